This design comes from an exercise in tuning for small area on the open sky130 flow, not from production work.
In this exercise RTL edits were held to simulation tests only and were not proved equivalent to the original.
Order is by start time. A run may have started before the one above it ended, and the first run may already hold edits.
The series may have gaps, and a smaller design here may also do less where the tests do not look.

### design/flow/run.sh
#!/bin/bash
# synth_recipe.tcl (not shown) runs the flow's synth.tcl, then flattens the netlist and writes it again
# the make line also repeats each setting of config.mk as NAME=value (left out here)
make -C /OpenROAD-flow-scripts/flow DESIGN_CONFIG=/design/flow/config.mk WORK_HOME=/design/flow/orfs CLKGATE_MAP_FILE= SYNTH_SCRIPT=/design/flow/synth_recipe.tcl finish
### design/flow/config.mk
export PLATFORM = sky130hd
export DESIGN_NAME = SA
export DESIGN_NICKNAME = SA
export VERILOG_FILES = /design/flow/design.v
export SDC_FILE = /design/flow/constraint.sdc
export NUM_CORES = 4
export LEC_CHECK = 0
export CAP_MARGIN = 20
export CORE_MARGIN = 2
export CORE_UTILIZATION = 35
export PLACE_DENSITY = 0.55
export SLEW_MARGIN = 20
### design/flow/constraint.sdc
create_clock -name core_clock -period 10.0 [get_ports {clk}]
set_input_delay 2.0000 -clock core_clock [delete_from_list [all_inputs] [get_ports {clk}]]
set_output_delay 2.0000 -clock core_clock [all_outputs]
set_load 0.01 [all_outputs]
### design/flow/design.v
module Counter #(
    parameter COUNT_NUM = 4
    )
    (
    input   clk,
    input   rst_n,
    input   start_i,
    output  done_o
    );
    localparam COUNT_LG2 = $clog2(COUNT_NUM);
    localparam IDLE = 2'b00;
    localparam RUN  = 2'b01;
    localparam DONE = 2'b10;
    reg [1:0] c_state, n_state;
    reg [COUNT_LG2-1:0] cnt_num;
    always @(posedge clk, negedge rst_n) begin
        if (!rst_n) begin
            c_state <= IDLE;
        end else begin
            c_state <= n_state;
        end
    end
    always @(*) begin 
        n_state = c_state;   
        case (c_state)
            IDLE    : begin
                if (start_i) begin
                    n_state = RUN;
                end
            end
            RUN     : begin
                if (cnt_num==COUNT_NUM-1) begin
                    n_state = DONE;
                end
            end
            DONE    : begin
                n_state = IDLE;
            end
            default : begin
                n_state = IDLE;
            end
        endcase
    end
    always @(posedge clk, negedge rst_n) begin
        if (!rst_n) begin
            cnt_num <= {(COUNT_LG2){1'b0}};
        end else begin
            case (c_state)
                IDLE    : cnt_num <= {(COUNT_LG2){1'b0}};
                RUN     : cnt_num <= cnt_num + 'd1;
                DONE    : cnt_num <= {(COUNT_LG2){1'b0}};
                default : cnt_num <= {(COUNT_LG2){1'b0}};
            endcase
        end
    end
    assign done_o = (c_state==DONE);
endmodule
module PE #(
    parameter DATA_WIDTH = 8,
    parameter PSUM_WIDTH = 32
    )
    (
    input   clk,
    input   rst_n,
    input   [DATA_WIDTH-1:0]        ifmap_i,
    input   [DATA_WIDTH-1:0]        weight_i,
    input   [PSUM_WIDTH-1:0]        psum_i,
    input                           ifmap_en_i,
    input                           weight_en_i,
    input                           psum_en_i,
    output  [DATA_WIDTH-1:0]        ifmap_o,
    output  [DATA_WIDTH-1:0]        weight_o,
    output  [PSUM_WIDTH-1:0]        psum_o,
    output                          weight_en_o,
    output                          psum_en_o
    );
    reg     [DATA_WIDTH-1:0]        ifmap_r;
    reg     [DATA_WIDTH-1:0]        weight_r;
    reg     [PSUM_WIDTH-1:0]        psum_r;
    reg     [(DATA_WIDTH*2)-1:0]    product_r;       
    reg                             weight_en_r;
    reg                             psum_en_r;
    always @(posedge clk, negedge rst_n) begin
        if (!rst_n) begin
            weight_en_r <= 1'b0;
            psum_en_r   <= 1'b0;
        end else begin
            weight_en_r <= weight_en_i;
            psum_en_r   <= psum_en_i;
        end
    end
    always @(posedge clk, negedge rst_n) begin
        if (!rst_n) begin
            ifmap_r <= {(DATA_WIDTH){1'b0}};
        end
        else if (ifmap_en_i) begin
            ifmap_r <= ifmap_i;
        end
    end
    always @(posedge clk, negedge rst_n) begin
        if (!rst_n) begin
            weight_r <= {(DATA_WIDTH){1'b0}};
        end 
        else if (weight_en_i) begin
            weight_r <= weight_i;
        end
    end
    always @(posedge clk, negedge rst_n) begin
        if (!rst_n) begin
            psum_r <= {(PSUM_WIDTH){1'b0}};
        end
        else if (psum_en_i) begin
            psum_r <= psum_i;        
        end
    end
    always @(posedge clk, negedge rst_n) begin
        if (!rst_n) begin
            product_r <= {(DATA_WIDTH*2){1'b0}};
        end else if (weight_en_i) begin
            product_r <= ifmap_r * weight_i;
        end
    end
    assign psum_o = product_r + psum_r;
    assign ifmap_o  = ifmap_r;
    assign weight_o = weight_r;
    assign weight_en_o  = weight_en_r;
    assign psum_en_o    = psum_en_r;
endmodule
module SA #(
    parameter PE_SIZE       = 8,
    parameter DATA_WIDTH    = 8,
    parameter PSUM_WIDTH    = 32
    )
    (
    input clk,
    input rst_n,
    input   [DATA_WIDTH*PE_SIZE-1:0]    ifmap_row_i,
    input   [DATA_WIDTH*PE_SIZE-1:0]    weight_col_i,
    input   [PSUM_WIDTH*PE_SIZE-1:0]    psum_row_i,
    input                               ifmap_preload_i,
    input   [PE_SIZE-1:0]               weight_en_col_i,
    input   [PE_SIZE-1:0]               psum_en_row_i,
    output  [DATA_WIDTH*PE_SIZE-1:0]    ifmap_row_o,
    output  [DATA_WIDTH*PE_SIZE-1:0]    weight_col_o,
    output  [PSUM_WIDTH*PE_SIZE-1:0]    psum_row_o,
    output  [PE_SIZE-1:0]               weight_en_col_o,      
    output  [PE_SIZE-1:0]               psum_en_row_o       
    );
    wire    [DATA_WIDTH*PE_SIZE-1:0]    ifmap_row_w         [0:PE_SIZE];
    wire    [DATA_WIDTH*PE_SIZE-1:0]    weight_col_w        [0:PE_SIZE];
    wire    [PSUM_WIDTH*PE_SIZE-1:0]    psum_row_w          [0:PE_SIZE];
    wire                                ifmap_en_w;
    wire    [PE_SIZE-1:0]               weight_en_col_w     [0:PE_SIZE];
    wire    [PE_SIZE-1:0]               psum_en_row_w       [0:PE_SIZE];
    assign ifmap_row_w[0]       = ifmap_row_i;
    assign weight_col_w[0]      = weight_col_i;
    assign psum_row_w[0]        = psum_row_i;
    assign weight_en_col_w[0]   = weight_en_col_i;
    assign psum_en_row_w[0]     = psum_en_row_i;
    wire preload_done_w;
    Counter #(
        .COUNT_NUM ( PE_SIZE-1 )
    )u_Counter(
        .clk     ( clk              ),
        .rst_n   ( rst_n            ),
        .start_i ( ifmap_preload_i  ),
        .done_o  ( preload_done_w   )
    );
    reg preload_r;
    always @(posedge clk, negedge rst_n) begin
        if (!rst_n) begin
            preload_r <= 1'b0;
        end else if (ifmap_preload_i) begin
            preload_r <= 1'b1;
        end else if (preload_done_w) begin
            preload_r <= 1'b0;
        end
    end 
    assign ifmap_en_w = (!preload_done_w) & (ifmap_preload_i | preload_r);
    genvar j, k;
    generate
        for (j=0; j < PE_SIZE; j=j+1) begin : GEN_COL_PE
            for (k=0; k < PE_SIZE; k=k+1) begin : GEN_ROW_PE
                PE #(
                    .DATA_WIDTH(DATA_WIDTH),
                    .PSUM_WIDTH(PSUM_WIDTH)
                ) PE_INST (   
                    .clk            ( clk   ), 
                    .rst_n          ( rst_n ), 
                    .ifmap_i        ( ifmap_row_w    [k][DATA_WIDTH*(PE_SIZE-j)-1 -: DATA_WIDTH] ), 
                    .weight_i       ( weight_col_w   [j][DATA_WIDTH*(PE_SIZE-k)-1 -: DATA_WIDTH] ), 
                    .psum_i         ( psum_row_w     [k][PSUM_WIDTH*(PE_SIZE-j)-1 -: PSUM_WIDTH] ), 
                    .ifmap_en_i     ( ifmap_en_w ), 
                    .weight_en_i    ( weight_en_col_w[j][(PE_SIZE-k)-1] ), 
                    .psum_en_i      ( psum_en_row_w  [k][(PE_SIZE-j)-1] ), 
                    .ifmap_o        ( ifmap_row_w    [k+1][DATA_WIDTH*(PE_SIZE-j)-1 -: DATA_WIDTH] ), 
                    .weight_o       ( weight_col_w   [j+1][DATA_WIDTH*(PE_SIZE-k)-1 -: DATA_WIDTH] ), 
                    .psum_o         ( psum_row_w     [k+1][PSUM_WIDTH*(PE_SIZE-j)-1 -: PSUM_WIDTH] ), 
                    .weight_en_o    ( weight_en_col_w[j+1][(PE_SIZE-k)-1] ), 
                    .psum_en_o      ( psum_en_row_w  [k+1][(PE_SIZE-j)-1] )
                );
            end
        end
    endgenerate
    assign ifmap_row_o  = ifmap_row_w   [PE_SIZE];
    assign weight_col_o = weight_col_w  [PE_SIZE];
    assign psum_row_o   = psum_row_w    [PE_SIZE];
    assign weight_en_col_o  = weight_en_col_w   [PE_SIZE];
    assign psum_en_row_o    = psum_en_row_w     [PE_SIZE];
endmodule
==> results of run 1 <==
[routing by layer]
| layer | part of all wire [%] | up-vias |
|---|---|---|
| met5 | 0.020 | - |
| met4 | 2.7 | 28 |
| met3 | 4.0 | 1015 |
| met2 | 43 | 4098 |
| met1 | 51 | 122500 |
| li1 | - | 115800 |
[cell families (layout without fill, tap and decap cells)]
kind of cell / after synthesis / count (layout) / synth area share [%]
xor gates and xnor gates: 2518 / 2518 / 6.375
AOI/OAI and AO/OA: 4865 / 4865 / 8.860
DFF: 4230 / 4230 / 30.60
adders and majority gates: 5698 / 5698 / 25.75
other: 0 / 31 / 0
and+or+nand+nor: 9266 / 9266 / 13.86
muxes: 2878 / 2878 / 9.328
buffers and inverters: 4799 / 5872 / 5.232
[cells in the final DEF (no fill, tap or decap), types with 112 or more instances in the layout]
cell type,Yosys,layout
a211oi_1,116,116
a21o_1,667,667
a21oi_1,2060,2060
a31oi_1,126,126
and2_1,3327,3327
and3_1,330,330
buf_4,17,143
clkbuf_16,0,565
clkdlybuf4s50_1,0,797
dfrtp_1,4230,4194
fa_1,2368,2368
ha_1,3330,3330
inv_1,3913,3913
mux2_2,2765,2765
mux2i_1,112,112
nand2_1,1864,1864
nand2b_1,138,138
nand3_1,610,610
nand4_1,170,170
nor2_1,1803,1803
nor2b_1,249,249
nor3_1,380,380
o21a_1,162,162
o21ai_0,660,660
o21bai_1,271,271
xnor2_1,1735,1735
xor2_1,783,783
[cell type report]
type                            count  share of cell area (%)
Antenna cell                       31                 0.02003
Clock inverter                    225                  0.7426
Sequential cell                  4230                   27.34
Clock buffer                      756                   4.091
Inverter                         3920                   3.799
Tap cell                        13030                   4.208
Multi-Input combinational cell  25230                   57.32
Timing Repair Buffer              971                   2.485
[flip-flops by register name, indices dropped and copies added (netlist names)]
register                                   flops
u_Counter.c_state                              2
u_Counter.cnt_num                              3
GEN_COL_PE.GEN_ROW_PE.PE_INST.psum_en_r       64
GEN_COL_PE.GEN_ROW_PE.PE_INST.product_r     1024
GEN_COL_PE.GEN_ROW_PE.PE_INST.ifmap_r        512
GEN_COL_PE.GEN_ROW_PE.PE_INST.weight_r       512
preload_r                                      1
GEN_COL_PE.GEN_ROW_PE.PE_INST.psum_r        2048
GEN_COL_PE.GEN_ROW_PE.PE_INST.weight_en_r     64
[stage by stage]
step	setup WS (ns)	utilization, %	cells	cell area [µm²]	hold slack (ns)
final	2.700	39.27	48390	387400	0.4348
after global routing	2.313	39.26	48360	387300	0.4405
after CTS	2.610	39.26	48350	387200	0.4353
after detailed placement	3.060	37.36	47370	368500	0.4238
after global placement	3.082	37.36	47370	368500	0.4148
after floorplan	4.123	-	34250	346000	0.3519
[worst max-delay path, stage by stage (launching register included)]
cell and delay, ns:
dfrtp_1 0.38, ha_1 0.29, a21o_1 0.11, a21oi_1 0.08, o21ai_0 0.18, a21oi_1 0.15, a2111oi_0 0.61, o21ai_0 0.24
a21oi_1 0.53, nand2_1 0.14, xnor2_1 0.66, clkdlybuf4s50_1 0.91
[worst min path at each step]
stage / slack, ns / cells past startpoint / endpoint / startpoint
floorplan: 0.35 / 0 / GEN_COL_PE[0].GEN_ROW_PE[2].PE_INST.psum_en_r / GEN_COL_PE[0].GEN_ROW_PE[1].PE_INST.psum_en_r
global placement: 0.41 / 1 / u_Counter.c_state[0] / u_Counter.c_state[1]
detailed placement: 0.42 / 1 / u_Counter.c_state[0] / u_Counter.c_state[1]
CTS: 0.44 / 1 / u_Counter.c_state[0] / u_Counter.c_state[1]
global route: 0.44 / 1 / u_Counter.c_state[0] / u_Counter.c_state[1]
finish: 0.43 / 1 / u_Counter.c_state[0] / u_Counter.c_state[1]
==> impl_metrics.ini, run 1 <==
[floorplanning]
fp.dieH_um = 998.2
fp.dieArea_um2 = 996400
fp.coreArea_um2 = 986400
pin_count = 803
die_x_um = 998.2
rows = 365
start_util_pct = 35.07

[finish]
synthToLayoutAreaGrowth_pct = 11.97
seqCellArea_um2 = 105900
n_fill_cell = 96920
multi_input_area_um2 = 222000
fin_nets = 41000
final_layout_size_suffix_gt1_share_pct = 11.49

[logic_synthesis]
ys_async_sr_fraction_pct = 100.0
yosysWarningCount = 3
synth.distinct_cells = 116
yosysTopAreaCell = dfrtp_1
synth_edf_count = 0
yosysMostFrequentCell = dfrtp_1
synthFlopType = dfrtp_1
synthTopCellsByArea = dfrtp_1 (31%), fa_1 (14%), ha_1 (12%), mux2_2 (9.0%), and2_1 (6.0%)
syn_area_um2 = 346000
synth_area_per_cell_um2 = 10.10
ys_seq_area_share_pct = 30.60
synth_top_area_share_pct = 30.60
synth_cells = 34250
yosys_register_bits = 4230
synth_commonest_cells = dfrtp_1 (4230), inv_1 (3913), ha_1 (3330)
syn_nets = 40360

[sta]
fin_crit_sh_pct = 73.00
rsz0062_at_grt = false
setup_violations = 0
period_minus_slack_ns = 7.300
tns_ns = 0
final_max_slew_viol_count = 0
final_hold_viol_count = 0
fmax_ghz = 0.1370
slew_headroom_pct = 18.35
fin_skew_ns = 0.1570
tightest_slew_ns = 1.219

[cts]
holdBufCountCts = 0
cts_root_buf = clkbuf_16
cts_sinks = 4230
clkSlewWorstSetupHoldPaths_ns = 0.06
cts_setup_buffers = 0
ctsHtreeMaxLevel = 6
cts_tree = built
post_cts_resized = 0
cts_buffers = 555
cts.path.max_buffers = 5
insertion_delay_ns = 1.08

[global_routing]
first_global_vias = 247600
grt_util_met3_pct = 2.142
busiest_layer = met1
grt.met2_usage_pct = 27.59
grt_pass1_wl_mm = 1462
grt-ovfl-total = 0
use_met1_pct = 28.01
gr-usage-all-layers_pct = 18.38
antenna_found_initial = 44
grt_max_degree = 174

[flow_run]
max_cap_violations = 0

[critical_path]
worstRegToRegCells = 16
start_kind = flip-flop
startpoint = GEN_COL_PE[5].GEN_ROW_PE[7].PE_INST.product_r[1]
cp-endpoint = psum_row_o[91]
critical_path_class = flip-flop to output pin
arrival_ns = 5.30
r2r_start = GEN_COL_PE[0].GEN_ROW_PE[3].PE_INST.weight_r[3]
end_kind = output pin
crit_required_ns = 8.00
ff2ff_setup_slack_ns = 5.01
cp_max_fo = 6

[placement]
gp_congestion = 0.8694
place_hpwl_mm = 724.6
io_buffers = 802

[detailed_routing]
drtIter0Drc = 14740
via_count = 243500
dr.pass1.iters = 7
routed_wl_mm = 922.0
ant_nets = 0
routed_via_density = 5.032
drc_errors = 0
wl_per_cell_um = 19.06

[min_path]
hold_path_class = flip-flop to flip-flop

[run_status]
run_status = finished clean
Power of run 1 is not shown: the default activity estimate is doubtful for this run.
==> inputs of run 2 (changes only) <==
==> design/flow/design.v (replaced) <==
module Counter #(
    parameter COUNT_NUM = 4
    )
    (
    input   clk,
    input   rst_n,
    input   start_i,
    output  done_o
    );
    localparam COUNT_LG2 = $clog2(COUNT_NUM);
    localparam IDLE = 2'b00;
    localparam RUN  = 2'b01;
    localparam DONE = 2'b10;
    reg [1:0] c_state, n_state;
    reg [COUNT_LG2-1:0] cnt_num;
    always @(posedge clk, negedge rst_n) begin
        if (!rst_n) begin
            c_state <= IDLE;
        end else begin
            c_state <= n_state;
        end
    end
    always @(*) begin 
        n_state = c_state;   
        case (c_state)
            IDLE    : begin
                if (start_i) begin
                    n_state = RUN;
                end
            end
            RUN     : begin
                if (cnt_num==COUNT_NUM-1) begin
                    n_state = DONE;
                end
            end
            DONE    : begin
                n_state = IDLE;
            end
            default : begin
                n_state = IDLE;
            end
        endcase
    end
    always @(posedge clk, negedge rst_n) begin
        if (!rst_n) begin
            cnt_num <= {(COUNT_LG2){1'b0}};
        end else begin
            case (c_state)
                IDLE    : cnt_num <= {(COUNT_LG2){1'b0}};
                RUN     : cnt_num <= cnt_num + 'd1;
                DONE    : cnt_num <= {(COUNT_LG2){1'b0}};
                default : cnt_num <= {(COUNT_LG2){1'b0}};
            endcase
        end
    end
    assign done_o = (c_state==DONE);
endmodule
module PE #(
    parameter DATA_WIDTH = 8,
    parameter WEIGHT_RST = 0
    )
    (
    input                           clk,
    input                           rst_n,
    input   [DATA_WIDTH-1:0]        ifmap_i,     
    input   [DATA_WIDTH-1:0]        weight_i,
    input                           weight_en_i,
    input   [15:0]                  lo_i,        
    output  [DATA_WIDTH-1:0]        weight_o,
    output  [16:0]                  sum_o        
    );
    reg     [DATA_WIDTH-1:0]        weight_r;
    reg     [DATA_WIDTH-1:0]        icopy_r;
    generate
        if (WEIGHT_RST) begin : G_WRST
            always @(posedge clk, negedge rst_n) begin
                if (!rst_n)
                    weight_r <= {(DATA_WIDTH){1'b0}};
                else if (weight_en_i)
                    weight_r <= weight_i;
            end
        end else begin : G_WNORST
            always @(posedge clk) begin
                if (weight_en_i)
                    weight_r <= weight_i;
            end
        end
    endgenerate
    always @(posedge clk, negedge rst_n) begin
        if (!rst_n)
            icopy_r <= {(DATA_WIDTH){1'b0}};
        else if (weight_en_i)
            icopy_r <= ifmap_i;
    end
    wire [7:0] pp [0:7];
    genvar g;
    generate
        for (g = 0; g < 8; g = g + 1) begin : G_PP
            assign pp[g] = icopy_r & {8{weight_r[g]}};
        end
    endgenerate
    wire s1, c2;
    assign s1 = pp[0][5] ^ pp[1][4];
    assign c2 = pp[0][5] & pp[1][4];
    wire s3, c4;
    assign s3 = pp[0][6] ^ pp[1][5] ^ pp[2][4];
    assign c4 = (pp[0][6] & pp[1][5]) | (pp[0][6] & pp[2][4]) | (pp[1][5] & pp[2][4]);
    wire s5, c6;
    assign s5 = pp[3][3] ^ pp[4][2];
    assign c6 = pp[3][3] & pp[4][2];
    wire s7, c8;
    assign s7 = pp[0][7] ^ pp[1][6] ^ pp[2][5];
    assign c8 = (pp[0][7] & pp[1][6]) | (pp[0][7] & pp[2][5]) | (pp[1][6] & pp[2][5]);
    wire s9, c10;
    assign s9 = pp[3][4] ^ pp[4][3] ^ pp[5][2];
    assign c10 = (pp[3][4] & pp[4][3]) | (pp[3][4] & pp[5][2]) | (pp[4][3] & pp[5][2]);
    wire s11, c12;
    assign s11 = pp[6][1] ^ pp[7][0];
    assign c12 = pp[6][1] & pp[7][0];
    wire s13, c14;
    assign s13 = pp[1][7] ^ pp[2][6] ^ pp[3][5];
    assign c14 = (pp[1][7] & pp[2][6]) | (pp[1][7] & pp[3][5]) | (pp[2][6] & pp[3][5]);
    wire s15, c16;
    assign s15 = pp[4][4] ^ pp[5][3] ^ pp[6][2];
    assign c16 = (pp[4][4] & pp[5][3]) | (pp[4][4] & pp[6][2]) | (pp[5][3] & pp[6][2]);
    wire s17, c18;
    assign s17 = pp[7][1] ^ lo_i[8];
    assign c18 = pp[7][1] & lo_i[8];
    wire s19, c20;
    assign s19 = pp[2][7] ^ pp[3][6] ^ pp[4][5];
    assign c20 = (pp[2][7] & pp[3][6]) | (pp[2][7] & pp[4][5]) | (pp[3][6] & pp[4][5]);
    wire s21, c22;
    assign s21 = pp[5][4] ^ pp[6][3] ^ pp[7][2];
    assign c22 = (pp[5][4] & pp[6][3]) | (pp[5][4] & pp[7][2]) | (pp[6][3] & pp[7][2]);
    wire s23, c24;
    assign s23 = pp[3][7] ^ pp[4][6] ^ pp[5][5];
    assign c24 = (pp[3][7] & pp[4][6]) | (pp[3][7] & pp[5][5]) | (pp[4][6] & pp[5][5]);
    wire s25, c26;
    assign s25 = pp[0][3] ^ pp[1][2];
    assign c26 = pp[0][3] & pp[1][2];
    wire s27, c28;
    assign s27 = pp[0][4] ^ pp[1][3] ^ pp[2][2];
    assign c28 = (pp[0][4] & pp[1][3]) | (pp[0][4] & pp[2][2]) | (pp[1][3] & pp[2][2]);
    wire s29, c30;
    assign s29 = pp[3][1] ^ pp[4][0];
    assign c30 = pp[3][1] & pp[4][0];
    wire s31, c32;
    assign s31 = s1 ^ pp[2][3] ^ pp[3][2];
    assign c32 = (s1 & pp[2][3]) | (s1 & pp[3][2]) | (pp[2][3] & pp[3][2]);
    wire s33, c34;
    assign s33 = pp[4][1] ^ pp[5][0] ^ lo_i[5];
    assign c34 = (pp[4][1] & pp[5][0]) | (pp[4][1] & lo_i[5]) | (pp[5][0] & lo_i[5]);
    wire s35, c36;
    assign s35 = s3 ^ s5 ^ pp[5][1];
    assign c36 = (s3 & s5) | (s3 & pp[5][1]) | (s5 & pp[5][1]);
    wire s37, c38;
    assign s37 = pp[6][0] ^ lo_i[6] ^ c2;
    assign c38 = (pp[6][0] & lo_i[6]) | (pp[6][0] & c2) | (lo_i[6] & c2);
    wire s39, c40;
    assign s39 = s7 ^ s9 ^ s11;
    assign c40 = (s7 & s9) | (s7 & s11) | (s9 & s11);
    wire s41, c42;
    assign s41 = lo_i[7] ^ c4 ^ c6;
    assign c42 = (lo_i[7] & c4) | (lo_i[7] & c6) | (c4 & c6);
    wire s43, c44;
    assign s43 = s13 ^ s15 ^ s17;
    assign c44 = (s13 & s15) | (s13 & s17) | (s15 & s17);
    wire s45, c46;
    assign s45 = c8 ^ c10 ^ c12;
    assign c46 = (c8 & c10) | (c8 & c12) | (c10 & c12);
    wire s47, c48;
    assign s47 = s19 ^ s21 ^ lo_i[9];
    assign c48 = (s19 & s21) | (s19 & lo_i[9]) | (s21 & lo_i[9]);
    wire s49, c50;
    assign s49 = c14 ^ c16 ^ c18;
    assign c50 = (c14 & c16) | (c14 & c18) | (c16 & c18);
    wire s51, c52;
    assign s51 = s23 ^ pp[6][4] ^ pp[7][3];
    assign c52 = (s23 & pp[6][4]) | (s23 & pp[7][3]) | (pp[6][4] & pp[7][3]);
    wire s53, c54;
    assign s53 = lo_i[10] ^ c20 ^ c22;
    assign c54 = (lo_i[10] & c20) | (lo_i[10] & c22) | (c20 & c22);
    wire s55, c56;
    assign s55 = pp[4][7] ^ pp[5][6] ^ pp[6][5];
    assign c56 = (pp[4][7] & pp[5][6]) | (pp[4][7] & pp[6][5]) | (pp[5][6] & pp[6][5]);
    wire s57, c58;
    assign s57 = pp[7][4] ^ lo_i[11] ^ c24;
    assign c58 = (pp[7][4] & lo_i[11]) | (pp[7][4] & c24) | (lo_i[11] & c24);
    wire s59, c60;
    assign s59 = pp[5][7] ^ pp[6][6] ^ pp[7][5];
    assign c60 = (pp[5][7] & pp[6][6]) | (pp[5][7] & pp[7][5]) | (pp[6][6] & pp[7][5]);
    wire s61, c62;
    assign s61 = pp[0][2] ^ pp[1][1];
    assign c62 = pp[0][2] & pp[1][1];
    wire s63, c64;
    assign s63 = s25 ^ pp[2][1] ^ pp[3][0];
    assign c64 = (s25 & pp[2][1]) | (s25 & pp[3][0]) | (pp[2][1] & pp[3][0]);
    wire s65, c66;
    assign s65 = s27 ^ s29 ^ lo_i[4];
    assign c66 = (s27 & s29) | (s27 & lo_i[4]) | (s29 & lo_i[4]);
    wire s67, c68;
    assign s67 = s31 ^ s33 ^ c28;
    assign c68 = (s31 & s33) | (s31 & c28) | (s33 & c28);
    wire s69, c70;
    assign s69 = s35 ^ s37 ^ c32;
    assign c70 = (s35 & s37) | (s35 & c32) | (s37 & c32);
    wire s71, c72;
    assign s71 = s39 ^ s41 ^ c36;
    assign c72 = (s39 & s41) | (s39 & c36) | (s41 & c36);
    wire s73, c74;
    assign s73 = s43 ^ s45 ^ c40;
    assign c74 = (s43 & s45) | (s43 & c40) | (s45 & c40);
    wire s75, c76;
    assign s75 = s47 ^ s49 ^ c44;
    assign c76 = (s47 & s49) | (s47 & c44) | (s49 & c44);
    wire s77, c78;
    assign s77 = s51 ^ s53 ^ c48;
    assign c78 = (s51 & s53) | (s51 & c48) | (s53 & c48);
    wire s79, c80;
    assign s79 = s55 ^ s57 ^ c52;
    assign c80 = (s55 & s57) | (s55 & c52) | (s57 & c52);
    wire s81, c82;
    assign s81 = s59 ^ lo_i[12] ^ c56;
    assign c82 = (s59 & lo_i[12]) | (s59 & c56) | (lo_i[12] & c56);
    wire s83, c84;
    assign s83 = pp[6][7] ^ pp[7][6] ^ lo_i[13];
    assign c84 = (pp[6][7] & pp[7][6]) | (pp[6][7] & lo_i[13]) | (pp[7][6] & lo_i[13]);
    wire s85, c86;
    assign s85 = pp[0][1] ^ pp[1][0];
    assign c86 = pp[0][1] & pp[1][0];
    wire s87, c88;
    assign s87 = s61 ^ pp[2][0] ^ lo_i[2];
    assign c88 = (s61 & pp[2][0]) | (s61 & lo_i[2]) | (pp[2][0] & lo_i[2]);
    wire s89, c90;
    assign s89 = s63 ^ lo_i[3] ^ c62;
    assign c90 = (s63 & lo_i[3]) | (s63 & c62) | (lo_i[3] & c62);
    wire s91, c92;
    assign s91 = s65 ^ c26 ^ c64;
    assign c92 = (s65 & c26) | (s65 & c64) | (c26 & c64);
    wire s93, c94;
    assign s93 = s67 ^ c30 ^ c66;
    assign c94 = (s67 & c30) | (s67 & c66) | (c30 & c66);
    wire s95, c96;
    assign s95 = s69 ^ c34 ^ c68;
    assign c96 = (s69 & c34) | (s69 & c68) | (c34 & c68);
    wire s97, c98;
    assign s97 = s71 ^ c38 ^ c70;
    assign c98 = (s71 & c38) | (s71 & c70) | (c38 & c70);
    wire s99, c100;
    assign s99 = s73 ^ c42 ^ c72;
    assign c100 = (s73 & c42) | (s73 & c72) | (c42 & c72);
    wire s101, c102;
    assign s101 = s75 ^ c46 ^ c74;
    assign c102 = (s75 & c46) | (s75 & c74) | (c46 & c74);
    wire s103, c104;
    assign s103 = s77 ^ c50 ^ c76;
    assign c104 = (s77 & c50) | (s77 & c76) | (c50 & c76);
    wire s105, c106;
    assign s105 = s79 ^ c54 ^ c78;
    assign c106 = (s79 & c54) | (s79 & c78) | (c54 & c78);
    wire s107, c108;
    assign s107 = s81 ^ c58 ^ c80;
    assign c108 = (s81 & c58) | (s81 & c80) | (c58 & c80);
    wire s109, c110;
    assign s109 = s83 ^ c60 ^ c82;
    assign c110 = (s83 & c60) | (s83 & c82) | (c60 & c82);
    wire s111, c112;
    assign s111 = pp[7][7] ^ lo_i[14] ^ c84;
    assign c112 = (pp[7][7] & lo_i[14]) | (pp[7][7] & c84) | (lo_i[14] & c84);
    wire s113, c114;
    assign s113 = pp[0][0] ^ lo_i[0];
    assign c114 = pp[0][0] & lo_i[0];
    wire s115, c116;
    assign s115 = s85 ^ lo_i[1] ^ c114;
    assign c116 = (s85 & lo_i[1]) | (s85 & c114) | (lo_i[1] & c114);
    wire s117, c118;
    assign s117 = s87 ^ c86 ^ c116;
    assign c118 = (s87 & c86) | (s87 & c116) | (c86 & c116);
    wire s119, c120;
    assign s119 = s89 ^ c88 ^ c118;
    assign c120 = (s89 & c88) | (s89 & c118) | (c88 & c118);
    wire s121, c122;
    assign s121 = s91 ^ c90 ^ c120;
    assign c122 = (s91 & c90) | (s91 & c120) | (c90 & c120);
    wire s123, c124;
    assign s123 = s93 ^ c92 ^ c122;
    assign c124 = (s93 & c92) | (s93 & c122) | (c92 & c122);
    wire s125, c126;
    assign s125 = s95 ^ c94 ^ c124;
    assign c126 = (s95 & c94) | (s95 & c124) | (c94 & c124);
    wire s127, c128;
    assign s127 = s97 ^ c96 ^ c126;
    assign c128 = (s97 & c96) | (s97 & c126) | (c96 & c126);
    wire s129, c130;
    assign s129 = s99 ^ c98 ^ c128;
    assign c130 = (s99 & c98) | (s99 & c128) | (c98 & c128);
    wire s131, c132;
    assign s131 = s101 ^ c100 ^ c130;
    assign c132 = (s101 & c100) | (s101 & c130) | (c100 & c130);
    wire s133, c134;
    assign s133 = s103 ^ c102 ^ c132;
    assign c134 = (s103 & c102) | (s103 & c132) | (c102 & c132);
    wire s135, c136;
    assign s135 = s105 ^ c104 ^ c134;
    assign c136 = (s105 & c104) | (s105 & c134) | (c104 & c134);
    wire s137, c138;
    assign s137 = s107 ^ c106 ^ c136;
    assign c138 = (s107 & c106) | (s107 & c136) | (c106 & c136);
    wire s139, c140;
    assign s139 = s109 ^ c108 ^ c138;
    assign c140 = (s109 & c108) | (s109 & c138) | (c108 & c138);
    wire s141, c142;
    assign s141 = s111 ^ c110 ^ c140;
    assign c142 = (s111 & c110) | (s111 & c140) | (c110 & c140);
    wire s143, c144;
    assign s143 = lo_i[15] ^ c112 ^ c142;
    assign c144 = (lo_i[15] & c112) | (lo_i[15] & c142) | (c112 & c142);
    assign sum_o = {c144, s143, s141, s139, s137, s135, s133, s131, s129, s127, s125, s123, s121, s119, s117, s115, s113};
    assign weight_o = weight_r;
endmodule
module SA #(
    parameter PE_SIZE       = 8,
    parameter DATA_WIDTH    = 8,
    parameter PSUM_WIDTH    = 32
    )
    (
    input clk,
    input rst_n,
    input   [DATA_WIDTH*PE_SIZE-1:0]    ifmap_row_i,
    input   [DATA_WIDTH*PE_SIZE-1:0]    weight_col_i,
    input   [PSUM_WIDTH*PE_SIZE-1:0]    psum_row_i,
    input                               ifmap_preload_i,
    input   [PE_SIZE-1:0]               weight_en_col_i,
    input   [PE_SIZE-1:0]               psum_en_row_i,
    output  [DATA_WIDTH*PE_SIZE-1:0]    ifmap_row_o,
    output  [DATA_WIDTH*PE_SIZE-1:0]    weight_col_o,
    output  [PSUM_WIDTH*PE_SIZE-1:0]    psum_row_o,
    output  [PE_SIZE-1:0]               weight_en_col_o,
    output  [PE_SIZE-1:0]               psum_en_row_o
    );
    localparam N  = PE_SIZE;
    localparam DW = DATA_WIDTH;
    localparam HW = PSUM_WIDTH - 16;      
    localparam CW = $clog2(N);            
    wire preload_done_w;
    Counter #(
        .COUNT_NUM ( PE_SIZE-1 )
    ) u_Counter (
        .clk     ( clk              ),
        .rst_n   ( rst_n            ),
        .start_i ( ifmap_preload_i  ),
        .done_o  ( preload_done_w   )
    );
    reg preload_r;
    always @(posedge clk, negedge rst_n) begin
        if (!rst_n)
            preload_r <= 1'b0;
        else if (ifmap_preload_i)
            preload_r <= 1'b1;
        else if (preload_done_w)
            preload_r <= 1'b0;
    end
    wire ifmap_en_w = (!preload_done_w) & (ifmap_preload_i | preload_r);
    genvar j, k;
    generate
        for (j = 0; j < N; j = j + 1) begin : G_LANE
            reg  [DW-1:0] ifmap_r [0:N-1];
            reg  [N-1:0]  pen_r;
            wire [15:0]   lo_q  [0:N-1];
            wire [HW-1:0] hi_q  [0:N-1];
            wire [CW-1:0] cnt_q [0:N-1];
            wire [16:0]   sum_w [0:N-1];
            always @(posedge clk, negedge rst_n) begin
                if (!rst_n)
                    pen_r <= {N{1'b0}};
                else
                    pen_r <= {pen_r[N-2:0], psum_en_row_i[N-1-j]};
            end
            for (k = 0; k < N; k = k + 1) begin : G_STAGE
                always @(posedge clk, negedge rst_n) begin
                    if (!rst_n)
                        ifmap_r[k] <= {DW{1'b0}};
                    else if (ifmap_en_w)
                        ifmap_r[k] <= (k == 0) ? ifmap_row_i[DW*(N-j)-1 -: DW] : ifmap_r[k-1 < 0 ? 0 : k-1];
                end
                if (k < N-1) begin : G_MID
                    localparam KW = (k == 0) ? 1 : $clog2(k+1);
                    reg [15:0]   lo_r;
                    reg [HW-1:0] hi_r;
                    reg [KW-1:0] c_r;
                    always @(posedge clk) begin
                        if (k == 0) begin
                            lo_r <= psum_row_i[PSUM_WIDTH*(N-j)-1-HW -: 16];
                            hi_r <= psum_row_i[PSUM_WIDTH*(N-j)-1 -: HW];
                            c_r  <= {KW{1'b0}};
                        end else begin
                            lo_r <= G_STAGE[k-1 < 0 ? 0 : k-1].G_MID.lo_n;
                            hi_r <= hi_q[k-1 < 0 ? 0 : k-1];
                            c_r  <= G_STAGE[k-1 < 0 ? 0 : k-1].G_MID.c_n[KW-1:0];
                        end
                    end
                    wire [15:0]  lo_n = sum_w[k][15:0];
                    wire [KW:0]  c_n  = c_r + sum_w[k][16];
                    assign lo_q[k]  = lo_r;
                    assign hi_q[k]  = hi_r;
                    assign cnt_q[k] = c_r;
                end else begin : G_LAST
                    reg [15:0]   lo_r;
                    reg [HW-1:0] hi_r;
                    reg [CW-1:0] c_r;
                    always @(posedge clk, negedge rst_n) begin
                        if (!rst_n) begin
                            lo_r <= 16'd0;
                            hi_r <= {HW{1'b0}};
                            c_r  <= {CW{1'b0}};
                        end else if (pen_r[N-2]) begin
                            lo_r <= G_STAGE[N-2].G_MID.lo_n;
                            hi_r <= hi_q[N-2];
                            c_r  <= G_STAGE[N-2].G_MID.c_n;
                        end
                    end
                    assign lo_q[k]  = lo_r;
                    assign hi_q[k]  = hi_r;
                    assign cnt_q[k] = c_r;
                    assign psum_row_o[PSUM_WIDTH*(N-j)-1 -: PSUM_WIDTH] =
                        {hi_r + c_r + sum_w[k][16], sum_w[k][15:0]};
                end
            end
            assign ifmap_row_o[DW*(N-j)-1 -: DW] = ifmap_r[N-1];
            assign psum_en_row_o[N-1-j] = pen_r[N-1];
        end
        for (k = 0; k < N; k = k + 1) begin : G_COL
            reg  [N-1:0]  wen_r;
            wire [DW-1:0] w_q [0:N-1];
            always @(posedge clk, negedge rst_n) begin
                if (!rst_n)
                    wen_r <= {N{1'b0}};
                else
                    wen_r <= {wen_r[N-2:0], weight_en_col_i[N-1-k]};
            end
            for (j = 0; j < N; j = j + 1) begin : G_PE
                PE #(
                    .DATA_WIDTH ( DW ),
                    .WEIGHT_RST ( j == N-1 )
                ) PE_INST (
                    .clk         ( clk ),
                    .rst_n       ( rst_n ),
                    .ifmap_i     ( G_LANE[j].ifmap_r[k] ),
                    .weight_i    ( (j == 0) ? weight_col_i[DW*(N-k)-1 -: DW] : w_q[j == 0 ? 0 : j-1] ),
                    .weight_en_i ( (j == 0) ? weight_en_col_i[N-1-k] : wen_r[j == 0 ? 0 : j-1] ),
                    .lo_i        ( G_LANE[j].lo_q[k] ),
                    .weight_o    ( w_q[j] ),
                    .sum_o       ( G_LANE[j].sum_w[k] )
                );
            end
            assign weight_col_o[DW*(N-k)-1 -: DW] = w_q[N-1];
            assign weight_en_col_o[N-1-k] = wen_r[N-1];
        end
    endgenerate
endmodule
==> run 2 against run 1 <==
Against the previous run:
- now fails the layout checks on setup timing
- first-iteration DRC count decreased by 63%
- sequential share of layout area grew 5.2 points
- core utilization increased by 1.2 points
- global-route usage decreased by 0.83 points
- wire length shrank 35%
- critical path type unchanged
==> impl_metrics.ini, run 2 <==
[run_status]
run_status = finished with violations
so.violations = setup timing

[sta]
fin_skew_ns = 0.1074
tightest_slew_ns = 1.109
final_max_slew_viol_count = 0
rsz0062_at_grt = true
fmax_ghz = 0.09201
final_hold_viol_count = 0
setup_violations = 120
fin_crit_sh_pct = 108.7
slew_headroom_pct = 26.05
period_minus_slack_ns = 10.87
setup_ws_ns = -0.8690

[placement]
gp_congestion = 0.8624
io_buffers = 802
post-place-ws_ns = -1.218
place_hpwl_mm = 472.9

[global_routing]
busiest_layer = met2
grt.met2_usage_pct = 29.94
first_global_vias = 145400
antenna_found_initial = 78
grt_pass1_wl_mm = 914.0
gr-usage-all-layers_pct = 17.55
grt-ovfl-total = 0
use_met1_pct = 23.10
grt_max_degree = 125
grt_util_met3_pct = 2.711

[critical_path]
cpMaxStageDelayCell = fa_1
cp_common_cell = fa_2
critical_path_class = flip-flop to output pin
start_kind = flip-flop
cp_max_fo = 4
arrival_ns = 8.87
worstRegToRegCells = 27
cpPeakStageDelay_ns = 0.51
end_kind = output pin
crit_required_ns = 8.00

[finish]
most-common-layout-cells = inv_1 (4184), fa_1 (3924), and2_1 (2983), dfxtp_1 (1904), dfrtp_1 (1491)
final_layout_size_suffix_gt1_share_pct = 13.81
layout_commonest_cell = inv_1
synthToLayoutAreaGrowth_pct = 15.47
multi_input_area_um2 = 131300
fin_nets = 25380
seqCellArea_um2 = 89170
n_fill_cell = 64280
reg_top3 = G_LANE.G_STAGE.G_MID.hi_r x896, G_LANE.G_STAGE.G_MID.lo_r x896

[logic_synthesis]
yosysTopAreaCell = fa_1
yosysWarningCount = 20
synth_commonest_cells = inv_1 (4256), fa_1 (4048), and2_1 (3026)
synthTopCellsByArea = fa_1 (34%), dfxtp_1 (16%), dfrtp_1 (16%), and2_1 (8.0%), inv_1 (6.7%)
synth.distinct_cells = 42
syn_area_um2 = 237000
yosys_register_bits = 3854
synth_top_area_share_pct = 34.19
ys_seq_area_share_pct = 37.62
yosysMostFrequentCell = inv_1
syn_nets = 24160
synthFlopType = dfxtp_1
synth_cells = 19030
synth_edf_count = 448
ys_async_sr_fraction_pct = 38.97
synth_area_per_cell_um2 = 12.45

[detailed_routing]
routed_via_density = 4.398
drc_errors = 0
ant_nets = 0
wl_per_cell_um = 20.08
routed_wl_mm = 595.4
dr.pass1.iters = 8
drtIter0Drc = 5420
via_count = 130400

[cts]
cts.path.max_buffers = 4
cts_buffers = 440
cts_root_buf = clkbuf_16
insertion_delay_ns = 1.07
clkSlewWorstSetupHoldPaths_ns = 0.06
ctsHtreeMaxLevel = 5
cts_tree = built
cts_sinks = 3854

[floorplanning]
pin_count = 803
start_util_pct = 35.08
fp.dieH_um = 826.9
die_x_um = 826.9
fp.dieArea_um2 = 683700
rows = 302
fp.coreArea_um2 = 675600

[min_path]
hold_path_class = flip-flop to flip-flop
holdPathStages = 0

[flow_run]
max_cap_violations = 0
[run 2: cell count changes after synthesis, sizes merged, moves of 1502 or more]
cell,previous run,this run
fa,2368,4048
dfrtp,4230,1502
ha,3330,674
mux2,2766,1264
nor2,1803,41
dfxtp,0,1904
xnor2,1735,89
a21oi,2066,32
[run 2: worst max-delay path, delay by kind of cell, from the launching register on]
kind | cells | cell delay, ns
fa+ha+maj | 18 | 6.03
buf+inv | 9 | 0.56
simple gates | 3 | 0.49
flops | 1 | 0.40
compound gates | 1 | 0.19
xor+xnor | 1 | 0.12
[run 2: routing by layer]
metal,up-vias,wire length [µm]
li1,58610,-
met1,68660,255600
met2,2277,292000
met3,817,26820
met4,38,20740
met5,-,231
[run 2: logic make-up after synthesis]
group,after synthesis,synth area share [%]
buf+inv,4575,7.554
flops,3854,37.62
compound gates,107,0.2450
simple gates,4335,10.16
xor+xnor,145,0.5359
fa+ha+maj,4722,37.75
mux,1294,6.133
[run 2: final cells by class]
class / count / share of cell area, %
well taps: 8968 / 4.100
diodes: 27 / 0.02469
inverters: 4256 / 5.839
repair buffers: 1104 / 3.722
flip-flops and latches: 3854 / 32.58
multi-input cells: 10600 / 47.99
clock buffers: 586 / 4.632
clock inverters: 251 / 1.107
[run 2: what timing repair did]
action	CTS	global route
buffers inserted	39	35
hold buffers	0	0
endpoints found under the setup margin	157	138
pin swaps	197	81
resized for setup	795	186
[run 2: metrics by stage]
| stage | util, % | instance area [µm²] | std cells | hold WS [ns] | setup TNS (ns) |
|---|---|---|---|---|---|
| floorplan | - | 237100 | 19030 | 0.3096 | 0 |
| global placement | 37.96 | 256500 | 28720 | 0.3096 | -81.07 |
| detailed placement | 37.96 | 256500 | 28720 | 0.3121 | -85.05 |
| CTS | 40.37 | 272700 | 29590 | 0.2678 | -84.46 |
| global route | 40.50 | 273600 | 29630 | 0.2808 | -93.66 |
| finish | 40.50 | 273700 | 29650 | 0.2700 | -58.06 |
[run 2: final timing paths]
kind                                                              to  slack, ns                                  from
worst max-delay path                                 psum_row_o[250]      -0.87  G_COL[7].G_PE[0].PE_INST.weight_r[0]
worst min-delay path              G_LANE[7].G_STAGE[5].G_MID.hi_r[4]       0.27    G_LANE[7].G_STAGE[4].G_MID.hi_r[4]
min in group asynchronous       G_LANE[4].G_STAGE[7].G_LAST.hi_r[12]       0.89                                 rst_n
max in group asynchronous                    G_LANE[7].ifmap_r[3][0]       7.05                                 rst_n
worst max register to register    G_LANE[0].G_STAGE[7].G_LAST.c_r[2]       1.14  G_COL[6].G_PE[0].PE_INST.weight_r[1]
worst min register to register    G_LANE[7].G_STAGE[5].G_MID.hi_r[4]       0.27    G_LANE[7].G_STAGE[4].G_MID.hi_r[4]
Power of run 2 is not shown: the default activity estimate is doubtful for this run.
==> inputs of run 3 (changes only) <==
==> design/flow/design.v (replaced) <==
module Counter #(
    parameter COUNT_NUM = 4
    )
    (
    input   clk,
    input   rst_n,
    input   start_i,
    output  done_o
    );
    localparam COUNT_LG2 = $clog2(COUNT_NUM);
    localparam IDLE = 2'b00;
    localparam RUN  = 2'b01;
    localparam DONE = 2'b10;
    reg [1:0] c_state, n_state;
    reg [COUNT_LG2-1:0] cnt_num;
    always @(posedge clk, negedge rst_n) begin
        if (!rst_n) begin
            c_state <= IDLE;
        end else begin
            c_state <= n_state;
        end
    end
    always @(*) begin 
        n_state = c_state;   
        case (c_state)
            IDLE    : begin
                if (start_i) begin
                    n_state = RUN;
                end
            end
            RUN     : begin
                if (cnt_num==COUNT_NUM-1) begin
                    n_state = DONE;
                end
            end
            DONE    : begin
                n_state = IDLE;
            end
            default : begin
                n_state = IDLE;
            end
        endcase
    end
    always @(posedge clk, negedge rst_n) begin
        if (!rst_n) begin
            cnt_num <= {(COUNT_LG2){1'b0}};
        end else begin
            case (c_state)
                IDLE    : cnt_num <= {(COUNT_LG2){1'b0}};
                RUN     : cnt_num <= cnt_num + 'd1;
                DONE    : cnt_num <= {(COUNT_LG2){1'b0}};
                default : cnt_num <= {(COUNT_LG2){1'b0}};
            endcase
        end
    end
    assign done_o = (c_state==DONE);
endmodule
module PE #(
    parameter DATA_WIDTH = 8,
    parameter WEIGHT_RST = 0
    )
    (
    input                           clk,
    input                           rst_n,
    input   [DATA_WIDTH-1:0]        ifmap_i,     
    input   [DATA_WIDTH-1:0]        weight_i,
    input                           weight_en_i,
    input   [15:0]                  lo_n_i,      
    output  [DATA_WIDTH-1:0]        weight_o,
    output  [16:0]                  sum_n_o      
    );
    reg     [DATA_WIDTH-1:0]        weight_r;
    reg     [DATA_WIDTH-1:0]        icopy_r;
    generate
        if (WEIGHT_RST) begin : G_WRST
            always @(posedge clk, negedge rst_n) begin
                if (!rst_n)
                    weight_r <= {(DATA_WIDTH){1'b0}};
                else if (weight_en_i)
                    weight_r <= weight_i;
            end
        end else begin : G_WNORST
            always @(posedge clk) begin
                if (weight_en_i)
                    weight_r <= weight_i;
            end
        end
    endgenerate
    always @(posedge clk, negedge rst_n) begin
        if (!rst_n)
            icopy_r <= {(DATA_WIDTH){1'b0}};
        else if (weight_en_i)
            icopy_r <= ifmap_i;
    end
    wire [7:0] ppn [0:7];
    genvar g;
    generate
        for (g = 0; g < 8; g = g + 1) begin : G_PP
            assign ppn[g] = ~(icopy_r & {8{weight_r[g]}});
        end
    endgenerate
    wire s1, c2;
    XNOR2 u_s1 (.a(ppn[0][5]), .b(ppn[1][4]), .y(s1));
    assign c2 = ppn[0][5] | ppn[1][4];
    wire s3, c4;
    FA u_s3 (.a(ppn[0][6]), .b(ppn[1][5]), .c(ppn[2][4]), .s(s3), .co(c4));
    wire s5, c6;
    XNOR2 u_s5 (.a(ppn[3][3]), .b(ppn[4][2]), .y(s5));
    assign c6 = ppn[3][3] | ppn[4][2];
    wire s7, c8;
    FA u_s7 (.a(ppn[0][7]), .b(ppn[1][6]), .c(ppn[2][5]), .s(s7), .co(c8));
    wire s9, c10;
    FA u_s9 (.a(ppn[3][4]), .b(ppn[4][3]), .c(ppn[5][2]), .s(s9), .co(c10));
    wire s11, c12;
    XNOR2 u_s11 (.a(ppn[6][1]), .b(ppn[7][0]), .y(s11));
    assign c12 = ppn[6][1] | ppn[7][0];
    wire s13, c14;
    FA u_s13 (.a(ppn[1][7]), .b(ppn[2][6]), .c(ppn[3][5]), .s(s13), .co(c14));
    wire s15, c16;
    FA u_s15 (.a(ppn[4][4]), .b(ppn[5][3]), .c(ppn[6][2]), .s(s15), .co(c16));
    wire s17, c18;
    XNOR2 u_s17 (.a(ppn[7][1]), .b(lo_n_i[8]), .y(s17));
    assign c18 = ppn[7][1] | lo_n_i[8];
    wire s19, c20;
    FA u_s19 (.a(ppn[2][7]), .b(ppn[3][6]), .c(ppn[4][5]), .s(s19), .co(c20));
    wire s21, c22;
    FA u_s21 (.a(ppn[5][4]), .b(ppn[6][3]), .c(ppn[7][2]), .s(s21), .co(c22));
    wire s23, c24;
    FA u_s23 (.a(ppn[3][7]), .b(ppn[4][6]), .c(ppn[5][5]), .s(s23), .co(c24));
    wire s25, c26;
    XNOR2 u_s25 (.a(ppn[0][3]), .b(ppn[1][2]), .y(s25));
    assign c26 = ppn[0][3] | ppn[1][2];
    wire s27, c28;
    FA u_s27 (.a(ppn[0][4]), .b(ppn[1][3]), .c(ppn[2][2]), .s(s27), .co(c28));
    wire s29, c30;
    XNOR2 u_s29 (.a(ppn[3][1]), .b(ppn[4][0]), .y(s29));
    assign c30 = ppn[3][1] | ppn[4][0];
    wire s31, c32;
    FA u_s31 (.a(s1), .b(ppn[2][3]), .c(ppn[3][2]), .s(s31), .co(c32));
    wire s33, c34;
    FA u_s33 (.a(ppn[4][1]), .b(ppn[5][0]), .c(lo_n_i[5]), .s(s33), .co(c34));
    wire s35, c36;
    FA u_s35 (.a(s3), .b(s5), .c(ppn[5][1]), .s(s35), .co(c36));
    wire s37, c38;
    FA u_s37 (.a(ppn[6][0]), .b(lo_n_i[6]), .c(c2), .s(s37), .co(c38));
    wire s39, c40;
    FA u_s39 (.a(s7), .b(s9), .c(s11), .s(s39), .co(c40));
    wire s41, c42;
    FA u_s41 (.a(lo_n_i[7]), .b(c4), .c(c6), .s(s41), .co(c42));
    wire s43, c44;
    FA u_s43 (.a(s13), .b(s15), .c(s17), .s(s43), .co(c44));
    wire s45, c46;
    FA u_s45 (.a(c8), .b(c10), .c(c12), .s(s45), .co(c46));
    wire s47, c48;
    FA u_s47 (.a(s19), .b(s21), .c(lo_n_i[9]), .s(s47), .co(c48));
    wire s49, c50;
    FA u_s49 (.a(c14), .b(c16), .c(c18), .s(s49), .co(c50));
    wire s51, c52;
    FA u_s51 (.a(s23), .b(ppn[6][4]), .c(ppn[7][3]), .s(s51), .co(c52));
    wire s53, c54;
    FA u_s53 (.a(lo_n_i[10]), .b(c20), .c(c22), .s(s53), .co(c54));
    wire s55, c56;
    FA u_s55 (.a(ppn[4][7]), .b(ppn[5][6]), .c(ppn[6][5]), .s(s55), .co(c56));
    wire s57, c58;
    FA u_s57 (.a(ppn[7][4]), .b(lo_n_i[11]), .c(c24), .s(s57), .co(c58));
    wire s59, c60;
    FA u_s59 (.a(ppn[5][7]), .b(ppn[6][6]), .c(ppn[7][5]), .s(s59), .co(c60));
    wire s61, c62;
    XNOR2 u_s61 (.a(ppn[0][2]), .b(ppn[1][1]), .y(s61));
    assign c62 = ppn[0][2] | ppn[1][1];
    wire s63, c64;
    FA u_s63 (.a(s25), .b(ppn[2][1]), .c(ppn[3][0]), .s(s63), .co(c64));
    wire s65, c66;
    FA u_s65 (.a(s27), .b(s29), .c(lo_n_i[4]), .s(s65), .co(c66));
    wire s67, c68;
    FA u_s67 (.a(s31), .b(s33), .c(c28), .s(s67), .co(c68));
    wire s69, c70;
    FA u_s69 (.a(s35), .b(s37), .c(c32), .s(s69), .co(c70));
    wire s71, c72;
    FA u_s71 (.a(s39), .b(s41), .c(c36), .s(s71), .co(c72));
    wire s73, c74;
    FA u_s73 (.a(s43), .b(s45), .c(c40), .s(s73), .co(c74));
    wire s75, c76;
    FA u_s75 (.a(s47), .b(s49), .c(c44), .s(s75), .co(c76));
    wire s77, c78;
    FA u_s77 (.a(s51), .b(s53), .c(c48), .s(s77), .co(c78));
    wire s79, c80;
    FA u_s79 (.a(s55), .b(s57), .c(c52), .s(s79), .co(c80));
    wire s81, c82;
    FA u_s81 (.a(s59), .b(lo_n_i[12]), .c(c56), .s(s81), .co(c82));
    wire s83, c84;
    FA u_s83 (.a(ppn[6][7]), .b(ppn[7][6]), .c(lo_n_i[13]), .s(s83), .co(c84));
    wire s85, c86;
    XNOR2 u_s85 (.a(ppn[0][1]), .b(ppn[1][0]), .y(s85));
    assign c86 = ppn[0][1] | ppn[1][0];
    wire s87, c88;
    FA u_s87 (.a(s61), .b(ppn[2][0]), .c(lo_n_i[2]), .s(s87), .co(c88));
    wire s89, c90;
    FA u_s89 (.a(s63), .b(lo_n_i[3]), .c(c62), .s(s89), .co(c90));
    wire s91, c92;
    FA u_s91 (.a(s65), .b(c26), .c(c64), .s(s91), .co(c92));
    wire s93, c94;
    FA u_s93 (.a(s67), .b(c30), .c(c66), .s(s93), .co(c94));
    wire s95, c96;
    FA u_s95 (.a(s69), .b(c34), .c(c68), .s(s95), .co(c96));
    wire s97, c98;
    FA u_s97 (.a(s71), .b(c38), .c(c70), .s(s97), .co(c98));
    wire s99, c100;
    FA u_s99 (.a(s73), .b(c42), .c(c72), .s(s99), .co(c100));
    wire s101, c102;
    FA u_s101 (.a(s75), .b(c46), .c(c74), .s(s101), .co(c102));
    wire s103, c104;
    FA u_s103 (.a(s77), .b(c50), .c(c76), .s(s103), .co(c104));
    wire s105, c106;
    FA u_s105 (.a(s79), .b(c54), .c(c78), .s(s105), .co(c106));
    wire s107, c108;
    FA u_s107 (.a(s81), .b(c58), .c(c80), .s(s107), .co(c108));
    wire s109, c110;
    FA u_s109 (.a(s83), .b(c60), .c(c82), .s(s109), .co(c110));
    wire s111, c112;
    FA u_s111 (.a(ppn[7][7]), .b(lo_n_i[14]), .c(c84), .s(s111), .co(c112));
    XNOR2 u_s113 (.a(ppn[0][0]), .b(lo_n_i[0]), .y(sum_n_o[0]));
    assign c114 = ppn[0][0] | lo_n_i[0];
    FA u_s115 (.a(s85), .b(lo_n_i[1]), .c(c114), .s(sum_n_o[1]), .co(c116));
    FA u_s117 (.a(s87), .b(c86), .c(c116), .s(sum_n_o[2]), .co(c118));
    FA u_s119 (.a(s89), .b(c88), .c(c118), .s(sum_n_o[3]), .co(c120));
    FA u_s121 (.a(s91), .b(c90), .c(c120), .s(sum_n_o[4]), .co(c122));
    FA u_s123 (.a(s93), .b(c92), .c(c122), .s(sum_n_o[5]), .co(c124));
    FA u_s125 (.a(s95), .b(c94), .c(c124), .s(sum_n_o[6]), .co(c126));
    FA u_s127 (.a(s97), .b(c96), .c(c126), .s(sum_n_o[7]), .co(c128));
    FA u_s129 (.a(s99), .b(c98), .c(c128), .s(sum_n_o[8]), .co(c130));
    FA u_s131 (.a(s101), .b(c100), .c(c130), .s(sum_n_o[9]), .co(c132));
    FA u_s133 (.a(s103), .b(c102), .c(c132), .s(sum_n_o[10]), .co(c134));
    FA u_s135 (.a(s105), .b(c104), .c(c134), .s(sum_n_o[11]), .co(c136));
    FA u_s137 (.a(s107), .b(c106), .c(c136), .s(sum_n_o[12]), .co(c138));
    FA u_s139 (.a(s109), .b(c108), .c(c138), .s(sum_n_o[13]), .co(c140));
    FA u_s141 (.a(s111), .b(c110), .c(c140), .s(sum_n_o[14]), .co(c142));
    FA u_s143 (.a(lo_n_i[15]), .b(c112), .c(c142), .s(sum_n_o[15]), .co(sum_n_o[16]));
    assign weight_o = weight_r;
endmodule
module FA (input a, input b, input c, output s, output co);
    assign s  = a ^ b ^ c;
    assign co = (a & b) | (a & c) | (b & c);
endmodule
module XNOR2 (input a, input b, output y);
    assign y = ~(a ^ b);
endmodule
module SA #(
    parameter PE_SIZE       = 8,
    parameter DATA_WIDTH    = 8,
    parameter PSUM_WIDTH    = 32
    )
    (
    input clk,
    input rst_n,
    input   [DATA_WIDTH*PE_SIZE-1:0]    ifmap_row_i,
    input   [DATA_WIDTH*PE_SIZE-1:0]    weight_col_i,
    input   [PSUM_WIDTH*PE_SIZE-1:0]    psum_row_i,
    input                               ifmap_preload_i,
    input   [PE_SIZE-1:0]               weight_en_col_i,
    input   [PE_SIZE-1:0]               psum_en_row_i,
    output  [DATA_WIDTH*PE_SIZE-1:0]    ifmap_row_o,
    output  [DATA_WIDTH*PE_SIZE-1:0]    weight_col_o,
    output  [PSUM_WIDTH*PE_SIZE-1:0]    psum_row_o,
    output  [PE_SIZE-1:0]               weight_en_col_o,
    output  [PE_SIZE-1:0]               psum_en_row_o
    );
    localparam N  = PE_SIZE;
    localparam DW = DATA_WIDTH;
    localparam HW = PSUM_WIDTH - 16;      
    localparam CW = $clog2(N);            
    wire preload_done_w;
    Counter #(
        .COUNT_NUM ( PE_SIZE-1 )
    ) u_Counter (
        .clk     ( clk              ),
        .rst_n   ( rst_n            ),
        .start_i ( ifmap_preload_i  ),
        .done_o  ( preload_done_w   )
    );
    reg preload_r;
    always @(posedge clk, negedge rst_n) begin
        if (!rst_n)
            preload_r <= 1'b0;
        else if (ifmap_preload_i)
            preload_r <= 1'b1;
        else if (preload_done_w)
            preload_r <= 1'b0;
    end
    wire ifmap_en_w = (!preload_done_w) & (ifmap_preload_i | preload_r);
    genvar j, k;
    generate
        for (j = 0; j < N; j = j + 1) begin : G_LANE
            reg  [DW-1:0] ifmap_r [0:N-1];
            reg  [N-1:0]  pen_r;
            wire [15:0]   lo_q  [0:N-1];
            wire [HW-1:0] hi_q  [0:N-1];
            wire [CW-1:0] cnt_q [0:N-1];
            wire [16:0]   sum_w [0:N-1];
            always @(posedge clk, negedge rst_n) begin
                if (!rst_n)
                    pen_r <= {N{1'b0}};
                else
                    pen_r <= {pen_r[N-2:0], psum_en_row_i[N-1-j]};
            end
            for (k = 0; k < N; k = k + 1) begin : G_STAGE
                always @(posedge clk, negedge rst_n) begin
                    if (!rst_n)
                        ifmap_r[k] <= {DW{1'b0}};
                    else if (ifmap_en_w)
                        ifmap_r[k] <= (k == 0) ? ifmap_row_i[DW*(N-j)-1 -: DW] : ifmap_r[k-1 < 0 ? 0 : k-1];
                end
                if (k < N-1) begin : G_MID
                    localparam KW = (k == 0) ? 1 : $clog2(k+1);
                    reg [15:0]   lo_r;
                    reg [HW-1:0] hi_r;
                    reg [KW-1:0] c_r;
                    always @(posedge clk) begin
                        if (k == 0) begin
                            lo_r <= ~psum_row_i[PSUM_WIDTH*(N-j)-1-HW -: 16];
                            hi_r <= psum_row_i[PSUM_WIDTH*(N-j)-1 -: HW];
                            c_r  <= {KW{1'b0}};
                        end else begin
                            lo_r <= G_STAGE[k-1 < 0 ? 0 : k-1].G_MID.lo_n;
                            hi_r <= hi_q[k-1 < 0 ? 0 : k-1];
                            c_r  <= G_STAGE[k-1 < 0 ? 0 : k-1].G_MID.c_n[KW-1:0];
                        end
                    end
                    wire [15:0]  lo_n = sum_w[k][15:0];
                    wire [KW:0]  c_n  = c_r + !sum_w[k][16];
                    assign lo_q[k]  = lo_r;
                    assign hi_q[k]  = hi_r;
                    assign cnt_q[k] = c_r;
                end else begin : G_LAST
                    reg [15:0]   lo_r;
                    reg [HW-1:0] hi_r;
                    reg [CW-1:0] c_r;
                    always @(posedge clk, negedge rst_n) begin
                        if (!rst_n) begin
                            lo_r <= 16'hffff;
                            hi_r <= {HW{1'b0}};
                            c_r  <= {CW{1'b0}};
                        end else if (pen_r[N-2]) begin
                            lo_r <= G_STAGE[N-2].G_MID.lo_n;
                            hi_r <= hi_q[N-2];
                            c_r  <= G_STAGE[N-2].G_MID.c_n;
                        end
                    end
                    assign lo_q[k]  = lo_r;
                    assign hi_q[k]  = hi_r;
                    assign cnt_q[k] = c_r;
                    assign psum_row_o[PSUM_WIDTH*(N-j)-1 -: PSUM_WIDTH] =
                        {hi_r + c_r + !sum_w[k][16], ~sum_w[k][15:0]};
                end
            end
            assign ifmap_row_o[DW*(N-j)-1 -: DW] = ifmap_r[N-1];
            assign psum_en_row_o[N-1-j] = pen_r[N-1];
        end
        for (k = 0; k < N; k = k + 1) begin : G_COL
            reg  [N-1:0]  wen_r;
            wire [DW-1:0] w_q [0:N-1];
            always @(posedge clk, negedge rst_n) begin
                if (!rst_n)
                    wen_r <= {N{1'b0}};
                else
                    wen_r <= {wen_r[N-2:0], weight_en_col_i[N-1-k]};
            end
            for (j = 0; j < N; j = j + 1) begin : G_PE
                PE #(
                    .DATA_WIDTH ( DW ),
                    .WEIGHT_RST ( j == N-1 )
                ) PE_INST (
                    .clk         ( clk ),
                    .rst_n       ( rst_n ),
                    .ifmap_i     ( G_LANE[j].ifmap_r[k] ),
                    .weight_i    ( (j == 0) ? weight_col_i[DW*(N-k)-1 -: DW] : w_q[j == 0 ? 0 : j-1] ),
                    .weight_en_i ( (j == 0) ? weight_en_col_i[N-1-k] : wen_r[j == 0 ? 0 : j-1] ),
                    .lo_n_i      ( G_LANE[j].lo_q[k] ),
                    .weight_o    ( w_q[j] ),
                    .sum_n_o     ( G_LANE[j].sum_w[k] )
                );
            end
            assign weight_col_o[DW*(N-k)-1 -: DW] = w_q[N-1];
            assign weight_en_col_o[N-1-k] = wen_r[N-1];
        end
    endgenerate
endmodule
--- a/design/flow/config.mk
+++ b/design/flow/config.mk
@@ -11,2 +11,3 @@
 export PLACE_DENSITY = 0.55
 export SLEW_MARGIN = 20
+export SYNTH_HIERARCHICAL = 1
==> run 3 against run 2 <==
Against the previous run:
- critical path type unchanged
- flip-flop and latch count unchanged
- core utilization is 0.48 points lower
- via count is 6.4% lower
- non-clock buffer count up 82
- synthesized cell count down 13%
- area after synthesis is 5.7% lower
- global-route usage fell by 0.75 points
- final cell count fell by 13%
- sequential share of layout area up 2.5 points
- clock-buffer cell count stayed put
- the layout still fails its checks (setup timing)
- die area is 5.7% lower
- largest cell class unchanged
==> impl_metrics.ini, run 3 <==
[critical_path]
worstRegToRegCells = 22
ff2ff_setup_slack_ns = 1.81
arrival_ns = 9.08
crit_required_ns = 8.00
start_kind = flip-flop
startpoint = G_COL[7].G_PE[7].PE_INST.icopy_r[2]
cp_max_fo = 4
cp-endpoint = psum_row_o[24]
end_kind = output pin
r2r_start = G_COL[6].G_PE[6].PE_INST.weight_r[1]
critical_path_class = flip-flop to output pin
r2r-end = G_LANE[6].G_STAGE[7].G_LAST.c_r[1]

[floorplanning]
pin_count = 803
die_x_um = 802.9
start_util_pct = 35.10
fp.dieH_um = 802.9
rows = 293
fp.coreArea_um2 = 636400
fp.dieArea_um2 = 644700

[placement]
gp_congestion = 0.8290
dpl.cell_count = 24860
place_hpwl_mm = 410.9
io_buffers = 802

[logic_synthesis]
ys_async_sr_fraction_pct = 38.97
yosysWarningCount = 86
synth_cells = 16540
syn_area_um2 = 223400
yosysTopAreaCell = fa_1
yosys_register_bits = 3854
ys_seq_area_share_pct = 39.98
synth_commonest_cells = nand2_1 (4153), fa_1 (4048), dfxtp_1 (1904)
synth_area_per_cell_um2 = 13.50
syn_nets = 21090
synth.distinct_cells = 41
synth_edf_count = 448
synthTopCellsByArea = fa_1 (36%), dfxtp_1 (17%), dfrtp_1 (15%), nand2_1 (7.0%), edfxtp_1 (6.0%)
synth_top_area_share_pct = 36.27
synthFlopType = dfxtp_1
yosysMostFrequentCell = nand2_1

[min_path]
hp-start = G_LANE[7].G_STAGE[2].G_MID.hi_r[1]
hold_path_class = flip-flop to flip-flop

[global_routing]
grt_pass1_wl_mm = 839.1
first_global_vias = 136700
grt_max_degree = 145
gr-usage-all-layers_pct = 16.80
grt-ovfl-total = 0
antenna_found_initial = 19

[sta]
setup_ws_ns = -1.082
fin_crit_sh_pct = 110.8
final_hold_viol_count = 0
final_max_slew_viol_count = 0
fin_skew_ns = 0.09132
slew_headroom_pct = 28.07
period_minus_slack_ns = 11.08
tightest_slew_ns = 1.079
rsz0062_at_grt = true
setup_violations = 127
fmax_ghz = 0.09024

[detailed_routing]
routed_wl_mm = 537.9
ant_nets = 0
routed_via_density = 4.737
drc_errors = 0
wl_per_cell_um = 20.87
via_count = 122100
dr.pass1.iters = 6
drtIter0Drc = 6801

[cts]
ctsHtreeMaxLevel = 5
cts.path.max_buffers = 4
insertion_delay_ns = 1.05
clkSlewWorstSetupHoldPaths_ns = 0.06
cts_root_buf = clkbuf_16
cts_tree = built
cts_sinks = 3854
cts_buffers = 434
holdBufCountCts = 0

[finish]
n_fill_cell = 59670
fin_util_pct = 40.02
most-common-layout-cells = nand2_1 (4107), fa_1 (3913), dfxtp_1 (1904), dfrtp_1 (1362), mux2_2 (807)
layout_commonest_cell = nand2_1
final_layout_size_suffix_gt1_share_pct = 17.62
fin_nets = 21510
instances_no_fill = 25770
synthToLayoutAreaGrowth_pct = 14.02
reg_top3 = G_LANE.G_STAGE.G_MID.hi_r x896, G_LANE.G_STAGE.G_MID.lo_r x896

[flow_run]
max_cap_violations = 0

[run_status]
run_status = finished with violations
so.violations = setup timing
==> run 3: cells by family (layout without fill, tap and decap cells) <==
family	count (synthesis)	in the layout	share of synthesized area, %
simple gates	4859	4859	9.002
fa+ha+maj	4146	4146	36.82
mux	1335	1335	7.616
flops	3854	3854	39.98
buf+inv	1558	2369	3.573
xor+xnor	721	721	2.827
compound gates	70	70	0.1831
other cells	0	7	0
==> run 3: metrics by stage <==
stage / setup WS (ns) / TNS, ns / hold slack [ns] / area (µm²)
after detailed placement: -0.9540 / -75.04 / 0.3121 / 238000
after CTS: -1.325 / -108.30 / 0.2779 / 253800
after global routing: -1.373 / -122.54 / 0.2909 / 254700
after floorplan: -0.01746 / -0.01746 / 0.3096 / 223700
after global placement: -0.8477 / -63.54 / 0.3095 / 238000
final: -1.082 / -84.60 / 0.2879 / 254700
==> run 3: cell type report <==
type / count / area [µm²] / share of cell area (%)
Inverter: 357 / 1344 / 0.5275
Tap cell: 8407 / 10520 / 4.129
Timing Repair Buffer: 1186 / 10840 / 4.255
Multi-Input combinational cell: 11130 / 127500 / 50.07
Sequential cell: 3854 / 89330 / 35.07
Antenna cell: 7 / 17.52 / 0.006877
Clock buffer: 586 / 12370 / 4.858
Clock inverter: 240 / 2761 / 1.084
==> run 3: worst max-delay path, stage by stage (launching register included) <==
cell and delay [ns]:
dfrtp_1 0.42, nand2_2 0.08, xnor2_2 0.14, fa_1 0.55, fa_1 0.46, fa_2 0.37, fa_2 0.40, fa_2 0.35
fa_2 0.35, fa_2 0.35, fa_2 0.36, fa_2 0.37, fa_2 0.36, fa_2 0.37, fa_2 0.36, fa_2 0.38
fa_2 0.38, fa_2 0.37, fa_2 0.37, fa_2 0.39, nor2b_4 0.14, o211a_1 0.20, buf_6 0.14, nand4_1 0.13
xnor2_2 0.17, buf_2 0.14
==> run 3: metal layers <==
metal | global-route usage (%) | routed length [µm] | up-vias
li1 | - | - | 52830
met1 | 20.81 | 207200 | 65680
met2 | 31.09 | 293900 | 2773
met3 | 2.093 | 22370 | 757
met4 | 3.977 | 14360 | 12
met5 | 0 | 76 | -
==> run 3: Yosys stat by module (local to each module, per instance), excerpt <==
module / flops+latches / area [µm²] / times used
FA: 0 / 20.02 / 4032
SA: 2825 / 76190 / 1
XNOR2: 0 / 8.758 / 576
==> run 3: timing repair <==
action | in CTS | in global routing
resized for setup | 831 | 132
setup endpoints to repair | 150 | 140
setup buffers | 45 | 35
pin swaps | 130 | 106
==> run 3: how the worst min path moves through the flow <==
stage | to | slack (ns) | cells after the start
2_1_floorplan | G_LANE[0].G_STAGE[1].G_MID.hi_r[0] | 0.31 | 0
3_3_place_gp | G_LANE[7].G_STAGE[4].G_MID.hi_r[0] | 0.31 | 0
3_5_place_dp | G_LANE[5].G_STAGE[2].G_MID.hi_r[13] | 0.31 | 0
4_1_cts | G_LANE[2].G_STAGE[6].G_MID.hi_r[10] | 0.28 | 0
5_1_grt | G_LANE[2].G_STAGE[6].G_MID.hi_r[10] | 0.29 | 0
6_report | G_LANE[7].G_STAGE[3].G_MID.hi_r[1] | 0.29 | 0
Power of run 3 is not shown: default switching activity piles up to over one toggle a cycle in this logic, so the estimate is an artifact.
==> inputs of run 4 (changes only) <==
--- a/design/flow/design.v
+++ b/design/flow/design.v
@@ -6,5 +6,6 @@
     input   rst_n,
     input   start_i,
-    output  done_o
+    output  done_o,
+    output  done_n_o         
     );
     localparam COUNT_LG2 = $clog2(COUNT_NUM);
@@ -54,5 +55,14 @@
         end
     end
+    reg done_nr;
+    always @(posedge clk, negedge rst_n) begin
+        if (!rst_n) begin
+            done_nr <= 1'b1;
+        end else begin
+            done_nr <= (n_state!=DONE);
+        end
+    end
     assign done_o = (c_state==DONE);
+    assign done_n_o = done_nr;
 endmodule
 module PE #(
@@ -66,4 +76,5 @@
     input   [DATA_WIDTH-1:0]        weight_i,
     input                           weight_en_i,
+    input                           weight_hold_i,   
     input   [15:0]                  lo_n_i,      
     output  [DATA_WIDTH-1:0]        weight_o,
@@ -72,4 +83,6 @@
     reg     [DATA_WIDTH-1:0]        weight_r;
     reg     [DATA_WIDTH-1:0]        icopy_r;
+    wire    [DATA_WIDTH-1:0]        en_m   = {(DATA_WIDTH){weight_en_i}};
+    wire    [DATA_WIDTH-1:0]        hold_m = {(DATA_WIDTH){weight_hold_i}};
     generate
         if (WEIGHT_RST) begin : G_WRST
@@ -77,11 +90,10 @@
                 if (!rst_n)
                     weight_r <= {(DATA_WIDTH){1'b0}};
-                else if (weight_en_i)
-                    weight_r <= weight_i;
+                else
+                    weight_r <= (weight_i & en_m) | (weight_r & hold_m);
             end
         end else begin : G_WNORST
             always @(posedge clk) begin
-                if (weight_en_i)
-                    weight_r <= weight_i;
+                weight_r <= (weight_i & en_m) | (weight_r & hold_m);
             end
         end
@@ -90,6 +102,6 @@
         if (!rst_n)
             icopy_r <= {(DATA_WIDTH){1'b0}};
-        else if (weight_en_i)
-            icopy_r <= ifmap_i;
+        else
+            icopy_r <= (ifmap_i & en_m) | (icopy_r & hold_m);
     end
     wire [7:0] ppn [0:7];
@@ -239,4 +251,240 @@
     assign weight_o = weight_r;
 endmodule
+module PE_LAST #(
+    parameter DATA_WIDTH = 8,
+    parameter WEIGHT_RST = 0
+    )
+    (
+    input                           clk,
+    input                           rst_n,
+    input   [DATA_WIDTH-1:0]        ifmap_i,     
+    input   [DATA_WIDTH-1:0]        weight_i,
+    input                           weight_en_i,
+    input                           weight_hold_i,   
+    input   [15:0]                  lo_n_i,      
+    output  [DATA_WIDTH-1:0]        weight_o,
+    output  [16:0]                  sum_n_o      
+    );
+    reg     [DATA_WIDTH-1:0]        weight_r;
+    reg     [DATA_WIDTH-1:0]        icopy_r;
+    wire    [DATA_WIDTH-1:0]        en_m   = {(DATA_WIDTH){weight_en_i}};
+    wire    [DATA_WIDTH-1:0]        hold_m = {(DATA_WIDTH){weight_hold_i}};
+    generate
+        if (WEIGHT_RST) begin : G_WRST
+            always @(posedge clk, negedge rst_n) begin
+                if (!rst_n)
+                    weight_r <= {(DATA_WIDTH){1'b0}};
+                else
+                    weight_r <= (weight_i & en_m) | (weight_r & hold_m);
+            end
+        end else begin : G_WNORST
+            always @(posedge clk) begin
+                weight_r <= (weight_i & en_m) | (weight_r & hold_m);
+            end
+        end
+    endgenerate
+    always @(posedge clk, negedge rst_n) begin
+        if (!rst_n)
+            icopy_r <= {(DATA_WIDTH){1'b0}};
+        else
+            icopy_r <= (ifmap_i & en_m) | (icopy_r & hold_m);
+    end
+    wire [7:0] ppn [0:7];
+    genvar g;
+    generate
+        for (g = 0; g < 8; g = g + 1) begin : G_PP
+            assign ppn[g] = ~(icopy_r & {8{weight_r[g]}});
+        end
+    endgenerate
+    wire s145, c146;
+    XNOR2 u_s145 (.a(ppn[0][5]), .b(ppn[1][4]), .y(s145));
+    assign c146 = ppn[0][5] | ppn[1][4];
+    wire s147, c148;
+    FA u_s147 (.a(ppn[0][6]), .b(ppn[1][5]), .c(ppn[2][4]), .s(s147), .co(c148));
+    wire s149, c150;
+    XNOR2 u_s149 (.a(ppn[3][3]), .b(ppn[4][2]), .y(s149));
+    assign c150 = ppn[3][3] | ppn[4][2];
+    wire s151, c152;
+    FA u_s151 (.a(ppn[0][7]), .b(ppn[1][6]), .c(ppn[2][5]), .s(s151), .co(c152));
+    wire s153, c154;
+    FA u_s153 (.a(ppn[3][4]), .b(ppn[4][3]), .c(ppn[5][2]), .s(s153), .co(c154));
+    wire s155, c156;
+    XNOR2 u_s155 (.a(ppn[6][1]), .b(ppn[7][0]), .y(s155));
+    assign c156 = ppn[6][1] | ppn[7][0];
+    wire s157, c158;
+    FA u_s157 (.a(ppn[1][7]), .b(ppn[2][6]), .c(ppn[3][5]), .s(s157), .co(c158));
+    wire s159, c160;
+    FA u_s159 (.a(ppn[4][4]), .b(ppn[5][3]), .c(ppn[6][2]), .s(s159), .co(c160));
+    wire s161, c162;
+    XNOR2 u_s161 (.a(ppn[7][1]), .b(lo_n_i[8]), .y(s161));
+    assign c162 = ppn[7][1] | lo_n_i[8];
+    wire s163, c164;
+    FA u_s163 (.a(ppn[2][7]), .b(ppn[3][6]), .c(ppn[4][5]), .s(s163), .co(c164));
+    wire s165, c166;
+    FA u_s165 (.a(ppn[5][4]), .b(ppn[6][3]), .c(ppn[7][2]), .s(s165), .co(c166));
+    wire s167, c168;
+    FA u_s167 (.a(ppn[3][7]), .b(ppn[4][6]), .c(ppn[5][5]), .s(s167), .co(c168));
+    wire s169, c170;
+    XNOR2 u_s169 (.a(ppn[0][3]), .b(ppn[1][2]), .y(s169));
+    assign c170 = ppn[0][3] | ppn[1][2];
+    wire s171, c172;
+    FA u_s171 (.a(ppn[0][4]), .b(ppn[1][3]), .c(ppn[2][2]), .s(s171), .co(c172));
+    wire s173, c174;
+    XNOR2 u_s173 (.a(ppn[3][1]), .b(ppn[4][0]), .y(s173));
+    assign c174 = ppn[3][1] | ppn[4][0];
+    wire s175, c176;
+    FA u_s175 (.a(s145), .b(ppn[2][3]), .c(ppn[3][2]), .s(s175), .co(c176));
+    wire s177, c178;
+    FA u_s177 (.a(ppn[4][1]), .b(ppn[5][0]), .c(lo_n_i[5]), .s(s177), .co(c178));
+    wire s179, c180;
+    FA u_s179 (.a(s147), .b(s149), .c(ppn[5][1]), .s(s179), .co(c180));
+    wire s181, c182;
+    FA u_s181 (.a(ppn[6][0]), .b(lo_n_i[6]), .c(c146), .s(s181), .co(c182));
+    wire s183, c184;
+    FA u_s183 (.a(s151), .b(s153), .c(s155), .s(s183), .co(c184));
+    wire s185, c186;
+    FA u_s185 (.a(lo_n_i[7]), .b(c148), .c(c150), .s(s185), .co(c186));
+    wire s187, c188;
+    FA u_s187 (.a(s157), .b(s159), .c(s161), .s(s187), .co(c188));
+    wire s189, c190;
+    FA u_s189 (.a(c152), .b(c154), .c(c156), .s(s189), .co(c190));
+    wire s191, c192;
+    FA u_s191 (.a(s163), .b(s165), .c(lo_n_i[9]), .s(s191), .co(c192));
+    wire s193, c194;
+    FA u_s193 (.a(c158), .b(c160), .c(c162), .s(s193), .co(c194));
+    wire s195, c196;
+    FA u_s195 (.a(s167), .b(ppn[6][4]), .c(ppn[7][3]), .s(s195), .co(c196));
+    wire s197, c198;
+    FA u_s197 (.a(lo_n_i[10]), .b(c164), .c(c166), .s(s197), .co(c198));
+    wire s199, c200;
+    FA u_s199 (.a(ppn[4][7]), .b(ppn[5][6]), .c(ppn[6][5]), .s(s199), .co(c200));
+    wire s201, c202;
+    FA u_s201 (.a(ppn[7][4]), .b(lo_n_i[11]), .c(c168), .s(s201), .co(c202));
+    wire s203, c204;
+    FA u_s203 (.a(ppn[5][7]), .b(ppn[6][6]), .c(ppn[7][5]), .s(s203), .co(c204));
+    wire s205, c206;
+    XNOR2 u_s205 (.a(ppn[0][2]), .b(ppn[1][1]), .y(s205));
+    assign c206 = ppn[0][2] | ppn[1][1];
+    wire s207, c208;
+    FA u_s207 (.a(s169), .b(ppn[2][1]), .c(ppn[3][0]), .s(s207), .co(c208));
+    wire s209, c210;
+    FA u_s209 (.a(s171), .b(s173), .c(lo_n_i[4]), .s(s209), .co(c210));
+    wire s211, c212;
+    FA u_s211 (.a(s175), .b(s177), .c(c172), .s(s211), .co(c212));
+    wire s213, c214;
+    FA u_s213 (.a(s179), .b(s181), .c(c176), .s(s213), .co(c214));
+    wire s215, c216;
+    FA u_s215 (.a(s183), .b(s185), .c(c180), .s(s215), .co(c216));
+    wire s217, c218;
+    FA u_s217 (.a(s187), .b(s189), .c(c184), .s(s217), .co(c218));
+    wire s219, c220;
+    FA u_s219 (.a(s191), .b(s193), .c(c188), .s(s219), .co(c220));
+    wire s221, c222;
+    FA u_s221 (.a(s195), .b(s197), .c(c192), .s(s221), .co(c222));
+    wire s223, c224;
+    FA u_s223 (.a(s199), .b(s201), .c(c196), .s(s223), .co(c224));
+    wire s225, c226;
+    FA u_s225 (.a(s203), .b(lo_n_i[12]), .c(c200), .s(s225), .co(c226));
+    wire s227, c228;
+    FA u_s227 (.a(ppn[6][7]), .b(ppn[7][6]), .c(lo_n_i[13]), .s(s227), .co(c228));
+    wire s229, c230;
+    XNOR2 u_s229 (.a(ppn[0][1]), .b(ppn[1][0]), .y(s229));
+    assign c230 = ppn[0][1] | ppn[1][0];
+    wire s231, c232;
+    FA u_s231 (.a(s205), .b(ppn[2][0]), .c(lo_n_i[2]), .s(s231), .co(c232));
+    wire s233, c234;
+    FA u_s233 (.a(s207), .b(lo_n_i[3]), .c(c206), .s(s233), .co(c234));
+    wire s235, c236;
+    FA u_s235 (.a(s209), .b(c170), .c(c208), .s(s235), .co(c236));
+    wire s237, c238;
+    FA u_s237 (.a(s211), .b(c174), .c(c210), .s(s237), .co(c238));
+    wire s239, c240;
+    FA u_s239 (.a(s213), .b(c178), .c(c212), .s(s239), .co(c240));
+    wire s241, c242;
+    FA u_s241 (.a(s215), .b(c182), .c(c214), .s(s241), .co(c242));
+    wire s243, c244;
+    FA u_s243 (.a(s217), .b(c186), .c(c216), .s(s243), .co(c244));
+    wire s245, c246;
+    FA u_s245 (.a(s219), .b(c190), .c(c218), .s(s245), .co(c246));
+    wire s247, c248;
+    FA u_s247 (.a(s221), .b(c194), .c(c220), .s(s247), .co(c248));
+    wire s249, c250;
+    FA u_s249 (.a(s223), .b(c198), .c(c222), .s(s249), .co(c250));
+    wire s251, c252;
+    FA u_s251 (.a(s225), .b(c202), .c(c224), .s(s251), .co(c252));
+    wire s253, c254;
+    FA u_s253 (.a(s227), .b(c204), .c(c226), .s(s253), .co(c254));
+    wire s255, c256;
+    FA u_s255 (.a(ppn[7][7]), .b(lo_n_i[14]), .c(c228), .s(s255), .co(c256));
+    wire s257, c258;
+    XNOR2 u_s257 (.a(ppn[0][0]), .b(lo_n_i[0]), .y(s257));
+    assign c258 = ppn[0][0] | lo_n_i[0];
+    wire s259, c260;
+    FA u_s259 (.a(s229), .b(lo_n_i[1]), .c(c258), .s(s259), .co(c260));
+    wire s261, c262;
+    FA u_s261 (.a(s231), .b(c230), .c(c260), .s(s261), .co(c262));
+    wire s263, c264;
+    FA u_s263 (.a(s233), .b(c232), .c(c262), .s(s263), .co(c264));
+    wire s265, c266;
+    FA u_s265 (.a(s235), .b(c234), .c(c264), .s(s265), .co(c266));
+    wire s267, c268;
+    FA u_s267 (.a(s237), .b(c236), .c(c266), .s(s267), .co(c268));
+    wire s269, c270;
+    FA u_s269 (.a(s239), .b(c238), .c(c268), .s(s269), .co(c270));
+    wire s271, c272;
+    FA u_s271 (.a(s241), .b(c240), .c(c270), .s(s271), .co(c272));
+    wire s273, c274;
+    XNOR2 u_s273 (.a(s243), .b(c242), .y(s273));
+    assign c274 = s243 | c242;
+    wire s275, c276;
+    FA u_s275 (.a(s245), .b(c244), .c(c274), .s(s275), .co(c276));
+    wire s277, c278;
+    FA u_s277 (.a(s247), .b(c246), .c(c276), .s(s277), .co(c278));
+    wire s279, c280;
+    FA u_s279 (.a(s249), .b(c248), .c(c278), .s(s279), .co(c280));
+    wire s281, c282;
+    FA u_s281 (.a(s251), .b(c250), .c(c280), .s(s281), .co(c282));
+    wire s283, c284;
+    FA u_s283 (.a(s253), .b(c252), .c(c282), .s(s283), .co(c284));
+    wire s285, c286;
+    FA u_s285 (.a(s255), .b(c254), .c(c284), .s(s285), .co(c286));
+    wire s287, c288;
+    FA u_s287 (.a(lo_n_i[15]), .b(c256), .c(c286), .s(s287), .co(c288));
+    wire s289, c290;
+    assign s289 = s243 ^ c242;
+    assign c290 = s243 & c242;
+    wire s291, c292;
+    FA u_s291 (.a(s245), .b(c244), .c(c290), .s(s291), .co(c292));
+    wire s293, c294;
+    FA u_s293 (.a(s247), .b(c246), .c(c292), .s(s293), .co(c294));
+    wire s295, c296;
+    FA u_s295 (.a(s249), .b(c248), .c(c294), .s(s295), .co(c296));
+    wire s297, c298;
+    FA u_s297 (.a(s251), .b(c250), .c(c296), .s(s297), .co(c298));
+    wire s299, c300;
+    FA u_s299 (.a(s253), .b(c252), .c(c298), .s(s299), .co(c300));
+    wire s301, c302;
+    FA u_s301 (.a(s255), .b(c254), .c(c300), .s(s301), .co(c302));
+    wire s303, c304;
+    FA u_s303 (.a(lo_n_i[15]), .b(c256), .c(c302), .s(s303), .co(c304));
+    assign sum_n_o[0] = s257;
+    assign sum_n_o[1] = s259;
+    assign sum_n_o[2] = s261;
+    assign sum_n_o[3] = s263;
+    assign sum_n_o[4] = s265;
+    assign sum_n_o[5] = s267;
+    assign sum_n_o[6] = s269;
+    assign sum_n_o[7] = s271;
+    assign sum_n_o[8] = c272 ? s273 : s289;
+    assign sum_n_o[9] = c272 ? s275 : s291;
+    assign sum_n_o[10] = c272 ? s277 : s293;
+    assign sum_n_o[11] = c272 ? s279 : s295;
+    assign sum_n_o[12] = c272 ? s281 : s297;
+    assign sum_n_o[13] = c272 ? s283 : s299;
+    assign sum_n_o[14] = c272 ? s285 : s301;
+    assign sum_n_o[15] = c272 ? s287 : s303;
+    assign sum_n_o[16] = c272 ? c288 : c304;
+    assign weight_o = weight_r;
+endmodule
 module FA (input a, input b, input c, output s, output co);
     assign s  = a ^ b ^ c;
@@ -271,4 +519,5 @@
     localparam CW = $clog2(N);            
     wire preload_done_w;
+    wire preload_ndone_w;     
     Counter #(
         .COUNT_NUM ( PE_SIZE-1 )
@@ -277,5 +526,6 @@
         .rst_n   ( rst_n            ),
         .start_i ( ifmap_preload_i  ),
-        .done_o  ( preload_done_w   )
+        .done_o  ( preload_done_w   ),
+        .done_n_o( preload_ndone_w  )
     );
     reg preload_r;
@@ -288,5 +538,15 @@
             preload_r <= 1'b0;
     end
-    wire ifmap_en_w = (!preload_done_w) & (ifmap_preload_i | preload_r);
+    reg preload_rb;
+    always @(posedge clk, negedge rst_n) begin
+        if (!rst_n)
+            preload_rb <= 1'b1;
+        else if (ifmap_preload_i)
+            preload_rb <= 1'b0;
+        else if (!preload_ndone_w)
+            preload_rb <= 1'b1;
+    end
+    wire ifmap_en_w   = (!preload_done_w) & (ifmap_preload_i | preload_r);
+    wire ifmap_hold_w = (!preload_ndone_w) | (!ifmap_preload_i & preload_rb);
     genvar j, k;
     generate
@@ -294,4 +554,5 @@
             reg  [DW-1:0] ifmap_r [0:N-1];
             reg  [N-1:0]  pen_r;
+            reg           pen_hold_r;
             wire [15:0]   lo_q  [0:N-1];
             wire [HW-1:0] hi_q  [0:N-1];
@@ -304,10 +565,17 @@
                     pen_r <= {pen_r[N-2:0], psum_en_row_i[N-1-j]};
             end
+            always @(posedge clk, negedge rst_n) begin
+                if (!rst_n)
+                    pen_hold_r <= 1'b1;
+                else
+                    pen_hold_r <= !pen_r[N-3];
+            end
             for (k = 0; k < N; k = k + 1) begin : G_STAGE
                 always @(posedge clk, negedge rst_n) begin
                     if (!rst_n)
                         ifmap_r[k] <= {DW{1'b0}};
-                    else if (ifmap_en_w)
-                        ifmap_r[k] <= (k == 0) ? ifmap_row_i[DW*(N-j)-1 -: DW] : ifmap_r[k-1 < 0 ? 0 : k-1];
+                    else
+                        ifmap_r[k] <= (((k == 0) ? ifmap_row_i[DW*(N-j)-1 -: DW] : ifmap_r[k-1 < 0 ? 0 : k-1]) & {DW{ifmap_en_w}})
+                                    | (ifmap_r[k] & {DW{ifmap_hold_w}});
                 end
                 if (k < N-1) begin : G_MID
@@ -341,8 +609,8 @@
                             hi_r <= {HW{1'b0}};
                             c_r  <= {CW{1'b0}};
-                        end else if (pen_r[N-2]) begin
-                            lo_r <= G_STAGE[N-2].G_MID.lo_n;
-                            hi_r <= hi_q[N-2];
-                            c_r  <= G_STAGE[N-2].G_MID.c_n;
+                        end else begin
+                            lo_r <= (G_STAGE[N-2].G_MID.lo_n & {16{pen_r[N-2]}}) | (lo_r & {16{pen_hold_r}});
+                            hi_r <= (hi_q[N-2] & {HW{pen_r[N-2]}}) | (hi_r & {HW{pen_hold_r}});
+                            c_r  <= (G_STAGE[N-2].G_MID.c_n[CW-1:0] & {CW{pen_r[N-2]}}) | (c_r & {CW{pen_hold_r}});
                         end
                     end
@@ -350,6 +618,7 @@
                     assign hi_q[k]  = hi_r;
                     assign cnt_q[k] = c_r;
+                    wire [HW-1:0] hi_c = hi_r + c_r;
                     assign psum_row_o[PSUM_WIDTH*(N-j)-1 -: PSUM_WIDTH] =
-                        {hi_r + c_r + !sum_w[k][16], ~sum_w[k][15:0]};
+                        {hi_c + !sum_w[k][16], ~sum_w[k][15:0]};
                 end
             end
@@ -359,4 +628,5 @@
         for (k = 0; k < N; k = k + 1) begin : G_COL
             reg  [N-1:0]  wen_r;
+            reg  [N-1:0]  wen_hold_r;    
             wire [DW-1:0] w_q [0:N-1];
             always @(posedge clk, negedge rst_n) begin
@@ -366,18 +636,42 @@
                     wen_r <= {wen_r[N-2:0], weight_en_col_i[N-1-k]};
             end
+            always @(posedge clk, negedge rst_n) begin
+                if (!rst_n)
+                    wen_hold_r <= {N{1'b1}};
+                else
+                    wen_hold_r <= ~{wen_r[N-2:0], weight_en_col_i[N-1-k]};
+            end
             for (j = 0; j < N; j = j + 1) begin : G_PE
-                PE #(
-                    .DATA_WIDTH ( DW ),
-                    .WEIGHT_RST ( j == N-1 )
-                ) PE_INST (
-                    .clk         ( clk ),
-                    .rst_n       ( rst_n ),
-                    .ifmap_i     ( G_LANE[j].ifmap_r[k] ),
-                    .weight_i    ( (j == 0) ? weight_col_i[DW*(N-k)-1 -: DW] : w_q[j == 0 ? 0 : j-1] ),
-                    .weight_en_i ( (j == 0) ? weight_en_col_i[N-1-k] : wen_r[j == 0 ? 0 : j-1] ),
-                    .lo_n_i      ( G_LANE[j].lo_q[k] ),
-                    .weight_o    ( w_q[j] ),
-                    .sum_n_o     ( G_LANE[j].sum_w[k] )
-                );
+                if (k < N-1) begin : G_MIDPE
+                    PE #(
+                        .DATA_WIDTH ( DW ),
+                        .WEIGHT_RST ( j == N-1 )
+                    ) PE_INST (
+                        .clk         ( clk ),
+                        .rst_n       ( rst_n ),
+                        .ifmap_i     ( G_LANE[j].ifmap_r[k] ),
+                        .weight_i    ( (j == 0) ? weight_col_i[DW*(N-k)-1 -: DW] : w_q[j == 0 ? 0 : j-1] ),
+                        .weight_en_i ( (j == 0) ? weight_en_col_i[N-1-k] : wen_r[j == 0 ? 0 : j-1] ),
+                        .weight_hold_i ( (j == 0) ? !weight_en_col_i[N-1-k] : wen_hold_r[j == 0 ? 0 : j-1] ),
+                        .lo_n_i      ( G_LANE[j].lo_q[k] ),
+                        .weight_o    ( w_q[j] ),
+                        .sum_n_o     ( G_LANE[j].sum_w[k] )
+                    );
+                end else begin : G_LASTPE
+                    PE_LAST #(
+                        .DATA_WIDTH ( DW ),
+                        .WEIGHT_RST ( j == N-1 )
+                    ) PE_INST (
+                        .clk         ( clk ),
+                        .rst_n       ( rst_n ),
+                        .ifmap_i     ( G_LANE[j].ifmap_r[k] ),
+                        .weight_i    ( (j == 0) ? weight_col_i[DW*(N-k)-1 -: DW] : w_q[j == 0 ? 0 : j-1] ),
+                        .weight_en_i ( (j == 0) ? weight_en_col_i[N-1-k] : wen_r[j == 0 ? 0 : j-1] ),
+                        .weight_hold_i ( (j == 0) ? !weight_en_col_i[N-1-k] : wen_hold_r[j == 0 ? 0 : j-1] ),
+                        .lo_n_i      ( G_LANE[j].lo_q[k] ),
+                        .weight_o    ( w_q[j] ),
+                        .sum_n_o     ( G_LANE[j].sum_w[k] )
+                    );
+                end
             end
             assign weight_col_o[DW*(N-k)-1 -: DW] = w_q[N-1];
--- a/design/flow/config.mk
+++ b/design/flow/config.mk
@@ -9,4 +9,5 @@
 export CORE_MARGIN = 2
 export CORE_UTILIZATION = 35
+export CTS_BUF_LIST = sky130_fd_sc_hd__clkbuf_8
 export PLACE_DENSITY = 0.55
 export SLEW_MARGIN = 20
==> run 4 against run 3 <==
Against the previous run:
- the layout still fails its checks (setup timing)
- setup slack improved by 0.63 ns
- fmax rose by 6.0%
- via count rose by 8.8%
- worst hold slack improved by 0.013 ns
- final cell count rose by 4.7%
- global-route usage rose by 0.80 points
- synthesized cell count rose by 6.5%
- die area rose by 0.36%
- clock-buffer cell count rose by 279
- non-clock buffer count fell by 9
- register-to-register slack got worse by 0.13 ns
- flip-flop and latch count rose by 66
- critical path type unchanged
- largest cell class unchanged
==> impl_metrics.ini, run 4 <==
[logic_synthesis]
synth.distinct_cells = 52
ys_seq_area_share_pct = 38.61
syn_area_um2 = 224200
yosys_register_bits = 3920
synth_cells = 17610
yosysMostFrequentCell = nand2_1
synth_top_area_share_pct = 36.57
ys_async_sr_fraction_pct = 40.00
synth_commonest_cells = nand2_1 (4133), fa_1 (4096), dfxtp_1 (2352)
synthFlopType = dfxtp_1
yosysTopAreaCell = fa_1
syn_nets = 22230
synthTopCellsByArea = fa_1 (37%), dfxtp_1 (21%), dfrtp_1 (15%), a22o_1 (7.1%), nand2_1 (6.9%)
yosysWarningCount = 88
synth_area_per_cell_um2 = 12.73
synth_edf_count = 0

[finish]
most-common-layout-cells = nand2_1 (4091), fa_1 (3924), dfxtp_1 (2315), a22o_1 (1815), dfrtp_1 (1351)
fin_nets = 22570
stdcell_area_um2 = 253300
layout_commonest_cell = nand2_1
final_layout_size_suffix_gt1_share_pct = 12.10
reg_top3 = G_LANE.G_STAGE.G_MID.hi_r x896, G_LANE.G_STAGE.G_MID.lo_r x896, G_LANE.ifmap_r x512
instances_no_fill = 26990
synthToLayoutAreaGrowth_pct = 12.96

[detailed_routing]
routed_wl_mm = 569.4
drtIter0Drc = 7859
drc_errors = 0
via_count = 132800
dr.pass1.iters = 6
ant_nets = 0
wl_per_cell_um = 21.10
routed_via_density = 4.921

[global_routing]
antenna_found_initial = 43
first_global_vias = 145800
grt_max_degree = 141
grt_pass1_wl_mm = 888.6
gr-usage-all-layers_pct = 17.61
grt-ovfl-total = 0

[floorplanning]
pin_count = 803
fp.coreArea_um2 = 637500
rows = 293
die_x_um = 804.4
start_util_pct = 35.17
fp.dieH_um = 804.4
fp.dieArea_um2 = 647000

[cts]
cts_buffers = 706
insertion_delay_ns = 1.29
cts_sinks = 3920
cts_tree = built
holdBufCountCts = 0
ctsHtreeMaxLevel = 6
cts_root_buf = clkbuf_8
clkSlewWorstSetupHoldPaths_ns = 0.06
cts.path.max_buffers = 4

[critical_path]
end_kind = output pin
startpoint = G_COL[7].G_PE[7].G_LASTPE.PE_INST.weight_r[1]
cp_max_fo = 4
start_kind = flip-flop
crit_required_ns = 8.00
critical-path-top-delay-family = adder cells
cp_common_cell = fa_2
r2r_start = G_COL[6].G_PE[4].G_MIDPE.PE_INST.weight_r[1]
arrival_ns = 8.46
worstRegToRegCells = 22
critical_path_class = flip-flop to output pin
critical_path_buf_inv_count = 6
cpPeakStageDelay_ns = 0.56
critical_path_depth = 26
cpMaxStageDelayCell = fa_1

[sta]
fmax_ghz = 0.09564
final_max_slew_viol_count = 0
fin_skew_ns = 0.06686
fin_crit_sh_pct = 104.6
rsz0062_at_grt = true
period_minus_slack_ns = 10.46
setup_violations = 79
final_hold_viol_count = 0
tightest_slew_ns = 1.028
setup_ws_ns = -0.4555
slew_headroom_pct = 31.45

[min_path]
hp-start = G_LANE[1].G_STAGE[3].G_MID.hi_r[12]
hold_path_class = flip-flop to flip-flop
holdPathStages = 0

[flow_run]
max_cap_violations = 0

[run_status]
run_status = finished with violations
so.violations = setup timing

[placement]
dpl.cell_count = 25520
dpl-instance-area_um2 = 235700
gp_congestion = 0.8297
place_hpwl_mm = 422.6
io_buffers = 802
-- run 4: kinds of logic after synthesis --
| family | after synthesis | synth area share (%) |
|---|---|---|
| simple gates | 4839 | 8.948 |
| fa+ha+maj | 4210 | 37.21 |
| flops | 3920 | 38.61 |
| buf+inv | 1990 | 4.800 |
| compound gates | 1855 | 7.229 |
| xor+xnor | 728 | 2.844 |
| mux | 72 | 0.3616 |
-- run 4: worst register-to-register path, cell delays in order (launching register included) --
cell and delay [ns]:
dfxtp_1 0.80, nand2_1 0.16, xnor2_1 0.27, fa_1 0.46, fa_1 0.52, fa_1 0.44
fa_1 0.38, fa_1 0.39, fa_1 0.38, fa_1 0.38, fa_1 0.40, fa_1 0.40
fa_1 0.40, fa_1 0.39, fa_1 0.39, fa_1 0.39, fa_1 0.38, fa_1 0.36
inv_1 0.06, ha_1 0.14, ha_1 0.15, xor2_1 0.42, a22o_1 0.20
-- run 4: what timing repair did --
| item | CTS | global route |
|---|---|---|
| hold endpoints to repair | 0 | 0 |
| gates cloned | 0 | 0 |
| pin swaps | 182 | 117 |
| setup endpoints to repair | 136 | 123 |
| gates resized for setup | 837 | 183 |
| buffers inserted | 96 | 42 |
-- run 4: worst paths after layout --
path	endpoint	slack [ns]
worst max-delay path	psum_row_o[26]	-0.46
worst min-delay path	G_LANE[1].G_STAGE[4].G_MID.hi_r[12]	0.30
worst max register to register	G_LANE[4].G_STAGE[7].G_LAST.c_r[2]	1.68
worst min register to register	G_LANE[1].G_STAGE[4].G_MID.hi_r[12]	0.30
max in group asynchronous	G_COL[0].G_PE[7].G_MIDPE.PE_INST.weight_r[2]	7.32
min in group asynchronous	G_LANE[5].G_STAGE[7].G_LAST.hi_r[13]	0.61
-- run 4: through the flow --
stage | hold WS (ns) | TNS, ns | util (%) | setup WS [ns]
after floorplan | 0.3096 | 0 | - | 0.5565
after global placement | 0.3096 | -0.1078 | 36.98 | -0.08759
after detailed placement | 0.3121 | -1.063 | 36.98 | -0.2229
after CTS | 0.2956 | -32.68 | 39.57 | -0.7156
after global routing | 0.2850 | -46.62 | 39.72 | -0.7798
final | 0.3014 | -13.22 | 39.73 | -0.4555
-- run 4: layer usage --
metal | wire length [µm] | GRT usage, %
met1 | 220600 | 22.01
met2 | 306000 | 31.86
met3 | 26590 | 2.468
met4 | 16110 | 4.696
met5 | 113 | 0
-- run 4: cell type report --
class	instances	area, µm²
sequential	3920	86660
multi-input combinational	11700	128200
clock inverter	459	3440
inverter	445	1673
tap	8407	10520
antenna	11	27.53
timing repair buffer	1177	10830
fill	60220	384200
clock buffer	865	11910
-- run 4: modules after synthesis (local to each module, per instance), excerpt --
| module | cells inside | cell area (µm²) |
|---|---|---|
| XNOR2 | 1 | 8.758 |
| SA | 4746 | 76410 |
| FA | 1 | 20.02 |
Power of run 4 is not shown: the default activity estimate is doubtful for this run.
==> inputs of run 5 (changes only) <==
--- a/design/flow/design.v
+++ b/design/flow/design.v
@@ -73,11 +73,12 @@
     input                           clk,
     input                           rst_n,
-    input   [DATA_WIDTH-1:0]        ifmap_i,     
+    input   [DATA_WIDTH-1:0]        ifmap_i,         
+    input                           ifmap_valid_i,   
     input   [DATA_WIDTH-1:0]        weight_i,
     input                           weight_en_i,
     input                           weight_hold_i,   
-    input   [15:0]                  lo_n_i,      
+    input   [15:0]                  lo_n_i,          
     output  [DATA_WIDTH-1:0]        weight_o,
-    output  [16:0]                  sum_n_o      
+    output  [16:0]                  sum_n_o          
     );
     reg     [DATA_WIDTH-1:0]        weight_r;
@@ -99,9 +100,10 @@
         end
     endgenerate
+    wire                            ld_v   = weight_en_i & ifmap_valid_i;
     always @(posedge clk, negedge rst_n) begin
         if (!rst_n)
             icopy_r <= {(DATA_WIDTH){1'b0}};
         else
-            icopy_r <= (ifmap_i & en_m) | (icopy_r & hold_m);
+            icopy_r <= (ifmap_i & {(DATA_WIDTH){ld_v}}) | (icopy_r & hold_m);
     end
     wire [7:0] ppn [0:7];
@@ -258,14 +260,15 @@
     input                           clk,
     input                           rst_n,
-    input   [DATA_WIDTH-1:0]        ifmap_i,     
+    input   [DATA_WIDTH-1:0]        ifmap_i,         
+    input                           ifmap_valid_i,   
     input   [DATA_WIDTH-1:0]        weight_i,
     input                           weight_en_i,
     input                           weight_hold_i,   
-    input   [15:0]                  lo_n_i,      
+    input   [15:0]                  lo_n_i,          
     output  [DATA_WIDTH-1:0]        weight_o,
-    output  [16:0]                  sum_n_o      
+    output  [16:0]                  sum_o            
     );
     reg     [DATA_WIDTH-1:0]        weight_r;
-    reg     [DATA_WIDTH-1:0]        icopy_r;
+    reg     [15:0]                  prod_n_r;        
     wire    [DATA_WIDTH-1:0]        en_m   = {(DATA_WIDTH){weight_en_i}};
     wire    [DATA_WIDTH-1:0]        hold_m = {(DATA_WIDTH){weight_hold_i}};
@@ -280,209 +283,227 @@
         end else begin : G_WNORST
             always @(posedge clk) begin
-                weight_r <= (weight_i & en_m) | (weight_r & hold_m);
+                weight_r <= weight_i;
             end
         end
     endgenerate
-    always @(posedge clk, negedge rst_n) begin
-        if (!rst_n)
-            icopy_r <= {(DATA_WIDTH){1'b0}};
-        else
-            icopy_r <= (ifmap_i & en_m) | (icopy_r & hold_m);
-    end
+    wire    [DATA_WIDTH-1:0]        ifm = ifmap_i & {(DATA_WIDTH){ifmap_valid_i}};
     wire [7:0] ppn [0:7];
     genvar g;
     generate
         for (g = 0; g < 8; g = g + 1) begin : G_PP
-            assign ppn[g] = ~(icopy_r & {8{weight_r[g]}});
+            assign ppn[g] = ~(ifm & {8{weight_i[g]}});
         end
     endgenerate
+    wire [15:0] prod_n;
+    wire s1, c2;
+    XNOR2 u_s1 (.a(ppn[0][6]), .b(ppn[1][5]), .y(s1));
+    assign c2 = ppn[0][6] | ppn[1][5];
+    wire s3, c4;
+    FA u_s3 (.a(ppn[0][7]), .b(ppn[1][6]), .c(ppn[2][5]), .s(s3), .co(c4));
+    wire s5, c6;
+    XNOR2 u_s5 (.a(ppn[3][4]), .b(ppn[4][3]), .y(s5));
+    assign c6 = ppn[3][4] | ppn[4][3];
+    wire s7, c8;
+    FA u_s7 (.a(ppn[1][7]), .b(ppn[2][6]), .c(ppn[3][5]), .s(s7), .co(c8));
+    wire s9, c10;
+    XNOR2 u_s9 (.a(ppn[4][4]), .b(ppn[5][3]), .y(s9));
+    assign c10 = ppn[4][4] | ppn[5][3];
+    wire s11, c12;
+    FA u_s11 (.a(ppn[2][7]), .b(ppn[3][6]), .c(ppn[4][5]), .s(s11), .co(c12));
+    wire s13, c14;
+    XNOR2 u_s13 (.a(ppn[0][4]), .b(ppn[1][3]), .y(s13));
+    assign c14 = ppn[0][4] | ppn[1][3];
+    wire s15, c16;
+    FA u_s15 (.a(ppn[0][5]), .b(ppn[1][4]), .c(ppn[2][3]), .s(s15), .co(c16));
+    wire s17, c18;
+    XNOR2 u_s17 (.a(ppn[3][2]), .b(ppn[4][1]), .y(s17));
+    assign c18 = ppn[3][2] | ppn[4][1];
+    wire s19, c20;
+    FA u_s19 (.a(s1), .b(ppn[2][4]), .c(ppn[3][3]), .s(s19), .co(c20));
+    wire s21, c22;
+    FA u_s21 (.a(ppn[4][2]), .b(ppn[5][1]), .c(ppn[6][0]), .s(s21), .co(c22));
+    wire s23, c24;
+    FA u_s23 (.a(s3), .b(s5), .c(ppn[5][2]), .s(s23), .co(c24));
+    wire s25, c26;
+    FA u_s25 (.a(ppn[6][1]), .b(ppn[7][0]), .c(c2), .s(s25), .co(c26));
+    wire s27, c28;
+    FA u_s27 (.a(s7), .b(s9), .c(ppn[6][2]), .s(s27), .co(c28));
+    wire s29, c30;
+    FA u_s29 (.a(ppn[7][1]), .b(c4), .c(c6), .s(s29), .co(c30));
+    wire s31, c32;
+    FA u_s31 (.a(s11), .b(ppn[5][4]), .c(ppn[6][3]), .s(s31), .co(c32));
+    wire s33, c34;
+    FA u_s33 (.a(ppn[7][2]), .b(c8), .c(c10), .s(s33), .co(c34));
+    wire s35, c36;
+    FA u_s35 (.a(ppn[3][7]), .b(ppn[4][6]), .c(ppn[5][5]), .s(s35), .co(c36));
+    wire s37, c38;
+    FA u_s37 (.a(ppn[6][4]), .b(ppn[7][3]), .c(c12), .s(s37), .co(c38));
+    wire s39, c40;
+    FA u_s39 (.a(ppn[4][7]), .b(ppn[5][6]), .c(ppn[6][5]), .s(s39), .co(c40));
+    wire s41, c42;
+    XNOR2 u_s41 (.a(ppn[0][3]), .b(ppn[1][2]), .y(s41));
+    assign c42 = ppn[0][3] | ppn[1][2];
+    wire s43, c44;
+    FA u_s43 (.a(s13), .b(ppn[2][2]), .c(ppn[3][1]), .s(s43), .co(c44));
+    wire s45, c46;
+    FA u_s45 (.a(s15), .b(s17), .c(ppn[5][0]), .s(s45), .co(c46));
+    wire s47, c48;
+    FA u_s47 (.a(s19), .b(s21), .c(c16), .s(s47), .co(c48));
+    wire s49, c50;
+    FA u_s49 (.a(s23), .b(s25), .c(c20), .s(s49), .co(c50));
+    wire s51, c52;
+    FA u_s51 (.a(s27), .b(s29), .c(c24), .s(s51), .co(c52));
+    wire s53, c54;
+    FA u_s53 (.a(s31), .b(s33), .c(c28), .s(s53), .co(c54));
+    wire s55, c56;
+    FA u_s55 (.a(s35), .b(s37), .c(c32), .s(s55), .co(c56));
+    wire s57, c58;
+    FA u_s57 (.a(s39), .b(ppn[7][4]), .c(c36), .s(s57), .co(c58));
+    wire s59, c60;
+    FA u_s59 (.a(ppn[5][7]), .b(ppn[6][6]), .c(ppn[7][5]), .s(s59), .co(c60));
+    wire s61, c62;
+    XNOR2 u_s61 (.a(ppn[0][2]), .b(ppn[1][1]), .y(s61));
+    assign c62 = ppn[0][2] | ppn[1][1];
+    wire s63, c64;
+    FA u_s63 (.a(s41), .b(ppn[2][1]), .c(ppn[3][0]), .s(s63), .co(c64));
+    wire s65, c66;
+    FA u_s65 (.a(s43), .b(ppn[4][0]), .c(c42), .s(s65), .co(c66));
+    wire s67, c68;
+    FA u_s67 (.a(s45), .b(c14), .c(c44), .s(s67), .co(c68));
+    wire s69, c70;
+    FA u_s69 (.a(s47), .b(c18), .c(c46), .s(s69), .co(c70));
+    wire s71, c72;
+    FA u_s71 (.a(s49), .b(c22), .c(c48), .s(s71), .co(c72));
+    wire s73, c74;
+    FA u_s73 (.a(s51), .b(c26), .c(c50), .s(s73), .co(c74));
+    wire s75, c76;
+    FA u_s75 (.a(s53), .b(c30), .c(c52), .s(s75), .co(c76));
+    wire s77, c78;
+    FA u_s77 (.a(s55), .b(c34), .c(c54), .s(s77), .co(c78));
+    wire s79, c80;
+    FA u_s79 (.a(s57), .b(c38), .c(c56), .s(s79), .co(c80));
+    wire s81, c82;
+    FA u_s81 (.a(s59), .b(c40), .c(c58), .s(s81), .co(c82));
+    wire s83, c84;
+    FA u_s83 (.a(ppn[6][7]), .b(ppn[7][6]), .c(c60), .s(s83), .co(c84));
+    wire s85, c86;
+    XNOR2 u_s85 (.a(ppn[0][1]), .b(ppn[1][0]), .y(s85));
+    assign c86 = ppn[0][1] | ppn[1][0];
+    wire s87, c88;
+    FA u_s87 (.a(s61), .b(ppn[2][0]), .c(c86), .s(s87), .co(c88));
+    wire s89, c90;
+    FA u_s89 (.a(s63), .b(c62), .c(c88), .s(s89), .co(c90));
+    wire s91, c92;
+    FA u_s91 (.a(s65), .b(c64), .c(c90), .s(s91), .co(c92));
+    wire s93, c94;
+    FA u_s93 (.a(s67), .b(c66), .c(c92), .s(s93), .co(c94));
+    wire s95, c96;
+    FA u_s95 (.a(s69), .b(c68), .c(c94), .s(s95), .co(c96));
+    wire s97, c98;
+    FA u_s97 (.a(s71), .b(c70), .c(c96), .s(s97), .co(c98));
+    wire s99, c100;
+    FA u_s99 (.a(s73), .b(c72), .c(c98), .s(s99), .co(c100));
+    wire s101, c102;
+    FA u_s101 (.a(s75), .b(c74), .c(c100), .s(s101), .co(c102));
+    wire s103, c104;
+    FA u_s103 (.a(s77), .b(c76), .c(c102), .s(s103), .co(c104));
+    wire s105, c106;
+    FA u_s105 (.a(s79), .b(c78), .c(c104), .s(s105), .co(c106));
+    wire s107, c108;
+    FA u_s107 (.a(s81), .b(c80), .c(c106), .s(s107), .co(c108));
+    wire s109, c110;
+    FA u_s109 (.a(s83), .b(c82), .c(c108), .s(s109), .co(c110));
+    wire s111, c112;
+    FA u_s111 (.a(ppn[7][7]), .b(c84), .c(c110), .s(s111), .co(c112));
+    assign prod_n[0] = ppn[0][0];
+    assign prod_n[1] = s85;
+    assign prod_n[2] = s87;
+    assign prod_n[3] = s89;
+    assign prod_n[4] = s91;
+    assign prod_n[5] = s93;
+    assign prod_n[6] = s95;
+    assign prod_n[7] = s97;
+    assign prod_n[8] = s99;
+    assign prod_n[9] = s101;
+    assign prod_n[10] = s103;
+    assign prod_n[11] = s105;
+    assign prod_n[12] = s107;
+    assign prod_n[13] = s109;
+    assign prod_n[14] = s111;
+    assign prod_n[15] = c112;
+    always @(posedge clk, negedge rst_n) begin
+        if (!rst_n)
+            prod_n_r <= 16'hffff;
+        else
+            prod_n_r <= (prod_n & {16{weight_en_i}}) | (prod_n_r & {16{weight_hold_i}});
+    end
+    wire s113, c114;
+    XNOR2 u_s113 (.a(lo_n_i[0]), .b(prod_n_r[0]), .y(s113));
+    assign c114 = lo_n_i[0] | prod_n_r[0];
+    wire s115, c116;
+    FA u_s115 (.a(lo_n_i[1]), .b(prod_n_r[1]), .c(c114), .s(s115), .co(c116));
+    wire s117, c118;
+    FA u_s117 (.a(lo_n_i[2]), .b(prod_n_r[2]), .c(c116), .s(s117), .co(c118));
+    wire s119, c120;
+    FA u_s119 (.a(lo_n_i[3]), .b(prod_n_r[3]), .c(c118), .s(s119), .co(c120));
+    wire s121, c122;
+    FA u_s121 (.a(lo_n_i[4]), .b(prod_n_r[4]), .c(c120), .s(s121), .co(c122));
+    wire s123, c124;
+    FA u_s123 (.a(lo_n_i[5]), .b(prod_n_r[5]), .c(c122), .s(s123), .co(c124));
+    wire s125, c126;
+    FA u_s125 (.a(lo_n_i[6]), .b(prod_n_r[6]), .c(c124), .s(s125), .co(c126));
+    wire s127, c128;
+    FA u_s127 (.a(lo_n_i[7]), .b(prod_n_r[7]), .c(c126), .s(s127), .co(c128));
+    wire s129, c130;
+    XNOR2 u_s129 (.a(lo_n_i[8]), .b(prod_n_r[8]), .y(s129));
+    assign c130 = lo_n_i[8] | prod_n_r[8];
+    wire s131, c132;
+    FA u_s131 (.a(lo_n_i[9]), .b(prod_n_r[9]), .c(c130), .s(s131), .co(c132));
+    wire s133, c134;
+    FA u_s133 (.a(lo_n_i[10]), .b(prod_n_r[10]), .c(c132), .s(s133), .co(c134));
+    wire s135, c136;
+    FA u_s135 (.a(lo_n_i[11]), .b(prod_n_r[11]), .c(c134), .s(s135), .co(c136));
+    wire s137, c138;
+    FA u_s137 (.a(lo_n_i[12]), .b(prod_n_r[12]), .c(c136), .s(s137), .co(c138));
+    wire s139, c140;
+    FA u_s139 (.a(lo_n_i[13]), .b(prod_n_r[13]), .c(c138), .s(s139), .co(c140));
+    wire s141, c142;
+    FA u_s141 (.a(lo_n_i[14]), .b(prod_n_r[14]), .c(c140), .s(s141), .co(c142));
+    wire s143, c144;
+    FA u_s143 (.a(lo_n_i[15]), .b(prod_n_r[15]), .c(c142), .s(s143), .co(c144));
     wire s145, c146;
-    XNOR2 u_s145 (.a(ppn[0][5]), .b(ppn[1][4]), .y(s145));
-    assign c146 = ppn[0][5] | ppn[1][4];
+    assign s145 = lo_n_i[8] ^ prod_n_r[8];
+    assign c146 = lo_n_i[8] & prod_n_r[8];
     wire s147, c148;
-    FA u_s147 (.a(ppn[0][6]), .b(ppn[1][5]), .c(ppn[2][4]), .s(s147), .co(c148));
+    FA u_s147 (.a(lo_n_i[9]), .b(prod_n_r[9]), .c(c146), .s(s147), .co(c148));
     wire s149, c150;
-    XNOR2 u_s149 (.a(ppn[3][3]), .b(ppn[4][2]), .y(s149));
-    assign c150 = ppn[3][3] | ppn[4][2];
+    FA u_s149 (.a(lo_n_i[10]), .b(prod_n_r[10]), .c(c148), .s(s149), .co(c150));
     wire s151, c152;
-    FA u_s151 (.a(ppn[0][7]), .b(ppn[1][6]), .c(ppn[2][5]), .s(s151), .co(c152));
+    FA u_s151 (.a(lo_n_i[11]), .b(prod_n_r[11]), .c(c150), .s(s151), .co(c152));
     wire s153, c154;
-    FA u_s153 (.a(ppn[3][4]), .b(ppn[4][3]), .c(ppn[5][2]), .s(s153), .co(c154));
+    FA u_s153 (.a(lo_n_i[12]), .b(prod_n_r[12]), .c(c152), .s(s153), .co(c154));
     wire s155, c156;
-    XNOR2 u_s155 (.a(ppn[6][1]), .b(ppn[7][0]), .y(s155));
-    assign c156 = ppn[6][1] | ppn[7][0];
+    FA u_s155 (.a(lo_n_i[13]), .b(prod_n_r[13]), .c(c154), .s(s155), .co(c156));
     wire s157, c158;
-    FA u_s157 (.a(ppn[1][7]), .b(ppn[2][6]), .c(ppn[3][5]), .s(s157), .co(c158));
+    FA u_s157 (.a(lo_n_i[14]), .b(prod_n_r[14]), .c(c156), .s(s157), .co(c158));
     wire s159, c160;
-    FA u_s159 (.a(ppn[4][4]), .b(ppn[5][3]), .c(ppn[6][2]), .s(s159), .co(c160));
-    wire s161, c162;
-    XNOR2 u_s161 (.a(ppn[7][1]), .b(lo_n_i[8]), .y(s161));
-    assign c162 = ppn[7][1] | lo_n_i[8];
-    wire s163, c164;
-    FA u_s163 (.a(ppn[2][7]), .b(ppn[3][6]), .c(ppn[4][5]), .s(s163), .co(c164));
-    wire s165, c166;
-    FA u_s165 (.a(ppn[5][4]), .b(ppn[6][3]), .c(ppn[7][2]), .s(s165), .co(c166));
-    wire s167, c168;
-    FA u_s167 (.a(ppn[3][7]), .b(ppn[4][6]), .c(ppn[5][5]), .s(s167), .co(c168));
-    wire s169, c170;
-    XNOR2 u_s169 (.a(ppn[0][3]), .b(ppn[1][2]), .y(s169));
-    assign c170 = ppn[0][3] | ppn[1][2];
-    wire s171, c172;
-    FA u_s171 (.a(ppn[0][4]), .b(ppn[1][3]), .c(ppn[2][2]), .s(s171), .co(c172));
-    wire s173, c174;
-    XNOR2 u_s173 (.a(ppn[3][1]), .b(ppn[4][0]), .y(s173));
-    assign c174 = ppn[3][1] | ppn[4][0];
-    wire s175, c176;
-    FA u_s175 (.a(s145), .b(ppn[2][3]), .c(ppn[3][2]), .s(s175), .co(c176));
-    wire s177, c178;
-    FA u_s177 (.a(ppn[4][1]), .b(ppn[5][0]), .c(lo_n_i[5]), .s(s177), .co(c178));
-    wire s179, c180;
-    FA u_s179 (.a(s147), .b(s149), .c(ppn[5][1]), .s(s179), .co(c180));
-    wire s181, c182;
-    FA u_s181 (.a(ppn[6][0]), .b(lo_n_i[6]), .c(c146), .s(s181), .co(c182));
-    wire s183, c184;
-    FA u_s183 (.a(s151), .b(s153), .c(s155), .s(s183), .co(c184));
-    wire s185, c186;
-    FA u_s185 (.a(lo_n_i[7]), .b(c148), .c(c150), .s(s185), .co(c186));
-    wire s187, c188;
-    FA u_s187 (.a(s157), .b(s159), .c(s161), .s(s187), .co(c188));
-    wire s189, c190;
-    FA u_s189 (.a(c152), .b(c154), .c(c156), .s(s189), .co(c190));
-    wire s191, c192;
-    FA u_s191 (.a(s163), .b(s165), .c(lo_n_i[9]), .s(s191), .co(c192));
-    wire s193, c194;
-    FA u_s193 (.a(c158), .b(c160), .c(c162), .s(s193), .co(c194));
-    wire s195, c196;
-    FA u_s195 (.a(s167), .b(ppn[6][4]), .c(ppn[7][3]), .s(s195), .co(c196));
-    wire s197, c198;
-    FA u_s197 (.a(lo_n_i[10]), .b(c164), .c(c166), .s(s197), .co(c198));
-    wire s199, c200;
-    FA u_s199 (.a(ppn[4][7]), .b(ppn[5][6]), .c(ppn[6][5]), .s(s199), .co(c200));
-    wire s201, c202;
-    FA u_s201 (.a(ppn[7][4]), .b(lo_n_i[11]), .c(c168), .s(s201), .co(c202));
-    wire s203, c204;
-    FA u_s203 (.a(ppn[5][7]), .b(ppn[6][6]), .c(ppn[7][5]), .s(s203), .co(c204));
-    wire s205, c206;
-    XNOR2 u_s205 (.a(ppn[0][2]), .b(ppn[1][1]), .y(s205));
-    assign c206 = ppn[0][2] | ppn[1][1];
-    wire s207, c208;
-    FA u_s207 (.a(s169), .b(ppn[2][1]), .c(ppn[3][0]), .s(s207), .co(c208));
-    wire s209, c210;
-    FA u_s209 (.a(s171), .b(s173), .c(lo_n_i[4]), .s(s209), .co(c210));
-    wire s211, c212;
-    FA u_s211 (.a(s175), .b(s177), .c(c172), .s(s211), .co(c212));
-    wire s213, c214;
-    FA u_s213 (.a(s179), .b(s181), .c(c176), .s(s213), .co(c214));
-    wire s215, c216;
-    FA u_s215 (.a(s183), .b(s185), .c(c180), .s(s215), .co(c216));
-    wire s217, c218;
-    FA u_s217 (.a(s187), .b(s189), .c(c184), .s(s217), .co(c218));
-    wire s219, c220;
-    FA u_s219 (.a(s191), .b(s193), .c(c188), .s(s219), .co(c220));
-    wire s221, c222;
-    FA u_s221 (.a(s195), .b(s197), .c(c192), .s(s221), .co(c222));
-    wire s223, c224;
-    FA u_s223 (.a(s199), .b(s201), .c(c196), .s(s223), .co(c224));
-    wire s225, c226;
-    FA u_s225 (.a(s203), .b(lo_n_i[12]), .c(c200), .s(s225), .co(c226));
-    wire s227, c228;
-    FA u_s227 (.a(ppn[6][7]), .b(ppn[7][6]), .c(lo_n_i[13]), .s(s227), .co(c228));
-    wire s229, c230;
-    XNOR2 u_s229 (.a(ppn[0][1]), .b(ppn[1][0]), .y(s229));
-    assign c230 = ppn[0][1] | ppn[1][0];
-    wire s231, c232;
-    FA u_s231 (.a(s205), .b(ppn[2][0]), .c(lo_n_i[2]), .s(s231), .co(c232));
-    wire s233, c234;
-    FA u_s233 (.a(s207), .b(lo_n_i[3]), .c(c206), .s(s233), .co(c234));
-    wire s235, c236;
-    FA u_s235 (.a(s209), .b(c170), .c(c208), .s(s235), .co(c236));
-    wire s237, c238;
-    FA u_s237 (.a(s211), .b(c174), .c(c210), .s(s237), .co(c238));
-    wire s239, c240;
-    FA u_s239 (.a(s213), .b(c178), .c(c212), .s(s239), .co(c240));
-    wire s241, c242;
-    FA u_s241 (.a(s215), .b(c182), .c(c214), .s(s241), .co(c242));
-    wire s243, c244;
-    FA u_s243 (.a(s217), .b(c186), .c(c216), .s(s243), .co(c244));
-    wire s245, c246;
-    FA u_s245 (.a(s219), .b(c190), .c(c218), .s(s245), .co(c246));
-    wire s247, c248;
-    FA u_s247 (.a(s221), .b(c194), .c(c220), .s(s247), .co(c248));
-    wire s249, c250;
-    FA u_s249 (.a(s223), .b(c198), .c(c222), .s(s249), .co(c250));
-    wire s251, c252;
-    FA u_s251 (.a(s225), .b(c202), .c(c224), .s(s251), .co(c252));
-    wire s253, c254;
-    FA u_s253 (.a(s227), .b(c204), .c(c226), .s(s253), .co(c254));
-    wire s255, c256;
-    FA u_s255 (.a(ppn[7][7]), .b(lo_n_i[14]), .c(c228), .s(s255), .co(c256));
-    wire s257, c258;
-    XNOR2 u_s257 (.a(ppn[0][0]), .b(lo_n_i[0]), .y(s257));
-    assign c258 = ppn[0][0] | lo_n_i[0];
-    wire s259, c260;
-    FA u_s259 (.a(s229), .b(lo_n_i[1]), .c(c258), .s(s259), .co(c260));
-    wire s261, c262;
-    FA u_s261 (.a(s231), .b(c230), .c(c260), .s(s261), .co(c262));
-    wire s263, c264;
-    FA u_s263 (.a(s233), .b(c232), .c(c262), .s(s263), .co(c264));
-    wire s265, c266;
-    FA u_s265 (.a(s235), .b(c234), .c(c264), .s(s265), .co(c266));
-    wire s267, c268;
-    FA u_s267 (.a(s237), .b(c236), .c(c266), .s(s267), .co(c268));
-    wire s269, c270;
-    FA u_s269 (.a(s239), .b(c238), .c(c268), .s(s269), .co(c270));
-    wire s271, c272;
-    FA u_s271 (.a(s241), .b(c240), .c(c270), .s(s271), .co(c272));
-    wire s273, c274;
-    XNOR2 u_s273 (.a(s243), .b(c242), .y(s273));
-    assign c274 = s243 | c242;
-    wire s275, c276;
-    FA u_s275 (.a(s245), .b(c244), .c(c274), .s(s275), .co(c276));
-    wire s277, c278;
-    FA u_s277 (.a(s247), .b(c246), .c(c276), .s(s277), .co(c278));
-    wire s279, c280;
-    FA u_s279 (.a(s249), .b(c248), .c(c278), .s(s279), .co(c280));
-    wire s281, c282;
-    FA u_s281 (.a(s251), .b(c250), .c(c280), .s(s281), .co(c282));
-    wire s283, c284;
-    FA u_s283 (.a(s253), .b(c252), .c(c282), .s(s283), .co(c284));
-    wire s285, c286;
-    FA u_s285 (.a(s255), .b(c254), .c(c284), .s(s285), .co(c286));
-    wire s287, c288;
-    FA u_s287 (.a(lo_n_i[15]), .b(c256), .c(c286), .s(s287), .co(c288));
-    wire s289, c290;
-    assign s289 = s243 ^ c242;
-    assign c290 = s243 & c242;
-    wire s291, c292;
-    FA u_s291 (.a(s245), .b(c244), .c(c290), .s(s291), .co(c292));
-    wire s293, c294;
-    FA u_s293 (.a(s247), .b(c246), .c(c292), .s(s293), .co(c294));
-    wire s295, c296;
-    FA u_s295 (.a(s249), .b(c248), .c(c294), .s(s295), .co(c296));
-    wire s297, c298;
-    FA u_s297 (.a(s251), .b(c250), .c(c296), .s(s297), .co(c298));
-    wire s299, c300;
-    FA u_s299 (.a(s253), .b(c252), .c(c298), .s(s299), .co(c300));
-    wire s301, c302;
-    FA u_s301 (.a(s255), .b(c254), .c(c300), .s(s301), .co(c302));
-    wire s303, c304;
-    FA u_s303 (.a(lo_n_i[15]), .b(c256), .c(c302), .s(s303), .co(c304));
-    assign sum_n_o[0] = s257;
-    assign sum_n_o[1] = s259;
-    assign sum_n_o[2] = s261;
-    assign sum_n_o[3] = s263;
-    assign sum_n_o[4] = s265;
-    assign sum_n_o[5] = s267;
-    assign sum_n_o[6] = s269;
-    assign sum_n_o[7] = s271;
-    assign sum_n_o[8] = c272 ? s273 : s289;
-    assign sum_n_o[9] = c272 ? s275 : s291;
-    assign sum_n_o[10] = c272 ? s277 : s293;
-    assign sum_n_o[11] = c272 ? s279 : s295;
-    assign sum_n_o[12] = c272 ? s281 : s297;
-    assign sum_n_o[13] = c272 ? s283 : s299;
-    assign sum_n_o[14] = c272 ? s285 : s301;
-    assign sum_n_o[15] = c272 ? s287 : s303;
-    assign sum_n_o[16] = c272 ? c288 : c304;
+    FA u_s159 (.a(lo_n_i[15]), .b(prod_n_r[15]), .c(c158), .s(s159), .co(c160));
+    assign sum_o[0] = ~s113;
+    assign sum_o[1] = ~s115;
+    assign sum_o[2] = ~s117;
+    assign sum_o[3] = ~s119;
+    assign sum_o[4] = ~s121;
+    assign sum_o[5] = ~s123;
+    assign sum_o[6] = ~s125;
+    assign sum_o[7] = ~s127;
+    assign sum_o[8] = ~(c128 ? s129 : s145);
+    assign sum_o[9] = ~(c128 ? s131 : s147);
+    assign sum_o[10] = ~(c128 ? s133 : s149);
+    assign sum_o[11] = ~(c128 ? s135 : s151);
+    assign sum_o[12] = ~(c128 ? s137 : s153);
+    assign sum_o[13] = ~(c128 ? s139 : s155);
+    assign sum_o[14] = ~(c128 ? s141 : s157);
+    assign sum_o[15] = ~(c128 ? s143 : s159);
+    assign sum_o[16] = ~(c128 ? c144 : c160);
     assign weight_o = weight_r;
 endmodule
@@ -549,4 +570,12 @@
     wire ifmap_en_w   = (!preload_done_w) & (ifmap_preload_i | preload_r);
     wire ifmap_hold_w = (!preload_ndone_w) | (!ifmap_preload_i & preload_rb);
+    reg [PE_SIZE-1:0] ifmap_v_r;
+    always @(posedge clk, negedge rst_n) begin
+        if (!rst_n)
+            ifmap_v_r <= {PE_SIZE{1'b0}};
+        else
+            ifmap_v_r <= ({ifmap_v_r[PE_SIZE-2:0], 1'b1} & {PE_SIZE{ifmap_en_w}})
+                       | (ifmap_v_r & {PE_SIZE{ifmap_hold_w}});
+    end
     genvar j, k;
     generate
@@ -572,10 +601,7 @@
             end
             for (k = 0; k < N; k = k + 1) begin : G_STAGE
-                always @(posedge clk, negedge rst_n) begin
-                    if (!rst_n)
-                        ifmap_r[k] <= {DW{1'b0}};
-                    else
-                        ifmap_r[k] <= (((k == 0) ? ifmap_row_i[DW*(N-j)-1 -: DW] : ifmap_r[k-1 < 0 ? 0 : k-1]) & {DW{ifmap_en_w}})
-                                    | (ifmap_r[k] & {DW{ifmap_hold_w}});
+                always @(posedge clk) begin
+                    ifmap_r[k] <= (((k == 0) ? ifmap_row_i[DW*(N-j)-1 -: DW] : ifmap_r[k-1 < 0 ? 0 : k-1]) & {DW{ifmap_en_w}})
+                                | (ifmap_r[k] & {DW{ifmap_hold_w}});
                 end
                 if (k < N-1) begin : G_MID
@@ -618,10 +644,27 @@
                     assign hi_q[k]  = hi_r;
                     assign cnt_q[k] = c_r;
-                    wire [HW-1:0] hi_c = hi_r + c_r;
+                    wire [HW-1:0] hi_c;
+                    wire [HW:0]   hc;
+                    assign hc[0] = 1'b0;
+                    genvar b;
+                    for (b = 0; b < HW; b = b + 1) begin : G_HI
+                        if (b < CW) begin : G_F
+                            assign hi_c[b]  = hi_r[b] ^ c_r[b] ^ hc[b];
+                            assign hc[b+1]  = (hi_r[b] & c_r[b]) | (hc[b] & (hi_r[b] ^ c_r[b]));
+                        end else begin : G_H
+                            assign hi_c[b]  = hi_r[b] ^ hc[b];
+                            assign hc[b+1]  = hi_r[b] & hc[b];
+                        end
+                    end
+                    wire [HW-1:0] ones;
+                    assign ones[0] = 1'b1;
+                    for (b = 1; b < HW; b = b + 1) begin : G_ONES
+                        assign ones[b] = &hi_c[b-1:0];
+                    end
                     assign psum_row_o[PSUM_WIDTH*(N-j)-1 -: PSUM_WIDTH] =
-                        {hi_c + !sum_w[k][16], ~sum_w[k][15:0]};
+                        {hi_c ^ (ones & {HW{sum_w[k][16]}}), sum_w[k][15:0]};
                 end
             end
-            assign ifmap_row_o[DW*(N-j)-1 -: DW] = ifmap_r[N-1];
+            assign ifmap_row_o[DW*(N-j)-1 -: DW] = ifmap_r[N-1] & {DW{ifmap_v_r[N-1]}};
             assign psum_en_row_o[N-1-j] = pen_r[N-1];
         end
@@ -651,4 +694,5 @@
                         .rst_n       ( rst_n ),
                         .ifmap_i     ( G_LANE[j].ifmap_r[k] ),
+                        .ifmap_valid_i ( ifmap_v_r[k] ),
                         .weight_i    ( (j == 0) ? weight_col_i[DW*(N-k)-1 -: DW] : w_q[j == 0 ? 0 : j-1] ),
                         .weight_en_i ( (j == 0) ? weight_en_col_i[N-1-k] : wen_r[j == 0 ? 0 : j-1] ),
@@ -666,4 +710,5 @@
                         .rst_n       ( rst_n ),
                         .ifmap_i     ( G_LANE[j].ifmap_r[k] ),
+                        .ifmap_valid_i ( ifmap_v_r[k] ),
                         .weight_i    ( (j == 0) ? weight_col_i[DW*(N-k)-1 -: DW] : w_q[j == 0 ? 0 : j-1] ),
                         .weight_en_i ( (j == 0) ? weight_en_col_i[N-1-k] : wen_r[j == 0 ? 0 : j-1] ),
@@ -671,5 +716,5 @@
                         .lo_n_i      ( G_LANE[j].lo_q[k] ),
                         .weight_o    ( w_q[j] ),
-                        .sum_n_o     ( G_LANE[j].sum_w[k] )
+                        .sum_o       ( G_LANE[j].sum_w[k] )
                     );
                 end
--- a/design/flow/config.mk
+++ b/design/flow/config.mk
@@ -8,7 +8,7 @@
 export CAP_MARGIN = 20
 export CORE_MARGIN = 2
-export CORE_UTILIZATION = 35
+export CORE_UTILIZATION = 55
 export CTS_BUF_LIST = sky130_fd_sc_hd__clkbuf_8
-export PLACE_DENSITY = 0.55
+export PLACE_DENSITY = 0.7
 export SLEW_MARGIN = 20
 export SYNTH_HIERARCHICAL = 1
==> run 5 against run 4 <==
Against the previous run:
- now clean on timing, DRC and antenna
- global-route usage rose by 7.7 points
- setup slack improved by 1.5 ns
- worst hold slack worse by 0.0067 ns
- highest routed layer unchanged
==> impl_metrics.ini, run 5 <==
[run_status]
run_status = finished clean

[cts]
ctsHtreeMaxLevel = 6
cts_setup_buffers = 0
holdBufCountCts = 0
post_cts_resized = 0
clkSlewWorstSetupHoldPaths_ns = 0.06
cts_buffers = 658
insertion_delay_ns = 1.28
cts_root_buf = clkbuf_8
cts_sinks = 3992
cts.path.max_buffers = 4
cts_tree = built

[sta]
fin_hold_ws_ns = 0.2946
fmax_ghz = 0.1118
period_minus_slack_ns = 8.948
setup_violations = 0
final_hold_viol_count = 0
rsz0062_at_grt = false
slew_headroom_pct = 20.69
fin_crit_sh_pct = 89.48
tns_ns = 0
fin_skew_ns = 0.08411
tightest_slew_ns = 1.190
final_max_slew_viol_count = 0

[logic_synthesis]
synth.distinct_cells = 43
yosys_register_bits = 3992
synth_top_area_share_pct = 36.15
syn_nets = 22590
syn_area_um2 = 226900
ys_async_sr_fraction_pct = 28.26
yosysTopAreaCell = fa_1
synthTopCellsByArea = fa_1 (36%), dfxtp_1 (25%), dfrtp_1 (8.9%), nand2_1 (6.8%), a22o_1 (5.3%)
synth_commonest_cells = nand2_1 (4111), fa_1 (4096), dfxtp_1 (2864)
yosysMostFrequentCell = nand2_1
synth_cells = 17880
synthFlopType = dfxtp_1
ys_seq_area_share_pct = 37.89
yosysWarningCount = 88
synth_edf_count = 0
synth_area_per_cell_um2 = 12.69

[detailed_routing]
routed_wl_mm = 520.3
drtIter0Drc = 10580
wl_per_cell_um = 21.79
ant_nets = 0
drc_errors = 0
dr.pass1.iters = 6
via_count = 136500
routed_via_density = 5.717

[critical_path]
critical_path_class = flip-flop to output pin
r2r_start = G_COL[6].G_PE[6].G_MIDPE.PE_INST.weight_r[0]
arrival_ns = 6.95
start_kind = flip-flop
worstRegToRegCells = 22
ff2ff_setup_slack_ns = 1.98
crit_required_ns = 8.00
end_kind = output pin
cp_max_fo = 10
r2r-end = G_LANE[6].G_STAGE[7].G_LAST.c_r[2]

[finish]
final_layout_size_suffix_gt1_share_pct = 7.888
fin_nets = 22550
synthToLayoutAreaGrowth_pct = 8.947
layout_commonest_cell = nand2_1
reg_top3 = G_LANE.G_STAGE.G_MID.hi_r x896, G_LANE.G_STAGE.G_MID.lo_r x896, G_LANE.ifmap_r x512
most-common-layout-cells = nand2_1 (4111), fa_1 (4096), dfxtp_1 (2864), a22o_1 (1383), clkdlybuf4s50_1 (801)
fin_util_pct = 60.26

[global_routing]
antenna_found_initial = 15
grt-ovfl-total = 0
gr-usage-all-layers_pct = 25.30
first_global_vias = 147400
grt_pass1_wl_mm = 831.3
grt_max_degree = 146

[min_path]
hold_end = G_LANE[6].G_STAGE[1].G_MID.hi_r[0]
hold_path_class = flip-flop to flip-flop
holdPathStages = 0
hp-start = G_LANE[6].G_STAGE[0].G_MID.hi_r[0]

[placement]
io_buffers = 802
place_hpwl_mm = 386.8
gp_congestion = 0.8922

[floorplanning]
die_x_um = 646.2
rows = 235
fp.coreArea_um2 = 410200
pin_count = 803
fp.dieArea_um2 = 417600
start_util_pct = 55.31
fp.dieH_um = 646.2

[flow_run]
max_cap_violations = 0
-- run 5: cell types whose count changed after synthesis, moves of 79 or more --
cell / delta
buf_2: -79
a22o_1: -432
ha_1: +96
dfxtp_1: +512
a32o_1: +448
and2_1: +79
dfrtp_1: -568
buf_6: +83
dfstp_2: +128
-- run 5: critical path, cell delays in order, from the launching register on --
cell and delay [ns]:
dfstp_2 0.38, or2_2 0.30, fa_1 0.39, fa_1 0.39, fa_1 0.40, fa_1 0.40, fa_1 0.39, fa_1 0.39
fa_1 0.60, mux2i_1 0.62, nand4b_4 0.26, nor4_1 0.42, xor2_1 0.19, clkdlybuf4s50_1 0.56
-- run 5: metrics by stage --
stage | setup WS [ns] | instances | cell area, µm²
finish | 1.052 | 23870 | 247200
global route | 0.6929 | 23870 | 247100
CTS | 0.9181 | 23860 | 247100
detailed placement | 1.204 | 22630 | 232700
global placement | 1.214 | 22630 | 232700
floorplan | 2.014 | 17880 | 226900
-- run 5: final cells by class --
class                   count  area, µm²
repair buffers            848       8541
clock buffers             784      10790
diodes                     15      37.54
inverters                 382       1434
flip-flops and latches   3992      85980
well taps                5451       6820
multi-input cells       11960     130000
clock inverters           442       3577
fillers                 32290     163000
-- run 5: metal layers --
layer  vias to the layer above  wire [µm]  GRT usage, %  share of wire (%)
li1                      58330          -             -                  -
met1                     71720     194600         32.01                 37
met2                      5185     271300         43.98                 52
met3                      1246      30860         3.273                5.9
met4                        10      23420         10.61                4.5
met5                         -         69             0              0.013
-- run 5: worst max path at each step --
stage | start | to | slack (ns) | cells after the start
floorplan | weight_col_i[2] | G_COL[7].G_PE[0].G_LASTPE.PE_INST.prod_n_r[14] | 2.01 | 16
global placement | weight_col_i[1] | G_COL[7].G_PE[0].G_LASTPE.PE_INST.prod_n_r[14] | 1.21 | 17
detailed placement | weight_col_i[1] | G_COL[7].G_PE[0].G_LASTPE.PE_INST.prod_n_r[14] | 1.20 | 17
CTS | G_COL[7].G_PE[5].G_LASTPE.PE_INST.prod_n_r[0] | psum_row_o[94] | 0.92 | 13
global route | G_COL[7].G_PE[5].G_LASTPE.PE_INST.prod_n_r[0] | psum_row_o[94] | 0.69 | 13
finish | G_COL[7].G_PE[5].G_LASTPE.PE_INST.prod_n_r[0] | psum_row_o[94] | 1.05 | 13
-- run 5: Yosys stat by module (local to each module, per instance), excerpt --
module | cell area, µm² | cells inside | flops+latches
FA | 20.02 | 1 | 0
SA | 75600 | 4812 | 2898
XNOR2 | 8.758 | 1 | 0
-- run 5: cells by family after synthesis --
group,share of synthesized area [%]
compound gates,7.333
xor+xnor,2.876
fa+ha+maj,37.30
buf+inv,4.815
flops,37.89
mux,0.3177
simple gates,9.461
Power of run 5 is not shown: the default activity estimate is doubtful for this run.
==> inputs of run 6 (changes only) <==
==> design/flow/flow/run.sh (new file) <==
#!/bin/bash
# Own layout flow: the standard layout (standard.sh runs the ORFS flow,
# synthesis through finish, with its scripts unchanged) with two settings
# changed:
#  - the input and output ports are buffered with sky130_fd_sc_hd__buf_1
#    rather than the buffer cell buffer_ports picks by default (every port
#    still gets its own buffer);
#  - clock tree synthesis builds the tree from clkbuf_8 with clusters of up
#    to 14 sinks and no dummy loads.
# ORFS writes each step's full log under orfs/logs/; make's own output
# goes to standard_make.log in the work folder.
set -euo pipefail
cd "$(dirname "$0")/.."
export BUFFER_PORTS_ARGS="-buffer_cell sky130_fd_sc_hd__buf_1"
export CTS_ARGS="-sink_clustering_enable -repair_clock_nets -sink_clustering_size 14 -sink_clustering_max_diameter 60 -buf_list sky130_fd_sc_hd__clkbuf_8 -dont_use_dummy_load"
bash standard.sh finish > standard_make.log 2>&1
==> design/flow/standard.sh (new file) <==
#!/bin/bash
# synth_recipe.tcl (not shown) runs the flow's synth.tcl, then flattens the netlist and writes it again
# the make line also repeats each setting of config.mk as NAME=value (left out here)
make -C /OpenROAD-flow-scripts/flow DESIGN_CONFIG=/design/flow/config.mk WORK_HOME=/design/flow/orfs CLKGATE_MAP_FILE= SYNTH_SCRIPT=/design/flow/synth_recipe.tcl "${@:-finish}"
--- a/design/flow/config.mk
+++ b/design/flow/config.mk
@@ -9,5 +9,4 @@
 export CORE_MARGIN = 2
 export CORE_UTILIZATION = 55
-export CTS_BUF_LIST = sky130_fd_sc_hd__clkbuf_8
 export PLACE_DENSITY = 0.7
 export SLEW_MARGIN = 20
removed: design/flow/run.sh
==> run 6 against run 5 <==
Against the previous run:
- still clean on timing, DRC and antenna
- via count decreased by 2.1%
- final area is 5.6% lower
- global-route usage decreased by 0.53 points
==> impl_metrics.ini, run 6 <==
[critical_path]
critical-path-top-delay-family = adder cells
r2r_start = G_COL[6].G_PE[7].G_MIDPE.PE_INST.weight_r[0]
crit_required_ns = 8.00
critical_path_buf_inv_count = 1
cp_max_fo = 10
cpPeakStageDelay_ns = 0.65
end_kind = output pin
cp_common_cell = fa_1
start_kind = flip-flop
arrival_ns = 6.56
cpMaxStageDelayCell = mux2i_1
startpoint = G_COL[7].G_PE[5].G_LASTPE.PE_INST.prod_n_r[0]
worstPathCellList = or2_2 > fa_1 > fa_1 > fa_1 > fa_1 > fa_1 > fa_1 > fa_1 > mux2i_1 > nand4b_4 > nor4_1 > xor2_1 > buf_1
critical_path_class = flip-flop to output pin

[finish]
final_layout_size_suffix_gt1_share_pct = 4.925
fin_nets = 22290
most-common-layout-cells = nand2_1 (4111), fa_1 (4096), dfxtp_1 (2864), a22o_1 (1383), buf_1 (801)
multi_input_area_um2 = 130000
reg_top3 = G_LANE.G_STAGE.G_MID.hi_r x896, G_LANE.G_STAGE.G_MID.lo_r x896, G_LANE.ifmap_r x512
seqCellArea_um2 = 85980
synthToLayoutAreaGrowth_pct = 2.818
n_fill_cell = 33550
layout_commonest_cell = nand2_1

[placement]
place_hpwl_mm = 385.9
io_buffers = 802
gp_congestion = 0.8912

[cts]
clkSlewWorstSetupHoldPaths_ns = 0.08
post_cts_resized = 0
cts_setup_buffers = 0
cts.path.max_buffers = 4
cts_buffers = 396
cts_root_buf = clkbuf_8
ctsHtreeMaxLevel = 5
cts_sinks = 3992
holdBufCountCts = 0
cts_tree = built
insertion_delay_ns = 1.16

[logic_synthesis]
synthTopCellsByArea = fa_1 (36%), dfxtp_1 (25%), dfrtp_1 (8.9%), nand2_1 (6.8%), a22o_1 (5.3%)
ys_seq_area_share_pct = 37.89
synth.distinct_cells = 43
synth_top_area_share_pct = 36.15
ys_async_sr_fraction_pct = 28.26
synth_commonest_cells = nand2_1 (4111), fa_1 (4096), dfxtp_1 (2864)
synth_edf_count = 0
yosysMostFrequentCell = nand2_1
synth_cells = 17880
yosysWarningCount = 88
syn_area_um2 = 226900
yosys_register_bits = 3992
yosysTopAreaCell = fa_1
syn_nets = 22590
synth_area_per_cell_um2 = 12.69
synthFlopType = dfxtp_1

[floorplanning]
fp.dieH_um = 646.2
fp.dieArea_um2 = 417600
rows = 235
start_util_pct = 55.31
fp.coreArea_um2 = 410200
die_x_um = 646.2
pin_count = 803

[global_routing]
grt.met2_usage_pct = 43.07
gr-usage-all-layers_pct = 24.77
grt_util_met3_pct = 3.114
grt_pass1_wl_mm = 811.9
use_met1_pct = 31.95
grt-ovfl-total = 0
busiest_layer = met2
grt_max_degree = 141
antenna_found_initial = 18
first_global_vias = 141700

[sta]
final_max_slew_viol_count = 0
tns_ns = 0
period_minus_slack_ns = 8.558
final_hold_viol_count = 0
fmax_ghz = 0.1169
fin_skew_ns = 0.1241
rsz0062_at_grt = false
slew_headroom_pct = 30.77
fin_crit_sh_pct = 85.58
tightest_slew_ns = 1.038
setup_violations = 0

[detailed_routing]
ant_nets = 0
routed_via_density = 5.798
drc_errors = 0
drtIter0Drc = 10780
wl_per_cell_um = 22.15
routed_wl_mm = 510.6
dr.pass1.iters = 6
via_count = 133700

[flow_run]
max_cap_violations = 0

[min_path]
hp-start = G_LANE[6].G_STAGE[5].G_MID.hi_r[11]
hold_path_class = flip-flop to flip-flop

[run_status]
run_status = finished clean
==> run 6: final cells by class <==
class / count / area share [%]
tap: 5451 / 2.924
clock buffer: 396 / 2.337
timing repair buffer: 854 / 1.519
inverter: 382 / 0.6147
antenna: 20 / 0.02146
multi-input combinational: 11960 / 55.72
sequential: 3992 / 36.86
==> run 6: final timing paths <==
check,end,slack [ns],cells after the start
max,psum_row_o[93],1.44,13
min in group asynchronous,G_COL[7].wen_r[4],0.94,1
max reg2reg,G_LANE[7].G_STAGE[7].G_LAST.c_r[1],2.02,21
min reg2reg,G_LANE[6].G_STAGE[6].G_MID.hi_r[11],0.20,0
max in group asynchronous,G_COL[0].wen_r[1],6.83,3
min,G_LANE[6].G_STAGE[6].G_MID.hi_r[11],0.20,0
==> run 6: layer usage <==
layer / wire [µm] / vias up
li1: - / 57190
met1: 193100 / 70610
met2: 265700 / 4780
met3: 30110 / 1079
met4: 21650 / 10
met5: 68 / -
==> run 6: cell families (layout without fill, tap and decap cells) <==
group,count (synthesis),count (layout),share of synthesized area (%)
AO/OA/AOI/OAI,1836,1836,7.333
XOR/XNOR,745,745,2.876
adder cells (fa/ha/maj),4306,4306,37.30
buffers and inverters,1929,1632,4.815
flip-flops,3992,3992,37.89
multiplexers,72,72,0.3177
other,0,20,0
AND/OR/NAND/NOR,5000,5000,9.461
==> run 6: Yosys stat by module, one instance, submodules excluded, excerpt <==
module | cells inside | area [µm²] | copies in the design | flip-flops and latches
SA | 4812 | 75600 | 1 | 2898
FA | 1 | 20.02 | 4080 | 0
XNOR2 | 1 | 8.758 | 584 | 0
==> run 6: stage by stage <==
step	setup WS [ns]	area, µm²	hold WS, ns	std cells	utilization, %
after floorplan	2.014	226900	0.3096	17880	-
after global placement	1.565	227800	0.3096	22640	55.53
after detailed placement	1.591	227800	0.3121	22640	55.53
after CTS	1.273	233200	0.2089	23030	56.85
after global routing	1.029	233200	0.2083	23050	56.87
final	1.442	233300	0.2046	23050	56.87
Power of run 6 is not shown: the default activity estimate is doubtful for this run.
==> inputs of run 7 (changes only) <==
--- a/design/flow/design.v
+++ b/design/flow/design.v
@@ -629,39 +629,37 @@
                     reg [15:0]   lo_r;
                     reg [HW-1:0] hi_r;
-                    reg [CW-1:0] c_r;
+                    wire [CW-1:0] c_in = G_STAGE[N-2].G_MID.c_n[CW-1:0];    
+                    wire [HW-1:0] hi_in;
+                    wire [HW:0]   hc;
+                    assign hc[0] = 1'b0;
+                    genvar b;
+                    for (b = 0; b < HW; b = b + 1) begin : G_HI
+                        if (b < CW) begin : G_F
+                            assign hi_in[b] = hi_q[N-2][b] ^ c_in[b] ^ hc[b];
+                            assign hc[b+1]  = (hi_q[N-2][b] & c_in[b]) | (hc[b] & (hi_q[N-2][b] ^ c_in[b]));
+                        end else begin : G_H
+                            assign hi_in[b] = hi_q[N-2][b] ^ hc[b];
+                            assign hc[b+1]  = hi_q[N-2][b] & hc[b];
+                        end
+                    end
                     always @(posedge clk, negedge rst_n) begin
                         if (!rst_n) begin
                             lo_r <= 16'hffff;
                             hi_r <= {HW{1'b0}};
-                            c_r  <= {CW{1'b0}};
                         end else begin
                             lo_r <= (G_STAGE[N-2].G_MID.lo_n & {16{pen_r[N-2]}}) | (lo_r & {16{pen_hold_r}});
-                            hi_r <= (hi_q[N-2] & {HW{pen_r[N-2]}}) | (hi_r & {HW{pen_hold_r}});
-                            c_r  <= (G_STAGE[N-2].G_MID.c_n[CW-1:0] & {CW{pen_r[N-2]}}) | (c_r & {CW{pen_hold_r}});
+                            hi_r <= (hi_in & {HW{pen_r[N-2]}}) | (hi_r & {HW{pen_hold_r}});
                         end
                     end
                     assign lo_q[k]  = lo_r;
                     assign hi_q[k]  = hi_r;
-                    assign cnt_q[k] = c_r;
-                    wire [HW-1:0] hi_c;
-                    wire [HW:0]   hc;
-                    assign hc[0] = 1'b0;
-                    genvar b;
-                    for (b = 0; b < HW; b = b + 1) begin : G_HI
-                        if (b < CW) begin : G_F
-                            assign hi_c[b]  = hi_r[b] ^ c_r[b] ^ hc[b];
-                            assign hc[b+1]  = (hi_r[b] & c_r[b]) | (hc[b] & (hi_r[b] ^ c_r[b]));
-                        end else begin : G_H
-                            assign hi_c[b]  = hi_r[b] ^ hc[b];
-                            assign hc[b+1]  = hi_r[b] & hc[b];
-                        end
-                    end
+                    assign cnt_q[k] = {CW{1'b0}};
                     wire [HW-1:0] ones;
                     assign ones[0] = 1'b1;
                     for (b = 1; b < HW; b = b + 1) begin : G_ONES
-                        assign ones[b] = &hi_c[b-1:0];
+                        assign ones[b] = &hi_r[b-1:0];
                     end
                     assign psum_row_o[PSUM_WIDTH*(N-j)-1 -: PSUM_WIDTH] =
-                        {hi_c ^ (ones & {HW{sum_w[k][16]}}), sum_w[k][15:0]};
+                        {hi_r ^ (ones & {HW{sum_w[k][16]}}), sum_w[k][15:0]};
                 end
             end
==> run 7 against run 6 <==
Against the previous run:
- fmax shrank 14%
- clock skew increased by 0.0028 ns
- non-clock buffer count grew 264
- critical path depth is 24 higher
- clock-buffer cell count up 1
- first-iteration DRC count down 5.2%
- worst hold slack better by 0.047 ns
- area after synthesis fell by 0.59%
- die area decreased by 0.59%
- setup slack got worse by 1.3 ns
- critical path type is now flip-flop to flip-flop
==> impl_metrics.ini, run 7 <==
[logic_synthesis]
yosysWarningCount = 88
synth_area_per_cell_um2 = 12.66
synthTopCellsByArea = fa_1 (36%), dfxtp_1 (25%), dfrtp_1 (8.7%), nand2_1 (6.9%), a22o_1 (5.2%)
syn_nets = 22520
ys_seq_area_share_pct = 37.85
synth.distinct_cells = 44
synth_top_area_share_pct = 36.36
ys_async_sr_fraction_pct = 27.82
yosysMostFrequentCell = nand2_1
synthFlopType = dfxtp_1
synth_commonest_cells = nand2_1 (4139), fa_1 (4096), dfxtp_1 (2864)
synth_cells = 17810
yosys_register_bits = 3968
yosysTopAreaCell = fa_1
syn_area_um2 = 225500
synth_edf_count = 0

[cts]
clkSlewWorstSetupHoldPaths_ns = 0.08
insertion_delay_ns = 1.18
cts_tree = built
cts_buffers = 397
cts_sinks = 3968
cts.path.max_buffers = 4
holdBufCountCts = 0
cts_root_buf = clkbuf_8
ctsHtreeMaxLevel = 5

[sta]
setup_violations = 0
period_minus_slack_ns = 9.901
rsz0062_at_grt = true
fin_crit_sh_pct = 99.01
fin_hold_ws_ns = 0.2520
tns_ns = 0
final_max_slew_viol_count = 0
slew_headroom_pct = 24.90
setup_ws_ns = 0.09869
fmax_ghz = 0.1010
final_hold_viol_count = 0
tightest_slew_ns = 1.126
fin_skew_ns = 0.1269

[critical_path]
start_kind = flip-flop
critical_path_class = flip-flop to flip-flop
crit_required_ns = 11.05
arrival_ns = 10.95
cp_max_fo = 4
startpoint = G_COL[6].G_PE[3].G_MIDPE.PE_INST.weight_r[1]
critical_path_buf_inv_count = 4
cpPeakStageDelay_ns = 0.56
critical-path-top-delay-family = adder cells
cpMaxStageDelayCell = fa_1
end_kind = flip-flop
r2r_start = G_COL[6].G_PE[3].G_MIDPE.PE_INST.weight_r[1]

[floorplanning]
fp.dieArea_um2 = 415200
die_x_um = 644.3
pin_count = 803
start_util_pct = 55.14
fp.coreArea_um2 = 409000
fp.dieH_um = 644.3
rows = 235

[finish]
final_layout_size_suffix_gt1_share_pct = 8.284
fin_nets = 22500
layout_commonest_cell = nand2_1
most-common-layout-cells = nand2_1 (4116), fa_1 (3964), dfxtp_1 (2848), a22o_1 (1343), buf_1 (801)
instances_no_fill = 23270
reg_top3 = G_LANE.G_STAGE.G_MID.hi_r x896, G_LANE.G_STAGE.G_MID.lo_r x896, G_LANE.ifmap_r x512
synthToLayoutAreaGrowth_pct = 4.659

[global_routing]
grt_max_degree = 152
first_global_vias = 143800
antenna_found_initial = 12
grt-ovfl-total = 0
grt_pass1_wl_mm = 832.2
gr-usage-all-layers_pct = 25.59

[detailed_routing]
via_count = 133900
routed_via_density = 5.755
dr.pass1.iters = 7
routed_wl_mm = 524.1
drc_errors = 0
drtIter0Drc = 10210
wl_per_cell_um = 22.53
ant_nets = 0

[placement]
place_hpwl_mm = 397.7
post-place-ws_ns = -0.5167
dpl.cell_count = 22810
io_buffers = 802
gp_congestion = 0.8981

[run_status]
run_status = finished clean

[flow_run]
max_cap_violations = 0

[min_path]
hp-start = G_LANE[2].G_STAGE[2].G_MID.hi_r[15]
hold_path_class = flip-flop to flip-flop
-- run 7: cell families after synthesis --
group	Yosys count	share of synthesized area, %
AO/OA/AOI/OAI	1812	7.255
XOR/XNOR	745	2.893
adder cells (fa/ha/maj)	4306	37.52
buffers and inverters	1915	4.806
flip-flops	3968	37.85
multiplexers	72	0.3196
AND/OR/NAND/NOR	4992	9.350
-- run 7: per-module statistics from Yosys (local to each module, per instance), a selection --
module  cells  area, µm²
XNOR2       1      8.758
FA          1      20.02
SA       4742      74260
-- run 7: path summary, 6_finish.rpt --
check / end / slack [ns] / cells past startpoint
max: G_LANE[3].G_STAGE[7].G_LAST.hi_r[14] / 0.1 / 37
min reg2reg: G_LANE[2].G_STAGE[3].G_MID.hi_r[15] / 0.25 / 0
min: G_LANE[2].G_STAGE[3].G_MID.hi_r[15] / 0.25 / 0
max in group asynchronous: G_COL[1].G_PE[7].G_MIDPE.PE_INST.icopy_r[0] / 6.87 / 4
min in group asynchronous: G_LANE[5].G_STAGE[7].G_LAST.hi_r[2] / 0.89 / 2
max reg2reg: G_LANE[3].G_STAGE[7].G_LAST.hi_r[14] / 0.1 / 37
-- run 7: metrics by stage --
step	cell area, µm²	util (%)
global placement	228400	55.83
floorplan	225800	-
finish	236000	57.71
CTS	234900	57.44
detailed placement	228400	55.83
global route	236000	57.70
-- run 7: what timing repair did --
item | in CTS | in global routing
pin swaps | 125 | 176
setup buffers | 23 | 13
cloned | 0 | 0
resized for setup | 228 | 176
setup endpoints to repair | 32 | 25
-- run 7: layout make-up --
cell class	instances	area, µm²
flip-flops and latches	3968	85450
clock buffers	397	5464
inverters	383	1443
repair buffers	1118	5572
fillers	33170	173000
diodes	21	52.55
multi-input cells	11930	131200
well taps	5451	6820
-- run 7: routing by layer --
metal | part of all wire [%] | GRT usage, % | vias to the layer above
li1 | - | - | 57390
met1 | 38 | 33.24 | 70700
met2 | 52 | 44.48 | 4685
met3 | 5.7 | 3.257 | 1115
met4 | 4.0 | 8.778 | 10
met5 | 0.012 | 0 | -
Power of run 7 is not shown: the default activity estimate is doubtful for this run.
==> inputs of run 8 (changes only) <==
==> design/flow/design.v: back to that of run 5 <==
--- a/design/flow/config.mk
+++ b/design/flow/config.mk
@@ -8,6 +8,6 @@
 export CAP_MARGIN = 20
 export CORE_MARGIN = 2
-export CORE_UTILIZATION = 55
-export PLACE_DENSITY = 0.7
+export CORE_UTILIZATION = 70
+export PLACE_DENSITY = 0.8
 export SLEW_MARGIN = 20
 export SYNTH_HIERARCHICAL = 1
==> run 8 against run 7 <==
Against the previous run:
- setup slack gained 1.3 ns
- still clean on timing, DRC and antenna
- non-clock buffer count shrank 265
- flip-flop and latch count grew 24
- fmax grew 15%
- wire length shrank 4.6%
- critical path depth shrank 24
==> impl_metrics.ini, run 8 <==
[detailed_routing]
routed_wl_mm = 500.1
wl_per_cell_um = 22.84
routed_via_density = 6.240
via_count = 136600
drtIter0Drc = 11920
ant_nets = 0
drc_errors = 0
dr.pass1.iters = 6

[floorplanning]
fp.dieH_um = 573.3
fp.dieArea_um2 = 328700
pin_count = 803
start_util_pct = 70.19
die_x_um = 573.3
rows = 209
fp.coreArea_um2 = 323200

[global_routing]
antenna_found_initial = 10
gr-usage-all-layers_pct = 31.09
grt_max_degree = 170
first_global_vias = 146800
grt_pass1_wl_mm = 805.7
grt-ovfl-total = 0

[logic_synthesis]
yosysWarningCount = 88
yosysTopAreaCell = fa_1
synth_cells = 17880
syn_nets = 22590
synth_commonest_cells = nand2_1 (4111), fa_1 (4096), dfxtp_1 (2864)
yosysMostFrequentCell = nand2_1
synth_area_per_cell_um2 = 12.69
synth_edf_count = 0
synthTopCellsByArea = fa_1 (36%), dfxtp_1 (25%), dfrtp_1 (8.9%), nand2_1 (6.8%), a22o_1 (5.3%)
synth_top_area_share_pct = 36.15
ys_async_sr_fraction_pct = 28.26
synthFlopType = dfxtp_1
ys_seq_area_share_pct = 37.89
yosys_register_bits = 3992
syn_area_um2 = 226900
synth.distinct_cells = 43

[sta]
final_hold_viol_count = 0
slew_headroom_pct = 27.85
final_max_slew_viol_count = 0
tns_ns = 0
fmax_ghz = 0.1161
fin_crit_sh_pct = 86.15
period_minus_slack_ns = 8.615
setup_violations = 0
rsz0062_at_grt = false
fin_skew_ns = 0.09984
tightest_slew_ns = 1.082

[critical_path]
critical_path_class = flip-flop to output pin
crit_required_ns = 8.00
end_kind = output pin
cpPeakStageDelay_ns = 0.74
cp_max_fo = 10
cp_common_cell = fa_1
arrival_ns = 6.62
cpMaxStageDelayCell = mux2i_1
worstPathCellList = or2_2 > fa_1 > fa_1 > fa_1 > fa_1 > fa_1 > fa_1 > fa_1 > mux2i_1 > nand4b_4 > nor4_1 > xor2_1 > buf_1
start_kind = flip-flop

[cts]
ctsHtreeMaxLevel = 5
cts_setup_buffers = 0
insertion_delay_ns = 1.13
clkSlewWorstSetupHoldPaths_ns = 0.07
post_cts_resized = 0
cts_buffers = 375
holdBufCountCts = 0
cts_sinks = 3992
cts_root_buf = clkbuf_8
cts.path.max_buffers = 4
cts_tree = built

[finish]
fin_nets = 22270
multi_input_area_um2 = 130000
final_layout_size_suffix_gt1_share_pct = 4.806
n_fill_cell = 21850
reg_top3 = G_LANE.G_STAGE.G_MID.hi_r x896, G_LANE.G_STAGE.G_MID.lo_r x896, G_LANE.ifmap_r x512
layout_commonest_cell = nand2_1
synthToLayoutAreaGrowth_pct = 2.051
most-common-layout-cells = nand2_1 (4111), fa_1 (4096), dfxtp_1 (2864), a22o_1 (1383), buf_1 (801)
seqCellArea_um2 = 85980

[flow_run]
max_cap_violations = 0

[run_status]
run_status = finished clean

[placement]
place_hpwl_mm = 374.8
gp_congestion = 0.9279
io_buffers = 802

[min_path]
hold_path_class = flip-flop to flip-flop
-- run 8: worst max-delay path: cells and delay by family (launching register included) --
kind	cells	cell delay [ns]
mux	1	0.74
simple gates	3	1.02
buf+inv	1	0.16
xor+xnor	1	0.18
fa+ha+maj	7	3.02
flops	1	0.39
-- run 8: layer usage --
metal / vias to the layer above / wire, µm / global-route usage [%]
li1: 57100 / - / -
met4: 6 / 25970 / 13.67
met3: 1561 / 37010 / 4.760
met5: - / 46 / 0
met2: 6512 / 257300 / 52.80
met1: 71450 / 179800 / 40.02
-- run 8: worst paths after layout --
kind / startpoint / to / slack, ns / depth (start not counted)
worst max register to register: G_COL[6].G_PE[7].G_MIDPE.PE_INST.weight_r[1] / G_LANE[7].G_STAGE[7].G_LAST.c_r[1] / 1.97 / 21
worst min register to register: G_LANE[6].G_STAGE[1].G_MID.hi_r[7] / G_LANE[6].G_STAGE[2].G_MID.hi_r[7] / 0.28 / 0
worst min-delay path: G_LANE[6].G_STAGE[1].G_MID.hi_r[7] / G_LANE[6].G_STAGE[2].G_MID.hi_r[7] / 0.28 / 0
min in group asynchronous: rst_n / G_LANE[6].G_STAGE[7].G_LAST.hi_r[8] / 0.96 / 1
max in group asynchronous: rst_n / G_COL[0].G_PE[7].G_MIDPE.PE_INST.icopy_r[6] / 6.89 / 3
worst max-delay path: G_COL[7].G_PE[4].G_LASTPE.PE_INST.prod_n_r[0] / psum_row_o[124] / 1.38 / 13
-- run 8: cells by family after synthesis --
kind of cell	after synthesis	synth area share, %
AOI/OAI and AO/OA	1836	7.333
and+or+nand+nor	5000	9.461
adders and majority gates	4306	37.30
muxes	72	0.3177
DFF	3992	37.89
xor gates and xnor gates	745	2.876
buffers and inverters	1929	4.815
-- run 8: layout make-up --
type	count	share of cell area, %
Clock buffer	375	2.229
Timing Repair Buffer	853	1.521
Tap cell	4325	2.337
Multi-Input combinational cell	11960	56.14
Inverter	382	0.6194
Sequential cell	3992	37.14
Antenna cell	11	0.01189
-- run 8: modules after synthesis, one instance, submodules excluded, a selection --
| module | area (µm²) | cells |
|---|---|---|
| XNOR2 | 8.758 | 1 |
| SA | 75600 | 4812 |
| FA | 20.02 | 1 |
-- run 8: metrics by stage --
step,hold slack (ns),utilization (%),cell area (µm²),std cells,worst slack [ns]
2_1_floorplan,0.3096,-,226900,17880,2.014
3_3_place_gp,0.3095,70.02,226300,21510,1.541
3_5_place_dp,0.3121,70.02,226300,21510,1.562
4_1_cts,0.2911,71.62,231500,21890,1.258
5_1_grt,0.2959,71.62,231500,21890,1.087
6_report,0.2829,71.63,231500,21900,1.385
Power of run 8 is not shown: the default activity estimate is doubtful for this run.
==> inputs of run 9 (changes only) <==
--- a/design/flow/design.v
+++ b/design/flow/design.v
@@ -270,5 +270,5 @@
     );
     reg     [DATA_WIDTH-1:0]        weight_r;
-    reg     [15:0]                  prod_n_r;        
+    reg     [DATA_WIDTH-1:0]        icopy_r;
     wire    [DATA_WIDTH-1:0]        en_m   = {(DATA_WIDTH){weight_en_i}};
     wire    [DATA_WIDTH-1:0]        hold_m = {(DATA_WIDTH){weight_hold_i}};
@@ -283,81 +283,86 @@
         end else begin : G_WNORST
             always @(posedge clk) begin
-                weight_r <= weight_i;
+                weight_r <= (weight_i & en_m) | (weight_r & hold_m);
             end
         end
     endgenerate
-    wire    [DATA_WIDTH-1:0]        ifm = ifmap_i & {(DATA_WIDTH){ifmap_valid_i}};
+    wire                            ld_v   = weight_en_i & ifmap_valid_i;
+    always @(posedge clk, negedge rst_n) begin
+        if (!rst_n)
+            icopy_r <= {(DATA_WIDTH){1'b0}};
+        else
+            icopy_r <= (ifmap_i & {(DATA_WIDTH){ld_v}}) | (icopy_r & hold_m);
+    end
     wire [7:0] ppn [0:7];
     genvar g;
     generate
         for (g = 0; g < 8; g = g + 1) begin : G_PP
-            assign ppn[g] = ~(ifm & {8{weight_i[g]}});
+            assign ppn[g] = ~(icopy_r & {8{weight_r[g]}});
         end
     endgenerate
-    wire [15:0] prod_n;
     wire s1, c2;
-    XNOR2 u_s1 (.a(ppn[0][6]), .b(ppn[1][5]), .y(s1));
-    assign c2 = ppn[0][6] | ppn[1][5];
+    XNOR2 u_s1 (.a(ppn[0][5]), .b(ppn[1][4]), .y(s1));
+    assign c2 = ppn[0][5] | ppn[1][4];
     wire s3, c4;
-    FA u_s3 (.a(ppn[0][7]), .b(ppn[1][6]), .c(ppn[2][5]), .s(s3), .co(c4));
+    FA u_s3 (.a(ppn[0][6]), .b(ppn[1][5]), .c(ppn[2][4]), .s(s3), .co(c4));
     wire s5, c6;
-    XNOR2 u_s5 (.a(ppn[3][4]), .b(ppn[4][3]), .y(s5));
-    assign c6 = ppn[3][4] | ppn[4][3];
+    XNOR2 u_s5 (.a(ppn[3][3]), .b(ppn[4][2]), .y(s5));
+    assign c6 = ppn[3][3] | ppn[4][2];
     wire s7, c8;
-    FA u_s7 (.a(ppn[1][7]), .b(ppn[2][6]), .c(ppn[3][5]), .s(s7), .co(c8));
+    FA u_s7 (.a(ppn[0][7]), .b(ppn[1][6]), .c(ppn[2][5]), .s(s7), .co(c8));
     wire s9, c10;
-    XNOR2 u_s9 (.a(ppn[4][4]), .b(ppn[5][3]), .y(s9));
-    assign c10 = ppn[4][4] | ppn[5][3];
+    FA u_s9 (.a(ppn[3][4]), .b(ppn[4][3]), .c(ppn[5][2]), .s(s9), .co(c10));
     wire s11, c12;
-    FA u_s11 (.a(ppn[2][7]), .b(ppn[3][6]), .c(ppn[4][5]), .s(s11), .co(c12));
+    XNOR2 u_s11 (.a(ppn[6][1]), .b(ppn[7][0]), .y(s11));
+    assign c12 = ppn[6][1] | ppn[7][0];
     wire s13, c14;
-    XNOR2 u_s13 (.a(ppn[0][4]), .b(ppn[1][3]), .y(s13));
-    assign c14 = ppn[0][4] | ppn[1][3];
+    FA u_s13 (.a(ppn[1][7]), .b(ppn[2][6]), .c(ppn[3][5]), .s(s13), .co(c14));
     wire s15, c16;
-    FA u_s15 (.a(ppn[0][5]), .b(ppn[1][4]), .c(ppn[2][3]), .s(s15), .co(c16));
+    FA u_s15 (.a(ppn[4][4]), .b(ppn[5][3]), .c(ppn[6][2]), .s(s15), .co(c16));
     wire s17, c18;
-    XNOR2 u_s17 (.a(ppn[3][2]), .b(ppn[4][1]), .y(s17));
-    assign c18 = ppn[3][2] | ppn[4][1];
+    XNOR2 u_s17 (.a(ppn[7][1]), .b(lo_n_i[8]), .y(s17));
+    assign c18 = ppn[7][1] | lo_n_i[8];
     wire s19, c20;
-    FA u_s19 (.a(s1), .b(ppn[2][4]), .c(ppn[3][3]), .s(s19), .co(c20));
+    FA u_s19 (.a(ppn[2][7]), .b(ppn[3][6]), .c(ppn[4][5]), .s(s19), .co(c20));
     wire s21, c22;
-    FA u_s21 (.a(ppn[4][2]), .b(ppn[5][1]), .c(ppn[6][0]), .s(s21), .co(c22));
+    FA u_s21 (.a(ppn[5][4]), .b(ppn[6][3]), .c(ppn[7][2]), .s(s21), .co(c22));
     wire s23, c24;
-    FA u_s23 (.a(s3), .b(s5), .c(ppn[5][2]), .s(s23), .co(c24));
+    FA u_s23 (.a(ppn[3][7]), .b(ppn[4][6]), .c(ppn[5][5]), .s(s23), .co(c24));
     wire s25, c26;
-    FA u_s25 (.a(ppn[6][1]), .b(ppn[7][0]), .c(c2), .s(s25), .co(c26));
+    XNOR2 u_s25 (.a(ppn[0][3]), .b(ppn[1][2]), .y(s25));
+    assign c26 = ppn[0][3] | ppn[1][2];
     wire s27, c28;
-    FA u_s27 (.a(s7), .b(s9), .c(ppn[6][2]), .s(s27), .co(c28));
+    FA u_s27 (.a(ppn[0][4]), .b(ppn[1][3]), .c(ppn[2][2]), .s(s27), .co(c28));
     wire s29, c30;
-    FA u_s29 (.a(ppn[7][1]), .b(c4), .c(c6), .s(s29), .co(c30));
+    XNOR2 u_s29 (.a(ppn[3][1]), .b(ppn[4][0]), .y(s29));
+    assign c30 = ppn[3][1] | ppn[4][0];
     wire s31, c32;
-    FA u_s31 (.a(s11), .b(ppn[5][4]), .c(ppn[6][3]), .s(s31), .co(c32));
+    FA u_s31 (.a(s1), .b(ppn[2][3]), .c(ppn[3][2]), .s(s31), .co(c32));
     wire s33, c34;
-    FA u_s33 (.a(ppn[7][2]), .b(c8), .c(c10), .s(s33), .co(c34));
+    FA u_s33 (.a(ppn[4][1]), .b(ppn[5][0]), .c(lo_n_i[5]), .s(s33), .co(c34));
     wire s35, c36;
-    FA u_s35 (.a(ppn[3][7]), .b(ppn[4][6]), .c(ppn[5][5]), .s(s35), .co(c36));
+    FA u_s35 (.a(s3), .b(s5), .c(ppn[5][1]), .s(s35), .co(c36));
     wire s37, c38;
-    FA u_s37 (.a(ppn[6][4]), .b(ppn[7][3]), .c(c12), .s(s37), .co(c38));
+    FA u_s37 (.a(ppn[6][0]), .b(lo_n_i[6]), .c(c2), .s(s37), .co(c38));
     wire s39, c40;
-    FA u_s39 (.a(ppn[4][7]), .b(ppn[5][6]), .c(ppn[6][5]), .s(s39), .co(c40));
+    FA u_s39 (.a(s7), .b(s9), .c(s11), .s(s39), .co(c40));
     wire s41, c42;
-    XNOR2 u_s41 (.a(ppn[0][3]), .b(ppn[1][2]), .y(s41));
-    assign c42 = ppn[0][3] | ppn[1][2];
+    FA u_s41 (.a(lo_n_i[7]), .b(c4), .c(c6), .s(s41), .co(c42));
     wire s43, c44;
-    FA u_s43 (.a(s13), .b(ppn[2][2]), .c(ppn[3][1]), .s(s43), .co(c44));
+    FA u_s43 (.a(s13), .b(s15), .c(s17), .s(s43), .co(c44));
     wire s45, c46;
-    FA u_s45 (.a(s15), .b(s17), .c(ppn[5][0]), .s(s45), .co(c46));
+    FA u_s45 (.a(c8), .b(c10), .c(c12), .s(s45), .co(c46));
     wire s47, c48;
-    FA u_s47 (.a(s19), .b(s21), .c(c16), .s(s47), .co(c48));
+    FA u_s47 (.a(s19), .b(s21), .c(lo_n_i[9]), .s(s47), .co(c48));
     wire s49, c50;
-    FA u_s49 (.a(s23), .b(s25), .c(c20), .s(s49), .co(c50));
+    FA u_s49 (.a(c14), .b(c16), .c(c18), .s(s49), .co(c50));
     wire s51, c52;
-    FA u_s51 (.a(s27), .b(s29), .c(c24), .s(s51), .co(c52));
+    FA u_s51 (.a(s23), .b(ppn[6][4]), .c(ppn[7][3]), .s(s51), .co(c52));
     wire s53, c54;
-    FA u_s53 (.a(s31), .b(s33), .c(c28), .s(s53), .co(c54));
+    FA u_s53 (.a(lo_n_i[10]), .b(c20), .c(c22), .s(s53), .co(c54));
     wire s55, c56;
-    FA u_s55 (.a(s35), .b(s37), .c(c32), .s(s55), .co(c56));
+    FA u_s55 (.a(ppn[4][7]), .b(ppn[5][6]), .c(ppn[6][5]), .s(s55), .co(c56));
     wire s57, c58;
-    FA u_s57 (.a(s39), .b(ppn[7][4]), .c(c36), .s(s57), .co(c58));
+    FA u_s57 (.a(ppn[7][4]), .b(lo_n_i[11]), .c(c24), .s(s57), .co(c58));
     wire s59, c60;
     FA u_s59 (.a(ppn[5][7]), .b(ppn[6][6]), .c(ppn[7][5]), .s(s59), .co(c60));
@@ -366,127 +371,111 @@
     assign c62 = ppn[0][2] | ppn[1][1];
     wire s63, c64;
-    FA u_s63 (.a(s41), .b(ppn[2][1]), .c(ppn[3][0]), .s(s63), .co(c64));
+    FA u_s63 (.a(s25), .b(ppn[2][1]), .c(ppn[3][0]), .s(s63), .co(c64));
     wire s65, c66;
-    FA u_s65 (.a(s43), .b(ppn[4][0]), .c(c42), .s(s65), .co(c66));
+    FA u_s65 (.a(s27), .b(s29), .c(lo_n_i[4]), .s(s65), .co(c66));
     wire s67, c68;
-    FA u_s67 (.a(s45), .b(c14), .c(c44), .s(s67), .co(c68));
+    FA u_s67 (.a(s31), .b(s33), .c(c28), .s(s67), .co(c68));
     wire s69, c70;
-    FA u_s69 (.a(s47), .b(c18), .c(c46), .s(s69), .co(c70));
+    FA u_s69 (.a(s35), .b(s37), .c(c32), .s(s69), .co(c70));
     wire s71, c72;
-    FA u_s71 (.a(s49), .b(c22), .c(c48), .s(s71), .co(c72));
+    FA u_s71 (.a(s39), .b(s41), .c(c36), .s(s71), .co(c72));
     wire s73, c74;
-    FA u_s73 (.a(s51), .b(c26), .c(c50), .s(s73), .co(c74));
+    FA u_s73 (.a(s43), .b(s45), .c(c40), .s(s73), .co(c74));
     wire s75, c76;
-    FA u_s75 (.a(s53), .b(c30), .c(c52), .s(s75), .co(c76));
+    FA u_s75 (.a(s47), .b(s49), .c(c44), .s(s75), .co(c76));
     wire s77, c78;
-    FA u_s77 (.a(s55), .b(c34), .c(c54), .s(s77), .co(c78));
+    FA u_s77 (.a(s51), .b(s53), .c(c48), .s(s77), .co(c78));
     wire s79, c80;
-    FA u_s79 (.a(s57), .b(c38), .c(c56), .s(s79), .co(c80));
+    FA u_s79 (.a(s55), .b(s57), .c(c52), .s(s79), .co(c80));
     wire s81, c82;
-    FA u_s81 (.a(s59), .b(c40), .c(c58), .s(s81), .co(c82));
+    FA u_s81 (.a(s59), .b(lo_n_i[12]), .c(c56), .s(s81), .co(c82));
     wire s83, c84;
-    FA u_s83 (.a(ppn[6][7]), .b(ppn[7][6]), .c(c60), .s(s83), .co(c84));
+    FA u_s83 (.a(ppn[6][7]), .b(ppn[7][6]), .c(lo_n_i[13]), .s(s83), .co(c84));
     wire s85, c86;
     XNOR2 u_s85 (.a(ppn[0][1]), .b(ppn[1][0]), .y(s85));
     assign c86 = ppn[0][1] | ppn[1][0];
     wire s87, c88;
-    FA u_s87 (.a(s61), .b(ppn[2][0]), .c(c86), .s(s87), .co(c88));
+    FA u_s87 (.a(s61), .b(ppn[2][0]), .c(lo_n_i[2]), .s(s87), .co(c88));
     wire s89, c90;
-    FA u_s89 (.a(s63), .b(c62), .c(c88), .s(s89), .co(c90));
+    FA u_s89 (.a(s63), .b(lo_n_i[3]), .c(c62), .s(s89), .co(c90));
     wire s91, c92;
-    FA u_s91 (.a(s65), .b(c64), .c(c90), .s(s91), .co(c92));
+    FA u_s91 (.a(s65), .b(c26), .c(c64), .s(s91), .co(c92));
     wire s93, c94;
-    FA u_s93 (.a(s67), .b(c66), .c(c92), .s(s93), .co(c94));
+    FA u_s93 (.a(s67), .b(c30), .c(c66), .s(s93), .co(c94));
     wire s95, c96;
-    FA u_s95 (.a(s69), .b(c68), .c(c94), .s(s95), .co(c96));
+    FA u_s95 (.a(s69), .b(c34), .c(c68), .s(s95), .co(c96));
     wire s97, c98;
-    FA u_s97 (.a(s71), .b(c70), .c(c96), .s(s97), .co(c98));
+    FA u_s97 (.a(s71), .b(c38), .c(c70), .s(s97), .co(c98));
     wire s99, c100;
-    FA u_s99 (.a(s73), .b(c72), .c(c98), .s(s99), .co(c100));
+    FA u_s99 (.a(s73), .b(c42), .c(c72), .s(s99), .co(c100));
     wire s101, c102;
-    FA u_s101 (.a(s75), .b(c74), .c(c100), .s(s101), .co(c102));
+    FA u_s101 (.a(s75), .b(c46), .c(c74), .s(s101), .co(c102));
     wire s103, c104;
-    FA u_s103 (.a(s77), .b(c76), .c(c102), .s(s103), .co(c104));
+    FA u_s103 (.a(s77), .b(c50), .c(c76), .s(s103), .co(c104));
     wire s105, c106;
-    FA u_s105 (.a(s79), .b(c78), .c(c104), .s(s105), .co(c106));
+    FA u_s105 (.a(s79), .b(c54), .c(c78), .s(s105), .co(c106));
     wire s107, c108;
-    FA u_s107 (.a(s81), .b(c80), .c(c106), .s(s107), .co(c108));
+    FA u_s107 (.a(s81), .b(c58), .c(c80), .s(s107), .co(c108));
     wire s109, c110;
-    FA u_s109 (.a(s83), .b(c82), .c(c108), .s(s109), .co(c110));
+    FA u_s109 (.a(s83), .b(c60), .c(c82), .s(s109), .co(c110));
     wire s111, c112;
-    FA u_s111 (.a(ppn[7][7]), .b(c84), .c(c110), .s(s111), .co(c112));
-    assign prod_n[0] = ppn[0][0];
-    assign prod_n[1] = s85;
-    assign prod_n[2] = s87;
-    assign prod_n[3] = s89;
-    assign prod_n[4] = s91;
-    assign prod_n[5] = s93;
-    assign prod_n[6] = s95;
-    assign prod_n[7] = s97;
-    assign prod_n[8] = s99;
-    assign prod_n[9] = s101;
-    assign prod_n[10] = s103;
-    assign prod_n[11] = s105;
-    assign prod_n[12] = s107;
-    assign prod_n[13] = s109;
-    assign prod_n[14] = s111;
-    assign prod_n[15] = c112;
-    always @(posedge clk, negedge rst_n) begin
-        if (!rst_n)
-            prod_n_r <= 16'hffff;
-        else
-            prod_n_r <= (prod_n & {16{weight_en_i}}) | (prod_n_r & {16{weight_hold_i}});
-    end
+    FA u_s111 (.a(ppn[7][7]), .b(lo_n_i[14]), .c(c84), .s(s111), .co(c112));
     wire s113, c114;
-    XNOR2 u_s113 (.a(lo_n_i[0]), .b(prod_n_r[0]), .y(s113));
-    assign c114 = lo_n_i[0] | prod_n_r[0];
+    XNOR2 u_s113 (.a(ppn[0][0]), .b(lo_n_i[0]), .y(s113));
+    assign c114 = ppn[0][0] | lo_n_i[0];
     wire s115, c116;
-    FA u_s115 (.a(lo_n_i[1]), .b(prod_n_r[1]), .c(c114), .s(s115), .co(c116));
+    FA u_s115 (.a(s85), .b(lo_n_i[1]), .c(c114), .s(s115), .co(c116));
     wire s117, c118;
-    FA u_s117 (.a(lo_n_i[2]), .b(prod_n_r[2]), .c(c116), .s(s117), .co(c118));
+    FA u_s117 (.a(s87), .b(c86), .c(c116), .s(s117), .co(c118));
     wire s119, c120;
-    FA u_s119 (.a(lo_n_i[3]), .b(prod_n_r[3]), .c(c118), .s(s119), .co(c120));
+    FA u_s119 (.a(s89), .b(c88), .c(c118), .s(s119), .co(c120));
     wire s121, c122;
-    FA u_s121 (.a(lo_n_i[4]), .b(prod_n_r[4]), .c(c120), .s(s121), .co(c122));
+    FA u_s121 (.a(s91), .b(c90), .c(c120), .s(s121), .co(c122));
     wire s123, c124;
-    FA u_s123 (.a(lo_n_i[5]), .b(prod_n_r[5]), .c(c122), .s(s123), .co(c124));
+    FA u_s123 (.a(s93), .b(c92), .c(c122), .s(s123), .co(c124));
     wire s125, c126;
-    FA u_s125 (.a(lo_n_i[6]), .b(prod_n_r[6]), .c(c124), .s(s125), .co(c126));
+    XNOR2 u_s125 (.a(s95), .b(c94), .y(s125));
+    assign c126 = s95 | c94;
     wire s127, c128;
-    FA u_s127 (.a(lo_n_i[7]), .b(prod_n_r[7]), .c(c126), .s(s127), .co(c128));
+    FA u_s127 (.a(s97), .b(c96), .c(c126), .s(s127), .co(c128));
     wire s129, c130;
-    XNOR2 u_s129 (.a(lo_n_i[8]), .b(prod_n_r[8]), .y(s129));
-    assign c130 = lo_n_i[8] | prod_n_r[8];
+    FA u_s129 (.a(s99), .b(c98), .c(c128), .s(s129), .co(c130));
     wire s131, c132;
-    FA u_s131 (.a(lo_n_i[9]), .b(prod_n_r[9]), .c(c130), .s(s131), .co(c132));
+    FA u_s131 (.a(s101), .b(c100), .c(c130), .s(s131), .co(c132));
     wire s133, c134;
-    FA u_s133 (.a(lo_n_i[10]), .b(prod_n_r[10]), .c(c132), .s(s133), .co(c134));
+    FA u_s133 (.a(s103), .b(c102), .c(c132), .s(s133), .co(c134));
     wire s135, c136;
-    FA u_s135 (.a(lo_n_i[11]), .b(prod_n_r[11]), .c(c134), .s(s135), .co(c136));
+    assign s135 = s95 ^ c94;
+    assign c136 = s95 & c94;
     wire s137, c138;
-    FA u_s137 (.a(lo_n_i[12]), .b(prod_n_r[12]), .c(c136), .s(s137), .co(c138));
+    FA u_s137 (.a(s97), .b(c96), .c(c136), .s(s137), .co(c138));
     wire s139, c140;
-    FA u_s139 (.a(lo_n_i[13]), .b(prod_n_r[13]), .c(c138), .s(s139), .co(c140));
+    FA u_s139 (.a(s99), .b(c98), .c(c138), .s(s139), .co(c140));
     wire s141, c142;
-    FA u_s141 (.a(lo_n_i[14]), .b(prod_n_r[14]), .c(c140), .s(s141), .co(c142));
+    FA u_s141 (.a(s101), .b(c100), .c(c140), .s(s141), .co(c142));
     wire s143, c144;
-    FA u_s143 (.a(lo_n_i[15]), .b(prod_n_r[15]), .c(c142), .s(s143), .co(c144));
+    FA u_s143 (.a(s103), .b(c102), .c(c142), .s(s143), .co(c144));
     wire s145, c146;
-    assign s145 = lo_n_i[8] ^ prod_n_r[8];
-    assign c146 = lo_n_i[8] & prod_n_r[8];
+    XNOR2 u_s145 (.a(s105), .b(c104), .y(s145));
+    assign c146 = s105 | c104;
     wire s147, c148;
-    FA u_s147 (.a(lo_n_i[9]), .b(prod_n_r[9]), .c(c146), .s(s147), .co(c148));
+    FA u_s147 (.a(s107), .b(c106), .c(c146), .s(s147), .co(c148));
     wire s149, c150;
-    FA u_s149 (.a(lo_n_i[10]), .b(prod_n_r[10]), .c(c148), .s(s149), .co(c150));
+    FA u_s149 (.a(s109), .b(c108), .c(c148), .s(s149), .co(c150));
     wire s151, c152;
-    FA u_s151 (.a(lo_n_i[11]), .b(prod_n_r[11]), .c(c150), .s(s151), .co(c152));
+    FA u_s151 (.a(s111), .b(c110), .c(c150), .s(s151), .co(c152));
     wire s153, c154;
-    FA u_s153 (.a(lo_n_i[12]), .b(prod_n_r[12]), .c(c152), .s(s153), .co(c154));
+    FA u_s153 (.a(lo_n_i[15]), .b(c112), .c(c152), .s(s153), .co(c154));
     wire s155, c156;
-    FA u_s155 (.a(lo_n_i[13]), .b(prod_n_r[13]), .c(c154), .s(s155), .co(c156));
+    assign s155 = s105 ^ c104;
+    assign c156 = s105 & c104;
     wire s157, c158;
-    FA u_s157 (.a(lo_n_i[14]), .b(prod_n_r[14]), .c(c156), .s(s157), .co(c158));
+    FA u_s157 (.a(s107), .b(c106), .c(c156), .s(s157), .co(c158));
     wire s159, c160;
-    FA u_s159 (.a(lo_n_i[15]), .b(prod_n_r[15]), .c(c158), .s(s159), .co(c160));
+    FA u_s159 (.a(s109), .b(c108), .c(c158), .s(s159), .co(c160));
+    wire s161, c162;
+    FA u_s161 (.a(s111), .b(c110), .c(c160), .s(s161), .co(c162));
+    wire s163, c164;
+    FA u_s163 (.a(lo_n_i[15]), .b(c112), .c(c162), .s(s163), .co(c164));
     assign sum_o[0] = ~s113;
     assign sum_o[1] = ~s115;
@@ -495,15 +484,16 @@
     assign sum_o[4] = ~s121;
     assign sum_o[5] = ~s123;
-    assign sum_o[6] = ~s125;
-    assign sum_o[7] = ~s127;
-    assign sum_o[8] = ~(c128 ? s129 : s145);
-    assign sum_o[9] = ~(c128 ? s131 : s147);
-    assign sum_o[10] = ~(c128 ? s133 : s149);
-    assign sum_o[11] = ~(c128 ? s135 : s151);
-    assign sum_o[12] = ~(c128 ? s137 : s153);
-    assign sum_o[13] = ~(c128 ? s139 : s155);
-    assign sum_o[14] = ~(c128 ? s141 : s157);
-    assign sum_o[15] = ~(c128 ? s143 : s159);
-    assign sum_o[16] = ~(c128 ? c144 : c160);
+    assign sum_o[6] = ~(c124 ? s125 : s135);
+    assign sum_o[7] = ~(c124 ? s127 : s137);
+    assign sum_o[8] = ~(c124 ? s129 : s139);
+    assign sum_o[9] = ~(c124 ? s131 : s141);
+    assign sum_o[10] = ~(c124 ? s133 : s143);
+    wire c2n = c124 ? c134 : c144;
+    assign sum_o[11] = ~(c2n ? s145 : s155);
+    assign sum_o[12] = ~(c2n ? s147 : s157);
+    assign sum_o[13] = ~(c2n ? s149 : s159);
+    assign sum_o[14] = ~(c2n ? s151 : s161);
+    assign sum_o[15] = ~(c2n ? s153 : s163);
+    assign sum_o[16] = ~(c2n ? c154 : c164);
     assign weight_o = weight_r;
 endmodule
@@ -662,6 +652,7 @@
                         assign ones[b] = &hi_c[b-1:0];
                     end
+                    wire [HW-1:0] hi_p1 = hi_c ^ ones;      
                     assign psum_row_o[PSUM_WIDTH*(N-j)-1 -: PSUM_WIDTH] =
-                        {hi_c ^ (ones & {HW{sum_w[k][16]}}), sum_w[k][15:0]};
+                        {sum_w[k][16] ? hi_p1 : hi_c, sum_w[k][15:0]};
                 end
             end
--- a/design/flow/config.mk
+++ b/design/flow/config.mk
@@ -8,6 +8,6 @@
 export CAP_MARGIN = 20
 export CORE_MARGIN = 2
-export CORE_UTILIZATION = 70
-export PLACE_DENSITY = 0.8
+export CORE_UTILIZATION = 55
+export PLACE_DENSITY = 0.7
 export SLEW_MARGIN = 20
 export SYNTH_HIERARCHICAL = 1
==> run 9 against run 8 <==
Against the previous run:
- still clean on timing, DRC and antenna
- global-route usage decreased by 6.2 points
- clock skew increased by 0.078 ns
- wire length increased by 2.0%
- critical endpoint is now psum_row_o[95]
==> impl_metrics.ini, run 9 <==
[logic_synthesis]
synth_cells = 17830
syn_nets = 22580
ys_seq_area_share_pct = 37.40
synth_commonest_cells = nand2_1 (4144), fa_1 (4096), dfxtp_1 (2864)
ys_async_sr_fraction_pct = 27.09
synth.distinct_cells = 42
syn_area_um2 = 225200
yosysTopAreaCell = fa_1
yosysMostFrequentCell = nand2_1
synth_area_per_cell_um2 = 12.63
yosysWarningCount = 88
synth_edf_count = 0
synth_top_area_share_pct = 36.42
synthTopCellsByArea = fa_1 (36%), dfxtp_1 (25%), dfrtp_1 (9.7%), nand2_1 (6.9%), a22o_1 (5.3%)
yosys_register_bits = 3928
synthFlopType = dfxtp_1

[detailed_routing]
drc_errors = 0
via_count = 133400
wl_per_cell_um = 22.21
dr.pass1.iters = 8
drtIter0Drc = 10560
routed_wl_mm = 510.0
ant_nets = 0
routed_via_density = 5.808

[sta]
slew_headroom_pct = 26.94
rsz0062_at_grt = false
final_hold_viol_count = 0
tns_ns = 0
fin_hold_ws_ns = 0.2739
final_max_slew_viol_count = 0
setup_violations = 0
tightest_slew_ns = 1.096
period_minus_slack_ns = 9.606
fin_crit_sh_pct = 96.06
setup_ws_ns = 0.3940
fin_skew_ns = 0.1781
fmax_ghz = 0.1041

[floorplanning]
rows = 234
pin_count = 803
die_x_um = 643.8
fp.dieH_um = 643.8
fp.dieArea_um2 = 414500
start_util_pct = 55.33
fp.coreArea_um2 = 407000

[critical_path]
r2r-end = G_LANE[7].G_STAGE[7].G_LAST.c_r[1]
cp_max_fo = 14
ff2ff_setup_slack_ns = 1.95
r2r_start = G_COL[6].G_PE[7].G_MIDPE.PE_INST.weight_r[1]
start_kind = flip-flop
startpoint = G_COL[7].G_PE[5].G_LASTPE.PE_INST.weight_r[1]
cp-endpoint = psum_row_o[95]
end_kind = output pin
worstRegToRegCells = 21
crit_required_ns = 8.00
arrival_ns = 7.61
critical_path_class = flip-flop to output pin

[finish]
layout_commonest_cell = nand2_1
n_fill_cell = 33250
most-common-layout-cells = nand2_1 (4144), fa_1 (4096), dfxtp_1 (2856), a22o_1 (1375), dfrtp_1 (861)
reg_top3 = G_LANE.G_STAGE.G_MID.hi_r x896, G_LANE.G_STAGE.G_MID.lo_r x896, G_LANE.ifmap_r x512
seqCellArea_um2 = 84220
final_layout_size_suffix_gt1_share_pct = 4.121
fin_nets = 22270
synthToLayoutAreaGrowth_pct = 2.839
multi_input_area_um2 = 130000

[cts]
cts_sinks = 3928
clkSlewWorstSetupHoldPaths_ns = 0.07
ctsHtreeMaxLevel = 5
cts_setup_buffers = 0
cts_tree = built
cts_root_buf = clkbuf_8
cts.path.max_buffers = 4
insertion_delay_ns = 1.18
cts_buffers = 389

[min_path]
hold_path_class = flip-flop to flip-flop
hp-start = G_LANE[1].G_STAGE[5].G_MID.hi_r[14]
holdPathStages = 0

[placement]
place_hpwl_mm = 383.0
gp_congestion = 0.8833
io_buffers = 802
post-place-ws_ns = 1.189

[global_routing]
gr-usage-all-layers_pct = 24.90
first_global_vias = 141900
grt_max_degree = 166
grt-ovfl-total = 0
antenna_found_initial = 18
grt_pass1_wl_mm = 814.3

[flow_run]
max_cap_violations = 0

[run_status]
run_status = finished clean
## run 9: cell types whose count changed after synthesis, sizes merged, moves of 51 or more
cell	change
dfstp	-128
nand3	-51
clkbuf	+102
dfrtp	+64
and2	-56
buf	-96
## run 9: how the worst min path moves through the flow
stage                                                     end  slack [ns]
final                     G_LANE[1].G_STAGE[6].G_MID.hi_r[14]        0.27
after CTS                 G_LANE[1].G_STAGE[6].G_MID.hi_r[14]        0.27
after floorplan            G_LANE[0].G_STAGE[1].G_MID.hi_r[0]        0.31
after global routing      G_LANE[1].G_STAGE[6].G_MID.hi_r[14]        0.27
after global placement     G_LANE[3].G_STAGE[2].G_MID.hi_r[6]        0.31
after detailed placement  G_LANE[4].G_STAGE[6].G_MID.hi_r[13]        0.31
## run 9: worst max-delay path, stage by stage, from the launching register on
cell and delay, ns:
dfxtp_1 0.71, nand2_1 0.16, fa_1 0.53, fa_1 0.53, fa_1 0.52, fa_1 0.55, inv_1 0.09, ha_1 0.13
inv_1 0.04, fa_1 0.38, fa_1 0.40, fa_1 0.40, fa_1 0.42, mux2i_4 0.31, mux2i_1 0.25, buf_4 0.24
nand4_1 0.19, nor4_4 0.26, nand4_1 0.16, xnor2_1 0.16, buf_1 0.17
## run 9: Yosys stat by module, one instance, submodules excluded, excerpt
module  copies in the design  cells inside
SA                         1          4838
FA                      4080             1
XNOR2                    592             1
## run 9: layout make-up
| cell class | instances | share of cell area [%] |
|---|---|---|
| multi-input combinational | 11940 | 56.16 |
| antenna | 16 | 0.01729 |
| inverter | 405 | 0.6565 |
| timing repair buffer | 856 | 1.545 |
| tap | 5428 | 2.933 |
| sequential | 3928 | 36.37 |
| clock buffer | 389 | 2.312 |
## run 9: timing repair
| action | in CTS | in global routing |
|---|---|---|
| gates cloned | 0 | 0 |
| pin swaps | 0 | 0 |
| setup endpoints to repair | 3 | 17 |
| resized for setup | 1 | 10 |
| hold buffers | 0 | 0 |
## run 9: through the flow
stage	std cells	area [µm²]	utilization, %
after floorplan	17830	225200	-
after global placement	22560	226100	55.56
after detailed placement	22560	226100	55.56
after CTS	22950	231500	56.88
after global routing	22960	231500	56.89
final	22960	231600	56.90
## run 9: metal layers
metal	track usage, %	part of all wire (%)
met5	0	0.015
met4	8.819	4.1
met3	2.937	5.8
met2	42.73	51
met1	32.90	39
## run 9: cells by family (layout without fill, tap and decap cells)
kind of cell / Yosys count / in the layout / synth area share (%)
simple gates: 4901 / 4901 / 9.094
mux: 124 / 124 / 0.6113
fa+ha+maj: 4346 / 4346 / 37.81
flops: 3928 / 3928 / 37.40
xor+xnor: 737 / 737 / 2.867
buf+inv: 1958 / 1650 / 4.857
other cells: 0 / 16 / 0
compound gates: 1832 / 1832 / 7.366
Power of run 9 is not shown: the default activity estimate is doubtful for this run.
==> inputs of run 10 (changes only) <==
--- a/design/flow/flow/run.sh
+++ b/design/flow/flow/run.sh
@@ -7,5 +7,5 @@
 #    still gets its own buffer);
 #  - clock tree synthesis builds the tree from clkbuf_8 with clusters of up
-#    to 14 sinks and no dummy loads.
+#    to 18 sinks and no dummy loads.
 # ORFS writes each step's full log under orfs/logs/; make's own output
 # goes to standard_make.log in the work folder.
@@ -13,4 +13,4 @@
 cd "$(dirname "$0")/.."
 export BUFFER_PORTS_ARGS="-buffer_cell sky130_fd_sc_hd__buf_1"
-export CTS_ARGS="-sink_clustering_enable -repair_clock_nets -sink_clustering_size 14 -sink_clustering_max_diameter 60 -buf_list sky130_fd_sc_hd__clkbuf_8 -dont_use_dummy_load"
+export CTS_ARGS="-sink_clustering_enable -repair_clock_nets -sink_clustering_size 18 -sink_clustering_max_diameter 60 -buf_list sky130_fd_sc_hd__clkbuf_8 -dont_use_dummy_load"
 bash standard.sh finish > standard_make.log 2>&1
--- a/design/flow/config.mk
+++ b/design/flow/config.mk
@@ -8,6 +8,6 @@
 export CAP_MARGIN = 20
 export CORE_MARGIN = 2
-export CORE_UTILIZATION = 55
-export PLACE_DENSITY = 0.7
+export CORE_UTILIZATION = 70
+export PLACE_DENSITY = 0.8
 export SLEW_MARGIN = 20
 export SYNTH_HIERARCHICAL = 1
==> run 10 against run 9 <==
Against the previous run:
- still clean on timing, DRC and antenna
- worst hold slack lost 0.027 ns
- fmax fell by 0.13%
- register-to-register slack got worse by 0.09 ns
- final area is 1.0% lower
- non-clock buffer count decreased by 4
- sequential share of layout area up 0.39 points
- flip-flop and latch count did not move
- setup slack worse by 0.012 ns
- critical path depth fell by 1
==> impl_metrics.ini, run 10 <==
[global_routing]
gr-usage-all-layers_pct = 31.06
first_global_vias = 143200
antenna_found_initial = 10
grt-ovfl-total = 0
grt_max_degree = 155
grt_pass1_wl_mm = 794.6

[finish]
most-common-layout-cells = nand2_1 (4144), fa_1 (4096), dfxtp_1 (2855), a22o_1 (1375), dfrtp_1 (862)
final_layout_size_suffix_gt1_share_pct = 3.731
layout_commonest_cell = nand2_1
synthToLayoutAreaGrowth_pct = 1.765
fin_nets = 22200
reg_top3 = G_LANE.G_STAGE.G_MID.hi_r x896, G_LANE.G_STAGE.G_MID.lo_r x896, G_LANE.ifmap_r x512

[floorplanning]
fp.coreArea_um2 = 320600
pin_count = 803
fp.dieH_um = 571.1
rows = 208
fp.dieArea_um2 = 326200
start_util_pct = 70.22
die_x_um = 571.1

[logic_synthesis]
synthSimpleGateAreaFrac_pct = 9.093
muxShareOfSynthArea_pct = 0.6113
synthFlopType = dfxtp_1
syn_area_um2 = 225200
yosys_register_bits = 3928
synth_edf_count = 0
synthXorXnorAreaFrac_pct = 2.867
yosysWarningCount = 88
synthTopCellsByArea = fa_1 (36%), dfxtp_1 (25%), dfrtp_1 (9.7%), nand2_1 (6.9%), a22o_1 (5.3%)
synth.distinct_cells = 42
yosysTopAreaCell = fa_1
synth_cells = 17830
syn_nets = 22580
synth_commonest_cells = nand2_1 (4144), fa_1 (4096), dfxtp_1 (2864)
synth_top_family_by_area = adder cells
synth_top_area_share_pct = 36.42
ys_seq_area_share_pct = 37.40
yosysMostFrequentCell = nand2_1
synthAdderAreaFrac_pct = 37.81
synth-compound-area-share_pct = 7.366
ys_async_sr_fraction_pct = 27.09
synth_area_per_cell_um2 = 12.63

[sta]
slew_headroom_pct = 27.79
fmax_ghz = 0.1040
final_max_slew_viol_count = 0
fin_skew_ns = 0.1321
fin_crit_sh_pct = 96.18
final_hold_viol_count = 0
setup_violations = 0
period_minus_slack_ns = 9.618
tightest_slew_ns = 1.083
fin_hold_ws_ns = 0.2466

[detailed_routing]
ant_nets = 0
routed_via_density = 6.220
drtIter0Drc = 11600
dr.pass1.iters = 6
via_count = 135400
drc_errors = 0
wl_per_cell_um = 22.72
routed_wl_mm = 494.3

[critical_path]
startpoint = G_COL[7].G_PE[6].G_LASTPE.PE_INST.weight_r[1]
cpMaxStageDelayCell = dfxtp_1
start_kind = flip-flop
worstPathCellList = nand2_1 > fa_1 > fa_1 > fa_1 > fa_1 > inv_1 > ha_1 > inv_1 > fa_1 > fa_1 > fa_1 > fa_1 > mux2i_4 > mux2i_1 > nand4_1 > nor4_4 > nand4_1 > xnor2_1 > buf_1
cpPeakStageDelay_ns = 0.64
crit_required_ns = 8.00
end_kind = output pin
critical_path_class = flip-flop to output pin
arrival_ns = 7.62
r2r_start = G_COL[6].G_PE[7].G_MIDPE.PE_INST.weight_r[1]
cp_max_fo = 14
cp_common_cell = fa_1

[min_path]
hp-start = G_LANE[1].G_STAGE[3].G_MID.hi_r[2]
hold_path_class = flip-flop to flip-flop

[cts]
insertion_delay_ns = 1.12
cts.path.max_buffers = 4
cts_sinks = 3928
cts_buffers = 323
clkSlewWorstSetupHoldPaths_ns = 0.10
ctsHtreeMaxLevel = 5
cts_tree = built
cts_root_buf = clkbuf_8
holdBufCountCts = 0

[run_status]
run_status = finished clean

[placement]
io_buffers = 802
gp_congestion = 0.9275
place_hpwl_mm = 371.4

[flow_run]
max_cap_violations = 0
## run 10: cell counts after synthesis
Identical to the previous run, type by type.
## run 10: cell type report
class | instances | area [µm²]
inverters | 405 | 1520
multi-input cells | 11940 | 130000
clock buffers | 323 | 4446
flip-flops and latches | 3928 | 84230
repair buffers | 852 | 3502
well taps | 4305 | 5386
fillers | 21750 | 91500
diodes | 8 | 20.02
## run 10: path summary, 6_finish.rpt
kind,endpoint,slack [ns],depth (start not counted)
worst max-delay path,psum_row_o[63],0.38,19
worst min-delay path,G_LANE[1].G_STAGE[4].G_MID.hi_r[2],0.25,0
max in group asynchronous,G_COL[1].G_PE[3].G_MIDPE.PE_INST.icopy_r[2],7.08,3
min in group asynchronous,G_COL[7].G_PE[4].G_LASTPE.PE_INST.icopy_r[6],0.83,1
worst max register to register,G_LANE[7].G_STAGE[7].G_LAST.c_r[1],1.86,21
worst min register to register,G_LANE[1].G_STAGE[4].G_MID.hi_r[2],0.25,0
## run 10: through the flow
stage               TNS (ns)  instance area, µm²  utilization [%]  setup WS [ns]  std cells
floorplan                  0              225200                -          1.913      17830
global placement           0              224700            70.07          1.424      21430
detailed placement         0              224700            70.07          1.353      21430
CTS                        0              229100            71.45         0.1515      21750
global route        -0.01399              229100            71.46      -0.007094      21760
finish                     0              229100            71.46         0.3820      21760
## run 10: per-module statistics from Yosys, one instance, submodules excluded, a selection
module	cells inside	flip-flops and latches	area (µm²)
XNOR2	1	0	8.758
FA	1	0	20.02
SA	4838	2898	76070
## run 10: what timing repair did
| action | CTS | global route |
|---|---|---|
| gates resized for setup | 0 | 9 |
| setup buffers | 0 | 0 |
| hold endpoints to repair | 0 | 0 |
| setup endpoints to repair | 0 | 14 |
## run 10: cell families (layout without fill, tap and decap cells)
logic type,count (synthesis),in the layout
AND/OR/NAND/NOR,4901,4901
adder cells (fa/ha/maj),4346,4346
flip-flops,3928,3928
buffers and inverters,1958,1580
AO/OA/AOI/OAI,1832,1832
XOR/XNOR,737,737
multiplexers,124,124
other,0,8
## run 10: critical path: cells and delay by family (launching register included)
family,cells,cell delay (ns)
adder cells (fa/ha/maj),9,3.83
AND/OR/NAND/NOR,4,0.85
multiplexers,2,0.80
flip-flops,1,0.64
buffers and inverters,3,0.29
XOR/XNOR,1,0.17
## run 10: routing by layer
layer | vias to the layer above | routed length [µm] | GRT usage, %
met3 | 1276 | 39780 | 5.365
li1 | 56780 | - | -
met2 | 6374 | 247900 | 51.30
met5 | - | 80 | 0
met1 | 70910 | 185700 | 41.83
met4 | 12 | 20850 | 11.51
Power of run 10 is not shown: the default activity estimate is doubtful for this run.

[what the ideal ports hide]
Ports are ideal in the flow. The routed layouts listed here were re-timed in OpenROAD.
Step 1, drivers: a clkbuf_16 drives clk and a buf_2 each remaining input, both assumed.
Step 2 moves the port delays by t, midway between the first and last clock arrival at a register: inputs arrive t later, outputs are due t later. That takes back most of the time a late clock gives input paths.
a / b / c = ideal / step 1 / step 2; a / b = the first two.
| run | t (ns) | slack for setup (ns) | latest minus earliest clock arrival (ns) | worst slew at a driven data input, ns |
|---|---|---|---|---|
| run 1 | 1.157 | 2.700 / 2.544 / 3.088 | 0.159 / 0.158 | 0.31 |
| run 2 | 1.157 | -0.869 / -0.997 / 0.161 | 0.129 / 0.129 | 0.23 |
| run 3 | 1.124 | -1.082 / -1.203 / -0.079 | 0.099 / 0.099 | 0.15 |
| run 4 | 1.373 | -0.455 / -0.581 / 0.792 | 0.093 / 0.093 | 0.20 |
| run 5 | 1.341 | 1.052 / 0.945 / 1.223 | 0.103 / 0.103 | 0.40 |
| run 6 | 1.235 | 1.442 / 1.329 / 1.582 | 0.163 / 0.162 | 0.45 |
| run 7 | 1.242 | 0.099 / 0.099 / 0.099 | 0.137 / 0.137 | 0.44 |
| run 8 | 1.200 | 1.385 / 1.272 / 1.608 | 0.132 / 0.132 | 0.10 |
| run 9 | 1.202 | 0.394 / 0.281 / 1.482 | 0.179 / 0.179 | 0.38 |
| run 10 | 1.176 | 0.382 / 0.277 / 1.454 | 0.162 / 0.161 | 0.30 |
